What follows belongs to an exercise in optimizing a design on an open flow for small area, a short achievable clock period and few clock cycles per item; a production flow would make more cautious choices.
At most, simulation tests tie the RTL to the original design; equivalence was not proved.
Order is by start time. A run may have started before the one above it ended, and the first run may already hold edits.
Some runs may be left out. An edit can pass the tests and still lose a function that they never use.
The RTL of runs 3, 8 to 10, 14 and 16 was laid out without a check of its function.

--- design/flow/config.mk ---
export PLATFORM = sky130hd
export DESIGN_NAME = fpu_top
export DESIGN_NICKNAME = fpu_top
export VERILOG_FILES = /design/flow/design.v
export SDC_FILE = /design/flow/constraint.sdc
export NUM_CORES = 4
export LEC_CHECK = 0
export CAP_MARGIN = 20
export CORE_MARGIN = 2
export CORE_UTILIZATION = 40
export SLEW_MARGIN = 20
--- design/flow/constraint.sdc ---
create_clock -name core_clock -period 45.0 [get_ports {clk}]
set_input_delay 9.0000 -clock core_clock [delete_from_list [all_inputs] [get_ports {clk}]]
set_output_delay 9.0000 -clock core_clock [all_outputs]
set_load 0.01 [all_outputs]
--- design/flow/design.v ---
module Float_Mult(
    input logic clk,
    input logic rst,
    input logic start,
    input logic [15:0] A,
    input logic [15:0] B,
    output logic [15:0] product,
    output logic valid,
    output logic underflag,overflag
);
    logic [10:0] A_mant, B_mant;
    logic product_sign;
    logic [21:0] product_mant;  
    logic signed [6:0] exp_sum;
    logic [9:0] norm_mant;
    logic signed [6:0] norm_exp;
    logic [1:0] state;
    assign A_mant = {1'b1, A[9:0]};
    assign B_mant = {1'b1, B[9:0]};
    always_ff @(posedge clk or negedge rst) begin
        if (!rst) begin
            valid <= 0;
            product <= 16'b0;
            underflag <= 0;
            overflag <= 0;
            state <= 2'b00;
            product_sign <= 0;
            product_mant <= 22'b0;
            exp_sum <= 7'sd0;
            norm_mant <= 10'b0;
            norm_exp <= 7'sd0;
        end else begin
            case (state)
            2'b00: begin
                if (start) begin
                    product_sign <= A[15] ^ B[15];
                    exp_sum <= $signed({2'b00, A[14:10]}) + $signed({2'b00, B[14:10]}) - 7'sd15;  
                    product_mant <= A_mant * B_mant;
                    valid <= 0;
                    state <= 2'b01;
                end
            end
            2'b01: begin
                norm_exp <= product_mant[21] ? exp_sum + 7'sd1 : exp_sum;
                norm_mant <= product_mant[21] ? product_mant[20:11] : product_mant[19:10];
                state <= 2'b10;
            end
            2'b10: begin
                if (norm_exp >= 7'sd31) begin
                    product <= {product_sign, 5'b11111, 10'b0};
                    overflag <= 1;
                    underflag <= 0;
                end else if (norm_exp <= 7'sd0) begin
                    product <= {product_sign, 5'b00000, 10'b0};
                    overflag <= 0;
                    underflag <= 1;
                end else begin
                    product <= {product_sign, norm_exp[4:0], norm_mant};
                    overflag <= 0;
                    underflag <= 0;
                end
                state <= 2'b11;
            end
            2'b11: begin
                valid <= 1;
                state <= 2'b00;
            end
            endcase
        end
    end
endmodule
module Float_Div(
    input logic clk,
    input logic rst,
    input logic start,
    input logic [15:0] A,
    input logic [15:0] B,
    output logic [15:0] quotient,
    output logic valid,
    output logic underflag,overflag
);
    logic quotient_sign;
    logic [10:0] A_mant, B_mant;
    logic [11:0] quotient_mant;
    logic signed [6:0] exp_diff;
    logic [9:0] norm_mant;
    logic signed [6:0] norm_exp;
    logic [1:0] state;
    always_ff @(posedge clk or negedge rst) begin
        if (!rst) begin
            valid <= 0;
            quotient <= 16'b0;
            underflag <= 0;
            overflag <= 0;
            state <= 2'b00;
            quotient_sign <= 0;
            A_mant <= 11'b0;
            B_mant <= 11'b0;
            quotient_mant <= 12'b0;
            exp_diff <= 7'sd0;
            norm_mant <= 10'b0;
            norm_exp <= 7'sd0;
        end else begin
            case (state)
            2'b00: begin
                if (start) begin
                    quotient_sign <= A[15] ^ B[15];
                    exp_diff <= $signed({2'b00, A[14:10]}) - $signed({2'b00, B[14:10]}) + 7'sd15;  
                    A_mant <= {1'b1, A[9:0]};
                    B_mant <= {1'b1, B[9:0]};
                    valid <= 0;
                    state <= 2'b01;
                end
            end
            2'b01: begin
                quotient_mant <= 12'({A_mant, 11'b0} / {11'b0, B_mant});
                state <= 2'b10;
            end
            2'b10: begin
                norm_mant <= quotient_mant[11] ? quotient_mant[10:1] : quotient_mant[9:0];
                norm_exp <= quotient_mant[11] ? exp_diff : exp_diff - 7'sd1;
                state <= 2'b11;
            end
            2'b11: begin
                if (norm_exp >= 7'sd31) begin
                    quotient <= {quotient_sign, 5'b11111, 10'b0};
                    overflag <= 1;
                    underflag <= 0;
                end else if (norm_exp <= 7'sd0) begin
                    quotient <= {quotient_sign, 5'b00000, 10'b0};
                    overflag <= 0;
                    underflag <= 1;
                end else begin
                    quotient <= {quotient_sign, norm_exp[4:0], norm_mant};
                    overflag <= 0;
                    underflag <= 0;
                end
                valid <= 1;
                state <= 2'b00;
            end
            endcase
        end
    end
endmodule
module Float_Add_16bit(clk, rst, start, X, Y, valid, sum, excflag);
input clk;
input rst;
input start;
input [15:0] X, Y;    
output [15:0] sum;    
output valid;
output excflag;       
reg X_sign, Y_sign;
reg [4:0] X_exp, Y_exp;
reg [10:0] X_mant, Y_mant;    
reg [15:0] X_r, Y_r;          
reg [10:0] X_mantissa, Y_mantissa;
reg [11:0] sum_mantissa, next_sum_mantissa;  
reg signed [6:0] sum_exp, next_sum_exp;
reg sum_sign, next_sum_sign;
reg [5:0] expsub;
reg [4:0] abs_diff;
reg [11:0] sum_mantissa_temp;
reg [1:0] next_state, pres_state;
reg valid, next_valid;
reg [15:0] sum, next_sum;
reg excflag, next_excflag;
reg [15:0] next_X_r, next_Y_r;
parameter IDLE = 2'b00;
parameter START = 2'b01;
parameter SHIFT_MANT = 2'b10;
always @ (posedge clk or negedge rst)
begin
    if(!rst)
    begin
        valid       <= 1'b0;
        pres_state  <= IDLE;
        sum_exp     <= 7'sd0;
        sum_mantissa <= 12'd0;
        sum_sign    <= 1'b0;
        sum         <= 16'd0;
        excflag     <= 1'b0;
        X_r         <= 16'd0;
        Y_r         <= 16'd0;
    end
    else
    begin
        valid       <= next_valid;
        pres_state  <= next_state;
        sum_exp     <= next_sum_exp;
        sum_mantissa <= next_sum_mantissa;
        sum_sign    <= next_sum_sign;
        sum         <= next_sum;
        excflag     <= next_excflag;
        X_r         <= next_X_r;
        Y_r         <= next_Y_r;
    end
end
always @ (*)
begin
    X_sign = X_r[15];
    X_exp = X_r[14:10];
    X_mant = {1'b1, X_r[9:0]};    
    Y_sign = Y_r[15];
    Y_exp = Y_r[14:10];
    Y_mant = {1'b1, Y_r[9:0]};
    next_valid = valid;
    next_sum_sign = sum_sign;
    next_sum_exp = sum_exp;
    next_sum_mantissa = sum_mantissa;
    next_state = pres_state;
    next_sum = sum;
    next_excflag = excflag;
    next_X_r = X_r;
    next_Y_r = Y_r;
    expsub = 6'd0;
    abs_diff = 5'd0;
    X_mantissa = 11'd0;
    Y_mantissa = 11'd0;
    sum_mantissa_temp = 12'd0;
    case(pres_state)
    IDLE:
    begin
        if (start)
        begin
            next_X_r = X;
            next_Y_r = Y;
            next_valid = 1'b0;
            next_state = START;
        end
    end
    START:
    begin
        expsub = {1'b0, X_exp} - {1'b0, Y_exp};
        abs_diff = expsub[5] ? ~(expsub[4:0]) + 1'b1 : expsub[4:0];   
        X_mantissa = expsub[5] ? X_mant >> abs_diff : X_mant;    
        Y_mantissa = expsub[5] ? Y_mant : Y_mant >> abs_diff;    
        next_sum_exp = expsub[5] ? {2'b00, Y_exp} : {2'b00, X_exp};   
        sum_mantissa_temp = !(X_sign ^ Y_sign) ? {1'b0, X_mantissa} + {1'b0, Y_mantissa} :  
                            (X_sign) ? {1'b0, Y_mantissa} - {1'b0, X_mantissa} :
                                       {1'b0, X_mantissa} - {1'b0, Y_mantissa};
        if ((X_sign ^ Y_sign) && sum_mantissa_temp[11])     
        begin
            next_sum_mantissa = ~(sum_mantissa_temp) + 1'b1;
            next_sum_sign = 1'b1;
        end
        else
        begin
            next_sum_mantissa = sum_mantissa_temp;
            next_sum_sign = (X_sign & Y_sign);
        end
        next_state = SHIFT_MANT;
    end
    SHIFT_MANT:                    
    begin
        if (sum_mantissa == 12'd0)
        begin
            next_sum = 16'd0;               
            next_excflag = 1'b0;
            next_valid = 1'b1;
            next_state = IDLE;
        end
        else if (sum_mantissa[11])
        begin
            next_sum_exp = sum_exp + 7'sd1;
            next_sum_mantissa = sum_mantissa >> 1;
        end
        else if (sum_mantissa[10])
        begin
            if (sum_exp >= 7'sd31)
            begin
                next_sum = {sum_sign, 5'b11111, 10'd0};
                next_excflag = 1'b1;
            end
            else if (sum_exp <= 7'sd0)
            begin
                next_sum = {sum_sign, 5'b00000, 10'd0};
                next_excflag = 1'b1;
            end
            else
            begin
                next_sum = {sum_sign, sum_exp[4:0], sum_mantissa[9:0]};
                next_excflag = 1'b0;
            end
            next_valid = 1'b1;
            next_state = IDLE;
        end
        else
        begin
            next_sum_exp = sum_exp - 7'sd1;
            next_sum_mantissa = sum_mantissa << 1;
        end
    end
    default:
        next_state = IDLE;
    endcase
end
endmodule
module fpu_top (
  input logic   clk,
  input logic   reset,
  input logic [15:0] a,
  input logic [15:0] b,
  output logic [15:0] quotient,product,sum,
  input logic start,
  output logic [4:0]  flags,
  output logic valid
);
logic div_valid, add_valid, mult_valid;
Float_Div div(
    .clk(clk),
    .rst(reset),
    .start(start),
    .A(a),
    .B(b),
    .quotient(quotient),
    .valid(div_valid),
    .underflag(flags[2]),
    .overflag(flags[3])
);
Float_Add_16bit add_sub(
.clk(clk),
.rst(reset),
.start(start),
.X(a),
.Y(b),
.valid(add_valid),
.sum(sum),
.excflag(flags[4])
);
Float_Mult mult(
    .clk(clk),
    .rst(reset),
    .start(start),
    .A(a),
    .B(b),
    .product(product),
    .valid(mult_valid),
    .underflag(flags[1]),
    .overflag(flags[0])
);
assign valid = div_valid & add_valid & mult_valid;
endmodule
--- design/flow/run.sh ---
#!/bin/bash
# synth_recipe.tcl (not shown) runs the flow's synth.tcl, then flattens the netlist and writes it again
# the make line also repeats each setting of config.mk as NAME=value (left out here)
make -C /OpenROAD-flow-scripts/flow DESIGN_CONFIG=/design/flow/config.mk WORK_HOME=/design/flow/orfs CLKGATE_MAP_FILE= SYNTH_SCRIPT=/design/flow/synth_recipe.tcl finish
==> results of run 1 <==
==> layout make-up <==
class | count | area share, %
Clock inverter | 15 | 0.5371
Sequential cell | 209 | 16.51
Timing Repair Buffer | 289 | 7.677
Inverter | 209 | 2.476
Tap cell | 873 | 3.447
Multi-Input combinational cell | 2738 | 66.94
Clock buffer | 35 | 2.417
==> critical path, delay by kind of cell (launching register included) <==
family / cells / cell delay, ns
AOI/OAI and AO/OA: 123 / 22.34
DFF: 1 / 0.34
muxes: 10 / 2.60
buffers and inverters: 14 / 1.86
adders and majority gates: 22 / 6.51
and+or+nand+nor: 52 / 8.97
==> what timing repair did <==
action,CTS,global route
pin swaps,1,42
setup endpoints to repair,1,2
endpoints found under the hold margin,0,0
setup buffers,3,64
cloned,0,3
gates resized for setup,12,97
==> cells by family after synthesis <==
group           after synthesis
xor+xnor                    170
compound gates              934
flops                       209
simple gates               1048
fa+ha+maj                   390
mux                         193
buf+inv                     349
==> state kept, by name, summed over array words and instances (netlist names), 11 cells and up <==
| name | count |
|---|---|
| mult.product_mant | 12 |
| div.B_mant | 11 |
| div.quotient_mant | 12 |
| add_sub.Y_r | 16 |
| add_sub.sum_mantissa | 12 |
| mult.product | 16 |
| add_sub.sum | 16 |
| div.quotient | 16 |
| add_sub.X_r | 16 |
==> metal layers <==
layer | track usage [%] | share of wire (%) | vias up
met5 | 0 | 0 | -
met4 | 4.886 | 2.3 | 0
met3 | 2.415 | 4.0 | 114
met2 | 36.89 | 48 | 513
met1 | 27.73 | 46 | 11780
li1 | - | - | 12160
==> worst max path at each step <==
stage,endpoint,cells after the start
3_5_place_dp,div.quotient_mant[0],214
6_report,div.quotient_mant[0],221
4_1_cts,div.quotient_mant[0],217
2_1_floorplan,div.quotient_mant[0],232
3_3_place_gp,div.quotient_mant[0],219
5_1_grt,div.quotient_mant[0],228
==> layout by cell type, fill, tap and decap left out, drive strengths merged, types with 22 or more instances in the layout <==
| cell type | synthesis | layout |
|---|---|---|
| a21o | 98 | 98 |
| a21oi | 231 | 231 |
| a22o | 22 | 22 |
| a31oi | 24 | 24 |
| and2 | 86 | 86 |
| and3 | 30 | 30 |
| buf | 28 | 201 |
| clkbuf | 112 | 36 |
| clkdlybuf4s50 | 0 | 87 |
| dfrtp | 209 | 209 |
| fa | 87 | 87 |
| ha | 303 | 303 |
| inv | 209 | 214 |
| mux2 | 109 | 109 |
| mux2i | 79 | 79 |
| nand2 | 314 | 314 |
| nand2b | 50 | 50 |
| nand3 | 71 | 71 |
| nand4 | 28 | 30 |
| nor2 | 273 | 273 |
| nor2b | 36 | 36 |
| nor3 | 74 | 74 |
| o211ai | 31 | 31 |
| o21a | 77 | 77 |
| o21ai | 212 | 212 |
| o31ai | 40 | 40 |
| xnor2 | 96 | 96 |
| xor2 | 74 | 74 |
==> through the flow <==
stage / setup TNS [ns] / setup WS, ns
6_report: 0 / 2.228
5_1_grt: -0.2968 / -0.2968
4_1_cts: 0 / 0.04906
3_5_place_dp: -1.314 / -1.314
3_3_place_gp: -0.3876 / -0.3876
2_1_floorplan: 0 / 0.04884
==> summary.txt, run 1 <==
crit-path max cell delay 0.62 ns; worst path required time 45.46 ns; simple-gate share of the synthesized area 18.80%; Mapped Area 27210 µm²; port bufs 88; Min-Delay Path Class flop to flop; WL per Instance 17.56 µm; Area Growth Syn to Fin 16.45%; register area share after synthesis 19.22%; layout cells sized above 1 15.39%; fillers 6620; 1st-pass router iterations 5; Data arrival, critical path 43.23 ns; Fmax 0.02338 GHz; Post-DP Area 29700 µm²; worst-path fanout max 15; first-pass GRT wire length 122.0 mm; Sink Count 209; r2r setup slk 2.23 ns; fin nets 3899; Period minus WS final 42.77 ns; Starting Density 40.44%; Synth Area in Compound Gates 23.15%; Max-cap violations 0; most used cell, CP o21a_1; hold path startpoint add_sub.sum[13]; worst setup path start div.B_mant[0]; cell accounting for the most synthesized area dfrtp_1; status finished clean; fin area 31680 µm²; antenna violations before repair 0; mux cell area share after synthesis 7.979%; Via density 5.623; GP Congestion 0.8904; post-route ant nets 0; Rel. slew slack 29.94%; multi-input logic area 21210 µm²; clk slew on worst S/H paths 0.07 ns; CTS tree yes; CP Launch Type flop; worst setup path class flop to flop; Synth top cells by count 314 x nand2_1, 303 x ha_1, 272 x nor2_1, 229 x a21oi_1, 209 x dfrtp_1; Starting DRT DRC Count 1415; GRT overflow 0; syn_nets 3718; hold slack 0.4755 ns; number of flops mapped to enable cells by yosys 0; DR vias 24560; Post-Place Cells 4247; final cell count without fillers 4368; clk_skew 0.02183 ns; R2R depth 221; worst reg2reg endpoint div.quotient_mant[0]; Post-synth ARST share 100.0%; num rows 95; Antenna Cells 0; Longest Clk Path Bufs 3; Worst Tran Pin Value 1.043 ns; xor and xnor area share after synthesis 5.500%; die width 264.8 µm; post-detail-place hpwl 58.01 mm; Top Ports 89; slowest CP cell or4b_2; core area 67280 µm²; CTS Buf Count 27; Synth Area per Inst 8.262 µm²; full die area 70120 µm²; final core area utilization 47.10%; Register Area 5230 µm²; Die H 264.8 µm; gr usage total 21.08%; hold path cells 2; yosys warns 3; largest family of logic cells by synthesized area compound AO/OA/AOI/OAI gates; CTS HTree Levels 1; # hold bufs at CTS 0; fin crit share 95.05%; number of synthesized register bits 209; Cells after Synth 3293; most frequent cell after synthesis nand2_1; vias in the first global route 23430; ys flop type dfrtp_1; root buf cell clkbuf_16; post-synth top area share 19.22%; Yosys cell types 125; fraction of the mapped netlist area in adder cells 20.34%; Max Slew Vio Count 0; Post-Route WL 76.72 mm; worst r2r src div.B_mant[0]; endpoints failing setup 0; nature of the critical path endpoint flop; Hold EP add_sub.sum[13]; Final Hold Fails 0; clock latency (worst-skew pair) 0.58 ns; Residual DRC 0; pin count of the biggest net entering global routing 87; top cells by area, synth dfrtp_1 19%, ha_1 14%, fa_1 6.4%, mux2_2 4.4%, nand2_1 4.3%
Testbench counts, summed over its fixed seeds: cycles 39,968, ops 8,000.
Power of run 1 is left out: the tool's default activity adds up to more than one toggle a clock period on the data nets, which glitch-free logic cannot reach.
==> inputs of run 2 (changes only) <==
==> design/flow/design.v (replaced) <==
module fpu_mul_comb (
    input  logic [15:0] x,
    input  logic [15:0] y,
    output logic [15:0] product,
    output logic        underflag,
    output logic        overflag
);
    logic [21:0] p;
    logic signed [6:0] e;
    logic        s;
    always_comb begin
        s = x[15] ^ y[15];
        p = {1'b1, x[9:0]} * {1'b1, y[9:0]};
        e = $signed({2'b00, x[14:10]}) + $signed({2'b00, y[14:10]}) - 7'sd15 + (p[21] ? 7'sd1 : 7'sd0);
        overflag  = (e >= 7'sd31);
        underflag = (e <= 7'sd0);
        if (overflag)
            product = {s, 5'b11111, 10'd0};
        else if (underflag)
            product = {s, 5'b00000, 10'd0};
        else
            product = {s, e[4:0], p[21] ? p[20:11] : p[19:10]};
    end
endmodule
module fpu_div_row (
    input  logic [10:0] r,
    input  logic [10:0] d,
    output logic        q,
    output logic [10:0] rn
);
    logic [11:0] s;
    always_comb begin
        s  = {r, 1'b0};
        q  = (s >= {1'b0, d});
        rn = q ? 11'(s - {1'b0, d}) : s[10:0];
    end
endmodule
module fpu_div_pre #(parameter int K = 6) (
    input  logic [15:0]  x,
    input  logic [15:0]  y,
    output logic [K-1:0] qhi,      
    output logic [10:0]  rem,
    output logic         sign,
    output logic [4:0]   exp,
    output logic         overflag,
    output logic         underflag
);
    logic [10:0] ma, mb;
    logic [10:0] r [0:K-1];
    logic signed [6:0] e;
    assign ma = {1'b1, x[9:0]};
    assign mb = {1'b1, y[9:0]};
    assign qhi[K-1] = (ma >= mb);
    assign r[0] = qhi[K-1] ? ma - mb : ma;
    for (genvar i = 1; i < K; i++) begin : g_row
        fpu_div_row row (.r(r[i-1]), .d(mb), .q(qhi[K-1-i]), .rn(r[i]));
    end
    assign rem = r[K-1];
    always_comb begin
        sign = x[15] ^ y[15];
        e = $signed({2'b00, x[14:10]}) - $signed({2'b00, y[14:10]}) + 7'sd14 + (qhi[K-1] ? 7'sd1 : 7'sd0);
        overflag  = (e >= 7'sd31);
        underflag = (e <= 7'sd0);
        exp = e[4:0];
    end
endmodule
module fpu_div_post #(parameter int K = 6) (
    input  logic [K-1:0] qhi,
    input  logic [10:0]  rem,
    input  logic [9:0]   fb,
    input  logic         sign,
    input  logic [4:0]   exp,
    input  logic         overflag,
    input  logic         underflag,
    output logic [15:0]  quotient
);
    logic [10:0] mb;
    logic [11:0] q;
    logic [10:0] r [0:12-K];
    assign mb = {1'b1, fb};
    assign q[11:12-K] = qhi;
    assign r[0] = rem;
    for (genvar i = 1; i <= 12 - K; i++) begin : g_row
        fpu_div_row row (.r(r[i-1]), .d(mb), .q(q[12-K-i]), .rn(r[i]));
    end
    always_comb begin
        if (overflag)
            quotient = {sign, 5'b11111, 10'd0};
        else if (underflag)
            quotient = {sign, 5'b00000, 10'd0};
        else
            quotient = {sign, exp, q[11] ? q[10:1] : q[9:0]};
    end
endmodule
module fpu_add_comb (
    input  logic [15:0] x,
    input  logic [15:0] y,
    output logic [15:0] sum,
    output logic        exc
);
    logic        xbig;
    logic        sb;
    logic [4:0]  eb, es;
    logic [10:0] mb, ms, msh;
    logic [4:0]  d;
    logic        sub;
    logic [11:0] m;
    logic [3:0]  lzc;
    logic [10:0] mn;
    logic signed [6:0] e;
    always_comb begin
        xbig = (x[14:0] >= y[14:0]);
        sb   = xbig ? x[15] : y[15];
        eb   = xbig ? x[14:10] : y[14:10];
        es   = xbig ? y[14:10] : x[14:10];
        mb   = {1'b1, xbig ? x[9:0] : y[9:0]};
        ms   = {1'b1, xbig ? y[9:0] : x[9:0]};
        d    = eb - es;
        msh  = ms >> d;
        sub  = x[15] ^ y[15];
        m    = sub ? ({1'b0, mb} - {1'b0, msh}) : ({1'b0, mb} + {1'b0, msh});
        lzc = 4'd0;
        for (int i = 0; i <= 10; i++)
            if (m[i]) lzc = 4'(10 - i);
        mn = m[10:0] << lzc;
        if (m[11])
            e = $signed({2'b00, eb}) + 7'sd1;
        else
            e = $signed({2'b00, eb}) - $signed({3'b000, lzc});
        if (m == 12'd0) begin
            sum = 16'd0;
            exc = 1'b0;
        end else if (e >= 7'sd31) begin
            sum = {sb, 5'b11111, 10'd0};
            exc = 1'b1;
        end else if (e <= 7'sd0) begin
            sum = {sb, 5'b00000, 10'd0};
            exc = 1'b1;
        end else begin
            sum = {sb, e[4:0], m[11] ? m[10:1] : mn[9:0]};
            exc = 1'b0;
        end
    end
endmodule
module fpu_top (
  input logic   clk,
  input logic   reset,
  input logic [15:0] a,
  input logic [15:0] b,
  output logic [15:0] quotient,product,sum,
  input logic start,
  output logic [4:0]  flags,
  output logic valid
);
localparam int K = 6;    
logic [15:0]  sum_d, prod_d;
logic         add_exc_d, mul_un_d, mul_ov_d;
logic [K-1:0] qhi_d;
logic [10:0]  rem_d;
logic         qsign_d, qov_d, qun_d;
logic [4:0]   qexp_d;
fpu_add_comb add_sub (.x(a), .y(b), .sum(sum_d), .exc(add_exc_d));
fpu_mul_comb mult (.x(a), .y(b), .product(prod_d), .underflag(mul_un_d), .overflag(mul_ov_d));
fpu_div_pre #(.K(K)) div_pre (
    .x(a), .y(b), .qhi(qhi_d), .rem(rem_d), .sign(qsign_d), .exp(qexp_d),
    .overflag(qov_d), .underflag(qun_d)
);
logic [15:0]  sum_q, prod_q;
logic         add_exc_q, mul_un_q, mul_ov_q;
logic [K-1:0] qhi_q;
logic [10:0]  rem_q;
logic [9:0]   fb_q;
logic         qsign_q, qov_q, qun_q;
logic [4:0]   qexp_q;
always_ff @(posedge clk) begin
    if (start) begin
        sum_q     <= sum_d;
        add_exc_q <= add_exc_d;
        prod_q    <= prod_d;
        mul_un_q  <= mul_un_d;
        mul_ov_q  <= mul_ov_d;
        qhi_q     <= qhi_d;
        rem_q     <= rem_d;
        fb_q      <= b[9:0];
        qsign_q   <= qsign_d;
        qexp_q    <= qexp_d;
        qov_q     <= qov_d;
        qun_q     <= qun_d;
    end
end
always_ff @(posedge clk or negedge reset) begin
    if (!reset)
        valid <= 1'b0;
    else if (start)
        valid <= 1'b1;
end
fpu_div_post #(.K(K)) div_post (
    .qhi(qhi_q), .rem(rem_q), .fb(fb_q), .sign(qsign_q), .exp(qexp_q),
    .overflag(qov_q), .underflag(qun_q), .quotient(quotient)
);
assign sum     = sum_q;
assign product = prod_q;
assign flags   = {add_exc_q, qov_q, qun_q, mul_un_q, mul_ov_q};
endmodule
--- a/design/flow/config.mk
+++ b/design/flow/config.mk
@@ -5,6 +5,7 @@
 export SDC_FILE = /design/flow/constraint.sdc
 export NUM_CORES = 4
 export LEC_CHECK = 0
+export ABC_AREA = 1
 export CAP_MARGIN = 20
 export CORE_MARGIN = 2
 export CORE_UTILIZATION = 40
==> summary.txt, run 2 <==
status finished clean; most common cell after layout, fill and taps aside nand2_1; 1st-pass router iterations 5 (unchanged); Starting DRT DRC Count 615 (-57%); # hold bufs at CTS 0 (unchanged); cts repair resizes 0 (-12); Longest Clk Path Bufs 2 (-1); Yosys cell types 50 (-60%); CTS Buf Count 9 (-67%); Post-CTS Setup Inserts 0 (-3); fin nets 2590 (-34%); register area share after synthesis 13.63% (-5.6 points); Max-cap violations 0 (unchanged); worst setup path class input pin to flop; fraction of the mapped netlist area in adder cells 27.93% (+7.6 points); worst path required time 45.10 ns (-0.36 ns); clk slew on worst S/H paths 0.06 ns (about the same); worst r2r src valid; max reg flops 16; fillers 3837 (-42%); WL per Instance 14.42 µm (-18%); top cells by area, synth ha_1 17%, edfxtp_1 13%, nand2_1 13%, fa_1 11%, inv_1 8.8%; simple-gate share of the synthesized area 25.73% (+6.9 points); Synth Area per Inst 6.935 µm² (-16%); port bufs 88 (unchanged); Post-Place Cells 2763 (-35%); layout cells sized above 1 4.718% (-11 points); ys flop type edfxtp_1; num rows 71 (-25%); Residual DRC 0 (unchanged); Post-synth ARST share 1.429% (-99 points); most frequent cells in the layout 533 x nand2_1, 361 x inv_1, 206 x ha_1, 147 x a21oi_1, 134 x nand3_1; Period minus WS final 23.90 ns (-18.88 ns); number of synthesized register bits 70 (-67%); DR vias 14140 (-42%); core area 37760 µm² (-44%); mux cell area share after synthesis 0% (-8.0 points); Cells after Synth 2219 (-33%); Antenna Cells 0 (unchanged); Via density 5.089 (-9.5%); vias in the first global route 13990 (-40%); cell accounting for the most synthesized area ha_1; GRT overflow 0 (unchanged); clk_skew 0 ns (-0.02183 ns); gr usage total 20.31% (-0.77 points); Rel. slew slack 33.29% (+3.3 points); full die area 40060 µm² (-43%); post-synth top area share 16.75% (-2.5 points); syn_nets 2546 (-32%); Mapped Area 15390 µm² (-43%); die width 200.2 µm (-24%); endpoints failing setup 0 (unchanged); antenna violations before repair 0 (unchanged); pin count of the biggest net entering global routing 71 (-18%); RSZ-0062 raised after global routing false; worst-path fanout max 23 (+8); Final Hold Fails 0 (unchanged); Area Growth Syn to Fin 10.16%; number of flops mapped to enable cells by yosys 69 (+69); Top Ports 89 (unchanged); post-route ant nets 0 (unchanged); CTS tree yes; Die H 200.2 µm (-24%); worst setup path start b[4]; crit-path max cell delay 0.98 ns (+0.36 ns); top flop regs sum_q (16), prod_q (15), rem_q (11); first-pass GRT wire length 67.68 mm (-45%); fin crit share 53.10% (-42 points); setup_tns 0 ns (unchanged); Max Slew Vio Count 0 (unchanged); hold path startpoint valid; Synth Area in Compound Gates 13.38% (-9.8 points); xor and xnor area share after synthesis 7.797% (+2.3 points); Largest Register sum_q; Fmax 0.04185 GHz (+79%); Sink Count 70 (-67%); Min-Delay Path Class flop to flop; nature of the critical path endpoint flop; fin area 16950 µm² (-46%); Worst Tran Pin Value 1.001 ns (-0.04274 ns); largest family of logic cells by synthesized area adder cells; Synth top cells by count 533 x nand2_1, 361 x inv_1, 206 x ha_1, 147 x a21oi_1, 134 x nand3_1; slowest CP cell clkdlybuf4s50_1; clock latency (worst-skew pair) 0.35 ns (-0.23 ns); GP Congestion 0.8892 (-0.13%); root buf cell clkbuf_16; Data arrival, critical path 23.99 ns (-19.24 ns); Starting Density 40.76% (+0.32 points); most frequent cell after synthesis nand2_1; yosys warns 10 (+7); post-detail-place hpwl 32.58 mm (-44%); CTS HTree Levels 3 (+2); Post-Route WL 40.08 mm (-48%); CP Launch Type input pin; final cell count without fillers 2779 (-36%); Post-DP Area 16620 µm² (-44%)
[run 2: cell count changes in the layout (fill, tap and decap cells not counted), moves of 73 or more]
cell | previous run | this run
a21o_1 | 97 | 10
dfrtp_1 | 209 | 1
and2_1 | 82 | 3
mux2i_1 | 73 | 0
mux2_2 | 106 | 0
nand2_1 | 310 | 533
ha_1 | 296 | 206
inv_1 | 207 | 361
buf_4 | 194 | 10
nor2_1 | 265 | 129
[run 2: through the flow]
stage	worst slack [ns]	utilization [%]	hold WS (ns)
after floorplan	23.81	-	0.5121
after global placement	21.29	44.03	0.4522
after detailed placement	20.84	44.03	0.4658
after CTS	21.18	44.90	0.4802
after global routing	19.34	44.90	0.4933
final	21.10	44.90	0.4797
[run 2: worst max-delay path, delay by kind of cell]
family | cells | cell delay (ns)
and+or+nand+nor | 28 | 3.95
AOI/OAI and AO/OA | 39 | 6.46
adders and majority gates | 6 | 2.11
buffers and inverters | 12 | 2.50
[run 2: kinds of logic (layout without fill, tap and decap cells)]
group / Yosys count / after routing
xor gates and xnor gates: 137 / 137
buffers and inverters: 443 / 492
adders and majority gates: 292 / 292
AOI/OAI and AO/OA: 368 / 368
and+or+nand+nor: 909 / 909
DFF: 70 / 70
[run 2: layout make-up]
cell class | instances | area [µm²] | share of cell area (%)
Timing Repair Buffer | 97 | 945.9 | 5.579
Inverter | 379 | 1423 | 8.391
Clock inverter | 7 | 105.1 | 0.6199
Tap cell | 511 | 639.4 | 3.771
Multi-Input combinational cell | 1706 | 11520 | 67.94
Clock buffer | 9 | 225.2 | 1.328
Sequential cell | 70 | 2097 | 12.37
[run 2: final timing paths]
kind / end / slack (ns) / depth (start not counted)
max in group asynchronous: valid / 36.12 / 1
setup / recovery: rem_q[8] / 21.10 / 85
setup reg to reg: valid / 44.22 / 1
hold reg to reg: valid / 0.48 / 1
hold / removal: valid / 0.48 / 1
min in group asynchronous: valid / 8.79 / 1
[run 2: routing by layer]
layer | up-vias | global-route usage (%) | part of all wire, % | wire, µm
met1 | 6603 | 26.58 | 47 | 18750
met2 | 246 | 35.97 | 48 | 19170
li1 | 7261 | - | - | -
met3 | 33 | 2.197 | 3.8 | 1536
met4 | 0 | 4.398 | 1.6 | 628
met5 | - | 0 | 0 | 0
Testbench counts for the RTL of run 2, summed over its fixed seeds: cycles 8,000, ops 8,000.
Power of run 2 is left out for the same reason.
==> inputs of run 3 (changes only) <==
--- a/design/flow/design.v
+++ b/design/flow/design.v
@@ -5,12 +5,12 @@
     output logic        underflag,
     output logic        overflag
 );
-    logic [21:0] p;
+    logic [21:10] p;
     logic signed [6:0] e;
     logic        s;
+    fpu_mant_mul mm (.fa(x[9:0]), .fb(y[9:0]), .p(p));
     always_comb begin
         s = x[15] ^ y[15];
-        p = {1'b1, x[9:0]} * {1'b1, y[9:0]};
         e = $signed({2'b00, x[14:10]}) + $signed({2'b00, y[14:10]}) - 7'sd15 + (p[21] ? 7'sd1 : 7'sd0);
         overflag  = (e >= 7'sd31);
         underflag = (e <= 7'sd0);
@@ -22,17 +22,263 @@
             product = {s, e[4:0], p[21] ? p[20:11] : p[19:10]};
     end
 endmodule
+module fpu_mant_mul (
+    input  logic [9:0]  fa,
+    input  logic [9:0]  fb,
+    output logic [21:10] p
+);
+    logic t1, t2, t3, t4, t5, t6, t7, t8, t9, t10, t11, t12, t13, t14, t15, t16, t17, t18, t19, t20, t21, t22, t23, t24, t25, t26, t27, t28, t29, t30, t31, t32, t33, t34, t35, t36, t37, t38, t39, t40, t41, t42, t43, t44, t45, t46, t47, t48, t49, t50, t51, t52, t53, t54, t55, t56, t57, t58, t59, t60, t61, t62, t63, t64, t65, t66, t67, t68, t69, t70, t71, t72, t73, t74, t75, t76, t77, t78, t79, t80, t81, t82, t83, t84, t85, t86, t87, t88, t89, t90, t91, t92, t93, t94, t95, t96, t97, t98, t99, t100, t101, t102, t103, t104, t105, t106, t107, t108, t109, t110, t111, t112, t113, t114, t115, t116, t117, t118, t119, t120, t121, t122, t123, t124, t125, t126, t127, t128, t129, t130, t131, t132, t133, t134, t135, t136, t137, t138, t139, t140, t141, t142, t143, t144, t145, t146, t147, t148, t149, t150, t151, t152, t153, t154, t155, t156, t157, t158, t159, t160, t161, t162, t163, t164, t165, t166, t167, t168, t169, t170, t171, t172, t173, t174, t175, t176, t177, t178, t179, t180, t181, t182, t183, t184, t185, t186, t187, t188, t189, t190, t191, t192, t193, t194, t195, t196, t197, t198, t199, t200, t201, t202, t203, t204, t205, t206, t207, t208, t209, t210, t211;
+    assign t1 = (fa[0] & fb[9]) ^ (fa[1] & fb[8]);
+    assign t2 = (fa[0] & fb[9]) & (fa[1] & fb[8]);
+    assign t3 = (fa[1] & fb[9]) ^ (fa[2] & fb[8]) ^ (fa[3] & fb[7]);
+    assign t4 = ((fa[1] & fb[9]) & (fa[2] & fb[8])) | ((fa[3] & fb[7]) & ((fa[1] & fb[9]) ^ (fa[2] & fb[8])));
+    assign t5 = (fa[4] & fb[6]) ^ (fa[5] & fb[5]);
+    assign t6 = (fa[4] & fb[6]) & (fa[5] & fb[5]);
+    assign t7 = (fa[2] & fb[9]) ^ (fa[3] & fb[8]) ^ (fa[4] & fb[7]);
+    assign t8 = ((fa[2] & fb[9]) & (fa[3] & fb[8])) | ((fa[4] & fb[7]) & ((fa[2] & fb[9]) ^ (fa[3] & fb[8])));
+    assign t9 = (fa[5] & fb[6]) ^ (fa[6] & fb[5]);
+    assign t10 = (fa[5] & fb[6]) & (fa[6] & fb[5]);
+    assign t11 = (fa[3] & fb[9]) ^ (fa[4] & fb[8]) ^ (fa[5] & fb[7]);
+    assign t12 = ((fa[3] & fb[9]) & (fa[4] & fb[8])) | ((fa[5] & fb[7]) & ((fa[3] & fb[9]) ^ (fa[4] & fb[8])));
+    assign t13 = (fa[0] & fb[6]) ^ (fa[1] & fb[5]);
+    assign t14 = (fa[0] & fb[6]) & (fa[1] & fb[5]);
+    assign t15 = (fa[0] & fb[7]) ^ (fa[1] & fb[6]) ^ (fa[2] & fb[5]);
+    assign t16 = ((fa[0] & fb[7]) & (fa[1] & fb[6])) | ((fa[2] & fb[5]) & ((fa[0] & fb[7]) ^ (fa[1] & fb[6])));
+    assign t17 = (fa[3] & fb[4]) ^ (fa[4] & fb[3]);
+    assign t18 = (fa[3] & fb[4]) & (fa[4] & fb[3]);
+    assign t19 = (fa[0] & fb[8]) ^ (fa[1] & fb[7]) ^ (fa[2] & fb[6]);
+    assign t20 = ((fa[0] & fb[8]) & (fa[1] & fb[7])) | ((fa[2] & fb[6]) & ((fa[0] & fb[8]) ^ (fa[1] & fb[7])));
+    assign t21 = (fa[3] & fb[5]) ^ (fa[4] & fb[4]) ^ (fa[5] & fb[3]);
+    assign t22 = ((fa[3] & fb[5]) & (fa[4] & fb[4])) | ((fa[5] & fb[3]) & ((fa[3] & fb[5]) ^ (fa[4] & fb[4])));
+    assign t23 = (fa[6] & fb[2]) ^ (fa[7] & fb[1]);
+    assign t24 = (fa[6] & fb[2]) & (fa[7] & fb[1]);
+    assign t25 = t1 ^ (fa[2] & fb[7]) ^ (fa[3] & fb[6]);
+    assign t26 = (t1 & (fa[2] & fb[7])) | ((fa[3] & fb[6]) & (t1 ^ (fa[2] & fb[7])));
+    assign t27 = (fa[4] & fb[5]) ^ (fa[5] & fb[4]) ^ (fa[6] & fb[3]);
+    assign t28 = ((fa[4] & fb[5]) & (fa[5] & fb[4])) | ((fa[6] & fb[3]) & ((fa[4] & fb[5]) ^ (fa[5] & fb[4])));
+    assign t29 = (fa[7] & fb[2]) ^ (fa[8] & fb[1]) ^ (fa[9] & fb[0]);
+    assign t30 = ((fa[7] & fb[2]) & (fa[8] & fb[1])) | ((fa[9] & fb[0]) & ((fa[7] & fb[2]) ^ (fa[8] & fb[1])));
+    assign t31 = t2 ^ t3 ^ t5;
+    assign t32 = (t2 & t3) | (t5 & (t2 ^ t3));
+    assign t33 = (fa[6] & fb[4]) ^ (fa[7] & fb[3]) ^ (fa[8] & fb[2]);
+    assign t34 = ((fa[6] & fb[4]) & (fa[7] & fb[3])) | ((fa[8] & fb[2]) & ((fa[6] & fb[4]) ^ (fa[7] & fb[3])));
+    assign t35 = (fa[9] & fb[1]) ^ fa[0] ^ fb[0];
+    assign t36 = ((fa[9] & fb[1]) & fa[0]) | (fb[0] & ((fa[9] & fb[1]) ^ fa[0]));
+    assign t37 = t4 ^ t6 ^ t7;
+    assign t38 = (t4 & t6) | (t7 & (t4 ^ t6));
+    assign t39 = t9 ^ (fa[7] & fb[4]) ^ (fa[8] & fb[3]);
+    assign t40 = (t9 & (fa[7] & fb[4])) | ((fa[8] & fb[3]) & (t9 ^ (fa[7] & fb[4])));
+    assign t41 = (fa[9] & fb[2]) ^ fa[1] ^ fb[1];
+    assign t42 = ((fa[9] & fb[2]) & fa[1]) | (fb[1] & ((fa[9] & fb[2]) ^ fa[1]));
+    assign t43 = t8 ^ t10 ^ t11;
+    assign t44 = (t8 & t10) | (t11 & (t8 ^ t10));
+    assign t45 = (fa[6] & fb[6]) ^ (fa[7] & fb[5]) ^ (fa[8] & fb[4]);
+    assign t46 = ((fa[6] & fb[6]) & (fa[7] & fb[5])) | ((fa[8] & fb[4]) & ((fa[6] & fb[6]) ^ (fa[7] & fb[5])));
+    assign t47 = (fa[9] & fb[3]) ^ fa[2] ^ fb[2];
+    assign t48 = ((fa[9] & fb[3]) & fa[2]) | (fb[2] & ((fa[9] & fb[3]) ^ fa[2]));
+    assign t49 = t12 ^ (fa[4] & fb[9]) ^ (fa[5] & fb[8]);
+    assign t50 = (t12 & (fa[4] & fb[9])) | ((fa[5] & fb[8]) & (t12 ^ (fa[4] & fb[9])));
+    assign t51 = (fa[6] & fb[7]) ^ (fa[7] & fb[6]) ^ (fa[8] & fb[5]);
+    assign t52 = ((fa[6] & fb[7]) & (fa[7] & fb[6])) | ((fa[8] & fb[5]) & ((fa[6] & fb[7]) ^ (fa[7] & fb[6])));
+    assign t53 = (fa[9] & fb[4]) ^ fa[3] ^ fb[3];
+    assign t54 = ((fa[9] & fb[4]) & fa[3]) | (fb[3] & ((fa[9] & fb[4]) ^ fa[3]));
+    assign t55 = (fa[5] & fb[9]) ^ (fa[6] & fb[8]) ^ (fa[7] & fb[7]);
+    assign t56 = ((fa[5] & fb[9]) & (fa[6] & fb[8])) | ((fa[7] & fb[7]) & ((fa[5] & fb[9]) ^ (fa[6] & fb[8])));
+    assign t57 = (fa[8] & fb[6]) ^ (fa[9] & fb[5]) ^ fa[4];
+    assign t58 = ((fa[8] & fb[6]) & (fa[9] & fb[5])) | (fa[4] & ((fa[8] & fb[6]) ^ (fa[9] & fb[5])));
+    assign t59 = (fa[6] & fb[9]) ^ (fa[7] & fb[8]) ^ (fa[8] & fb[7]);
+    assign t60 = ((fa[6] & fb[9]) & (fa[7] & fb[8])) | ((fa[8] & fb[7]) & ((fa[6] & fb[9]) ^ (fa[7] & fb[8])));
+    assign t61 = (fa[0] & fb[4]) ^ (fa[1] & fb[3]);
+    assign t62 = (fa[0] & fb[4]) & (fa[1] & fb[3]);
+    assign t63 = (fa[0] & fb[5]) ^ (fa[1] & fb[4]) ^ (fa[2] & fb[3]);
+    assign t64 = ((fa[0] & fb[5]) & (fa[1] & fb[4])) | ((fa[2] & fb[3]) & ((fa[0] & fb[5]) ^ (fa[1] & fb[4])));
+    assign t65 = (fa[3] & fb[2]) ^ (fa[4] & fb[1]);
+    assign t66 = (fa[3] & fb[2]) & (fa[4] & fb[1]);
+    assign t67 = t13 ^ (fa[2] & fb[4]) ^ (fa[3] & fb[3]);
+    assign t68 = (t13 & (fa[2] & fb[4])) | ((fa[3] & fb[3]) & (t13 ^ (fa[2] & fb[4])));
+    assign t69 = (fa[4] & fb[2]) ^ (fa[5] & fb[1]) ^ (fa[6] & fb[0]);
+    assign t70 = ((fa[4] & fb[2]) & (fa[5] & fb[1])) | ((fa[6] & fb[0]) & ((fa[4] & fb[2]) ^ (fa[5] & fb[1])));
+    assign t71 = t14 ^ t15 ^ t17;
+    assign t72 = (t14 & t15) | (t17 & (t14 ^ t15));
+    assign t73 = (fa[5] & fb[2]) ^ (fa[6] & fb[1]) ^ (fa[7] & fb[0]);
+    assign t74 = ((fa[5] & fb[2]) & (fa[6] & fb[1])) | ((fa[7] & fb[0]) & ((fa[5] & fb[2]) ^ (fa[6] & fb[1])));
+    assign t75 = t16 ^ t18 ^ t19;
+    assign t76 = (t16 & t18) | (t19 & (t16 ^ t18));
+    assign t77 = t21 ^ t23 ^ (fa[8] & fb[0]);
+    assign t78 = (t21 & t23) | ((fa[8] & fb[0]) & (t21 ^ t23));
+    assign t79 = t20 ^ t22 ^ t24;
+    assign t80 = (t20 & t22) | (t24 & (t20 ^ t22));
+    assign t81 = t25 ^ t27 ^ t29;
+    assign t82 = (t25 & t27) | (t29 & (t25 ^ t27));
+    assign t83 = t26 ^ t28 ^ t30;
+    assign t84 = (t26 & t28) | (t30 & (t26 ^ t28));
+    assign t85 = t31 ^ t33 ^ t35;
+    assign t86 = (t31 & t33) | (t35 & (t31 ^ t33));
+    assign t87 = t32 ^ t34 ^ t36;
+    assign t88 = (t32 & t34) | (t36 & (t32 ^ t34));
+    assign t89 = t37 ^ t39 ^ t41;
+    assign t90 = (t37 & t39) | (t41 & (t37 ^ t39));
+    assign t91 = t38 ^ t40 ^ t42;
+    assign t92 = (t38 & t40) | (t42 & (t38 ^ t40));
+    assign t93 = t43 ^ t45 ^ t47;
+    assign t94 = (t43 & t45) | (t47 & (t43 ^ t45));
+    assign t95 = t44 ^ t46 ^ t48;
+    assign t96 = (t44 & t46) | (t48 & (t44 ^ t46));
+    assign t97 = t49 ^ t51 ^ t53;
+    assign t98 = (t49 & t51) | (t53 & (t49 ^ t51));
+    assign t99 = t50 ^ t52 ^ t54;
+    assign t100 = (t50 & t52) | (t54 & (t50 ^ t52));
+    assign t101 = t55 ^ t57 ^ fb[4];
+    assign t102 = (t55 & t57) | (fb[4] & (t55 ^ t57));
+    assign t103 = t56 ^ t58 ^ t59;
+    assign t104 = (t56 & t58) | (t59 & (t56 ^ t58));
+    assign t105 = (fa[9] & fb[6]) ^ fa[5] ^ fb[5];
+    assign t106 = ((fa[9] & fb[6]) & fa[5]) | (fb[5] & ((fa[9] & fb[6]) ^ fa[5]));
+    assign t107 = t60 ^ (fa[7] & fb[9]) ^ (fa[8] & fb[8]);
+    assign t108 = (t60 & (fa[7] & fb[9])) | ((fa[8] & fb[8]) & (t60 ^ (fa[7] & fb[9])));
+    assign t109 = (fa[9] & fb[7]) ^ fa[6] ^ fb[6];
+    assign t110 = ((fa[9] & fb[7]) & fa[6]) | (fb[6] & ((fa[9] & fb[7]) ^ fa[6]));
+    assign t111 = (fa[8] & fb[9]) ^ (fa[9] & fb[8]) ^ fa[7];
+    assign t112 = ((fa[8] & fb[9]) & (fa[9] & fb[8])) | (fa[7] & ((fa[8] & fb[9]) ^ (fa[9] & fb[8])));
+    assign t113 = (fa[0] & fb[3]) ^ (fa[1] & fb[2]);
+    assign t114 = (fa[0] & fb[3]) & (fa[1] & fb[2]);
+    assign t115 = t61 ^ (fa[2] & fb[2]) ^ (fa[3] & fb[1]);
+    assign t116 = (t61 & (fa[2] & fb[2])) | ((fa[3] & fb[1]) & (t61 ^ (fa[2] & fb[2])));
+    assign t117 = t62 ^ t63 ^ t65;
+    assign t118 = (t62 & t63) | (t65 & (t62 ^ t63));
+    assign t119 = t64 ^ t66 ^ t67;
+    assign t120 = (t64 & t66) | (t67 & (t64 ^ t66));
+    assign t121 = t68 ^ t70 ^ t71;
+    assign t122 = (t68 & t70) | (t71 & (t68 ^ t70));
+    assign t123 = t72 ^ t74 ^ t75;
+    assign t124 = (t72 & t74) | (t75 & (t72 ^ t74));
+    assign t125 = t76 ^ t78 ^ t79;
+    assign t126 = (t76 & t78) | (t79 & (t76 ^ t78));
+    assign t127 = t80 ^ t82 ^ t83;
+    assign t128 = (t80 & t82) | (t83 & (t80 ^ t82));
+    assign t129 = t84 ^ t86 ^ t87;
+    assign t130 = (t84 & t86) | (t87 & (t84 ^ t86));
+    assign t131 = t88 ^ t90 ^ t91;
+    assign t132 = (t88 & t90) | (t91 & (t88 ^ t90));
+    assign t133 = t92 ^ t94 ^ t95;
+    assign t134 = (t92 & t94) | (t95 & (t92 ^ t94));
+    assign t135 = t96 ^ t98 ^ t99;
+    assign t136 = (t96 & t98) | (t99 & (t96 ^ t98));
+    assign t137 = t100 ^ t102 ^ t103;
+    assign t138 = (t100 & t102) | (t103 & (t100 ^ t102));
+    assign t139 = t104 ^ t106 ^ t107;
+    assign t140 = (t104 & t106) | (t107 & (t104 ^ t106));
+    assign t141 = t108 ^ t110 ^ t111;
+    assign t142 = (t108 & t110) | (t111 & (t108 ^ t110));
+    assign t143 = t112 ^ (fa[9] & fb[9]) ^ fa[8];
+    assign t144 = (t112 & (fa[9] & fb[9])) | (fa[8] & (t112 ^ (fa[9] & fb[9])));
+    assign t145 = (fa[0] & fb[2]) ^ (fa[1] & fb[1]);
+    assign t146 = (fa[0] & fb[2]) & (fa[1] & fb[1]);
+    assign t147 = t113 ^ (fa[2] & fb[1]) ^ (fa[3] & fb[0]);
+    assign t148 = (t113 & (fa[2] & fb[1])) | ((fa[3] & fb[0]) & (t113 ^ (fa[2] & fb[1])));
+    assign t149 = t114 ^ t115 ^ (fa[4] & fb[0]);
+    assign t150 = (t114 & t115) | ((fa[4] & fb[0]) & (t114 ^ t115));
+    assign t151 = t116 ^ t117 ^ (fa[5] & fb[0]);
+    assign t152 = (t116 & t117) | ((fa[5] & fb[0]) & (t116 ^ t117));
+    assign t153 = t118 ^ t119 ^ t69;
+    assign t154 = (t118 & t119) | (t69 & (t118 ^ t119));
+    assign t155 = t120 ^ t121 ^ t73;
+    assign t156 = (t120 & t121) | (t73 & (t120 ^ t121));
+    assign t157 = t122 ^ t123 ^ t77;
+    assign t158 = (t122 & t123) | (t77 & (t122 ^ t123));
+    assign t159 = t124 ^ t125 ^ t81;
+    assign t160 = (t124 & t125) | (t81 & (t124 ^ t125));
+    assign t161 = t126 ^ t127 ^ t85;
+    assign t162 = (t126 & t127) | (t85 & (t126 ^ t127));
+    assign t163 = t128 ^ t129 ^ t89;
+    assign t164 = (t128 & t129) | (t89 & (t128 ^ t129));
+    assign t165 = t130 ^ t131 ^ t93;
+    assign t166 = (t130 & t131) | (t93 & (t130 ^ t131));
+    assign t167 = t132 ^ t133 ^ t97;
+    assign t168 = (t132 & t133) | (t97 & (t132 ^ t133));
+    assign t169 = t134 ^ t135 ^ t101;
+    assign t170 = (t134 & t135) | (t101 & (t134 ^ t135));
+    assign t171 = t136 ^ t137 ^ t105;
+    assign t172 = (t136 & t137) | (t105 & (t136 ^ t137));
+    assign t173 = t138 ^ t139 ^ t109;
+    assign t174 = (t138 & t139) | (t109 & (t138 ^ t139));
+    assign t175 = t140 ^ t141 ^ fb[7];
+    assign t176 = (t140 & t141) | (fb[7] & (t140 ^ t141));
+    assign t177 = t142 ^ t143 ^ fb[8];
+    assign t178 = (t142 & t143) | (fb[8] & (t142 ^ t143));
+    assign t179 = t144 ^ fa[9] ^ fb[9];
+    assign t180 = (t144 & fa[9]) | (fb[9] & (t144 ^ fa[9]));
+    assign t181 = (fa[0] & fb[1]) & (fa[1] & fb[0]);
+    assign t182 = (t145 & (fa[2] & fb[0])) | (t181 & (t145 | (fa[2] & fb[0])));
+    assign t183 = (t146 & t147) | (t182 & (t146 | t147));
+    assign t184 = (t148 & t149) | (t183 & (t148 | t149));
+    assign t185 = (t150 & t151) | (t184 & (t150 | t151));
+    assign t186 = (t152 & t153) | (t185 & (t152 | t153));
+    assign t187 = (t154 & t155) | (t186 & (t154 | t155));
+    assign t188 = (t156 & t157) | (t187 & (t156 | t157));
+    assign t189 = (t158 & t159) | (t188 & (t158 | t159));
+    assign t190 = t160 ^ t161 ^ t189;
+    assign t191 = (t160 & t161) | (t189 & (t160 ^ t161));
+    assign t192 = t162 ^ t163 ^ t191;
+    assign t193 = (t162 & t163) | (t191 & (t162 ^ t163));
+    assign t194 = t164 ^ t165 ^ t193;
+    assign t195 = (t164 & t165) | (t193 & (t164 ^ t165));
+    assign t196 = t166 ^ t167 ^ t195;
+    assign t197 = (t166 & t167) | (t195 & (t166 ^ t167));
+    assign t198 = t168 ^ t169 ^ t197;
+    assign t199 = (t168 & t169) | (t197 & (t168 ^ t169));
+    assign t200 = t170 ^ t171 ^ t199;
+    assign t201 = (t170 & t171) | (t199 & (t170 ^ t171));
+    assign t202 = t172 ^ t173 ^ t201;
+    assign t203 = (t172 & t173) | (t201 & (t172 ^ t173));
+    assign t204 = t174 ^ t175 ^ t203;
+    assign t205 = (t174 & t175) | (t203 & (t174 ^ t175));
+    assign t206 = t176 ^ t177 ^ t205;
+    assign t207 = (t176 & t177) | (t205 & (t176 ^ t177));
+    assign t208 = t178 ^ t179 ^ t207;
+    assign t209 = (t178 & t179) | (t207 & (t178 ^ t179));
+    assign t210 = t180 ^ 1'b1 ^ t209;
+    assign t211 = (t180 & 1'b1) | (t209 & (t180 ^ 1'b1));
+    assign p[10] = t190;
+    assign p[11] = t192;
+    assign p[12] = t194;
+    assign p[13] = t196;
+    assign p[14] = t198;
+    assign p[15] = t200;
+    assign p[16] = t202;
+    assign p[17] = t204;
+    assign p[18] = t206;
+    assign p[19] = t208;
+    assign p[20] = t210;
+    assign p[21] = t211;
+endmodule
 module fpu_div_row (
     input  logic [10:0] r,
     input  logic [10:0] d,
     output logic        q,
     output logic [10:0] rn
 );
-    logic [11:0] s;
+    logic [11:0] a, b, g, t, G, T, Gn, Tn, bin;
     always_comb begin
-        s  = {r, 1'b0};
-        q  = (s >= {1'b0, d});
-        rn = q ? 11'(s - {1'b0, d}) : s[10:0];
+        a = {r, 1'b0};
+        b = {1'b0, d};
+        g = ~a & b;
+        t = ~a | b;
+        G = g;
+        T = t;
+        for (int s = 1; s < 12; s = s * 2) begin
+            Gn = G;
+            Tn = T;
+            for (int i = s; i < 12; i++) begin
+                Gn[i] = G[i] | (T[i] & G[i-s]);
+                Tn[i] = T[i] & T[i-s];
+            end
+            G = Gn;
+            T = Tn;
+        end
+        bin = {G[10:0], 1'b0};
+        q   = ~G[11];
+        rn  = a[10:0] ^ ({11{q}} & (b[10:0] ^ bin[10:0]));
     end
 endmodule
 module fpu_div_pre #(parameter int K = 6) (
@@ -101,32 +347,25 @@
     logic        xbig;
     logic        sb;
     logic [4:0]  eb, es;
-    logic [10:0] mb, ms, msh;
+    logic [9:0]  fb, fs;
+    logic [10:0] msh;
     logic [4:0]  d;
-    logic        sub;
     logic [11:0] m;
     logic [3:0]  lzc;
-    logic [10:0] mn;
+    logic [11:0] mn;
     logic signed [6:0] e;
     always_comb begin
         xbig = (x[14:0] >= y[14:0]);
-        sb   = xbig ? x[15] : y[15];
-        eb   = xbig ? x[14:10] : y[14:10];
-        es   = xbig ? y[14:10] : x[14:10];
-        mb   = {1'b1, xbig ? x[9:0] : y[9:0]};
-        ms   = {1'b1, xbig ? y[9:0] : x[9:0]};
+        {sb, eb, fb} = xbig ? x : y;
+        {es, fs}     = xbig ? y[14:0] : x[14:0];
         d    = eb - es;
-        msh  = ms >> d;
-        sub  = x[15] ^ y[15];
-        m    = sub ? ({1'b0, mb} - {1'b0, msh}) : ({1'b0, mb} + {1'b0, msh});
+        msh  = {1'b1, fs} >> d;
+        m    = (x[15] ^ y[15]) ? ({1'b0, 1'b1, fb} - {1'b0, msh}) : ({1'b0, 1'b1, fb} + {1'b0, msh});
         lzc = 4'd0;
-        for (int i = 0; i <= 10; i++)
-            if (m[i]) lzc = 4'(10 - i);
-        mn = m[10:0] << lzc;
-        if (m[11])
-            e = $signed({2'b00, eb}) + 7'sd1;
-        else
-            e = $signed({2'b00, eb}) - $signed({3'b000, lzc});
+        for (int i = 0; i <= 11; i++)
+            if (m[i]) lzc = 4'(11 - i);
+        mn = m << lzc;
+        e  = $signed({2'b00, eb}) + 7'sd1 - $signed({3'b000, lzc});
         if (m == 12'd0) begin
             sum = 16'd0;
             exc = 1'b0;
@@ -137,7 +376,7 @@
             sum = {sb, 5'b00000, 10'd0};
             exc = 1'b1;
         end else begin
-            sum = {sb, e[4:0], m[11] ? m[10:1] : mn[9:0]};
+            sum = {sb, e[4:0], mn[10:1]};
             exc = 1'b0;
         end
     end
==> design/flow/flow/run.sh (new file) <==
#!/bin/bash
# Own flow: the standard layout (standard.sh), with two changes:
#  - synthesis maps the logic with ABC's area-oriented mapper (flow/abc_area.script:
#    strash; dch; map -a) instead of ORFS's ABC script; everything else in synthesis,
#    including flip-flop mapping, flattening and renaming, is the standard flow's own script;
#  - port buffers are sky130_fd_sc_hd__buf_2 cells.
set -euo pipefail
W=$PWD
# ORFS synth.tcl with the ABC script replaced, right after its preamble.
sed "s|^source \$::env(SCRIPTS_DIR)/synth_preamble.tcl\$|&\nset abc_args [lreplace \$abc_args 1 1 $W/flow/abc_area.script]|" \
    "$FLOW_HOME/scripts/synth.tcl" > "$W/own_synth.tcl"
grep -q "own\|abc_area.script" "$W/own_synth.tcl"
sed "s|source \$::env(SCRIPTS_DIR)/synth.tcl|source $W/own_synth.tcl|" synth_recipe.tcl > "$W/own_synth_recipe.tcl"
grep -q own_synth.tcl "$W/own_synth_recipe.tcl"
sed -e "s|SYNTH_SCRIPT=[^ ]*|SYNTH_SCRIPT=$W/own_synth_recipe.tcl 'BUFFER_PORTS_ARGS=-buffer_cell sky130_fd_sc_hd__buf_2'|" standard.sh > "$W/own_standard.sh"
grep -q own_synth_recipe.tcl "$W/own_standard.sh"
bash "$W/own_standard.sh" > "$W/own_flow.log" 2>&1
==> design/flow/flow/abc_area.script (new file) <==
strash
dch
map -a
topo
stime -c
==> design/flow/standard.sh (new file) <==
#!/bin/bash
# synth_recipe.tcl (not shown) runs the flow's synth.tcl, then flattens the netlist and writes it again
# the make line also repeats each setting of config.mk as NAME=value (left out here)
make -C /OpenROAD-flow-scripts/flow DESIGN_CONFIG=/design/flow/config.mk WORK_HOME=/design/flow/orfs CLKGATE_MAP_FILE= SYNTH_SCRIPT=/design/flow/synth_recipe.tcl "${@:-finish}"
removed: design/flow/run.sh
==> summary.txt, run 3 <==
status finished clean; Sink Count 70 (unchanged); GP Congestion 0.9174 (+3.2%); fin crit share 46.20% (-6.9 points); Die H 185.6 µm (-7.2%); WL per Instance 14.58 µm (+1.1%); worst-path fanout max 23 (unchanged); yosys warns 10 (unchanged); clk slew on worst S/H paths 0.06 ns (about the same); top flop regs sum_q (16), prod_q (15), rem_q (11); full die area 34460 µm² (-14%); fin nets 2281 (-12%); worst setup path start b[2]; r2r setup slk 44.23 ns (about the same); post-detail-place hpwl 29.42 mm (-9.7%); clock latency (worst-skew pair) 0.35 ns (about the same); most common cell after layout, fill and taps aside nor2_1; Synth Area per Inst 6.619 µm² (-4.6%); Hold EP valid; worst r2r src valid; ys flop type edfxtp_1; first-pass GRT wire length 61.75 mm (-8.8%); Period minus WS final 20.79 ns (-3.107 ns); root buf cell clkbuf_16; post-synth top area share 15.70% (-1.0 points); Longest Clk Path Bufs 2 (unchanged); endpoints failing setup 0 (unchanged); Rel. slew slack 40.07% (+6.8 points); Data arrival, critical path 20.87 ns (-3.12 ns); number of flops mapped to enable cells by yosys 69 (unchanged); port bufs 88 (unchanged); most frequent cells in the layout 411 x nor2_1, 334 x clkinv_1, 330 x nand2_1, 157 x o21ai_0, 154 x a21oi_1; Starting DRT DRC Count 755 (+23%); DR vias 12920 (-8.7%); Min-Delay Path Class flop to flop; Synth top cells by count 411 x nor2_1, 334 x clkinv_1, 330 x nand2_1, 157 x o21ai_0, 154 x a21oi_1; CTS Buf Count 9 (unchanged); syn_nets 2186 (-14%); cell accounting for the most synthesized area edfxtp_1; max reg flops 16 (unchanged); post-route ant nets 0 (unchanged); CTS tree yes; setup_tns 0 ns (unchanged); hold path cells 1 (unchanged); CTS HTree Levels 3 (unchanged); GRT overflow 0 (unchanged); worst path required time 45.08 ns (-0.02 ns); Post-Route WL 36.99 mm (-7.7%); Mapped Area 13200 µm² (-14%); num rows 66 (-7.0%); Starting Density 40.56% (-0.20 points); Max-cap violations 0 (unchanged); vias in the first global route 12600 (-9.9%); number of synthesized register bits 70 (unchanged); antenna violations before repair 0 (unchanged); Post-CTS Setup Inserts 0 (unchanged); layout cells sized above 1 6.113% (+1.4 points); Post-synth ARST share 1.429% (unchanged); # hold bufs at CTS 0 (unchanged); crit-path max cell delay 0.63 ns (-0.35 ns); Area Growth Syn to Fin 9.395%; worst reg2reg endpoint valid; RSZ-0062 raised after global routing false; R2R depth 1 (unchanged); nature of the critical path endpoint flop; 1st-pass router iterations 5 (unchanged); Worst Tran Pin Value 0.8990 ns (-0.1016 ns); Top Ports 89 (unchanged); pin count of the biggest net entering global routing 71 (unchanged); Final Hold Fails 0 (unchanged); Largest Register sum_q; clk_skew 0 ns (unchanged); die width 185.6 µm (-7.2%); Antenna Cells 0 (unchanged); slowest CP cell clkinv_1; Residual DRC 0 (unchanged); Cells after Synth 1994 (-10%); register area share after synthesis 15.89% (+2.3 points); Max Slew Vio Count 0 (unchanged); worst setup path class input pin to flop; cts repair resizes 0 (unchanged); gr usage total 22.27% (+2.0 points); most frequent cell after synthesis nor2_1; top cells by area, synth edfxtp_1 16%, fa_1 14%, nor2_1 12%, clkinv_1 9.5%, nand2_1 9.4%; hold path startpoint valid; Yosys cell types 39 (-22%); hold slack 0.4616 ns (-0.01804 ns); Fmax 0.04810 GHz (+15%); CP Launch Type input pin; Via density 5.093 (about the same); core area 32540 µm² (-14%)
[run 3: changes by cell type in the layout (fill, tap and decap cells not counted), moves of 19 or more]
cell,before,now
buf_2,0,88
clkdlybuf4s50_1,87,0
clkinv_1,5,334
ha_1,206,62
inv_1,361,0
nand2_1,533,330
nand3_1,134,48
nand4_1,28,9
nor2_1,129,411
nor3_1,11,35
o21ai_0,132,157
xnor2_1,61,33
xor2_1,76,136
[run 3: cell families (layout without fill, tap and decap cells)]
group | Yosys count | count (layout) | share of synthesized area [%]
mux | 1 | 1 | 0.07585
buf+inv | 341 | 441 | 9.898
fa+ha+maj | 159 | 159 | 20.44
xor+xnor | 169 | 169 | 11.22
compound gates | 393 | 393 | 16.44
simple gates | 861 | 861 | 26.04
flops | 70 | 70 | 15.89
[run 3: cell type report]
class | count | area, µm²
timing repair buffer | 91 | 462.9
clock buffer | 9 | 225.2
multi-input combinational | 1583 | 9794
inverter | 334 | 1254
fill | 3452 | 18100
clock inverter | 7 | 51.30
sequential | 70 | 2097
tap | 442 | 553.0
[run 3: metal layers]
metal | track usage [%] | wire length [µm] | share of wire, % | vias to the layer above
met5 | 0 | 0 | 0 | -
met2 | 39.82 | 17990 | 49 | 288
li1 | - | - | - | 6642
met4 | 6.236 | 860 | 2.3 | 0
met3 | 2.544 | 1502 | 4.1 | 56
met1 | 28.32 | 16630 | 45 | 5930
[run 3: worst max path at each step]
stage,end,slack [ns],cells past startpoint
4_1_cts,rem_q[3],24.25,62
2_1_floorplan,sum_q[6],26.54,56
5_1_grt,rem_q[3],22.70,66
6_report,rem_q[3],24.21,62
3_3_place_gp,rem_q[8],24.10,62
3_5_place_dp,rem_q[3],23.91,62
[run 3: through the flow]
| step | util [%] | instances | area, µm² | setup WS, ns |
|---|---|---|---|---|
| floorplan | - | 1994 | 13200 | 26.54 |
| global placement | 43.52 | 2520 | 14160 | 24.10 |
| detailed placement | 43.52 | 2520 | 14160 | 23.91 |
| CTS | 44.37 | 2536 | 14440 | 24.25 |
| global route | 44.37 | 2536 | 14440 | 22.70 |
| finish | 44.37 | 2536 | 14440 | 24.21 |
[run 3: critical path: cells and delay by family]
kind / cells / cell delay (ns)
AOI/OAI and AO/OA: 16 / 2.94
xor gates and xnor gates: 5 / 1.26
adders and majority gates: 1 / 0.57
buffers and inverters: 15 / 3.13
and+or+nand+nor: 25 / 3.97
Power of run 3 is left out for the same reason.
==> inputs of run 4 (changes only) <==
--- a/design/flow/design.v
+++ b/design/flow/design.v
@@ -269,9 +269,11 @@
         for (int s = 1; s < 12; s = s * 2) begin
             Gn = G;
             Tn = T;
-            for (int i = s; i < 12; i++) begin
-                Gn[i] = G[i] | (T[i] & G[i-s]);
-                Tn[i] = T[i] & T[i-s];
+            for (int i = 0; i < 12; i++) begin
+                if ((i / s) % 2 == 1) begin
+                    Gn[i] = G[i] | (T[i] & G[(i / s) * s - 1]);
+                    Tn[i] = T[i] & T[(i / s) * s - 1];
+                end
             end
             G = Gn;
             T = Tn;
==> summary.txt, run 4 <==
Cells after Synth 1872 (-6.1%); Residual DRC 0 (unchanged); ys flop type edfxtp_1; Min-Delay Path Class flop to flop; routing usage on met2 38.05% (-1.8 points); dpl ws 23.54 ns (-0.3710 ns); fin crit share 47.15% (+0.95 points); port bufs 88 (unchanged); max reg flops 16 (unchanged); Die H 182.8 µm (-1.5%); Max Slew Vio Count 0 (unchanged); nature of the critical path endpoint flop; pin count of the biggest net entering global routing 67 (-5.6%); GRT met3 Usage 2.204% (-0.34 points); Rel. slew slack 38.86% (-1.2 points); CP Launch Type input pin; Yosys cell types 39 (unchanged); post-detail-place hpwl 28.17 mm (-4.3%); GRT overflow 0 (unchanged); first-pass GRT wire length 59.43 mm (-3.8%); fillers 3315 (-4.0%); status finished clean; Area Growth Syn to Fin 9.942%; Starting Density 40.52% (-0.044 points); post-synth top area share 16.21% (+0.51 points); fin nets 2163 (-5.2%); most frequent cells in the layout 358 x nand2_1, 323 x nor2_1, 295 x clkinv_1, 169 x o21ai_0, 138 x xor2_1; slowest CP cell clkinv_1; vias in the first global route 11880 (-5.7%); Mapped Area 12790 µm² (-3.1%); die width 182.8 µm (-1.5%); Post-synth ARST share 1.429% (unchanged); CTS Buf Count 9 (unchanged); Sink Count 70 (unchanged); full die area 33410 µm² (-3.1%); core area 31560 µm² (-3.0%); DR vias 12410 (-3.9%); Top Ports 89 (unchanged); worst setup path class input pin to flop; yosys warns 10 (unchanged); register area share after synthesis 16.40% (+0.51 points); endpoints failing setup 0 (unchanged); num rows 65 (-1.5%); cell accounting for the most synthesized area edfxtp_1; Final Hold Fails 0 (unchanged); Setup WS post-layout 23.78 ns (-0.4276 ns); top flop regs sum_q (16), prod_q (15), rem_q (11); WL per Instance 14.94 µm (+2.4%); Synth top cells by count 358 x nand2_1, 323 x nor2_1, 295 x clkinv_1, 169 x o21ai_0, 138 x xor2_1; grt met1 use 29.51% (+1.2 points); root buf cell clkbuf_16; antenna violations before repair 0 (unchanged); number of synthesized register bits 70 (unchanged); CTS HTree Levels 3 (unchanged); syn_nets 2064 (-5.6%); worst path required time 45.19 ns (+0.11 ns); clock latency (worst-skew pair) 0.35 ns (about the same); Via density 5.220 (+2.5%); gr usage total 21.92% (-0.36 points); # hold bufs at CTS 0 (unchanged); post-route ant nets 0 (unchanged); Longest Clk Path Bufs 2 (unchanged); CTS tree yes; GP Congestion 0.8682 (-5.4%); number of flops mapped to enable cells by yosys 69 (unchanged); Synth Area per Inst 6.830 µm² (+3.2%); Antenna Cells 0 (unchanged); clk slew on worst S/H paths 0.06 ns (about the same); 1st-pass router iterations 5 (unchanged); Post-CTS Setup Inserts 0 (unchanged); Fmax 0.04713 GHz (-2.0%); cts repair resizes 0 (unchanged); Largest Register sum_q; Worst Tran Pin Value 0.9171 ns (+0.01813 ns); Max-cap violations 0 (unchanged); Period minus WS final 21.22 ns (+0.4276 ns); clk_skew 0 ns (unchanged); most common cell after layout, fill and taps aside nand2_1; worst-path fanout max 48 (+110%); most used cell, CP nor2_1; RSZ-0062 raised after global routing false; Post-Route WL 35.52 mm (-4.0%); Data arrival, critical path 21.40 ns (+0.53 ns); layout cells sized above 1 6.680% (+0.57 points); most frequent cell after synthesis nand2_1; Starting DRT DRC Count 739 (-2.1%); crit-path max cell delay 0.64 ns (about the same); setup_tns 0 ns (unchanged); top cells by area, synth edfxtp_1 16%, fa_1 15%, nand2_1 11%, nor2_1 9.5%, xor2_1 9.5%; grt peak-use layer met2
## run 4: cell types whose count changed after synthesis, moves of 7 or more
cell,before,now
nor2_1,411,323
a21oi_1,154,111
clkinv_1,334,295
nand2_1,330,358
o21ai_0,157,169
mux2i_1,1,12
nand3_1,48,59
nor3_1,35,26
o211ai_1,6,14
xnor2_1,33,40
## run 4: critical path: cells and delay by family
family | cells | cell delay, ns
AND/OR/NAND/NOR | 28 | 4.07
XOR/XNOR | 2 | 0.43
buffers and inverters | 13 | 3.06
adder cells (fa/ha/maj) | 5 | 2.01
AO/OA/AOI/OAI | 14 | 2.82
## run 4: kinds of logic (layout without fill, tap and decap cells)
family                     after synthesis  in the layout  synth area share (%)
and+or+nand+nor                        791            791                 24.58
AOI/OAI and AO/OA                      361            361                 15.79
buffers and inverters                  302            406                 9.071
xor gates and xnor gates               178            178                 12.19
adders and majority gates              158            158                 21.02
DFF                                     70             70                 16.40
muxes                                   12             12                0.9395
## run 4: final timing paths
check,start,endpoint,slack (ns),cells after the start
worst max-delay path,b[5],sum_q[5],23.78,62
worst min-delay path,valid,valid,0.47,1
worst max register to register,valid,valid,44.23,1
worst min register to register,valid,valid,0.47,1
max in group asynchronous,reset,valid,36.51,1
min in group asynchronous,reset,valid,8.41,1
## run 4: final cells by class
type	instances	area (µm²)	share of cell area (%)
Clock buffer	11	242.7	1.727
Sequential cell	70	2097	14.92
Tap cell	402	503.0	3.578
Clock inverter	5	82.58	0.5875
Inverter	295	1107	7.877
Timing Repair Buffer	95	495.5	3.525
Multi-Input combinational cell	1500	9529	67.79
## run 4: per-layer routing
layer	vias to the layer above	share of wire (%)
met5	-	0
met4	0	1.8
met3	39	3.7
met2	276	48
met1	5795	46
li1	6303	-
## run 4: stage by stage
| step | hold WS, ns | instances | utilization, % | cell area [µm²] |
|---|---|---|---|---|
| final | 0.4651 | 2378 | 44.55 | 14060 |
| after global routing | 0.4875 | 2378 | 44.55 | 14060 |
| after CTS | 0.4679 | 2378 | 44.55 | 14060 |
| after detailed placement | 0.4535 | 2362 | 43.52 | 13730 |
| after global placement | 0.4465 | 2362 | 43.52 | 13730 |
| after floorplan | 0.5121 | 1872 | - | 12790 |
Testbench counts for the RTL of run 4, summed over its fixed seeds: cycles 8,000, ops 8,000.
Power of run 4 is left out for the same reason.
==> inputs of run 5 (changes only) <==
--- a/design/flow/flow/run.sh
+++ b/design/flow/flow/run.sh
@@ -12,6 +12,6 @@
 grep -q "own\|abc_area.script" "$W/own_synth.tcl"
 sed "s|source \$::env(SCRIPTS_DIR)/synth.tcl|source $W/own_synth.tcl|" synth_recipe.tcl > "$W/own_synth_recipe.tcl"
 grep -q own_synth.tcl "$W/own_synth_recipe.tcl"
-sed -e "s|SYNTH_SCRIPT=[^ ]*|SYNTH_SCRIPT=$W/own_synth_recipe.tcl 'BUFFER_PORTS_ARGS=-buffer_cell sky130_fd_sc_hd__buf_2'|" standard.sh > "$W/own_standard.sh"
+sed -e "s|SYNTH_SCRIPT=[^ ]*|SYNTH_SCRIPT=$W/own_synth_recipe.tcl 'BUFFER_PORTS_ARGS=-buffer_cell sky130_fd_sc_hd__buf_2' SETUP_SLACK_MARGIN=26|" standard.sh > "$W/own_standard.sh"
 grep -q own_synth_recipe.tcl "$W/own_standard.sh"
 bash "$W/own_standard.sh" > "$W/own_flow.log" 2>&1
==> summary.txt, run 5 <==
status finished clean; syn_nets 2064 (unchanged); clk_skew 0 ns (unchanged); GRT overflow 0 (unchanged); endpoints failing setup 0 (unchanged); Sink Count 70 (unchanged); gr usage total 22.70% (+0.79 points); Register Area 2097 µm² (unchanged); Rel. slew slack 34.71% (-4.1 points); multi-input logic area 10150 µm² (+6.5%); Mapped Area 12790 µm² (unchanged); clk slew on worst S/H paths 0.06 ns (about the same); Max Slew Vio Count 0 (unchanged); register area share after synthesis 16.40% (unchanged); core area 31560 µm² (unchanged); worst-path fanout max 13 (-73%); Largest Register sum_q; Residual DRC 0 (unchanged); CP Launch Type flop; post-detail-place hpwl 28.43 mm (+0.95%); fillers 3203 (-3.4%); Yosys cell types 39 (unchanged); top cells by area, synth edfxtp_1 16%, fa_1 15%, nand2_1 11%, nor2_1 9.5%, xor2_1 9.5%; CTS HTree Levels 3 (unchanged); max reg flops 16 (unchanged); Max-cap violations 0 (unchanged); antenna violations before repair 0 (unchanged); most common cell after layout, fill and taps aside nand2_1; Worst Tran Pin Value 0.9793 ns (+0.06220 ns); 1st-pass router iterations 5 (unchanged); fin crit share 40.78% (-6.4 points); Cells after Synth 1872 (unchanged); vias in the first global route 12300 (+3.5%); die width 182.8 µm (unchanged); top flop regs sum_q (16), prod_q (15), rem_q (11); RSZ-0062 raised after global routing true; Area Growth Syn to Fin 18.79%; port bufs 88 (unchanged); Min-Delay Path Class flop to flop; WL per Instance 15.77 µm (+5.6%); Data arrival, critical path 9.35 ns (-12.05 ns); most frequent cells in the layout 342 x nand2_1, 309 x nor2_1, 262 x clkinv_1, 146 x o21ai_0, 123 x xor2_1; fin nets 2213 (+2.3%); Via density 5.291 (+1.4%); post-route ant nets 0 (unchanged); nature of the critical path endpoint primary output; Period minus WS final 18.35 ns (-2.866 ns); worst setup path class flop to primary output; Synth Area per Inst 6.830 µm² (unchanged); # hold bufs at CTS 0 (unchanged); number of flops mapped to enable cells by yosys 69 (unchanged); Die H 182.8 µm (unchanged); setup_tns 0 ns (unchanged); Antenna Cells 0 (unchanged); number of synthesized register bits 70 (unchanged); root buf cell clkbuf_16; slowest CP cell edfxtp_1; ys flop type edfxtp_1; cell accounting for the most synthesized area edfxtp_1; first-pass GRT wire length 61.63 mm (+3.7%); CTS tree yes; layout cells sized above 1 15.30% (+8.6 points); Longest Clk Path Bufs 2 (unchanged); Synth top cells by count 358 x nand2_1, 323 x nor2_1, 295 x clkinv_1, 169 x o21ai_0, 138 x xor2_1; Post-synth ARST share 1.429% (unchanged); num rows 65 (unchanged); yosys warns 10 (unchanged); clock latency (worst-skew pair) 0.35 ns (about the same); Final Hold Fails 0 (unchanged); Post-Route WL 38.29 mm (+7.8%); post-synth top area share 16.21% (unchanged); Starting DRT DRC Count 771 (+4.3%); GP Congestion 0.9200 (+6.0%); CTS Buf Count 9 (unchanged); pin count of the biggest net entering global routing 71 (+6.0%); Top Ports 89 (unchanged); worst path required time 36.00 ns (-9.19 ns); Fmax 0.05450 GHz (+16%); most frequent cell after synthesis nand2_1; DR vias 12850 (+3.5%); Starting Density 40.52% (unchanged); crit-path max cell delay 0.40 ns (-0.24 ns); full die area 33410 µm² (unchanged)
==> run 5: cell types whose count changed in the layout (fill, tap and decap cells not counted), moves of 12 or more <==
cell | previous run | this run
buf_4 | 8 | 53
clkinv_1 | 295 | 262
o21ai_0 | 169 | 146
nand2_1 | 358 | 342
clkinvlp_4 | 0 | 15
xor2_1 | 138 | 123
xor2_2 | 0 | 15
nor2_1 | 323 | 309
o21ai_1 | 0 | 14
nand2_2 | 0 | 13
nor2_2 | 0 | 12
==> run 5: routing by layer <==
metal,GRT usage [%],share of wire (%),vias to the layer above
met5,0,0,-
met4,5.664,2.0,0
met3,2.323,4.8,57
met2,40.61,50,352
met1,29.43,43,6053
li1,-,-,6385
==> run 5: cell families (layout without fill, tap and decap cells) <==
kind of cell / after synthesis / in the layout / share of synthesized area [%]
compound gates: 361 / 361 / 15.79
xor+xnor: 178 / 178 / 12.19
fa+ha+maj: 158 / 158 / 21.02
buf+inv: 302 / 453 / 9.071
flops: 70 / 70 / 16.40
mux: 12 / 12 / 0.9395
simple gates: 791 / 794 / 24.58
==> run 5: layout make-up <==
| class | count | share of cell area, % |
|---|---|---|
| sequential | 70 | 13.81 |
| clock buffer | 11 | 1.598 |
| timing repair buffer | 138 | 5.808 |
| inverter | 295 | 8.081 |
| multi-input combinational | 1503 | 66.83 |
| clock inverter | 5 | 0.3872 |
| timing repair inverter | 4 | 0.1812 |
| tap | 402 | 3.312 |
==> run 5: through the flow <==
stage	utilization (%)	hold slack, ns	instance area (µm²)	std cells	setup WS [ns]
2_1_floorplan	-	0.5121	12790	1872	26.08
3_3_place_gp	43.44	0.4467	13710	2358	23.48
3_5_place_dp	43.44	0.4485	13710	2358	23.19
4_1_cts	45.44	0.4654	14340	2390	26.03
5_1_grt	48.13	0.4873	15190	2428	25.84
6_report	48.13	0.4618	15190	2428	26.65
==> run 5: path summary, 6_finish.rpt <==
path                           from          end  slack (ns)  depth (start not counted)
max in group asynchronous     reset        valid       36.51                          1
min in group asynchronous     reset        valid        8.41                          1
setup / recovery           rem_q[4]  quotient[0]       26.65                         63
setup reg to reg              valid        valid       44.23                          1
hold / removal                valid        valid        0.46                          1
hold reg to reg               valid        valid        0.46                          1
==> run 5: critical path, delay by kind of cell, from the launching register on <==
kind	cells	cell delay (ns)
compound gates	17	2.95
simple gates	28	3.29
flops	1	0.40
buf+inv	14	1.62
xor+xnor	4	0.70
==> run 5: repair_timing <==
action,in CTS,in global routing
buffers inserted,14,33
pin swaps,7,23
cloned,2,5
endpoints found under the setup margin,44,41
gates resized for setup,74,141
Power of run 5 is left out for the same reason.
==> inputs of run 6 (changes only) <==
--- a/design/flow/flow/run.sh
+++ b/design/flow/flow/run.sh
@@ -12,6 +12,6 @@
 grep -q "own\|abc_area.script" "$W/own_synth.tcl"
 sed "s|source \$::env(SCRIPTS_DIR)/synth.tcl|source $W/own_synth.tcl|" synth_recipe.tcl > "$W/own_synth_recipe.tcl"
 grep -q own_synth.tcl "$W/own_synth_recipe.tcl"
-sed -e "s|SYNTH_SCRIPT=[^ ]*|SYNTH_SCRIPT=$W/own_synth_recipe.tcl 'BUFFER_PORTS_ARGS=-buffer_cell sky130_fd_sc_hd__buf_2' SETUP_SLACK_MARGIN=26|" standard.sh > "$W/own_standard.sh"
+sed -e "s|SYNTH_SCRIPT=[^ ]*|SYNTH_SCRIPT=$W/own_synth_recipe.tcl 'BUFFER_PORTS_ARGS=-buffer_cell sky130_fd_sc_hd__buf_2' SETUP_SLACK_MARGIN=24|" standard.sh > "$W/own_standard.sh"
 grep -q own_synth_recipe.tcl "$W/own_standard.sh"
 bash "$W/own_standard.sh" > "$W/own_flow.log" 2>&1
==> summary.txt, run 6 <==
endpoints failing setup 0 (unchanged); worst setup path class flop to primary output; DR vias 12500 (-2.7%); setup_tns 0 ns (unchanged); fin nets 2193 (-0.90%); post-synth top area share 16.21% (unchanged); Largest Register sum_q; WL per Instance 14.82 µm (-6.0%); syn_nets 2064 (unchanged); Min-Delay Path Class flop to flop; Rel. slew slack 38.30% (+3.6 points); Post-DP Area 13730 µm² (+0.18%); num rows 65 (unchanged); Starting DRT DRC Count 665 (-14%); GRT overflow 0 (unchanged); xor and xnor area share after synthesis 12.19% (unchanged); Area Growth Syn to Fin 12.66%; slowest CP cell edfxtp_1; first-pass GRT wire length 59.43 mm (-3.6%); most used cell, CP nand2_1; Mapped Area 12790 µm² (unchanged); pin count of the biggest net entering global routing 67 (-5.6%); Post-Route WL 35.68 mm (-6.8%); post-route ant nets 0 (unchanged); hold path cells 1 (unchanged); Synth Area in Compound Gates 15.79% (unchanged); register area share after synthesis 16.40% (unchanged); r2r setup slk 44.23 ns (about the same); R2R depth 1 (unchanged); Synth Area per Inst 6.830 µm² (unchanged); root buf cell clkbuf_16; post-detail-place hpwl 28.17 mm (-0.94%); max reg flops 16 (unchanged); Data arrival, critical path 10.70 ns (+1.35 ns); Yosys cell types 39 (unchanged); worst-path fanout max 12 (-1); CTS HTree Levels 3 (unchanged); core area 31560 µm² (unchanged); fraction of the mapped netlist area in adder cells 21.02% (unchanged); hold path startpoint valid; port bufs 88 (unchanged); layout cells sized above 1 9.422% (-5.9 points); CP Launch Type flop; Period minus WS final 19.70 ns (+1.354 ns); 1st-pass router iterations 6 (+1); worst reg2reg endpoint valid; Post-synth ARST share 1.429% (unchanged); most frequent cells in the layout 355 x nand2_1, 321 x nor2_1, 281 x clkinv_1, 163 x o21ai_0, 138 x xor2_1; status finished clean; worst path required time 36.00 ns (about the same); Fmax 0.05075 GHz (-6.9%); top flop regs sum_q (16), prod_q (15), rem_q (11); crit-path max cell delay 0.41 ns (about the same); fin crit share 43.79% (+3.0 points); Die H 182.8 µm (unchanged); Top Ports 89 (unchanged); Max Slew Vio Count 0 (unchanged); worst r2r src valid; # hold bufs at CTS 0 (unchanged); Residual DRC 0 (unchanged); Final Hold Fails 0 (unchanged); Antenna Cells 0 (unchanged); mux cell area share after synthesis 0.9394% (unchanged); fin area 14410 µm² (-5.2%); CTS tree yes; gr usage total 21.92% (-0.79 points); cell accounting for the most synthesized area edfxtp_1; Via density 5.192 (-1.9%); Synth top cells by count 358 x nand2_1, 323 x nor2_1, 295 x clkinv_1, 169 x o21ai_0, 138 x xor2_1; CTS Buf Count 9 (unchanged); top cells by area, synth edfxtp_1 16%, fa_1 15%, nand2_1 11%, nor2_1 9.5%, xor2_1 9.5%; full die area 33410 µm² (unchanged); number of flops mapped to enable cells by yosys 69 (unchanged); antenna violations before repair 0 (unchanged); number of synthesized register bits 70 (unchanged); yosys warns 10 (unchanged); Cells after Synth 1872 (unchanged); ys flop type edfxtp_1; Max-cap violations 0 (unchanged); hold slack 0.4629 ns (+0.001073 ns); Starting Density 40.52% (unchanged); Hold EP valid; simple-gate share of the synthesized area 24.58% (unchanged); Worst Tran Pin Value 0.9256 ns (-0.05377 ns); clk slew on worst S/H paths 0.06 ns (about the same); most common cell after layout, fill and taps aside nand2_1; clock latency (worst-skew pair) 0.35 ns (about the same); most frequent cell after synthesis nand2_1; nature of the critical path endpoint primary output; vias in the first global route 11880 (-3.4%); clk_skew 0 ns (unchanged); die width 182.8 µm (unchanged); GP Congestion 0.8682 (-5.6%); largest family of logic cells by synthesized area simple AND/OR/NAND/NOR gates; Longest Clk Path Bufs 2 (unchanged); RSZ-0062 raised after global routing false; Sink Count 70 (unchanged)
run 6: critical path, delay by kind of cell (launching register included):
kind	cells	cell delay [ns]
flops	1	0.41
compound gates	14	2.60
simple gates	34	4.15
xor+xnor	4	0.98
buf+inv	14	2.19
run 6: cell type report:
type                            count  area, µm²
Timing Repair inverter              1      5.005
Inverter                          295       1156
Timing Repair Buffer              124      721.9
Sequential cell                    70       2097
Clock inverter                      5      82.58
Tap cell                          402      503.0
Fill cell                        3299      17150
Multi-Input combinational cell   1500       9597
Clock buffer                       11      242.7
run 6: cell families (layout without fill, tap and decap cells):
family / after synthesis / count (layout)
AO/OA/AOI/OAI: 361 / 361
XOR/XNOR: 178 / 178
adder cells (fa/ha/maj): 158 / 158
buffers and inverters: 302 / 436
flip-flops: 70 / 70
multiplexers: 12 / 12
AND/OR/NAND/NOR: 791 / 791
run 6: what timing repair did:
item	in CTS	in global routing
setup endpoints to repair	6	29
gates cloned	0	1
hold endpoints to repair	0	0
resized for setup	3	40
buffers inserted	0	29
run 6: routing by layer:
layer | GRT usage (%) | up-vias | part of all wire (%)
met5 | 0 | - | 0
met2 | 38.05 | 273 | 48
met3 | 2.204 | 27 | 4.3
li1 | - | 6357 | -
met4 | 5.120 | 0 | 1.3
met1 | 29.51 | 5845 | 46
run 6: worst max path at each step:
stage / startpoint / to / slack [ns]
floorplan: b[4] / sum_q[4] / 25.66
global placement: b[5] / sum_q[4] / 23.68
detailed placement: b[5] / sum_q[5] / 23.54
CTS: fb_q[3] / quotient[0] / 24.05
global route: b[4] / sum_q[4] / 23.98
finish: fb_q[0] / quotient[0] / 25.30
run 6: metrics by stage:
| step | cells | util, % | worst slack, ns |
|---|---|---|---|
| after detailed placement | 2362 | 43.52 | 23.54 |
| after CTS | 2378 | 44.56 | 24.05 |
| after floorplan | 1872 | - | 25.66 |
| final | 2408 | 45.65 | 25.30 |
| after global routing | 2408 | 45.65 | 23.98 |
| after global placement | 2362 | 43.52 | 23.68 |
Power of run 6 is left out for the same reason.
==> inputs of run 7 (changes only) <==
--- a/design/flow/flow/run.sh
+++ b/design/flow/flow/run.sh
@@ -12,6 +12,6 @@
 grep -q "own\|abc_area.script" "$W/own_synth.tcl"
 sed "s|source \$::env(SCRIPTS_DIR)/synth.tcl|source $W/own_synth.tcl|" synth_recipe.tcl > "$W/own_synth_recipe.tcl"
 grep -q own_synth.tcl "$W/own_synth_recipe.tcl"
-sed -e "s|SYNTH_SCRIPT=[^ ]*|SYNTH_SCRIPT=$W/own_synth_recipe.tcl 'BUFFER_PORTS_ARGS=-buffer_cell sky130_fd_sc_hd__buf_2' SETUP_SLACK_MARGIN=24|" standard.sh > "$W/own_standard.sh"
+sed -e "s|SYNTH_SCRIPT=[^ ]*|SYNTH_SCRIPT=$W/own_synth_recipe.tcl 'BUFFER_PORTS_ARGS=-buffer_cell sky130_fd_sc_hd__buf_2' SETUP_SLACK_MARGIN=29|" standard.sh > "$W/own_standard.sh"
 grep -q own_synth_recipe.tcl "$W/own_standard.sh"
 bash "$W/own_standard.sh" > "$W/own_flow.log" 2>&1
==> summary.txt, run 7 <==
status finished clean; CP Launch Type flop; nature of the critical path endpoint primary output; fin crit share 40.24% (-3.5 points); root buf cell clkbuf_16; layout cells sized above 1 46.56% (+37 points); clk slew on worst S/H paths 0.07 ns (about the same); Die H 182.8 µm (unchanged); clock latency (worst-skew pair) 0.35 ns (about the same); Data arrival, critical path 9.11 ns (-1.59 ns); worst-path fanout max 15 (+3); Longest Clk Path Bufs 2 (unchanged); Synth Area per Inst 6.830 µm² (unchanged); cell accounting for the most synthesized area edfxtp_1; core area 31560 µm² (unchanged); Post-synth ARST share 1.429% (unchanged); CTS Buf Count 9 (unchanged); antenna violations before repair 0 (unchanged); fillers 2382 (-28%); top flop regs sum_q (16), prod_q (15), rem_q (11); DR vias 15480 (+24%); Starting DRT DRC Count 1169 (+76%); WL per Instance 18.90 µm (+28%); Mapped Area 12790 µm² (unchanged); post-detail-place hpwl 30.20 mm (+7.2%); multi-input logic area 12590 µm² (+31%); Fmax 0.05523 GHz (+8.8%); Worst Tran Pin Value 1.220 ns (+0.2946 ns); Antenna Cells 0 (unchanged); Area Growth Syn to Fin 67.93%; Max Slew Vio Count 0 (unchanged); Top Ports 89 (unchanged); ys flop type edfxtp_1; GRT overflow 0 (unchanged); r2r setup slk 44.23 ns (about the same); Post-Place Cells 2356 (-0.25%); vias in the first global route 15340 (+29%); num rows 65 (unchanged); fin nets 2599 (+19%); Top delay family on crit path compound AO/OA/AOI/OAI gates; port bufs 88 (unchanged); Max-cap violations 0 (unchanged); die width 182.8 µm (unchanged); worst r2r src valid; Residual DRC 0 (unchanged); most common cell after layout, fill and taps aside buf_4; full die area 33410 µm² (unchanged); gr usage total 29.89% (+8.0 points); number of synthesized register bits 70 (unchanged); Starting Density 40.52% (unchanged); yosys warns 10 (unchanged); CTS HTree Levels 3 (unchanged); worst setup path class flop to primary output; endpoints failing setup 0 (unchanged); syn_nets 2064 (unchanged); most frequent cell after synthesis nand2_1; register area share after synthesis 16.40% (unchanged); worst path required time 36.00 ns (about the same); Rel. slew slack 18.35% (-20 points); Post-Route WL 53.18 mm (+49%); post-route ant nets 0 (unchanged); Cells after Synth 1872 (unchanged); slowest CP cell edfxtp_1; post-synth top area share 16.21% (unchanged); Final Hold Fails 0 (unchanged); 1st-pass router iterations 5 (-1); Period minus WS final 18.11 ns (-1.597 ns); GP Congestion 0.9130 (+5.2%); Min-Delay Path Class flop to flop; Sink Count 70 (unchanged); Synth top cells by count 358 x nand2_1, 323 x nor2_1, 295 x clkinv_1, 169 x o21ai_0, 138 x xor2_1; most frequent cells in the layout 373 x buf_4, 263 x nand2_1, 242 x nor2_1, 184 x clkinv_1; max reg flops 16 (unchanged); CTS tree yes; hold path startpoint valid; setup_tns 0 ns (unchanged); worst setup path start fb_q[9]; pin count of the biggest net entering global routing 71 (+6.0%); worst path bufs/invs 12 (-2); Largest Register sum_q; number of flops mapped to enable cells by yosys 69 (unchanged); top cells by area, synth edfxtp_1 16%, fa_1 15%, nand2_1 11%, nor2_1 9.5%, xor2_1 9.5%; final cell count without fillers 2814 (+17%); RSZ-0062 raised after global routing true; Yosys cell types 39 (unchanged); clk_skew 0 ns (unchanged); # hold bufs at CTS 0 (unchanged); Via density 5.502 (+6.0%); first-pass GRT wire length 78.71 mm (+32%); crit-path max cell delay 0.75 ns (+0.34 ns); Register Area 2097 µm² (unchanged)
-- run 7: cell counts after synthesis --
No cell type changed its count.
-- run 7: kinds of logic after synthesis --
group / Yosys count / share of synthesized area [%]
flip-flops: 70 / 16.40
XOR/XNOR: 178 / 12.19
AO/OA/AOI/OAI: 361 / 15.79
multiplexers: 12 / 0.9395
adder cells (fa/ha/maj): 158 / 21.02
buffers and inverters: 302 / 9.071
AND/OR/NAND/NOR: 791 / 24.58
-- run 7: cell type report --
type                    instances  area share (%)
flip-flops and latches         70           9.766
clock buffers                   9           1.049
inverters                     295           7.552
multi-input cells            1506           58.62
repair inverters                4          0.1573
clock inverters                 7          0.4895
repair buffers                521           20.03
well taps                     402           2.343
-- run 7: worst paths after layout --
| path | end | depth (start not counted) |
|---|---|---|
| setup / recovery | quotient[0] | 57 |
| hold / removal | valid | 1 |
| setup reg to reg | valid | 1 |
| hold reg to reg | valid | 1 |
| max in group asynchronous | valid | 1 |
| min in group asynchronous | valid | 1 |
-- run 7: per-layer routing --
metal  share of wire [%]  global-route usage, %
met5                   0                      0
met4                 4.5                  12.64
met3                 6.3                  3.574
met2                  50                  53.61
met1                  39                  36.28
-- run 7: repair_timing --
action | 4_1_cts | 5_1_grt
cloned | 12 | 0
resized for setup | 476 | 248
endpoints found under the setup margin | 50 | 49
pin swaps | 209 | 123
buffers inserted | 360 | 70
-- run 7: per-stage QoR --
step           hold slack (ns)  setup slack, ns  util, %  instance area, µm²
2_1_floorplan           0.5121            27.99        -               13830
3_3_place_gp            0.4454            25.70    46.69               14730
3_5_place_dp            0.4525            25.60    46.69               14730
4_1_cts                 0.4681            27.66    63.36               19990
5_1_grt                 0.4837            26.12    68.05               21470
6_report                0.4649            26.89    68.05               21470
Power of run 7 is left out for the same reason.
==> inputs of run 8 (changes only) <==
--- a/design/flow/design.v
+++ b/design/flow/design.v
@@ -406,7 +406,8 @@
     .x(a), .y(b), .qhi(qhi_d), .rem(rem_d), .sign(qsign_d), .exp(qexp_d),
     .overflag(qov_d), .underflag(qun_d)
 );
-logic [15:0]  sum_q, prod_q;
+logic [15:0]  sum_q;
+logic [14:0]  prod_q;
 logic         add_exc_q, mul_un_q, mul_ov_q;
 logic [K-1:0] qhi_q;
 logic [10:0]  rem_q;
@@ -417,7 +418,7 @@
     if (start) begin
         sum_q     <= sum_d;
         add_exc_q <= add_exc_d;
-        prod_q    <= prod_d;
+        prod_q    <= prod_d[14:0];
         mul_un_q  <= mul_un_d;
         mul_ov_q  <= mul_ov_d;
         qhi_q     <= qhi_d;
@@ -440,6 +441,6 @@
     .overflag(qov_q), .underflag(qun_q), .quotient(quotient)
 );
 assign sum     = sum_q;
-assign product = prod_q;
+assign product = {qsign_q, prod_q};    
 assign flags   = {add_exc_q, qov_q, qun_q, mul_un_q, mul_ov_q};
 endmodule
--- a/design/flow/flow/run.sh
+++ b/design/flow/flow/run.sh
@@ -12,6 +12,6 @@
 grep -q "own\|abc_area.script" "$W/own_synth.tcl"
 sed "s|source \$::env(SCRIPTS_DIR)/synth.tcl|source $W/own_synth.tcl|" synth_recipe.tcl > "$W/own_synth_recipe.tcl"
 grep -q own_synth.tcl "$W/own_synth_recipe.tcl"
-sed -e "s|SYNTH_SCRIPT=[^ ]*|SYNTH_SCRIPT=$W/own_synth_recipe.tcl 'BUFFER_PORTS_ARGS=-buffer_cell sky130_fd_sc_hd__buf_2' SETUP_SLACK_MARGIN=29|" standard.sh > "$W/own_standard.sh"
+sed -e "s|SYNTH_SCRIPT=[^ ]*|SYNTH_SCRIPT=$W/own_synth_recipe.tcl 'BUFFER_PORTS_ARGS=-buffer_cell sky130_fd_sc_hd__buf_2' SETUP_SLACK_MARGIN=26|" standard.sh > "$W/own_standard.sh"
 grep -q own_synth_recipe.tcl "$W/own_standard.sh"
 bash "$W/own_standard.sh" > "$W/own_flow.log" 2>&1
--- a/design/flow/config.mk
+++ b/design/flow/config.mk
@@ -8,5 +8,6 @@
 export ABC_AREA = 1
 export CAP_MARGIN = 20
 export CORE_MARGIN = 2
-export CORE_UTILIZATION = 40
+export CORE_UTILIZATION = 60
+export PLACE_DENSITY = 0.75
 export SLEW_MARGIN = 20
==> summary.txt, run 8 <==
clk_skew 0 ns (unchanged); Post-Route WL 35.90 mm (-32%); port bufs 88 (unchanged); number of synthesized register bits 70 (unchanged); Max Slew Vio Count 0 (unchanged); Antenna Cells 0 (unchanged); most frequent cells in the layout 348 x nand2_1, 305 x nor2_1, 265 x clkinv_1, 146 x o21ai_0, 126 x xor2_1; most common cell after layout, fill and taps aside nand2_1; Die H 150.0 µm (-18%); number of flops mapped to enable cells by yosys 69 (unchanged); slowest CP cell fa_1; register area share after synthesis 16.40% (unchanged); post-route ant nets 0 (unchanged); most frequent cell after synthesis nand2_1; Starting DRT DRC Count 912 (-22%); yosys warns 10 (unchanged); gr usage total 31.90% (+2.0 points); CTS HTree Levels 3 (unchanged); vias in the first global route 11930 (-22%); cell accounting for the most synthesized area edfxtp_1; Final Hold Fails 0 (unchanged); Rel. slew slack 37.95% (+20 points); fin crit share 40.96% (+0.72 points); Top Ports 89 (unchanged); post-detail-place hpwl 26.89 mm (-11%); Period minus WS final 18.43 ns (+0.3262 ns); num rows 53 (-18%); Cells after Synth 1872 (unchanged); status finished clean; Sink Count 70 (unchanged); Largest Register sum_q; RSZ-0062 raised after global routing true; most used cell, CP fa_1; Starting Density 61.02% (+20 points); Min-Delay Path Class flop to flop; Residual DRC 0 (unchanged); max reg flops 16 (unchanged); CTS tree yes; 1st-pass router iterations 5 (unchanged); Mapped Area 12790 µm² (unchanged); WL per Instance 15.66 µm (-17%); Longest Clk Path Bufs 2 (unchanged); full die area 22490 µm² (-33%); crit-path max cell delay 0.55 ns (-0.20 ns); syn_nets 2064 (unchanged); Worst Tran Pin Value 0.9307 ns (-0.2895 ns); root buf cell clkbuf_16; Fmax 0.05425 GHz (-1.8%); fin nets 2205 (-15%); GRT overflow 0 (unchanged); GP Congestion 0.8911 (-2.4%); ys flop type edfxtp_1; antenna violations before repair 0 (unchanged); top flop regs sum_q (16), prod_q (15), rem_q (11); CTS Buf Count 9 (unchanged); top cells by area, synth edfxtp_1 16%, fa_1 15%, nand2_1 11%, nor2_1 9.5%, xor2_1 9.5%; worst setup path class input pin to flop; first-pass GRT wire length 57.08 mm (-27%); setup_tns 0 ns (unchanged); nature of the critical path endpoint flop; Synth top cells by count 358 x nand2_1, 323 x nor2_1, 295 x clkinv_1, 169 x o21ai_0, 138 x xor2_1; Via density 5.629 (+2.3%); Post-synth ARST share 1.429% (unchanged); Yosys cell types 39 (unchanged); endpoints failing setup 0 (unchanged); Area Growth Syn to Fin 16.01%; worst path required time 45.10 ns (+9.10 ns); layout cells sized above 1 13.88% (-33 points); DR vias 12910 (-17%); clock latency (worst-skew pair) 0.36 ns (about the same); core area 20960 µm² (-34%); # hold bufs at CTS 0 (unchanged); die width 150.0 µm (-18%); clk slew on worst S/H paths 0.07 ns (about the same); Max-cap violations 0 (unchanged); fillers 1805 (-24%); worst-path fanout max 13 (-2); post-synth top area share 16.21% (unchanged); Data arrival, critical path 18.54 ns (+9.43 ns); CP Launch Type input pin; pin count of the biggest net entering global routing 71 (unchanged); Synth Area per Inst 6.830 µm² (unchanged)
## run 8: cell counts after synthesis
Identical to the previous run, type by type.
## run 8: worst paths after layout
check / from / endpoint / slack [ns] / depth (start not counted)
setup / recovery: a[1] / prod_q[9] / 26.57 / 38
hold / removal: valid / valid / 0.47 / 1
setup reg to reg: valid / valid / 44.23 / 1
hold reg to reg: valid / valid / 0.47 / 1
max in group asynchronous: reset / valid / 36.52 / 1
min in group asynchronous: reset / valid / 8.40 / 1
## run 8: routing by layer
metal,share of wire (%),GRT usage [%],wire length (µm)
met3,7.1,3.354,2543
met5,0,0,0
met2,48,53.22,17130
met4,3.7,13.44,1330
met1,42,42.29,14900
## run 8: cell families (layout without fill, tap and decap cells)
kind of cell    Yosys count  after routing  share of synthesized area [%]
buf+inv                 302            445                          9.071
mux                      12             12                         0.9395
compound gates          361            361                          15.79
fa+ha+maj               158            158                          21.02
simple gates            791            794                          24.58
xor+xnor                178            178                          12.19
flops                    70             70                          16.40
## run 8: layout make-up
type / instances / area (µm²) / area share (%)
Clock buffer: 9 / 225.2 / 1.518
Clock inverter: 7 / 61.31 / 0.4133
Inverter: 295 / 1219 / 8.216
Multi-Input combinational cell: 1503 / 10060 / 67.80
Sequential cell: 70 / 2097 / 14.14
Tap cell: 275 / 344.1 / 2.320
Timing Repair Buffer: 133 / 822.0 / 5.542
Timing Repair inverter: 1 / 7.507 / 0.05061
## run 8: stage by stage
step                cell area (µm²)  std cells  hold WS, ns  worst slack [ns]  util, %
floorplan                     12790       1872       0.5121             26.08        -
global placement              13540       2230       0.4458             23.33    64.60
detailed placement            13540       2230       0.4537             23.22    64.60
CTS                           14100       2258       0.4698             26.02    67.30
global route                  14830       2293       0.5104             25.86    70.78
finish                        14830       2293       0.4668             26.57    70.78
## run 8: what timing repair did
| item | CTS | global route |
|---|---|---|
| endpoints found under the setup margin | 40 | 43 |
| cloned | 2 | 2 |
| resized for setup | 67 | 123 |
| pin swaps | 4 | 19 |
| setup buffers | 10 | 33 |
## run 8: worst max-delay path, delay by kind of cell
| kind | cells | cell delay, ns |
|---|---|---|
| xor gates and xnor gates | 1 | 0.19 |
| buffers and inverters | 8 | 1.21 |
| and+or+nand+nor | 8 | 1.03 |
| adders and majority gates | 17 | 6.37 |
| AOI/OAI and AO/OA | 4 | 0.73 |
Power of run 8 is left out for the same reason.
==> inputs of run 9 (changes only) <==
==> design/flow/flow/abc_area.script (replaced) <==
strash
ifraig
dch
map -a
topo
stime -c
==> summary.txt, run 9 <==
core area 20960 µm² (unchanged); GRT overflow 0 (unchanged); worst setup path start a[1]; most frequent cells in the layout 348 x nand2_1, 296 x nor2_1, 265 x clkinv_1, 156 x o21ai_0, 129 x xor2_1; GP Congestion 0.9339 (+4.8%); most common cell after layout, fill and taps aside nand2_1; # hold bufs at CTS 0 (unchanged); Antenna Cells 0 (unchanged); number of synthesized register bits 70 (unchanged); Starting Density 60.96% (about the same); WL per Instance 15.93 µm (+1.8%); worst r2r src valid; Top Ports 89 (unchanged); endpoints failing setup 0 (unchanged); Period minus WS final 18.38 ns (-0.05320 ns); die width 149.9 µm (about the same); num rows 53 (unchanged); full die area 22470 µm² (about the same); Yosys cell types 41 (+5.1%); nature of the critical path endpoint flop; most used cell, CP fa_1; cell accounting for the most synthesized area edfxtp_1; clk slew on worst S/H paths 0.08 ns (about the same); CTS HTree Levels 3 (unchanged); vias in the first global route 12080 (+1.2%); Post-synth ARST share 1.429% (unchanged); clock latency (worst-skew pair) 0.35 ns (about the same); Worst Tran Pin Value 1.148 ns (+0.2174 ns); RSZ-0062 raised after global routing false; Via density 5.700 (+1.3%); worst path required time 45.18 ns (+0.08 ns); root buf cell clkbuf_16; Min-Delay Path Class flop to flop; gr usage total 32.27% (+0.37 points); Synth top cells by count 362 x nand2_1, 308 x nor2_1, 300 x clkinv_1, 179 x o21ai_0, 144 x xor2_1; worst setup path class input pin to flop; worst-path fanout max 13 (unchanged); post-detail-place hpwl 26.98 mm (+0.34%); register area share after synthesis 16.42% (about the same); status finished clean; setup_tns 0 ns (unchanged); Rel. slew slack 22.87% (-15 points); port bufs 88 (unchanged); antenna violations before repair 1 (+1); Area Growth Syn to Fin 16.21%; fin crit share 40.84% (-0.12 points); fin nets 2206 (+0.045%); 1st-pass router iterations 6 (+1); Max-cap violations 0 (unchanged); Max Slew Vio Count 0 (unchanged); post-route ant nets 0 (unchanged); Post-Route WL 36.55 mm (+1.8%); Cells after Synth 1873 (+0.053%); Fmax 0.05441 GHz (+0.29%); Synth Area per Inst 6.820 µm² (-0.15%); Sink Count 70 (unchanged); final core area utilization 70.84% (about the same); CP Launch Type input pin; slowest CP cell fa_1; Largest Register sum_q; ys flop type edfxtp_1; Longest Clk Path Bufs 2 (unchanged); Die H 149.9 µm (about the same); top cells by area, synth edfxtp_1 16%, fa_1 15%, nand2_1 11%, xor2_1 9.9%, nor2_1 9.1%; Residual DRC 0 (unchanged); CTS tree yes; hold path startpoint valid; CTS Buf Count 9 (unchanged); most frequent cell after synthesis nand2_1; post-synth top area share 16.22% (about the same); layout cells sized above 1 14.61% (+0.74 points); pin count of the biggest net entering global routing 71 (unchanged); Starting DRT DRC Count 990 (+8.6%); crit-path max cell delay 0.55 ns (about the same); Final Hold Fails 0 (unchanged); max reg flops 16 (unchanged); yosys warns 10 (unchanged); DR vias 13080 (+1.3%); top flop regs sum_q (16), prod_q (15), rem_q (11); number of flops mapped to enable cells by yosys 69 (unchanged); Mapped Area 12770 µm² (about the same); clk_skew 0 ns (unchanged); first-pass GRT wire length 57.90 mm (+1.5%); Data arrival, critical path 18.56 ns (+0.02 ns); syn_nets 2065 (+0.048%)
==> run 9: routing by layer <==
metal | vias to the layer above | track usage [%] | routed length, µm
met5 | - | 0 | 0
met4 | 0 | 10.85 | 1495
met3 | 127 | 3.323 | 2308
met2 | 490 | 55.75 | 17580
met1 | 6081 | 42.33 | 15170
li1 | 6378 | - | -
==> run 9: path summary, 6_finish.rpt <==
check | slack [ns] | depth (start not counted) | endpoint
worst max-delay path | 26.62 | 39 | prod_q[9]
worst min-delay path | 0.47 | 1 | valid
worst max register to register | 44.23 | 1 | valid
worst min register to register | 0.47 | 1 | valid
max in group asynchronous | 36.51 | 1 | valid
min in group asynchronous | 8.41 | 1 | valid
==> run 9: cell families (layout without fill, tap and decap cells) <==
group | Yosys count | count (layout) | synth area share, %
AND/OR/NAND/NOR | 794 | 795 | 24.87
AO/OA/AOI/OAI | 360 | 360 | 15.74
buffers and inverters | 307 | 452 | 9.227
XOR/XNOR | 175 | 175 | 12.00
adder cells (fa/ha/maj) | 158 | 158 | 21.04
flip-flops | 70 | 70 | 16.42
multiplexers | 9 | 9 | 0.7053
==> run 9: final cells by class <==
| cell class | instances | area (µm²) |
|---|---|---|
| repair buffers | 133 | 854.6 |
| well taps | 275 | 344.1 |
| inverters | 300 | 1256 |
| repair inverters | 3 | 22.52 |
| multi-input cells | 1497 | 9983 |
| flip-flops and latches | 70 | 2097 |
| fillers | 1787 | 6111 |
| clock inverters | 7 | 61.31 |
| clock buffers | 9 | 225.2 |
==> run 9: per-stage QoR <==
| step | std cells | instance area (µm²) | hold slack [ns] | setup WS (ns) |
|---|---|---|---|---|
| after global routing | 2294 | 14840 | 0.4878 | 25.84 |
| final | 2294 | 14840 | 0.4707 | 26.62 |
| after CTS | 2260 | 14110 | 0.4737 | 25.99 |
| after global placement | 2232 | 13530 | 0.4467 | 23.32 |
| after floorplan | 1873 | 12770 | 0.5121 | 26.26 |
| after detailed placement | 2232 | 13530 | 0.4579 | 23.12 |
==> run 9: critical path: cells and delay by family <==
kind / cells / cell delay, ns
simple gates: 7 / 0.98
buf+inv: 8 / 1.03
compound gates: 7 / 1.05
fa+ha+maj: 17 / 6.48
==> run 9: what timing repair did <==
action,4_1_cts,5_1_grt
gates cloned,1,3
resized for setup,70,143
setup endpoints to repair,41,39
pin swaps,4,25
setup buffers,11,31
Power of run 9 is left out for the same reason.
==> inputs of run 10 (changes only) <==
--- a/design/flow/flow/run.sh
+++ b/design/flow/flow/run.sh
@@ -12,6 +12,6 @@
 grep -q "own\|abc_area.script" "$W/own_synth.tcl"
 sed "s|source \$::env(SCRIPTS_DIR)/synth.tcl|source $W/own_synth.tcl|" synth_recipe.tcl > "$W/own_synth_recipe.tcl"
 grep -q own_synth.tcl "$W/own_synth_recipe.tcl"
-sed -e "s|SYNTH_SCRIPT=[^ ]*|SYNTH_SCRIPT=$W/own_synth_recipe.tcl 'BUFFER_PORTS_ARGS=-buffer_cell sky130_fd_sc_hd__buf_2' SETUP_SLACK_MARGIN=26|" standard.sh > "$W/own_standard.sh"
+sed -e "s|SYNTH_SCRIPT=[^ ]*|SYNTH_SCRIPT=$W/own_synth_recipe.tcl 'BUFFER_PORTS_ARGS=-buffer_cell sky130_fd_sc_hd__buf_2' SETUP_SLACK_MARGIN=27|" standard.sh > "$W/own_standard.sh"
 grep -q own_synth_recipe.tcl "$W/own_standard.sh"
 bash "$W/own_standard.sh" > "$W/own_flow.log" 2>&1
==> design/flow/flow/abc_area.script (replaced) <==
strash
dch
map -a
topo
stime -c
==> summary.txt, run 10 <==
Yosys cell types 39 (-4.9%); CTS HTree Levels 3 (unchanged); max reg flops 16 (unchanged); syn_nets 2064 (-0.048%); root buf cell clkbuf_16; fin crit share 41.61% (+0.76 points); post-synth top area share 16.21% (about the same); full die area 22490 µm² (about the same); antenna violations before repair 0 (-1); layout cells sized above 1 25.24% (+11 points); Synth top cells by count 358 x nand2_1, 323 x nor2_1, 295 x clkinv_1, 169 x o21ai_0, 138 x xor2_1; top flop regs sum_q (16), prod_q (15), rem_q (11); cell accounting for the most synthesized area edfxtp_1; core area 20960 µm² (unchanged); simple-gate share of the synthesized area 24.58% (-0.29 points); Worst Tran Pin Value 0.8840 ns (-0.2642 ns); pin count of the biggest net entering global routing 52 (-27%); status finished clean; endpoints failing setup 0 (unchanged); final core area utilization 78.96% (+8.1 points); Data arrival, critical path 9.72 ns (-8.84 ns); number of synthesized register bits 70 (unchanged); num rows 53 (unchanged); clock latency (worst-skew pair) 0.35 ns (about the same); Final Hold Fails 0 (unchanged); most used cell, CP nand2_1; Post-Route WL 42.47 mm (+16%); most frequent cell after synthesis nand2_1; ys flop type edfxtp_1; GRT overflow 0 (unchanged); RSZ-0062 raised after global routing true; clk_skew 0 ns (unchanged); hold path startpoint valid; Cells after Synth 1872 (-0.053%); Post-DP Area 13590 µm² (+0.43%); fin nets 2299 (+4.2%); Residual DRC 0 (unchanged); Via density 5.985 (+5.0%); Starting Density 61.02% (about the same); Max Slew Vio Count 0 (unchanged); number of flops mapped to enable cells by yosys 69 (unchanged); crit-path max cell delay 0.52 ns (-0.03 ns); largest family of logic cells by synthesized area simple AND/OR/NAND/NOR gates; worst path bufs/invs 12 (+4); Longest Clk Path Bufs 2 (unchanged); nature of the critical path endpoint primary output; Antenna Cells 0 (unchanged); DR vias 14290 (+9.3%); worst r2r src valid; post-detail-place hpwl 26.69 mm (-1.1%); hold slack 0.4600 ns (-0.01068 ns); most frequent cells in the layout 324 x nand2_1, 289 x nor2_1, 232 x clkinv_1, 135 x o21ai_0, 131 x buf_4; port bufs 88 (unchanged); Max-cap violations 0 (unchanged); fin area 16550 µm² (+11%); worst setup path class flop to primary output; fraction of the mapped netlist area in adder cells 21.02% (about the same); CP Launch Type flop; Min-Delay Path Class flop to flop; clk slew on worst S/H paths 0.06 ns (-0.02 ns); top cells by area, synth edfxtp_1 16%, fa_1 15%, nand2_1 11%, nor2_1 9.5%, xor2_1 9.5%; Die H 150.0 µm (about the same); mux cell area share after synthesis 0.9394% (+0.23 points); most common cell after layout, fill and taps aside nand2_1; # hold bufs at CTS 0 (unchanged); Area Growth Syn to Fin 29.42%; Synth Area per Inst 6.830 µm² (+0.15%); Rel. slew slack 40.44% (+18 points); Mapped Area 12790 µm² (about the same); CTS Buf Count 9 (unchanged); first-pass GRT wire length 60.25 mm (+4.1%); CTS tree yes; Top Ports 89 (unchanged); setup_tns 0 ns (unchanged); WL per Instance 17.79 µm (+12%); GP Congestion 0.9341 (about the same); die width 150.0 µm (about the same); gr usage total 33.55% (+1.3 points); post-route ant nets 0 (unchanged); 1st-pass router iterations 6 (unchanged); worst path required time 36.00 ns (-9.18 ns); worst setup path start fb_q[0]; Largest Register sum_q; slowest CP cell xor2_1; register area share after synthesis 16.40% (about the same); xor and xnor area share after synthesis 12.19% (+0.19 points); Sink Count 70 (unchanged); Period minus WS final 18.72 ns (+0.3431 ns); Fmax 0.05341 GHz (-1.8%); Synth Area in Compound Gates 15.79% (+0.053 points); Post-synth ARST share 1.429% (unchanged); Top delay family on crit path simple AND/OR/NAND/NOR gates; vias in the first global route 12660 (+4.8%); yosys warns 10 (unchanged); Starting DRT DRC Count 1284 (+30%); worst-path fanout max 8 (-5)
==> run 10: logic make-up after synthesis <==
kind of cell    Yosys count
compound gates          361
xor+xnor                178
fa+ha+maj               158
buf+inv                 302
flops                    70
mux                      12
simple gates            791
==> run 10: worst paths after layout <==
kind / to / slack (ns) / cells after the start
worst min register to register: valid / 0.46 / 1
min in group asynchronous: valid / 8.41 / 1
worst max register to register: valid / 44.23 / 1
max in group asynchronous: valid / 36.51 / 1
worst max-delay path: quotient[0] / 26.28 / 61
worst min-delay path: valid / 0.46 / 1
==> run 10: cell type report <==
class	count	area (µm²)
Multi-Input combinational cell	1506	10910
Tap cell	275	344.1
Fill cell	1492	4408
Clock buffer	10	239.0
Timing Repair Buffer	220	1560
Clock inverter	6	68.82
Sequential cell	70	2097
Timing Repair inverter	5	30.03
Inverter	295	1296
==> run 10: routing by layer <==
layer / routed length [µm] / up-vias / part of all wire, % / GRT usage [%]
met2: 19780 / 861 / 47 / 56.30
met1: 15980 / 6591 / 38 / 43.16
met3: 4237 / 263 / 10 / 5.823
li1: - / 6571 / - / -
met5: 0 / - / 0 / 0
met4: 2471 / 0 / 5.8 / 13.16
==> run 10: stage by stage <==
stage / setup WS, ns / cells
6_report: 26.28 / 2387
3_5_place_dp: 23.74 / 2232
2_1_floorplan: 27.03 / 1872
5_1_grt: 25.90 / 2387
3_3_place_gp: 23.79 / 2232
4_1_cts: 27.01 / 2305
==> run 10: timing repair <==
| action | 4_1_cts | 5_1_grt |
|---|---|---|
| cloned | 4 | 7 |
| setup buffers | 53 | 75 |
| resized for setup | 160 | 263 |
| setup endpoints to repair | 48 | 45 |
| pin swaps | 34 | 89 |
Power of run 10 is left out for the same reason.
==> inputs of run 11 (changes only) <==
--- a/design/flow/design.v
+++ b/design/flow/design.v
@@ -340,22 +340,18 @@
             quotient = {sign, exp, q[11] ? q[10:1] : q[9:0]};
     end
 endmodule
-module fpu_add_comb (
+module fpu_add_pre (
     input  logic [15:0] x,
     input  logic [15:0] y,
-    output logic [15:0] sum,
-    output logic        exc
+    output logic [11:0] m,       
+    output logic [4:0]  eb,      
+    output logic        sb       
 );
     logic        xbig;
-    logic        sb;
-    logic [4:0]  eb, es;
+    logic [4:0]  es;
     logic [9:0]  fb, fs;
     logic [10:0] msh;
     logic [4:0]  d;
-    logic [11:0] m;
-    logic [3:0]  lzc;
-    logic [11:0] mn;
-    logic signed [6:0] e;
     always_comb begin
         xbig = (x[14:0] >= y[14:0]);
         {sb, eb, fb} = xbig ? x : y;
@@ -363,6 +359,19 @@
         d    = eb - es;
         msh  = {1'b1, fs} >> d;
         m    = (x[15] ^ y[15]) ? ({1'b0, 1'b1, fb} - {1'b0, msh}) : ({1'b0, 1'b1, fb} + {1'b0, msh});
+    end
+endmodule
+module fpu_add_post (
+    input  logic [11:0] m,
+    input  logic [4:0]  eb,
+    input  logic        sb,
+    output logic [15:0] sum,
+    output logic        exc
+);
+    logic [3:0]  lzc;
+    logic [11:0] mn;
+    logic signed [6:0] e;
+    always_comb begin
         lzc = 4'd0;
         for (int i = 0; i <= 11; i++)
             if (m[i]) lzc = 4'(11 - i);
@@ -394,21 +403,26 @@
   output logic valid
 );
 localparam int K = 6;    
-logic [15:0]  sum_d, prod_d;
-logic         add_exc_d, mul_un_d, mul_ov_d;
+logic [15:0]  prod_d;
+logic [11:0]  add_m_d;
+logic [4:0]   add_e_d;
+logic         add_s_d;
+logic         mul_un_d, mul_ov_d;
 logic [K-1:0] qhi_d;
 logic [10:0]  rem_d;
 logic         qsign_d, qov_d, qun_d;
 logic [4:0]   qexp_d;
-fpu_add_comb add_sub (.x(a), .y(b), .sum(sum_d), .exc(add_exc_d));
+fpu_add_pre add_pre (.x(a), .y(b), .m(add_m_d), .eb(add_e_d), .sb(add_s_d));
 fpu_mul_comb mult (.x(a), .y(b), .product(prod_d), .underflag(mul_un_d), .overflag(mul_ov_d));
 fpu_div_pre #(.K(K)) div_pre (
     .x(a), .y(b), .qhi(qhi_d), .rem(rem_d), .sign(qsign_d), .exp(qexp_d),
     .overflag(qov_d), .underflag(qun_d)
 );
-logic [15:0]  sum_q;
+logic [11:0]  add_m_q;
+logic [4:0]   add_e_q;
+logic         add_s_q, add_exc;
 logic [14:0]  prod_q;
-logic         add_exc_q, mul_un_q, mul_ov_q;
+logic         mul_un_q, mul_ov_q;
 logic [K-1:0] qhi_q;
 logic [10:0]  rem_q;
 logic [9:0]   fb_q;
@@ -416,8 +430,9 @@
 logic [4:0]   qexp_q;
 always_ff @(posedge clk) begin
     if (start) begin
-        sum_q     <= sum_d;
-        add_exc_q <= add_exc_d;
+        add_m_q   <= add_m_d;
+        add_e_q   <= add_e_d;
+        add_s_q   <= add_s_d;
         prod_q    <= prod_d[14:0];
         mul_un_q  <= mul_un_d;
         mul_ov_q  <= mul_ov_d;
@@ -440,7 +455,7 @@
     .qhi(qhi_q), .rem(rem_q), .fb(fb_q), .sign(qsign_q), .exp(qexp_q),
     .overflag(qov_q), .underflag(qun_q), .quotient(quotient)
 );
-assign sum     = sum_q;
+fpu_add_post add_post (.m(add_m_q), .eb(add_e_q), .sb(add_s_q), .sum(sum), .exc(add_exc));
 assign product = {qsign_q, prod_q};    
-assign flags   = {add_exc_q, qov_q, qun_q, mul_un_q, mul_ov_q};
+assign flags   = {add_exc, qov_q, qun_q, mul_un_q, mul_ov_q};
 endmodule
--- a/design/flow/flow/run.sh
+++ b/design/flow/flow/run.sh
@@ -12,6 +12,6 @@
 grep -q "own\|abc_area.script" "$W/own_synth.tcl"
 sed "s|source \$::env(SCRIPTS_DIR)/synth.tcl|source $W/own_synth.tcl|" synth_recipe.tcl > "$W/own_synth_recipe.tcl"
 grep -q own_synth.tcl "$W/own_synth_recipe.tcl"
-sed -e "s|SYNTH_SCRIPT=[^ ]*|SYNTH_SCRIPT=$W/own_synth_recipe.tcl 'BUFFER_PORTS_ARGS=-buffer_cell sky130_fd_sc_hd__buf_2' SETUP_SLACK_MARGIN=27|" standard.sh > "$W/own_standard.sh"
+sed -e "s|SYNTH_SCRIPT=[^ ]*|SYNTH_SCRIPT=$W/own_synth_recipe.tcl 'BUFFER_PORTS_ARGS=-buffer_cell sky130_fd_sc_hd__buf_2' SETUP_SLACK_MARGIN=26|" standard.sh > "$W/own_standard.sh"
 grep -q own_synth_recipe.tcl "$W/own_standard.sh"
 bash "$W/own_standard.sh" > "$W/own_flow.log" 2>&1
==> summary.txt, run 11 <==
status finished clean; largest family of logic cells by synthesized area simple AND/OR/NAND/NOR gates; r2r setup slk 44.22 ns (about the same); worst setup path class input pin to flop; fin area 14690 µm² (-11%); clk_skew 0 ns (unchanged); post-route ant nets 0 (unchanged); die width 150.0 µm (about the same); clk slew on worst S/H paths 0.07 ns (about the same); simple-gate share of the synthesized area 25.12% (+0.53 points); worst-path fanout max 19 (+11); GRT overflow 0 (unchanged); fin crit share 40.80% (-0.80 points); Fmax 0.05446 GHz (+2.0%); Min-Delay Path Class flop to flop; nature of the critical path endpoint flop; Via density 5.616 (-6.2%); most used cell, CP nand2_1; register area share after synthesis 16.64% (+0.24 points); 1st-pass router iterations 5 (-1); setup_tns 0 ns (unchanged); number of flops mapped to enable cells by yosys 70 (+1.4%); vias in the first global route 11710 (-7.5%); fraction of the mapped netlist area in adder cells 21.10% (+0.082 points); Worst Tran Pin Value 1.012 ns (+0.1277 ns); most common cell after layout, fill and taps aside nand2_1; WL per Instance 15.15 µm (-15%); clock latency (worst-skew pair) 0.34 ns (about the same); top cells by area, synth edfxtp_1 16%, fa_1 15%, nand2_1 11%, xor2_1 9.6%, nor2_1 8.8%; CTS tree yes; slowest CP cell xnor2_1; Longest Clk Path Bufs 2 (unchanged); Starting DRT DRC Count 946 (-26%); num rows 53 (unchanged); dpl ws 24.39 ns (+0.6437 ns); Max-cap violations 0 (unchanged); Post-Route WL 34.73 mm (-18%); gr usage total 30.44% (-3.1 points); max reg flops 15 (-1); crit-path max cell delay 0.49 ns (-0.03 ns); Cells after Synth 1865 (-0.37%); Rel. slew slack 32.30% (-8.1 points); Synth Area in Compound Gates 15.34% (-0.46 points); Largest Register prod_q; fin nets 2204 (-4.1%); Post-synth ARST share 1.408% (-0.020 points); Post-DP Area 13550 µm² (-0.24%); DR vias 12870 (-9.9%); GP Congestion 0.9658 (+3.4%); Mapped Area 12780 µm² (about the same); cell accounting for the most synthesized area edfxtp_1; Final Hold Fails 0 (unchanged); Antenna Cells 0 (unchanged); Setup WS post-layout 26.64 ns (+0.3616 ns); endpoints failing setup 0 (unchanged); yosys warns 11 (+1); Top Ports 89 (unchanged); post-synth top area share 16.44% (+0.24 points); full die area 22490 µm² (about the same); pin count of the biggest net entering global routing 72 (+38%); R2R depth 1 (unchanged); Residual DRC 0 (unchanged); xor and xnor area share after synthesis 12.26% (+0.071 points); worst path required time 45.10 ns (+9.10 ns); first-pass GRT wire length 55.10 mm (-8.5%); most frequent cells in the layout 380 x nand2_1, 296 x nor2_1, 257 x clkinv_1, 150 x o21ai_0, 132 x xor2_1; number of synthesized register bits 71 (+1.4%); mux cell area share after synthesis 0.7928% (-0.15 points); ys flop type edfxtp_1; Die H 150.0 µm (about the same); Sink Count 71 (+1.4%); core area 20960 µm² (unchanged); layout cells sized above 1 12.64% (-13 points); Synth top cells by count 390 x nand2_1, 301 x nor2_1, 284 x clkinv_1, 172 x o21ai_0, 140 x xor2_1; Max Slew Vio Count 0 (unchanged); Post-Place Cells 2226 (-0.27%); Area Growth Syn to Fin 14.90%; Data arrival, critical path 18.46 ns (+8.74 ns); final cell count without fillers 2292 (-4.0%); CP Launch Type input pin; top flop regs prod_q (15), add_m_q (12), rem_q (11); CTS HTree Levels 3 (unchanged); fillers 1807 (+21%); RSZ-0062 raised after global routing true; Starting Density 61.00% (about the same); port bufs 88 (unchanged); most frequent cell after synthesis nand2_1; hold path cells 1 (unchanged); syn_nets 2057 (-0.34%); Period minus WS final 18.36 ns (-0.3616 ns); Synth Area per Inst 6.854 µm² (+0.36%); post-detail-place hpwl 26.15 mm (-2.0%); antenna violations before repair 0 (unchanged); Yosys cell types 44 (+13%); CTS Buf Count 9 (unchanged); root buf cell clkbuf_16
## run 11: cell count changes in the layout (fill, tap and decap cells not counted), moves of 16 or more
| cell | change |
|---|---|
| nand2_1 | +56 |
| nand2_2 | -16 |
| nor2_2 | -18 |
| inv_2 | -19 |
| buf_4 | -78 |
| clkinv_1 | +25 |
## run 11: logic make-up after synthesis
group                    after synthesis
adder cells (fa/ha/maj)              159
flip-flops                            71
multiplexers                          10
XOR/XNOR                             179
AND/OR/NAND/NOR                      808
AO/OA/AOI/OAI                        347
buffers and inverters                291
## run 11: final cells by class
class / instances / area (µm²) / area share (%)
clock buffer: 9 / 225.2 / 1.533
clock inverter: 7 / 77.57 / 0.5282
inverter: 284 / 1167 / 7.948
multi-input combinational: 1505 / 9869 / 67.20
sequential: 71 / 2127 / 14.48
tap: 275 / 344.1 / 2.343
timing repair buffer: 137 / 849.6 / 5.784
timing repair inverter: 4 / 27.53 / 0.1874
## run 11: metal layers
metal	global-route usage [%]	wire length (µm)	up-vias
met5	0	0	-
met4	8.632	883	0
met3	4.451	2376	74
met2	51.48	16830	422
met1	40.70	14650	6009
li1	-	-	6368
## run 11: through the flow
step | hold WS, ns | util [%]
floorplan | 0.5121 | -
global placement | 0.4476 | 64.68
detailed placement | 0.4699 | 64.68
CTS | 0.4819 | 66.88
global route | 0.5000 | 70.09
finish | 0.4703 | 70.09
## run 11: worst max-delay path, delay by kind of cell
family / cells / cell delay, ns
adder cells (fa/ha/maj): 1 / 0.39
AND/OR/NAND/NOR: 27 / 3.29
buffers and inverters: 14 / 1.88
XOR/XNOR: 5 / 1.20
AO/OA/AOI/OAI: 15 / 2.65
## run 11: what timing repair did
action	in CTS	in global routing
cloned	1	5
resized for setup	50	103
pin swaps	1	18
buffers inserted	4	40
hold buffers	0	0
setup endpoints to repair	17	18
## run 11: worst paths after layout
| path | from | end |
|---|---|---|
| max | b[6] | rem_q[7] |
| min | valid | valid |
| max reg2reg | valid | valid |
| min reg2reg | valid | valid |
| max in group asynchronous | reset | valid |
| min in group asynchronous | reset | valid |
Testbench counts for the RTL of run 11, summed over its fixed seeds: cycles 8,000, ops 8,000.
Power of run 11 is left out for the same reason.
==> inputs of run 12 (changes only) <==
--- a/design/flow/flow/run.sh
+++ b/design/flow/flow/run.sh
@@ -12,6 +12,6 @@
 grep -q "own\|abc_area.script" "$W/own_synth.tcl"
 sed "s|source \$::env(SCRIPTS_DIR)/synth.tcl|source $W/own_synth.tcl|" synth_recipe.tcl > "$W/own_synth_recipe.tcl"
 grep -q own_synth.tcl "$W/own_synth_recipe.tcl"
-sed -e "s|SYNTH_SCRIPT=[^ ]*|SYNTH_SCRIPT=$W/own_synth_recipe.tcl 'BUFFER_PORTS_ARGS=-buffer_cell sky130_fd_sc_hd__buf_2' SETUP_SLACK_MARGIN=26|" standard.sh > "$W/own_standard.sh"
+sed -e "s|SYNTH_SCRIPT=[^ ]*|SYNTH_SCRIPT=$W/own_synth_recipe.tcl 'BUFFER_PORTS_ARGS=-buffer_cell sky130_fd_sc_hd__buf_2' SETUP_SLACK_MARGIN=27|" standard.sh > "$W/own_standard.sh"
 grep -q own_synth_recipe.tcl "$W/own_standard.sh"
 bash "$W/own_standard.sh" > "$W/own_flow.log" 2>&1
--- a/design/flow/config.mk
+++ b/design/flow/config.mk
@@ -9,5 +9,6 @@
 export CAP_MARGIN = 20
 export CORE_MARGIN = 2
 export CORE_UTILIZATION = 60
+export CTS_BUF_LIST = sky130_fd_sc_hd__clkbuf_8
 export PLACE_DENSITY = 0.75
 export SLEW_MARGIN = 20
==> summary.txt, run 12 <==
pin count of the biggest net entering global routing 72 (unchanged); hold path startpoint valid; Post-Route WL 37.93 mm (+9.2%); antenna violations before repair 0 (unchanged); routing usage on met2 52.24% (+0.75 points); post-route ant nets 0 (unchanged); Post-DP Area 13550 µm² (unchanged); Rel. slew slack 26.95% (-5.4 points); Longest Clk Path Bufs 2 (unchanged); top flop regs prod_q (15), add_m_q (12), rem_q (11); Mapped Area 12780 µm² (unchanged); yosys warns 11 (unchanged); Final Hold Fails 0 (unchanged); most frequent cell after synthesis nand2_1; most frequent cells in the layout 372 x nand2_1, 275 x nor2_1, 226 x clkinv_1, 137 x o21ai_0, 122 x xor2_1; Top Ports 89 (unchanged); Data arrival, critical path 18.13 ns (-0.33 ns); WL per Instance 16.13 µm (+6.5%); R2R depth 1 (unchanged); worst r2r src valid; num rows 53 (unchanged); max reg flops 15 (unchanged); Starting DRT DRC Count 1009 (+6.7%); RSZ-0062 raised after global routing false; clk_skew 0 ns (unchanged); most used cell, CP nand2_1; Starting Density 61.00% (unchanged); nature of the critical path endpoint flop; core area 20960 µm² (unchanged); CP Launch Type input pin; GRT met3 Usage 3.994% (-0.46 points); Synth top cells by count 390 x nand2_1, 301 x nor2_1, 284 x clkinv_1, 172 x o21ai_0, 140 x xor2_1; CTS HTree Levels 3 (unchanged); worst-path fanout max 19 (unchanged); root buf cell clkbuf_8; fin area 15640 µm² (+6.5%); grt peak-use layer met2; Max Slew Vio Count 0 (unchanged); number of flops mapped to enable cells by yosys 70 (unchanged); post-detail-place hpwl 26.15 mm (unchanged); Largest Register prod_q; die width 150.0 µm (unchanged); Post-synth ARST share 1.408% (unchanged); Worst Tran Pin Value 1.092 ns (+0.07997 ns); r2r setup slk 44.22 ns (about the same); fin nets 2263 (+2.7%); fin crit share 40.02% (-0.79 points); fillers 1620 (-10%); Yosys cell types 44 (unchanged); setup_tns 0 ns (unchanged); most common cell after layout, fill and taps aside nand2_1; slowest CP cell ha_2; GP Congestion 0.9658 (unchanged); Area Growth Syn to Fin 22.33%; layout cells sized above 1 20.76% (+8.1 points); Die H 150.0 µm (unchanged); Hold EP valid; worst reg2reg endpoint valid; Cells after Synth 1865 (unchanged); Via density 5.752 (+2.4%); port bufs 88 (unchanged); CTS tree yes; Max-cap violations 0 (unchanged); endpoints failing setup 0 (unchanged); worst path required time 45.12 ns (+0.02 ns); clk slew on worst S/H paths 0.09 ns (+0.02 ns); Period minus WS final 18.01 ns (-0.3538 ns); post-synth top area share 16.44% (unchanged); hold path cells 1 (unchanged); full die area 22490 µm² (unchanged); first-pass GRT wire length 55.86 mm (+1.4%); Antenna Cells 0 (unchanged); Sink Count 71 (unchanged); status finished clean; worst setup path class input pin to flop; grt met1 use 40.95% (+0.25 points); vias in the first global route 11950 (+2.0%); clock latency (worst-skew pair) 0.36 ns (+0.02 ns); Min-Delay Path Class flop to flop; ys flop type edfxtp_1; top cells by area, synth edfxtp_1 16%, fa_1 15%, nand2_1 11%, xor2_1 9.6%, nor2_1 8.8%; Fmax 0.05553 GHz (+2.0%); Residual DRC 0 (unchanged); register area share after synthesis 16.64% (unchanged); 1st-pass router iterations 5 (unchanged); syn_nets 2057 (unchanged); gr usage total 30.78% (+0.35 points); hold slack 0.4761 ns (+0.005752 ns); DR vias 13520 (+5.0%); crit-path max cell delay 0.34 ns (-0.15 ns); number of synthesized register bits 71 (unchanged); CTS Buf Count 9 (unchanged); Synth Area per Inst 6.854 µm² (unchanged); GRT overflow 0 (unchanged); cell accounting for the most synthesized area edfxtp_1
## run 12: area by class of cell
class	instances	area, µm²	area share [%]
Clock inverter	7	77.57	0.4960
Multi-Input combinational cell	1506	10380	66.34
Timing Repair Buffer	195	1348	8.617
Inverter	284	1224	7.825
Timing Repair inverter	4	20.02	0.1280
Clock buffer	9	123.9	0.7921
Sequential cell	71	2127	13.60
Tap cell	275	344.1	2.200
## run 12: worst max-delay path by stage
| stage | from | end | slack, ns |
|---|---|---|---|
| 5_1_grt | b[6] | rem_q[9] | 26.48 |
| 2_1_floorplan | b[4] | rem_q[8] | 27.11 |
| 3_5_place_dp | b[4] | rem_q[7] | 24.39 |
| 6_report | b[6] | rem_q[9] | 26.99 |
| 3_3_place_gp | b[3] | rem_q[8] | 24.94 |
| 4_1_cts | b[2] | rem_q[1] | 27.01 |
## run 12: critical path, delay by kind of cell
kind / cells / cell delay [ns]
AO/OA/AOI/OAI: 14 / 2.27
adder cells (fa/ha/maj): 1 / 0.34
AND/OR/NAND/NOR: 28 / 3.49
XOR/XNOR: 6 / 1.24
buffers and inverters: 15 / 1.76
## run 12: what timing repair did
| action | CTS | global route |
|---|---|---|
| pin swaps | 17 | 75 |
| hold buffers | 0 | 0 |
| gates resized for setup | 109 | 214 |
| endpoints found under the setup margin | 32 | 30 |
| buffers inserted | 29 | 73 |
| cloned | 1 | 6 |
## run 12: layer usage
metal | vias up | wire, µm
li1 | 6476 | -
met1 | 6336 | 15060
met2 | 573 | 18510
met3 | 137 | 2900
met4 | 0 | 1457
met5 | - | 0
## run 12: logic make-up after synthesis
kind of cell,Yosys count,share of synthesized area [%]
fa+ha+maj,159,21.10
simple gates,808,25.12
compound gates,347,15.34
flops,71,16.64
xor+xnor,179,12.26
buf+inv,291,8.750
mux,10,0.7928
## run 12: per-stage QoR
step	util, %	setup slack, ns	std cells
global route	74.63	26.48	2351
floorplan	-	27.11	1865
global placement	64.68	24.94	2226
detailed placement	64.68	24.39	2226
finish	74.63	26.99	2351
CTS	68.33	27.01	2272
Power of run 12 is left out for the same reason.
==> inputs of run 13 (changes only) <==
--- a/design/flow/flow/run.sh
+++ b/design/flow/flow/run.sh
@@ -12,6 +12,6 @@
 grep -q "own\|abc_area.script" "$W/own_synth.tcl"
 sed "s|source \$::env(SCRIPTS_DIR)/synth.tcl|source $W/own_synth.tcl|" synth_recipe.tcl > "$W/own_synth_recipe.tcl"
 grep -q own_synth.tcl "$W/own_synth_recipe.tcl"
-sed -e "s|SYNTH_SCRIPT=[^ ]*|SYNTH_SCRIPT=$W/own_synth_recipe.tcl 'BUFFER_PORTS_ARGS=-buffer_cell sky130_fd_sc_hd__buf_2' SETUP_SLACK_MARGIN=27|" standard.sh > "$W/own_standard.sh"
+sed -e "s|SYNTH_SCRIPT=[^ ]*|SYNTH_SCRIPT=$W/own_synth_recipe.tcl 'BUFFER_PORTS_ARGS=-buffer_cell sky130_fd_sc_hd__buf_2' SETUP_SLACK_MARGIN=26|" standard.sh > "$W/own_standard.sh"
 grep -q own_synth_recipe.tcl "$W/own_standard.sh"
 bash "$W/own_standard.sh" > "$W/own_flow.log" 2>&1
==> summary.txt, run 13 <==
Cells after Synth 1865 (unchanged); slowest CP cell xnor2_1; Longest Clk Path Bufs 2 (unchanged); Yosys cell types 44 (unchanged); Synth Area in Compound Gates 15.34% (unchanged); Setup WS post-layout 26.68 ns (-0.3113 ns); xor and xnor area share after synthesis 12.26% (unchanged); status finished clean; nature of the critical path endpoint flop; die width 150.0 µm (unchanged); Fmax 0.05459 GHz (-1.7%); number of synthesized register bits 71 (unchanged); crit-path max cell delay 0.49 ns (+0.15 ns); CTS HTree Levels 3 (unchanged); worst path required time 45.12 ns (about the same); most common cell after layout, fill and taps aside nand2_1; 1st-pass router iterations 5 (unchanged); CTS Buf Count 9 (unchanged); CTS tree yes; post-detail-place hpwl 26.15 mm (unchanged); fraction of the mapped netlist area in adder cells 21.10% (unchanged); post-route ant nets 0 (unchanged); DR vias 12900 (-4.6%); most frequent cell after synthesis nand2_1; dpl ws 24.39 ns (unchanged); core area 20960 µm² (unchanged); most frequent cells in the layout 380 x nand2_1, 296 x nor2_1, 257 x clkinv_1, 150 x o21ai_0, 132 x xor2_1; pin count of the biggest net entering global routing 72 (unchanged); # hold bufs at CTS 0 (unchanged); mux cell area share after synthesis 0.7928% (unchanged); Post-synth ARST share 1.408% (unchanged); ys flop type edfxtp_1; fin crit share 40.71% (+0.69 points); syn_nets 2057 (unchanged); Min-Delay Path Class flop to flop; setup_tns 0 ns (unchanged); clk slew on worst S/H paths 0.07 ns (-0.02 ns); cell accounting for the most synthesized area edfxtp_1; top flop regs prod_q (15), add_m_q (12), rem_q (11); largest family of logic cells by synthesized area simple AND/OR/NAND/NOR gates; Final Hold Fails 0 (unchanged); Period minus WS final 18.32 ns (+0.3113 ns); clock latency (worst-skew pair) 0.36 ns (about the same); Top Ports 89 (unchanged); endpoints failing setup 0 (unchanged); top cells by area, synth edfxtp_1 16%, fa_1 15%, nand2_1 11%, xor2_1 9.6%, nor2_1 8.8%; Sink Count 71 (unchanged); Starting Density 61.00% (unchanged); Antenna Cells 0 (unchanged); worst setup path class input pin to flop; RSZ-0062 raised after global routing false; register area share after synthesis 16.64% (unchanged); Via density 5.627 (-2.2%); simple-gate share of the synthesized area 25.12% (unchanged); number of flops mapped to enable cells by yosys 70 (unchanged); Synth Area per Inst 6.854 µm² (unchanged); Synth top cells by count 390 x nand2_1, 301 x nor2_1, 284 x clkinv_1, 172 x o21ai_0, 140 x xor2_1; Post-Route WL 34.59 mm (-8.8%); WL per Instance 15.09 µm (-6.4%); Rel. slew slack 31.01% (+4.1 points); Max-cap violations 0 (unchanged); GP Congestion 0.9658 (unchanged); first-pass GRT wire length 54.92 mm (-1.7%); Area Growth Syn to Fin 14.02%; max reg flops 15 (unchanged); layout cells sized above 1 12.59% (-8.2 points); gr usage total 30.30% (-0.48 points); fillers 1823 (+13%); clk_skew 0 ns (unchanged); worst-path fanout max 20 (+1); fin nets 2204 (-2.6%); Worst Tran Pin Value 1.031 ns (-0.06058 ns); Data arrival, critical path 18.44 ns (+0.31 ns); Largest Register prod_q; GRT overflow 0 (unchanged); Mapped Area 12780 µm² (unchanged); full die area 22490 µm² (unchanged); port bufs 88 (unchanged); num rows 53 (unchanged); Starting DRT DRC Count 880 (-13%); Die H 150.0 µm (unchanged); root buf cell clkbuf_8; Residual DRC 0 (unchanged); antenna violations before repair 0 (unchanged); vias in the first global route 11710 (-2.1%); most used cell, CP nand2_1; post-synth top area share 16.44% (unchanged); Max Slew Vio Count 0 (unchanged); CP Launch Type input pin; yosys warns 11 (unchanged)
run 13: cell counts after synthesis:
Identical to the previous run, type by type.
run 13: logic make-up (layout without fill, tap and decap cells):
| family | count (synthesis) | in the layout |
|---|---|---|
| adder cells (fa/ha/maj) | 159 | 159 |
| multiplexers | 10 | 10 |
| AO/OA/AOI/OAI | 347 | 347 |
| buffers and inverters | 291 | 441 |
| XOR/XNOR | 179 | 179 |
| AND/OR/NAND/NOR | 808 | 810 |
| flip-flops | 71 | 71 |
run 13: stage by stage:
step | hold WS [ns] | instances | instance area [µm²] | utilization [%]
4_1_cts | 0.4862 | 2247 | 13910 | 66.40
3_3_place_gp | 0.4476 | 2226 | 13550 | 64.68
3_5_place_dp | 0.4699 | 2226 | 13550 | 64.68
5_1_grt | 0.5049 | 2292 | 14580 | 69.55
6_report | 0.4752 | 2292 | 14580 | 69.55
2_1_floorplan | 0.5121 | 1865 | 12780 | -
run 13: cell type report:
cell class	instances	area (µm²)	area share (%)
timing repair buffer	138	849.6	5.829
clock inverter	7	77.57	0.5322
multi-input combinational	1505	9866	67.69
tap	275	344.1	2.361
inverter	284	1165	7.992
sequential	71	2127	14.59
clock buffer	9	123.9	0.8499
timing repair inverter	3	22.52	0.1545
run 13: timing repair:
action	in CTS	in global routing
gates cloned	1	4
gates resized for setup	50	98
pin swaps	1	18
setup endpoints to repair	15	18
buffers inserted	4	41
run 13: final timing paths:
path	start	to	slack, ns	cells past startpoint
worst max-delay path	b[9]	rem_q[1]	26.68	62
worst min-delay path	valid	valid	0.48	1
worst max register to register	valid	valid	44.22	1
worst min register to register	valid	valid	0.48	1
max in group asynchronous	reset	valid	36.52	1
min in group asynchronous	reset	valid	8.40	1
run 13: per-layer routing:
layer	part of all wire (%)	up-vias	global-route usage [%]
met5	0	-	0
met4	2.4	0	9.057
met3	7.3	72	3.902
met2	49	456	51.30
met1	42	6003	40.62
li1	-	6366	-
run 13: critical path, delay by kind of cell:
family / cells / cell delay, ns
xor+xnor: 5 / 1.21
simple gates: 29 / 3.16
compound gates: 13 / 2.50
fa+ha+maj: 1 / 0.37
buf+inv: 14 / 2.18
Power of run 13 is left out for the same reason.
==> inputs of run 14 (changes only) <==
--- a/design/flow/design.v
+++ b/design/flow/design.v
@@ -27,7 +27,7 @@
     input  logic [9:0]  fb,
     output logic [21:10] p
 );
-    logic t1, t2, t3, t4, t5, t6, t7, t8, t9, t10, t11, t12, t13, t14, t15, t16, t17, t18, t19, t20, t21, t22, t23, t24, t25, t26, t27, t28, t29, t30, t31, t32, t33, t34, t35, t36, t37, t38, t39, t40, t41, t42, t43, t44, t45, t46, t47, t48, t49, t50, t51, t52, t53, t54, t55, t56, t57, t58, t59, t60, t61, t62, t63, t64, t65, t66, t67, t68, t69, t70, t71, t72, t73, t74, t75, t76, t77, t78, t79, t80, t81, t82, t83, t84, t85, t86, t87, t88, t89, t90, t91, t92, t93, t94, t95, t96, t97, t98, t99, t100, t101, t102, t103, t104, t105, t106, t107, t108, t109, t110, t111, t112, t113, t114, t115, t116, t117, t118, t119, t120, t121, t122, t123, t124, t125, t126, t127, t128, t129, t130, t131, t132, t133, t134, t135, t136, t137, t138, t139, t140, t141, t142, t143, t144, t145, t146, t147, t148, t149, t150, t151, t152, t153, t154, t155, t156, t157, t158, t159, t160, t161, t162, t163, t164, t165, t166, t167, t168, t169, t170, t171, t172, t173, t174, t175, t176, t177, t178, t179, t180, t181, t182, t183, t184, t185, t186, t187, t188, t189, t190, t191, t192, t193, t194, t195, t196, t197, t198, t199, t200, t201, t202, t203, t204, t205, t206, t207, t208, t209, t210, t211;
+    logic t1, t2, t3, t4, t5, t6, t7, t8, t9, t10, t11, t12, t13, t14, t15, t16, t17, t18, t19, t20, t21, t22, t23, t24, t25, t26, t27, t28, t29, t30, t31, t32, t33, t34, t35, t36, t37, t38, t39, t40, t41, t42, t43, t44, t45, t46, t47, t48, t49, t50, t51, t52, t53, t54, t55, t56, t57, t58, t59, t60, t61, t62, t63, t64, t65, t66, t67, t68, t69, t70, t71, t72, t73, t74, t75, t76, t77, t78, t79, t80, t81, t82, t83, t84, t85, t86, t87, t88, t89, t90, t91, t92, t93, t94, t95, t96, t97, t98, t99, t100, t101, t102, t103, t104, t105, t106, t107, t108, t109, t110, t111, t112, t113, t114, t115, t116, t117, t118, t119, t120, t121, t122, t123, t124, t125, t126, t127, t128, t129, t130, t131, t132, t133, t134, t135, t136, t137, t138, t139, t140, t141, t142, t143, t144, t145, t146, t147, t148, t149, t150, t151, t152, t153, t154, t155, t156, t157, t158, t159, t160, t161, t162, t163, t164, t165, t166, t167, t168, t169, t170, t171, t172, t173, t174, t175, t176, t177, t178, t179, t180, t181, t182, t183, t184, t185, t186, t187, t188, t189, cin_;
     assign t1 = (fa[0] & fb[9]) ^ (fa[1] & fb[8]);
     assign t2 = (fa[0] & fb[9]) & (fa[1] & fb[8]);
     assign t3 = (fa[1] & fb[9]) ^ (fa[2] & fb[8]) ^ (fa[3] & fb[7]);
@@ -217,40 +217,31 @@
     assign t187 = (t154 & t155) | (t186 & (t154 | t155));
     assign t188 = (t156 & t157) | (t187 & (t156 | t157));
     assign t189 = (t158 & t159) | (t188 & (t158 | t159));
-    assign t190 = t160 ^ t161 ^ t189;
-    assign t191 = (t160 & t161) | (t189 & (t160 ^ t161));
-    assign t192 = t162 ^ t163 ^ t191;
-    assign t193 = (t162 & t163) | (t191 & (t162 ^ t163));
-    assign t194 = t164 ^ t165 ^ t193;
-    assign t195 = (t164 & t165) | (t193 & (t164 ^ t165));
-    assign t196 = t166 ^ t167 ^ t195;
-    assign t197 = (t166 & t167) | (t195 & (t166 ^ t167));
-    assign t198 = t168 ^ t169 ^ t197;
-    assign t199 = (t168 & t169) | (t197 & (t168 ^ t169));
-    assign t200 = t170 ^ t171 ^ t199;
-    assign t201 = (t170 & t171) | (t199 & (t170 ^ t171));
-    assign t202 = t172 ^ t173 ^ t201;
-    assign t203 = (t172 & t173) | (t201 & (t172 ^ t173));
-    assign t204 = t174 ^ t175 ^ t203;
-    assign t205 = (t174 & t175) | (t203 & (t174 ^ t175));
-    assign t206 = t176 ^ t177 ^ t205;
-    assign t207 = (t176 & t177) | (t205 & (t176 ^ t177));
-    assign t208 = t178 ^ t179 ^ t207;
-    assign t209 = (t178 & t179) | (t207 & (t178 ^ t179));
-    assign t210 = t180 ^ 1'b1 ^ t209;
-    assign t211 = (t180 & 1'b1) | (t209 & (t180 ^ 1'b1));
-    assign p[10] = t190;
-    assign p[11] = t192;
-    assign p[12] = t194;
-    assign p[13] = t196;
-    assign p[14] = t198;
-    assign p[15] = t200;
-    assign p[16] = t202;
-    assign p[17] = t204;
-    assign p[18] = t206;
-    assign p[19] = t208;
-    assign p[20] = t210;
-    assign p[21] = t211;
+    logic [11:0] ha_, hb_;
+    assign ha_ = {1'b0, t180, t178, t176, t174, t172, t170, t168, t166, t164, t162, t160};
+    assign hb_ = {1'b0, 1'b1, t179, t177, t175, t173, t171, t169, t167, t165, t163, t161};
+    assign cin_ = t189;
+    logic [11:0] g_, t_, G_, T_, Gn_, Tn_;
+    always_comb begin
+        g_ = ha_ & hb_;
+        t_ = ha_ | hb_;
+        g_[0] = g_[0] | (t_[0] & cin_);
+        G_ = g_;
+        T_ = t_;
+        for (int s = 1; s < 12; s = s * 2) begin
+            Gn_ = G_;
+            Tn_ = T_;
+            for (int i = 0; i < 12; i++) begin
+                if ((i / s) % 2 == 1) begin
+                    Gn_[i] = G_[i] | (T_[i] & G_[(i / s) * s - 1]);
+                    Tn_[i] = T_[i] & T_[(i / s) * s - 1];
+                end
+            end
+            G_ = Gn_;
+            T_ = Tn_;
+        end
+        p = ha_ ^ hb_ ^ {G_[10:0], cin_};
+    end
 endmodule
 module fpu_div_row (
     input  logic [10:0] r,
==> summary.txt, run 14 <==
antenna violations before repair 1 (+1); root buf cell clkbuf_8; CP Launch Type input pin; Starting Density 61.32% (+0.32 points); WL per Instance 14.81 µm (-1.8%); fin crit share 40.65% (-0.063 points); r2r setup slk 44.22 ns (about the same); worst path bufs/invs 14 (unchanged); clk_skew 0 ns (unchanged); register area share after synthesis 16.45% (-0.19 points); nature of the critical path endpoint flop; worst reg2reg endpoint valid; max reg flops 15 (unchanged); Starting DRT DRC Count 890 (+1.1%); Max Slew Vio Count 0 (unchanged); clock latency (worst-skew pair) 0.37 ns (about the same); Residual DRC 0 (unchanged); vias in the first global route 11210 (-4.2%); full die area 22740 µm² (+1.1%); setup_tns 0 ns (unchanged); fin nets 2209 (+0.23%); ys flop type edfxtp_1; Fmax 0.05467 GHz (+0.15%); CTS Buf Count 9 (unchanged); Setup WS post-layout 26.71 ns (+0.02820 ns); slowest CP cell ha_4; Worst Tran Pin Value 0.9390 ns (-0.09210 ns); first-pass GRT wire length 53.83 mm (-2.0%); Synth top cells by count 409 x nand2_1, 295 x clkinv_1, 272 x nor2_1, 178 x o21ai_0, 148 x xor2_1; Area Growth Syn to Fin 12.99%; layout cells sized above 1 11.63% (-0.96 points); num rows 53 (unchanged); CTS tree yes; post-route ant nets 0 (unchanged); most frequent cell after synthesis nand2_1; Post-Route WL 33.88 mm (-2.1%); top flop regs prod_q (15), add_m_q (12), rem_q (11); fillers 1850 (+1.5%); status finished clean; Post-DP Area 13690 µm² (+0.98%); pin count of the biggest net entering global routing 72 (unchanged); worst-path fanout max 22 (+10%); hold path cells 1 (unchanged); # hold bufs at CTS 0 (unchanged); Rel. slew slack 37.40% (+6.4 points); endpoints failing setup 0 (unchanged); worst r2r src valid; Min-Delay Path Class flop to flop; dpl ws 23.78 ns (-0.6122 ns); Mapped Area 12930 µm² (+1.2%); clk slew on worst S/H paths 0.09 ns (+0.02 ns); fin area 14610 µm² (+0.24%); Max-cap violations 0 (unchanged); Period minus WS final 18.29 ns (-0.02820 ns); top cells by area, synth edfxtp_1 16%, fa_1 14%, nand2_1 12%, xor2_1 10%, clkinv_1 8.6%; gr usage total 29.49% (-0.81 points); Longest Clk Path Bufs 2 (unchanged); most common cell after layout, fill and taps aside nand2_1; worst setup path class input pin to flop; number of synthesized register bits 71 (unchanged); Cells after Synth 1888 (+1.2%); port bufs 88 (unchanged); Antenna Cells 0 (unchanged); yosys warns 12 (+1); die width 150.8 µm (+0.56%); most frequent cells in the layout 405 x nand2_1, 267 x clkinv_1, 264 x nor2_1, 160 x o21ai_0, 128 x xor2_1; hold path startpoint valid; RSZ-0062 raised after global routing true; post-synth top area share 16.26% (-0.19 points); Sink Count 71 (unchanged); Die H 150.8 µm (+0.56%); Top Ports 89 (unchanged); cell accounting for the most synthesized area edfxtp_1; number of flops mapped to enable cells by yosys 70 (unchanged); Final Hold Fails 0 (unchanged); Top delay family on crit path simple AND/OR/NAND/NOR gates; worst path required time 45.12 ns (about the same); crit-path max cell delay 0.33 ns (-0.16 ns); R2R depth 1 (unchanged); Hold EP valid; Data arrival, critical path 18.41 ns (-0.03 ns); 1st-pass router iterations 7 (+2); most used cell, CP nand2_1; syn_nets 2090 (+1.6%); post-detail-place hpwl 25.89 mm (-1.0%); CTS HTree Levels 3 (unchanged); Yosys cell types 44 (unchanged); core area 21090 µm² (+0.63%); Via density 5.569 (-1.0%); Post-synth ARST share 1.408% (unchanged); GP Congestion 0.9339 (-3.3%); Largest Register prod_q; GRT overflow 0 (unchanged); DR vias 12740 (-1.2%); Synth Area per Inst 6.849 µm² (about the same)
## run 14: repair_timing
item,CTS,global route
setup endpoints to repair,13,13
cloned,0,2
pin swaps,0,14
resized for setup,50,102
buffers inserted,6,16
hold endpoints to repair,0,0
## run 14: how the worst max path moves through the flow
| stage | start | endpoint | slack (ns) | cells past startpoint |
|---|---|---|---|---|
| final | b[5] | rem_q[1] | 26.71 | 64 |
| after global routing | b[8] | rem_q[1] | 25.86 | 64 |
| after CTS | b[2] | rem_q[1] | 26.01 | 67 |
| after detailed placement | b[8] | rem_q[1] | 23.78 | 63 |
| after global placement | b[8] | rem_q[1] | 24.42 | 63 |
| after floorplan | b[2] | rem_q[1] | 26.60 | 65 |
## run 14: cell type report
class | instances | area, µm² | area share (%)
clock buffer | 9 | 123.9 | 0.8478
clock inverter | 7 | 72.57 | 0.4967
sequential | 71 | 2127 | 14.56
timing repair buffer | 113 | 673.1 | 4.607
tap | 275 | 344.1 | 2.355
multi-input combinational | 1517 | 10050 | 68.79
inverter | 295 | 1219 | 8.341
## run 14: layer usage
layer	track usage, %	share of wire, %	vias up
li1	-	-	6380
met1	40.40	44	5880
met2	50.32	47	415
met3	2.801	6.4	59
met4	7.710	2.2	2
met5	0	0.047	-
## run 14: metrics by stage
stage               cells  hold WS (ns)  util [%]
floorplan            1888        0.5121         -
global placement     2247        0.4454     64.90
detailed placement   2247        0.4638     64.90
CTS                  2269        0.4903     66.58
global route         2287        0.4918     69.28
finish               2287        0.4820     69.28
## run 14: cells by family (layout without fill, tap and decap cells)
| kind of cell | after synthesis | after routing | share of synthesized area, % |
|---|---|---|---|
| simple gates | 801 | 803 | 24.71 |
| compound gates | 355 | 355 | 15.41 |
| buf+inv | 302 | 424 | 8.970 |
| xor+xnor | 185 | 185 | 12.53 |
| fa+ha+maj | 173 | 173 | 21.85 |
| flops | 71 | 71 | 16.45 |
| mux | 1 | 1 | 0.07741 |
Power of run 14 is left out for the same reason.
==> inputs of run 15 (changes only) <==
==> design/flow/design.v: back to that of run 11 <==
--- a/design/flow/config.mk
+++ b/design/flow/config.mk
@@ -8,7 +8,7 @@
 export ABC_AREA = 1
 export CAP_MARGIN = 20
 export CORE_MARGIN = 2
-export CORE_UTILIZATION = 60
+export CORE_UTILIZATION = 70
 export CTS_BUF_LIST = sky130_fd_sc_hd__clkbuf_8
-export PLACE_DENSITY = 0.75
+export PLACE_DENSITY = 0.85
 export SLEW_MARGIN = 20
==> summary.txt, run 15 <==
status finished clean; Cells after Synth 1865 (-1.2%); Largest Register prod_q; Mapped Area 12780 µm² (-1.1%); Synth top cells by count 390 x nand2_1, 301 x nor2_1, 284 x clkinv_1, 172 x o21ai_0, 140 x xor2_1; core area 17960 µm² (-15%); DR vias 13400 (+5.2%); ys flop type edfxtp_1; Longest Clk Path Bufs 2 (unchanged); WL per Instance 16.06 µm (+8.4%); max reg flops 15 (unchanged); top cells by area, synth edfxtp_1 16%, fa_1 15%, nand2_1 11%, xor2_1 9.6%, nor2_1 8.8%; Antenna Cells 0 (unchanged); CTS HTree Levels 3 (unchanged); top flop regs prod_q (15), add_m_q (12), rem_q (11); worst path required time 45.12 ns (about the same); # hold bufs at CTS 0 (unchanged); antenna violations before repair 0 (-1); worst-path fanout max 13 (-41%); layout cells sized above 1 12.54% (+0.91 points); first-pass GRT wire length 57.11 mm (+6.1%); Top Ports 89 (unchanged); most common cell after layout, fill and taps aside nand2_1; grt met1 use 45.26% (+4.9 points); Min-Delay Path Class flop to flop; fin crit share 41.25% (+0.61 points); num rows 49 (-7.5%); Residual DRC 0 (unchanged); clk slew on worst S/H paths 0.08 ns (about the same); endpoints failing setup 0 (unchanged); 1st-pass router iterations 9 (+2); Post-synth ARST share 1.408% (unchanged); worst setup path class input pin to flop; clk_skew 0 ns (unchanged); syn_nets 2057 (-1.6%); Starting DRT DRC Count 971 (+9.1%); Period minus WS final 18.56 ns (+0.2724 ns); most used cell, CP nand2_1; Final Hold Fails 0 (unchanged); number of flops mapped to enable cells by yosys 70 (unchanged); Synth Area per Inst 6.854 µm² (about the same); most frequent cell after synthesis nand2_1; GRT overflow 0 (unchanged); post-route ant nets 0 (unchanged); Rel. slew slack 25.21% (-12 points); post-detail-place hpwl 26.69 mm (+3.1%); crit-path max cell delay 0.37 ns (+0.04 ns); die width 139.1 µm (-7.7%); gr usage total 35.84% (+6.3 points); slowest CP cell o31ai_2; Yosys cell types 44 (unchanged); yosys warns 11 (-1); Worst Tran Pin Value 1.118 ns (+0.1788 ns); RSZ-0062 raised after global routing true; pin count of the biggest net entering global routing 72 (unchanged); CTS Buf Count 9 (unchanged); register area share after synthesis 16.64% (+0.19 points); fillers 1289 (-30%); number of synthesized register bits 71 (unchanged); Via density 5.967 (+7.2%); root buf cell clkbuf_8; Max Slew Vio Count 0 (unchanged); full die area 19360 µm² (-15%); CP Launch Type input pin; clock latency (worst-skew pair) 0.37 ns (about the same); setup_tns 0 ns (unchanged); Data arrival, critical path 18.69 ns (+0.28 ns); Area Growth Syn to Fin 13.37%; post-synth top area share 16.44% (+0.19 points); Starting Density 71.16% (+9.8 points); fin nets 2204 (-0.23%); routing usage on met2 62.35% (+12 points); Die H 139.1 µm (-7.7%); Sink Count 71 (unchanged); port bufs 88 (unchanged); vias in the first global route 12410 (+11%); GP Congestion 0.9829 (+5.2%); most frequent cells in the layout 381 x nand2_1, 295 x nor2_1, 259 x clkinv_1, 157 x o21ai_0, 130 x xor2_1; Max-cap violations 0 (unchanged); Fmax 0.05387 GHz (-1.5%); cell accounting for the most synthesized area edfxtp_1; CTS tree yes; GRT met3 Usage 4.385% (+1.6 points); grt peak-use layer met2; Post-Route WL 36.06 mm (+6.4%); nature of the critical path endpoint flop
==> run 15: final cells by class <==
type	count	area, µm²	share of cell area (%)
Timing Repair Buffer	136	849.6	5.862
Multi-Input combinational cell	1505	9869	68.10
Sequential cell	71	2127	14.68
Clock buffer	9	123.9	0.8547
Clock inverter	7	47.55	0.3281
Inverter	284	1151	7.943
Timing Repair inverter	5	37.54	0.2590
Tap cell	229	286.5	1.977
==> run 15: per-layer routing <==
| layer | vias to the layer above | wire length, µm |
|---|---|---|
| li1 | 6369 | - |
| met5 | - | 0 |
| met3 | 151 | 2884 |
| met2 | 633 | 17410 |
| met1 | 6250 | 13970 |
| met4 | 0 | 1808 |
==> run 15: cells by family after synthesis <==
logic type,synth area share (%)
muxes,0.7928
adders and majority gates,21.10
buffers and inverters,8.750
AOI/OAI and AO/OA,15.34
DFF,16.64
and+or+nand+nor,25.12
xor gates and xnor gates,12.26
==> run 15: path summary, 6_finish.rpt <==
check                           startpoint        to  slack, ns  depth (start not counted)
max in group asynchronous            reset     valid      36.53                          1
worst min-delay path                 valid     valid       0.47                          1
worst min register to register       valid     valid       0.47                          1
min in group asynchronous            reset     valid       8.39                          1
worst max register to register       valid     valid      44.23                          1
worst max-delay path                  b[1]  rem_q[8]      26.44                         66
==> run 15: repair_timing <==
| action | in CTS | in global routing |
|---|---|---|
| resized for setup | 42 | 97 |
| setup endpoints to repair | 15 | 24 |
| gates cloned | 0 | 7 |
| pin swaps | 1 | 19 |
| setup buffers | 1 | 40 |
==> run 15: worst max-delay path: cells and delay by family <==
kind                     cells  cell delay [ns]
AO/OA/AOI/OAI               11             2.17
adder cells (fa/ha/maj)      1             0.36
XOR/XNOR                     5             0.87
AND/OR/NAND/NOR             31             3.77
buffers and inverters       18             2.50
==> run 15: stage by stage <==
step / instance area, µm² / hold WS, ns / util [%] / worst slack [ns] / cells
6_report: 14490 / 0.4693 / 80.68 / 26.44 / 2246
5_1_grt: 14490 / 0.4835 / 80.68 / 25.70 / 2246
4_1_cts: 13790 / 0.4706 / 76.78 / 26.02 / 2199
3_5_place_dp: 13510 / 0.4533 / 75.21 / 24.42 / 2182
3_3_place_gp: 13510 / 0.4471 / 75.21 / 25.08 / 2182
2_1_floorplan: 12780 / 0.5121 / - / 27.11 / 1865
Testbench counts for the RTL of run 15, summed over its fixed seeds: cycles 8,000, ops 8,000.
Power of run 15 is left out for the same reason.
==> inputs of run 16 (changes only) <==
--- a/design/flow/design.v
+++ b/design/flow/design.v
@@ -283,10 +283,10 @@
         rn  = a[10:0] ^ ({11{q}} & (b[10:0] ^ bin[10:0]));
     end
 endmodule
-module fpu_div_pre #(parameter int K = 6) (
+module fpu_div_pre #(parameter int K = 5) (
     input  logic [15:0]  x,
     input  logic [15:0]  y,
-    output logic [K-1:0] qhi,      
+    output logic [K-1:0] fhi,      
     output logic [10:0]  rem,
     output logic         sign,
     output logic [4:0]   exp,
@@ -294,26 +294,31 @@
     output logic         underflag
 );
     logic [10:0] ma, mb;
-    logic [10:0] r [0:K-1];
+    logic [11:0] d1;           
+    logic [11:0] d2;           
+    logic        q11;
+    logic [10:0] r [0:K];
     logic signed [6:0] e;
     assign ma = {1'b1, x[9:0]};
     assign mb = {1'b1, y[9:0]};
-    assign qhi[K-1] = (ma >= mb);
-    assign r[0] = qhi[K-1] ? ma - mb : ma;
-    for (genvar i = 1; i < K; i++) begin : g_row
-        fpu_div_row row (.r(r[i-1]), .d(mb), .q(qhi[K-1-i]), .rn(r[i]));
+    assign d1 = {1'b0, ma} - {1'b0, mb};
+    assign d2 = {ma, 1'b0} - {1'b0, mb};
+    assign q11 = ~d1[11];
+    assign r[0] = q11 ? d1[10:0] : d2[10:0];
+    for (genvar i = 1; i <= K; i++) begin : g_row
+        fpu_div_row row (.r(r[i-1]), .d(mb), .q(fhi[K-i]), .rn(r[i]));
     end
-    assign rem = r[K-1];
+    assign rem = r[K];
     always_comb begin
         sign = x[15] ^ y[15];
-        e = $signed({2'b00, x[14:10]}) - $signed({2'b00, y[14:10]}) + 7'sd14 + (qhi[K-1] ? 7'sd1 : 7'sd0);
+        e = $signed({2'b00, x[14:10]}) - $signed({2'b00, y[14:10]}) + 7'sd14 + (q11 ? 7'sd1 : 7'sd0);
         overflag  = (e >= 7'sd31);
         underflag = (e <= 7'sd0);
         exp = e[4:0];
     end
 endmodule
-module fpu_div_post #(parameter int K = 6) (
-    input  logic [K-1:0] qhi,
+module fpu_div_post #(parameter int K = 5) (
+    input  logic [K-1:0] fhi,
     input  logic [10:0]  rem,
     input  logic [9:0]   fb,
     input  logic         sign,
@@ -323,13 +328,13 @@
     output logic [15:0]  quotient
 );
     logic [10:0] mb;
-    logic [11:0] q;
-    logic [10:0] r [0:12-K];
+    logic [9:0]  f;
+    logic [10:0] r [0:10-K];
     assign mb = {1'b1, fb};
-    assign q[11:12-K] = qhi;
+    assign f[9:10-K] = fhi;
     assign r[0] = rem;
-    for (genvar i = 1; i <= 12 - K; i++) begin : g_row
-        fpu_div_row row (.r(r[i-1]), .d(mb), .q(q[12-K-i]), .rn(r[i]));
+    for (genvar i = 1; i <= 10 - K; i++) begin : g_row
+        fpu_div_row row (.r(r[i-1]), .d(mb), .q(f[10-K-i]), .rn(r[i]));
     end
     always_comb begin
         if (overflag)
@@ -337,7 +342,7 @@
         else if (underflag)
             quotient = {sign, 5'b00000, 10'd0};
         else
-            quotient = {sign, exp, q[11] ? q[10:1] : q[9:0]};
+            quotient = {sign, exp, f};
     end
 endmodule
 module fpu_add_pre (
@@ -402,20 +407,20 @@
   output logic [4:0]  flags,
   output logic valid
 );
-localparam int K = 6;    
+localparam int K = 4;    
 logic [15:0]  prod_d;
 logic [11:0]  add_m_d;
 logic [4:0]   add_e_d;
 logic         add_s_d;
 logic         mul_un_d, mul_ov_d;
-logic [K-1:0] qhi_d;
+logic [K-1:0] fhi_d;
 logic [10:0]  rem_d;
 logic         qsign_d, qov_d, qun_d;
 logic [4:0]   qexp_d;
 fpu_add_pre add_pre (.x(a), .y(b), .m(add_m_d), .eb(add_e_d), .sb(add_s_d));
 fpu_mul_comb mult (.x(a), .y(b), .product(prod_d), .underflag(mul_un_d), .overflag(mul_ov_d));
 fpu_div_pre #(.K(K)) div_pre (
-    .x(a), .y(b), .qhi(qhi_d), .rem(rem_d), .sign(qsign_d), .exp(qexp_d),
+    .x(a), .y(b), .fhi(fhi_d), .rem(rem_d), .sign(qsign_d), .exp(qexp_d),
     .overflag(qov_d), .underflag(qun_d)
 );
 logic [11:0]  add_m_q;
@@ -423,7 +428,7 @@
 logic         add_s_q, add_exc;
 logic [14:0]  prod_q;
 logic         mul_un_q, mul_ov_q;
-logic [K-1:0] qhi_q;
+logic [K-1:0] fhi_q;
 logic [10:0]  rem_q;
 logic [9:0]   fb_q;
 logic         qsign_q, qov_q, qun_q;
@@ -436,7 +441,7 @@
         prod_q    <= prod_d[14:0];
         mul_un_q  <= mul_un_d;
         mul_ov_q  <= mul_ov_d;
-        qhi_q     <= qhi_d;
+        fhi_q     <= fhi_d;
         rem_q     <= rem_d;
         fb_q      <= b[9:0];
         qsign_q   <= qsign_d;
@@ -452,7 +457,7 @@
         valid <= 1'b1;
 end
 fpu_div_post #(.K(K)) div_post (
-    .qhi(qhi_q), .rem(rem_q), .fb(fb_q), .sign(qsign_q), .exp(qexp_q),
+    .fhi(fhi_q), .rem(rem_q), .fb(fb_q), .sign(qsign_q), .exp(qexp_q),
     .overflag(qov_q), .underflag(qun_q), .quotient(quotient)
 );
 fpu_add_post add_post (.m(add_m_q), .eb(add_e_q), .sb(add_s_q), .sum(sum), .exc(add_exc));
--- a/design/flow/config.mk
+++ b/design/flow/config.mk
@@ -8,7 +8,7 @@
 export ABC_AREA = 1
 export CAP_MARGIN = 20
 export CORE_MARGIN = 2
-export CORE_UTILIZATION = 70
+export CORE_UTILIZATION = 60
 export CTS_BUF_LIST = sky130_fd_sc_hd__clkbuf_8
-export PLACE_DENSITY = 0.85
+export PLACE_DENSITY = 0.75
 export SLEW_MARGIN = 20
==> summary.txt, run 16 <==
status finished clean; Min-Delay Path Class flop to flop; Synth top cells by count 386 x nand2_1, 294 x clkinv_1, 287 x nor2_1, 154 x o21ai_0, 122 x xor2_1; Starting DRT DRC Count 1027 (+5.8%); Starting Density 60.59% (-11 points); Synth Area per Inst 6.872 µm² (+0.26%); simple-gate share of the synthesized area 25.24% (+0.12 points); most frequent cells in the layout 377 x nand2_1, 282 x nor2_1, 271 x clkinv_1, 142 x o21ai_0, 112 x xor2_1; Rel. slew slack 39.50% (+14 points); Top Ports 89 (unchanged); yosys warns 11 (unchanged); antenna violations before repair 0 (unchanged); Via density 5.517 (-7.6%); root buf cell clkbuf_8; Yosys cell types 41 (-6.8%); Worst Tran Pin Value 0.9042 ns (-0.2136 ns); DR vias 12390 (-7.6%); pin count of the biggest net entering global routing 70 (-2.8%); Largest Register prod_q; Area Growth Syn to Fin 12.37%; xor and xnor area share after synthesis 10.97% (-1.3 points); number of synthesized register bits 69 (-2.8%); clk_skew 0 ns (unchanged); Max Slew Vio Count 0 (unchanged); Setup WS post-layout 26.52 ns (+0.08380 ns); Mapped Area 12620 µm² (-1.3%); worst-path fanout max 11 (-2); Data arrival, critical path 18.67 ns (-0.02 ns); endpoints failing setup 0 (unchanged); Final Hold Fails 0 (unchanged); vias in the first global route 11260 (-9.3%); RSZ-0062 raised after global routing true; Max-cap violations 0 (unchanged); clock latency (worst-skew pair) 0.36 ns (about the same); first-pass GRT wire length 54.32 mm (-4.9%); Longest Clk Path Bufs 2 (unchanged); Die H 149.0 µm (+7.1%); Sink Count 69 (-2.8%); cell accounting for the most synthesized area edfxtp_1; Synth Area in Compound Gates 14.45% (-0.89 points); WL per Instance 14.85 µm (-7.5%); slowest CP cell fa_1; post-synth top area share 16.18% (-0.26 points); ys flop type edfxtp_1; hold path startpoint valid; max reg flops 15 (unchanged); 1st-pass router iterations 6 (-3); GP Congestion 0.9613 (-2.2%); setup_tns 0 ns (unchanged); top cells by area, synth edfxtp_1 16%, fa_1 15%, nand2_1 11%, clkinv_1 8.7%, nor2_1 8.5%; dpl ws 24.82 ns (+0.3995 ns); mux cell area share after synthesis 0.1587% (-0.63 points); nature of the critical path endpoint flop; CTS tree yes; Cells after Synth 1836 (-1.6%); fin crit share 41.06% (-0.19 points); most common cell after layout, fill and taps aside nand2_1; Top delay family on crit path adder cells; crit-path max cell delay 0.57 ns (+0.20 ns); die width 149.0 µm (+7.1%); worst path required time 45.19 ns (+0.07 ns); number of flops mapped to enable cells by yosys 68 (-2.9%); fin nets 2177 (-1.2%); Fmax 0.05411 GHz (+0.45%); CTS Buf Count 9 (unchanged); Period minus WS final 18.48 ns (-0.08380 ns); Post-synth ARST share 1.449% (+0.041 points); port bufs 88 (unchanged); worst setup path start a[0]; top flop regs prod_q (15), add_m_q (12), rem_q (11); post-detail-place hpwl 26.03 mm (-2.5%); worst path bufs/invs 5 (-13); Antenna Cells 0 (unchanged); layout cells sized above 1 11.52% (-1.0 points); clk slew on worst S/H paths 0.08 ns (about the same); final core area utilization 68.09% (-13 points); Post-Route WL 33.35 mm (-7.5%); Residual DRC 0 (unchanged); gr usage total 30.40% (-5.4 points); GRT overflow 0 (unchanged); most frequent cell after synthesis nand2_1; full die area 22200 µm² (+15%); syn_nets 2047 (-0.49%); CP Launch Type input pin; worst r2r src valid; worst setup path class input pin to flop; fraction of the mapped netlist area in adder cells 23.64% (+2.5 points); register area share after synthesis 16.38% (-0.26 points); largest family of logic cells by synthesized area simple AND/OR/NAND/NOR gates; core area 20820 µm² (+16%); # hold bufs at CTS 0 (unchanged); CTS HTree Levels 3 (unchanged); post-route ant nets 0 (unchanged); most used cell, CP fa_1; num rows 53 (+8.2%)
run 16: cell count changes in the layout (fill, tap and decap cells not counted), moves of 11 or more:
cell and change:
ha_1 +22, a21oi_1 +11, o21ai_0 -15, buf_4 -11, nor2_1 -13, xor2_1 -18, clkinv_1 +12
run 16: timing repair:
item,in CTS,in global routing
endpoints found under the hold margin,0,0
pin swaps,6,19
resized for setup,32,72
cloned,0,1
endpoints found under the setup margin,25,29
setup buffers,8,25
run 16: worst paths after layout:
path	depth (start not counted)	to	slack [ns]
worst max register to register	1	valid	44.23
worst min-delay path	1	valid	0.47
min in group asynchronous	1	valid	8.39
worst min register to register	1	valid	0.47
worst max-delay path	33	prod_q[2]	26.52
max in group asynchronous	1	valid	36.53
run 16: area by class of cell:
class,instances,area (µm²)
fillers,1855,6645
clock inverters,7,113.9
clock buffers,9,123.9
well taps,275,344.1
flip-flops and latches,69,2067
repair inverters,1,7.507
inverters,294,1152
multi-input cells,1466,9643
repair buffers,125,725.7
run 16: kinds of logic (layout without fill, tap and decap cells):
| family | after synthesis | in the layout |
|---|---|---|
| buf+inv | 301 | 436 |
| simple gates | 795 | 795 |
| xor+xnor | 158 | 158 |
| flops | 69 | 69 |
| mux | 2 | 2 |
| compound gates | 329 | 329 |
| fa+ha+maj | 182 | 182 |
run 16: metal layers:
layer / part of all wire, % / global-route usage, %
met5: 0 / 0
met4: 2.0 / 8.238
met3: 7.1 / 3.761
met2: 46 / 50.39
met1: 44 / 42.23
run 16: stage by stage:
| step | hold slack (ns) | std cells | instance area [µm²] |
|---|---|---|---|
| floorplan | 0.5121 | 1836 | 12620 |
| global placement | 0.4483 | 2196 | 13380 |
| detailed placement | 0.4478 | 2196 | 13380 |
| CTS | 0.4733 | 2220 | 13770 |
| global route | 0.4865 | 2246 | 14180 |
| finish | 0.4677 | 2246 | 14180 |
Power of run 16 is left out for the same reason.
==> inputs of run 17 (changes only) <==
--- a/design/flow/design.v
+++ b/design/flow/design.v
@@ -27,7 +27,7 @@
     input  logic [9:0]  fb,
     output logic [21:10] p
 );
-    logic t1, t2, t3, t4, t5, t6, t7, t8, t9, t10, t11, t12, t13, t14, t15, t16, t17, t18, t19, t20, t21, t22, t23, t24, t25, t26, t27, t28, t29, t30, t31, t32, t33, t34, t35, t36, t37, t38, t39, t40, t41, t42, t43, t44, t45, t46, t47, t48, t49, t50, t51, t52, t53, t54, t55, t56, t57, t58, t59, t60, t61, t62, t63, t64, t65, t66, t67, t68, t69, t70, t71, t72, t73, t74, t75, t76, t77, t78, t79, t80, t81, t82, t83, t84, t85, t86, t87, t88, t89, t90, t91, t92, t93, t94, t95, t96, t97, t98, t99, t100, t101, t102, t103, t104, t105, t106, t107, t108, t109, t110, t111, t112, t113, t114, t115, t116, t117, t118, t119, t120, t121, t122, t123, t124, t125, t126, t127, t128, t129, t130, t131, t132, t133, t134, t135, t136, t137, t138, t139, t140, t141, t142, t143, t144, t145, t146, t147, t148, t149, t150, t151, t152, t153, t154, t155, t156, t157, t158, t159, t160, t161, t162, t163, t164, t165, t166, t167, t168, t169, t170, t171, t172, t173, t174, t175, t176, t177, t178, t179, t180, t181, t182, t183, t184, t185, t186, t187, t188, t189, t190, t191, t192, t193, t194, t195, t196, t197, t198, t199, t200, t201, t202, t203, t204, t205, t206, t207, t208, t209, t210, t211;
+    logic t1, t2, t3, t4, t5, t6, t7, t8, t9, t10, t11, t12, t13, t14, t15, t16, t17, t18, t19, t20, t21, t22, t23, t24, t25, t26, t27, t28, t29, t30, t31, t32, t33, t34, t35, t36, t37, t38, t39, t40, t41, t42, t43, t44, t45, t46, t47, t48, t49, t50, t51, t52, t53, t54, t55, t56, t57, t58, t59, t60, t61, t62, t63, t64, t65, t66, t67, t68, t69, t70, t71, t72, t73, t74, t75, t76, t77, t78, t79, t80, t81, t82, t83, t84, t85, t86, t87, t88, t89, t90, t91, t92, t93, t94, t95, t96, t97, t98, t99, t100, t101, t102, t103, t104, t105, t106, t107, t108, t109, t110, t111, t112, t113, t114, t115, t116, t117, t118, t119, t120, t121, t122, t123, t124, t125, t126, t127, t128, t129, t130, t131, t132, t133, t134, t135, t136, t137, t138, t139, t140, t141, t142, t143, t144, t145, t146, t147, t148, t149, t150, t151, t152, t153, t154, t155, t156, t157, t158, t159, t160, t161, t162, t163, t164, t165, t166, t167, t168, t169, t170, t171, t172, t173, t174, t175, t176, t177, t178, t179, t180, t181, t182, t183, t184, t185, t186, t187, t188, t189, cin_;
     assign t1 = (fa[0] & fb[9]) ^ (fa[1] & fb[8]);
     assign t2 = (fa[0] & fb[9]) & (fa[1] & fb[8]);
     assign t3 = (fa[1] & fb[9]) ^ (fa[2] & fb[8]) ^ (fa[3] & fb[7]);
@@ -217,40 +217,31 @@
     assign t187 = (t154 & t155) | (t186 & (t154 | t155));
     assign t188 = (t156 & t157) | (t187 & (t156 | t157));
     assign t189 = (t158 & t159) | (t188 & (t158 | t159));
-    assign t190 = t160 ^ t161 ^ t189;
-    assign t191 = (t160 & t161) | (t189 & (t160 ^ t161));
-    assign t192 = t162 ^ t163 ^ t191;
-    assign t193 = (t162 & t163) | (t191 & (t162 ^ t163));
-    assign t194 = t164 ^ t165 ^ t193;
-    assign t195 = (t164 & t165) | (t193 & (t164 ^ t165));
-    assign t196 = t166 ^ t167 ^ t195;
-    assign t197 = (t166 & t167) | (t195 & (t166 ^ t167));
-    assign t198 = t168 ^ t169 ^ t197;
-    assign t199 = (t168 & t169) | (t197 & (t168 ^ t169));
-    assign t200 = t170 ^ t171 ^ t199;
-    assign t201 = (t170 & t171) | (t199 & (t170 ^ t171));
-    assign t202 = t172 ^ t173 ^ t201;
-    assign t203 = (t172 & t173) | (t201 & (t172 ^ t173));
-    assign t204 = t174 ^ t175 ^ t203;
-    assign t205 = (t174 & t175) | (t203 & (t174 ^ t175));
-    assign t206 = t176 ^ t177 ^ t205;
-    assign t207 = (t176 & t177) | (t205 & (t176 ^ t177));
-    assign t208 = t178 ^ t179 ^ t207;
-    assign t209 = (t178 & t179) | (t207 & (t178 ^ t179));
-    assign t210 = t180 ^ 1'b1 ^ t209;
-    assign t211 = (t180 & 1'b1) | (t209 & (t180 ^ 1'b1));
-    assign p[10] = t190;
-    assign p[11] = t192;
-    assign p[12] = t194;
-    assign p[13] = t196;
-    assign p[14] = t198;
-    assign p[15] = t200;
-    assign p[16] = t202;
-    assign p[17] = t204;
-    assign p[18] = t206;
-    assign p[19] = t208;
-    assign p[20] = t210;
-    assign p[21] = t211;
+    logic [11:0] ha_, hb_;
+    assign ha_ = {1'b0, t180, t178, t176, t174, t172, t170, t168, t166, t164, t162, t160};
+    assign hb_ = {1'b0, 1'b1, t179, t177, t175, t173, t171, t169, t167, t165, t163, t161};
+    assign cin_ = t189;
+    logic [11:0] g_, t_, G_, T_, Gn_, Tn_;
+    always_comb begin
+        g_ = ha_ & hb_;
+        t_ = ha_ | hb_;
+        g_[0] = g_[0] | (t_[0] & cin_);
+        G_ = g_;
+        T_ = t_;
+        for (int s = 1; s < 12; s = s * 2) begin
+            Gn_ = G_;
+            Tn_ = T_;
+            for (int i = 0; i < 12; i++) begin
+                if ((i / s) % 2 == 1) begin
+                    Gn_[i] = G_[i] | (T_[i] & G_[(i / s) * s - 1]);
+                    Tn_[i] = T_[i] & T_[(i / s) * s - 1];
+                end
+            end
+            G_ = Gn_;
+            T_ = Tn_;
+        end
+        p = ha_ ^ hb_ ^ {G_[10:0], cin_};
+    end
 endmodule
 module fpu_div_row (
     input  logic [10:0] r,
==> summary.txt, run 17 <==
GP Congestion 0.9228 (-4.0%); yosys warns 12 (+1); Max Slew Vio Count 0 (unchanged); Mapped Area 12840 µm² (+1.8%); Worst Tran Pin Value 0.9068 ns (+0.002636 ns); num rows 53 (unchanged); setup_tns 0 ns (unchanged); most common cell after layout, fill and taps aside nand2_1; xor and xnor area share after synthesis 11.32% (+0.36 points); Starting Density 61.08% (+0.49 points); Rel. slew slack 39.54% (+0.047 points); post-route ant nets 0 (unchanged); clk_skew 0 ns (unchanged); top flop regs prod_q (15), add_m_q (12), rem_q (11); worst setup path class input pin to flop; fraction of the mapped netlist area in adder cells 23.84% (+0.19 points); status finished clean; Top Ports 89 (unchanged); port bufs 88 (unchanged); endpoints failing setup 0 (unchanged); slowest CP cell clkinv_1; crit-path max cell delay 0.57 ns (about the same); Data arrival, critical path 18.29 ns (-0.38 ns); Cells after Synth 1875 (+2.1%); fin nets 2211 (+1.6%); Synth Area per Inst 6.848 µm² (-0.35%); CP Launch Type input pin; post-detail-place hpwl 26.44 mm (+1.6%); Synth Area in Compound Gates 14.99% (+0.54 points); worst-path fanout max 17 (+6); most frequent cells in the layout 376 x nand2_1, 294 x nor2_1, 288 x clkinv_1, 161 x o21ai_0, 116 x xor2_1; 1st-pass router iterations 5 (-1); vias in the first global route 11690 (+3.8%); fillers 1855 (unchanged); Fmax 0.05500 GHz (+1.6%); Die H 150.3 µm (+0.86%); CTS HTree Levels 3 (unchanged); Min-Delay Path Class flop to flop; largest family of logic cells by synthesized area simple AND/OR/NAND/NOR gates; RSZ-0062 raised after global routing false; max reg flops 15 (unchanged); full die area 22590 µm² (+1.7%); Starting DRT DRC Count 655 (-36%); layout cells sized above 1 10.23% (-1.3 points); register area share after synthesis 16.10% (-0.28 points); Residual DRC 0 (unchanged); worst path required time 45.10 ns (-0.09 ns); Post-Route WL 33.34 mm (about the same); Largest Register prod_q; Final Hold Fails 0 (unchanged); Yosys cell types 43 (+4.9%); top cells by area, synth edfxtp_1 16%, fa_1 14%, nand2_1 11%, ha_1 9.3%, clkinv_1 9.1%; ys flop type edfxtp_1; Max-cap violations 0 (unchanged); root buf cell clkbuf_8; fin crit share 40.41% (-0.66 points); Area Growth Syn to Fin 10.51%; nature of the critical path endpoint flop; mux cell area share after synthesis 0.07796% (-0.081 points); post-synth top area share 15.90% (-0.28 points); clock latency (worst-skew pair) 0.37 ns (about the same); number of synthesized register bits 69 (unchanged); GRT overflow 0 (unchanged); pin count of the biggest net entering global routing 70 (unchanged); cell accounting for the most synthesized area edfxtp_1; Longest Clk Path Bufs 2 (unchanged); WL per Instance 14.69 µm (-1.1%); die width 150.3 µm (+0.86%); gr usage total 30.25% (-0.15 points); Antenna Cells 0 (unchanged); Post-synth ARST share 1.449% (unchanged); number of flops mapped to enable cells by yosys 68 (unchanged); most used cell, CP nand2_1; clk slew on worst S/H paths 0.09 ns (about the same); Sink Count 69 (unchanged); core area 21020 µm² (+0.96%); Via density 5.496 (-0.37%); syn_nets 2096 (+2.4%); CTS tree yes; simple-gate share of the synthesized area 24.15% (-1.1 points); Period minus WS final 18.18 ns (-0.2963 ns); CTS Buf Count 9 (unchanged); DR vias 12480 (+0.69%); first-pass GRT wire length 54.70 mm (+0.69%); Synth top cells by count 385 x nand2_1, 312 x clkinv_1, 302 x nor2_1, 174 x o21ai_0, 123 x xor2_1; antenna violations before repair 0 (unchanged); most frequent cell after synthesis nand2_1
[run 17: timing repair]
| item | CTS | global route |
|---|---|---|
| pin swaps | 3 | 16 |
| gates cloned | 0 | 1 |
| gates resized for setup | 29 | 69 |
| buffers inserted | 0 | 17 |
| endpoints found under the setup margin | 13 | 14 |
| hold buffers | 0 | 0 |
[run 17: final cells by class]
cell class,instances,area (µm²),share of cell area [%]
clock inverters,7,73.82,0.5202
well taps,275,344.1,2.425
clock buffers,9,123.9,0.8729
multi-input cells,1487,9729,68.57
repair inverters,1,7.507,0.05291
repair buffers,110,620.6,4.373
flip-flops and latches,69,2067,14.57
inverters,312,1224,8.624
[run 17: worst paths after layout]
check                      start       end  slack [ns]  depth (start not counted)
setup / recovery            b[9]  rem_q[2]       26.82                         57
hold / removal             valid     valid        0.48                          1
setup reg to reg           valid     valid       44.22                          1
hold reg to reg            valid     valid        0.48                          1
max in group asynchronous  reset     valid       36.54                          1
min in group asynchronous  reset     valid        8.38                          1
[run 17: logic make-up after synthesis]
family,after synthesis
compound gates,345
buf+inv,319
mux,1
xor+xnor,166
fa+ha+maj,191
simple gates,784
flops,69
[run 17: worst max-delay path, delay by kind of cell]
| kind | cells | cell delay, ns |
|---|---|---|
| AOI/OAI and AO/OA | 11 | 1.74 |
| adders and majority gates | 3 | 1.31 |
| and+or+nand+nor | 30 | 3.73 |
| buffers and inverters | 10 | 2.02 |
| xor gates and xnor gates | 3 | 0.47 |
[run 17: routing by layer]
metal	part of all wire (%)	track usage, %	vias to the layer above
met1	43	38.09	5782
met3	4.5	3.030	59
met5	0	0	-
met2	50	54.43	349
li1	-	-	6287
met4	2.6	9.670	0
[run 17: stage by stage]
| stage | utilization, % | worst slack, ns | cell area (µm²) | hold WS (ns) | std cells |
|---|---|---|---|---|---|
| global route | 67.50 | 25.89 | 14190 | 0.4873 | 2270 |
| CTS | 65.98 | 26.00 | 13870 | 0.4817 | 2252 |
| finish | 67.50 | 26.82 | 14190 | 0.4809 | 2270 |
| detailed placement | 64.74 | 24.32 | 13610 | 0.4529 | 2236 |
| global placement | 64.74 | 24.45 | 13610 | 0.4474 | 2236 |
| floorplan | - | 27.55 | 12840 | 0.5121 | 1875 |
Testbench counts for the RTL of run 17, summed over its fixed seeds: cycles 8,000, ops 8,000.
Power of run 17 is left out for the same reason.
==> inputs of run 18 (changes only) <==
--- a/design/flow/flow/run.sh
+++ b/design/flow/flow/run.sh
@@ -12,6 +12,6 @@
 grep -q "own\|abc_area.script" "$W/own_synth.tcl"
 sed "s|source \$::env(SCRIPTS_DIR)/synth.tcl|source $W/own_synth.tcl|" synth_recipe.tcl > "$W/own_synth_recipe.tcl"
 grep -q own_synth.tcl "$W/own_synth_recipe.tcl"
-sed -e "s|SYNTH_SCRIPT=[^ ]*|SYNTH_SCRIPT=$W/own_synth_recipe.tcl 'BUFFER_PORTS_ARGS=-buffer_cell sky130_fd_sc_hd__buf_2' SETUP_SLACK_MARGIN=26|" standard.sh > "$W/own_standard.sh"
+sed -e "s|SYNTH_SCRIPT=[^ ]*|SYNTH_SCRIPT=$W/own_synth_recipe.tcl 'BUFFER_PORTS_ARGS=-buffer_cell sky130_fd_sc_hd__buf_2' SETUP_SLACK_MARGIN=27|" standard.sh > "$W/own_standard.sh"
 grep -q own_synth_recipe.tcl "$W/own_standard.sh"
 bash "$W/own_standard.sh" > "$W/own_flow.log" 2>&1
==> summary.txt, run 18 <==
status finished clean; register area share after synthesis 16.10% (unchanged); cell accounting for the most synthesized area edfxtp_1; antenna violations before repair 0 (unchanged); Area Growth Syn to Fin 16.89%; number of flops mapped to enable cells by yosys 68 (unchanged); fin crit share 39.32% (-1.1 points); Residual DRC 0 (unchanged); hold slack 0.4816 ns (+0.0007670 ns); top flop regs prod_q (15), add_m_q (12), rem_q (11); Period minus WS final 17.69 ns (-0.4906 ns); Post-synth ARST share 1.449% (unchanged); gr usage total 30.82% (+0.57 points); worst path required time 36.00 ns (-9.10 ns); Synth top cells by count 385 x nand2_1, 312 x clkinv_1, 302 x nor2_1, 174 x o21ai_0, 123 x xor2_1; Post-Route WL 35.58 mm (+6.7%); 1st-pass router iterations 5 (unchanged); num rows 53 (unchanged); die width 150.3 µm (unchanged); post-synth top area share 15.90% (unchanged); post-detail-place hpwl 26.44 mm (unchanged); GP Congestion 0.9228 (unchanged); most common cell after layout, fill and taps aside nand2_1; Yosys cell types 43 (unchanged); fillers 1736 (-6.4%); Largest Register prod_q; Starting DRT DRC Count 768 (+17%); Max Slew Vio Count 0 (unchanged); worst-path fanout max 17 (unchanged); Max-cap violations 0 (unchanged); endpoints failing setup 0 (unchanged); most frequent cell after synthesis nand2_1; CP Launch Type flop; Final Hold Fails 0 (unchanged); most frequent cells in the layout 366 x nand2_1, 285 x nor2_1, 267 x clkinv_1, 146 x o21ai_0, 110 x xor2_1; Rel. slew slack 39.63% (+0.087 points); layout cells sized above 1 16.34% (+6.1 points); post-route ant nets 0 (unchanged); pin count of the biggest net entering global routing 70 (unchanged); CTS HTree Levels 3 (unchanged); ys flop type edfxtp_1; clock latency (worst-skew pair) 0.38 ns (about the same); full die area 22590 µm² (unchanged); port bufs 88 (unchanged); Min-Delay Path Class flop to flop; Via density 5.582 (+1.6%); syn_nets 2096 (unchanged); Longest Clk Path Bufs 2 (unchanged); clk_skew 0 ns (unchanged); slowest CP cell edfxtp_1; most used cell, CP nand2_1; Fmax 0.05652 GHz (+2.8%); Synth Area per Inst 6.848 µm² (unchanged); vias in the first global route 11890 (+1.7%); DR vias 12940 (+3.7%); fin nets 2260 (+2.2%); WL per Instance 15.34 µm (+4.4%); core area 21020 µm² (unchanged); yosys warns 12 (unchanged); top cells by area, synth edfxtp_1 16%, fa_1 14%, nand2_1 11%, ha_1 9.3%, clkinv_1 9.1%; number of synthesized register bits 69 (unchanged); Top Ports 89 (unchanged); CTS Buf Count 9 (unchanged); Die H 150.3 µm (unchanged); Data arrival, critical path 8.69 ns (-9.60 ns); Antenna Cells 0 (unchanged); first-pass GRT wire length 55.68 mm (+1.8%); Cells after Synth 1875 (unchanged); Worst Tran Pin Value 0.9055 ns (-0.001304 ns); clk slew on worst S/H paths 0.09 ns (about the same); root buf cell clkbuf_8; Sink Count 69 (unchanged); GRT overflow 0 (unchanged); setup_tns 0 ns (unchanged); nature of the critical path endpoint primary output; crit-path max cell delay 0.77 ns (+0.20 ns); worst setup path class flop to primary output; Mapped Area 12840 µm² (unchanged); CTS tree yes; RSZ-0062 raised after global routing true; Starting Density 61.08% (unchanged); max reg flops 15 (unchanged)
run 18: final timing paths:
path                            startpoint           to  slack, ns  depth (start not counted)
worst min register to register       valid        valid       0.48                          1
worst max-delay path               fb_q[8]  quotient[0]      27.31                         54
worst max register to register       valid        valid      44.22                          1
min in group asynchronous            reset        valid       8.38                          1
max in group asynchronous            reset        valid      36.54                          1
worst min-delay path                 valid        valid       0.48                          1
run 18: cells by family (layout without fill, tap and decap cells):
logic type	count (synthesis)	after routing	synth area share [%]
AOI/OAI and AO/OA	345	345	14.99
xor gates and xnor gates	166	166	11.32
adders and majority gates	191	191	23.84
buffers and inverters	319	488	9.530
DFF	69	69	16.10
muxes	1	1	0.07796
and+or+nand+nor	784	784	24.15
run 18: per-layer routing:
layer | vias up | GRT usage, % | share of wire (%)
li1 | 6382 | - | -
met1 | 6049 | 38.59 | 42
met2 | 430 | 55.48 | 50
met3 | 83 | 3.091 | 5.1
met4 | 0 | 10.38 | 3.2
met5 | - | 0 | 0
run 18: what timing repair did:
action,CTS,global route
gates cloned,0,3
hold endpoints to repair,0,0
gates resized for setup,79,154
setup endpoints to repair,15,14
buffers inserted,19,45
hold buffers,0,0
pin swaps,15,56
run 18: area by class of cell:
type	instances	area, µm²	share of cell area, %
multi-input cells	1487	10090	67.25
flip-flops and latches	69	2067	13.77
inverters	312	1280	8.529
repair buffers	157	1006	6.703
well taps	275	344.1	2.293
clock buffers	9	123.9	0.8253
clock inverters	7	73.82	0.4919
repair inverters	3	20.02	0.1334
run 18: critical path, delay by kind of cell, from the launching register on:
kind / cells / cell delay, ns
buffers and inverters: 11 / 1.33
AOI/OAI and AO/OA: 16 / 2.31
and+or+nand+nor: 21 / 2.58
DFF: 1 / 0.77
xor gates and xnor gates: 5 / 1.11
adders and majority gates: 1 / 0.19
run 18: per-stage QoR:
step	cells	instance area (µm²)	worst slack [ns]	utilization, %
after floorplan	1875	12840	27.55	-
after global placement	2236	13610	24.45	64.74
after detailed placement	2236	13610	24.32	64.74
after CTS	2271	14170	27.01	67.42
after global routing	2319	15010	26.65	71.39
final	2319	15010	27.31	71.39
Power of run 18 is left out for the same reason.
==> inputs of run 19 (changes only) <==
--- a/design/flow/flow/run.sh
+++ b/design/flow/flow/run.sh
@@ -12,6 +12,6 @@
 grep -q "own\|abc_area.script" "$W/own_synth.tcl"
 sed "s|source \$::env(SCRIPTS_DIR)/synth.tcl|source $W/own_synth.tcl|" synth_recipe.tcl > "$W/own_synth_recipe.tcl"
 grep -q own_synth.tcl "$W/own_synth_recipe.tcl"
-sed -e "s|SYNTH_SCRIPT=[^ ]*|SYNTH_SCRIPT=$W/own_synth_recipe.tcl 'BUFFER_PORTS_ARGS=-buffer_cell sky130_fd_sc_hd__buf_2' SETUP_SLACK_MARGIN=27|" standard.sh > "$W/own_standard.sh"
+sed -e "s|SYNTH_SCRIPT=[^ ]*|SYNTH_SCRIPT=$W/own_synth_recipe.tcl 'BUFFER_PORTS_ARGS=-buffer_cell sky130_fd_sc_hd__buf_2' SETUP_SLACK_MARGIN=25|" standard.sh > "$W/own_standard.sh"
 grep -q own_synth_recipe.tcl "$W/own_standard.sh"
 bash "$W/own_standard.sh" > "$W/own_flow.log" 2>&1
==> summary.txt, run 19 <==
root buf cell clkbuf_8; Synth Area in Compound Gates 14.99% (unchanged); register area share after synthesis 16.10% (unchanged); r2r setup slk 44.22 ns (about the same); mux cell area share after synthesis 0.07796% (unchanged); worst path required time 45.12 ns (+9.12 ns); CTS HTree Levels 3 (unchanged); worst setup path class input pin to flop; Critical Path Stages 65 (+20%); Largest Register prod_q; Fmax 0.05295 GHz (-6.3%); Worst Tran Pin Value 0.9123 ns (+0.006796 ns); gr usage total 30.22% (-0.60 points); clk_skew 0 ns (unchanged); antenna violations before repair 0 (unchanged); first-pass GRT wire length 54.65 mm (-1.8%); CTS tree yes; syn_nets 2096 (unchanged); most used cell, CP nand2_1; Starting Density 61.08% (unchanged); most frequent cells in the layout 381 x nand2_1, 298 x nor2_1, 293 x clkinv_1, 169 x o21ai_0, 119 x xor2_1; Residual DRC 0 (unchanged); vias in the first global route 11670 (-1.8%); most common cell after layout, fill and taps aside nand2_1; Post-synth ARST share 1.449% (unchanged); fraction of the mapped netlist area in adder cells 23.84% (unchanged); endpoints failing setup 0 (unchanged); Top delay family on crit path simple AND/OR/NAND/NOR gates; post-detail-place hpwl 26.44 mm (unchanged); num rows 53 (unchanged); slowest CP cell maj3_1; Data arrival, critical path 19.00 ns (+10.31 ns); R2R depth 1 (unchanged); port bufs 88 (unchanged); Rel. slew slack 39.18% (-0.45 points); setup_tns 0 ns (unchanged); die width 150.3 µm (unchanged); nature of the critical path endpoint flop; most frequent cell after synthesis nand2_1; pin count of the biggest net entering global routing 70 (unchanged); cell accounting for the most synthesized area edfxtp_1; simple-gate share of the synthesized area 24.15% (unchanged); Antenna Cells 0 (unchanged); Min-Delay Path Class flop to flop; GP Congestion 0.9228 (unchanged); worst setup path start b[2]; Max-cap violations 0 (unchanged); Die H 150.3 µm (unchanged); top flop regs prod_q (15), add_m_q (12), rem_q (11); Mapped Area 12840 µm² (unchanged); CP Launch Type input pin; post-synth top area share 15.90% (unchanged); Cells after Synth 1875 (unchanged); Period minus WS final 18.89 ns (+1.194 ns); Longest Clk Path Bufs 2 (unchanged); fin crit share 41.97% (+2.7 points); Via density 5.508 (-1.3%); xor and xnor area share after synthesis 11.32% (unchanged); worst reg2reg endpoint valid; Final Hold Fails 0 (unchanged); worst-path fanout max 15 (-2); worst r2r src valid; Max Slew Vio Count 0 (unchanged); number of synthesized register bits 69 (unchanged); clock latency (worst-skew pair) 0.38 ns (about the same); Synth Area per Inst 6.848 µm² (unchanged); ys flop type edfxtp_1; Synth top cells by count 385 x nand2_1, 312 x clkinv_1, 302 x nor2_1, 174 x o21ai_0, 123 x xor2_1; post-route ant nets 0 (unchanged); core area 21020 µm² (unchanged); WL per Instance 14.65 µm (-4.5%); RSZ-0062 raised after global routing false; Area Growth Syn to Fin 9.121%; full die area 22590 µm² (unchanged); CTS Buf Count 9 (unchanged); DR vias 12470 (-3.7%); # hold bufs at CTS 0 (unchanged); number of flops mapped to enable cells by yosys 68 (unchanged); GRT overflow 0 (unchanged); largest family of logic cells by synthesized area simple AND/OR/NAND/NOR gates; 1st-pass router iterations 7 (+2); Starting DRT DRC Count 622 (-19%); Top Ports 89 (unchanged); yosys warns 12 (unchanged); fin nets 2205 (-2.4%); top cells by area, synth edfxtp_1 16%, fa_1 14%, nand2_1 11%, ha_1 9.3%, clkinv_1 9.1%; status finished clean; max reg flops 15 (unchanged); Post-Route WL 33.17 mm (-6.8%); worst path bufs/invs 14 (+3); end of the critical path rem_q[8]; clk slew on worst S/H paths 0.09 ns (about the same); Yosys cell types 43 (unchanged); layout cells sized above 1 8.597% (-7.7 points); crit-path max cell delay 0.39 ns (-0.38 ns); Sink Count 69 (unchanged)
==> run 19: cells by family (layout without fill, tap and decap cells) <==
| family | after synthesis | after routing |
|---|---|---|
| and+or+nand+nor | 784 | 784 |
| AOI/OAI and AO/OA | 345 | 345 |
| buffers and inverters | 319 | 433 |
| adders and majority gates | 191 | 191 |
| xor gates and xnor gates | 166 | 166 |
| DFF | 69 | 69 |
| muxes | 1 | 1 |
==> run 19: metrics by stage <==
step           setup slack, ns  hold WS (ns)  util [%]  cell area [µm²]  std cells
3_5_place_dp             24.32        0.4529     64.74            13610       2236
5_1_grt                  25.00        0.4880     66.65            14010       2264
4_1_cts                  25.15        0.4817     65.72            13820       2252
2_1_floorplan            27.55        0.5121         -            12840       1875
6_report                 26.11        0.4809     66.65            14010       2264
3_3_place_gp             24.45        0.4474     64.74            13610       2236
==> run 19: area by class of cell <==
class	count	area, µm²
Inverter	312	1216
Tap cell	275	344.1
Multi-Input combinational cell	1487	9615
Sequential cell	69	2067
Clock inverter	7	73.82
Timing Repair inverter	2	10.01
Fill cell	1879	7010
Timing Repair Buffer	103	560.5
Clock buffer	9	123.9
==> run 19: how the worst min path moves through the flow <==
| stage | startpoint | end | slack (ns) | cells after the start |
|---|---|---|---|---|
| 3_5_place_dp | valid | valid | 0.45 | 1 |
| 4_1_cts | valid | valid | 0.48 | 1 |
| 3_3_place_gp | valid | valid | 0.45 | 1 |
| 2_1_floorplan | valid | valid | 0.51 | 1 |
| 6_report | valid | valid | 0.48 | 1 |
| 5_1_grt | valid | valid | 0.49 | 1 |
==> run 19: metal layers <==
| metal | up-vias | wire (µm) | GRT usage (%) |
|---|---|---|---|
| met2 | 336 | 16450 | 54.41 |
| li1 | 6275 | - | - |
| met1 | 5798 | 14200 | 37.93 |
| met3 | 62 | 1583 | 3.091 |
| met4 | 0 | 937 | 9.764 |
| met5 | - | 0 | 0 |
==> run 19: what timing repair did <==
action                                  CTS  global route
cloned                                    0             2
pin swaps                                 0             3
endpoints found under the setup margin   11            13
gates resized for setup                   7            40
setup buffers                             0            10
Power of run 19 is left out for the same reason.
==> inputs of run 20 (changes only) <==
--- a/design/flow/flow/run.sh
+++ b/design/flow/flow/run.sh
@@ -12,6 +12,6 @@
 grep -q "own\|abc_area.script" "$W/own_synth.tcl"
 sed "s|source \$::env(SCRIPTS_DIR)/synth.tcl|source $W/own_synth.tcl|" synth_recipe.tcl > "$W/own_synth_recipe.tcl"
 grep -q own_synth.tcl "$W/own_synth_recipe.tcl"
-sed -e "s|SYNTH_SCRIPT=[^ ]*|SYNTH_SCRIPT=$W/own_synth_recipe.tcl 'BUFFER_PORTS_ARGS=-buffer_cell sky130_fd_sc_hd__buf_2' SETUP_SLACK_MARGIN=25|" standard.sh > "$W/own_standard.sh"
+sed -e "s|SYNTH_SCRIPT=[^ ]*|SYNTH_SCRIPT=$W/own_synth_recipe.tcl 'BUFFER_PORTS_ARGS=-buffer_cell sky130_fd_sc_hd__buf_2' SETUP_SLACK_MARGIN=26|" standard.sh > "$W/own_standard.sh"
 grep -q own_synth_recipe.tcl "$W/own_standard.sh"
 bash "$W/own_standard.sh" > "$W/own_flow.log" 2>&1
==> design/flow/flow/abc_area.script (replaced) <==
strash
&get -n
&dch
&put
map -a
topo
stime -c
==> summary.txt, run 20 <==
first-pass GRT wire length 54.52 mm (-0.25%); cell accounting for the most synthesized area edfxtp_1; num rows 53 (unchanged); layout cells sized above 1 10.36% (+1.8 points); Post-synth ARST share 1.449% (unchanged); worst path required time 36.00 ns (-9.12 ns); clk_skew 0 ns (unchanged); CTS Buf Count 9 (unchanged); full die area 22820 µm² (+1.0%); Longest Clk Path Bufs 2 (unchanged); Cells after Synth 1899 (+1.3%); CP Launch Type flop; Starting Density 61.34% (+0.26 points); post-synth top area share 15.74% (-0.17 points); Data arrival, critical path 9.32 ns (-9.68 ns); syn_nets 2120 (+1.1%); RSZ-0062 raised after global routing true; Top Ports 89 (unchanged); CTS tree yes; worst-path fanout max 11 (-4); 1st-pass router iterations 5 (-2); # hold bufs at CTS 0 (unchanged); DR vias 12610 (+1.1%); Final Hold Fails 0 (unchanged); crit-path max cell delay 0.46 ns (+0.07 ns); Largest Register prod_q; Max Slew Vio Count 0 (unchanged); Period minus WS final 18.32 ns (-0.5687 ns); clk slew on worst S/H paths 0.08 ns (about the same); setup_tns 0 ns (unchanged); post-detail-place hpwl 26.44 mm (about the same); Starting DRT DRC Count 812 (+31%); slowest CP cell edfxtp_1; GRT overflow 0 (unchanged); Post-DP Area 13740 µm² (+0.94%); port bufs 88 (unchanged); GP Congestion 0.9523 (+3.2%); max reg flops 15 (unchanged); top flop regs prod_q (15), add_m_q (12), rem_q (11); Residual DRC 0 (unchanged); number of flops mapped to enable cells by yosys 68 (unchanged); fin nets 2245 (+1.8%); post-route ant nets 0 (unchanged); pin count of the biggest net entering global routing 70 (unchanged); Synth top cells by count 375 x nand2_1, 326 x clkinv_1, 313 x nor2_1, 154 x o21ai_0, 132 x xor2_1; Rel. slew slack 37.16% (-2.0 points); final core area utilization 67.98% (+1.3 points); register area share after synthesis 15.93% (-0.17 points); clock latency (worst-skew pair) 0.37 ns (about the same); Min-Delay Path Class flop to flop; Synth Area per Inst 6.833 µm² (-0.22%); Post-Route WL 33.71 mm (+1.6%); worst setup path class flop to primary output; yosys warns 12 (unchanged); most frequent cell after synthesis nand2_1; nature of the critical path endpoint primary output; Mapped Area 12970 µm² (+1.1%); Sink Count 69 (unchanged); antenna violations before repair 0 (unchanged); Antenna Cells 0 (unchanged); die width 151.1 µm (+0.51%); root buf cell clkbuf_8; number of synthesized register bits 69 (unchanged); hold slack 0.4689 ns (-0.01198 ns); Worst Tran Pin Value 0.9425 ns (+0.03023 ns); Via density 5.477 (-0.57%); endpoints failing setup 0 (unchanged); core area 21150 µm² (+0.63%); Fmax 0.05459 GHz (+3.1%); vias in the first global route 11450 (-1.9%); most frequent cells in the layout 371 x nand2_1, 306 x nor2_1, 303 x clkinv_1, 143 x o21ai_0, 128 x xor2_1; CTS HTree Levels 3 (unchanged); Max-cap violations 0 (unchanged); most used cell, CP nand2_1; most common cell after layout, fill and taps aside nand2_1; fin crit share 40.71% (-1.3 points); Yosys cell types 43 (unchanged); Die H 151.1 µm (+0.51%); status finished clean; Area Growth Syn to Fin 10.84%; fin area 14380 µm² (+2.6%); gr usage total 30.01% (-0.21 points); WL per Instance 14.64 µm (-0.11%); ys flop type edfxtp_1; top cells by area, synth edfxtp_1 16%, fa_1 14%, nand2_1 11%, clkinv_1 9.4%, ha_1 9.2%
run 20: cell count changes after synthesis, moves of 3 or more:
cell | previous run | this run
a211oi_1 | 13 | 10
a22oi_1 | 3 | 10
a31oi_1 | 4 | 10
clkinv_1 | 312 | 326
nand2_1 | 385 | 375
nand3_1 | 43 | 49
nor2_1 | 302 | 313
nor3_1 | 29 | 33
nor4_1 | 7 | 3
o211ai_1 | 8 | 12
o21ai_0 | 174 | 154
or2_2 | 8 | 14
xnor2_1 | 43 | 36
xor2_1 | 123 | 132
run 20: final timing paths:
| kind | from | endpoint | slack [ns] | cells after the start |
|---|---|---|---|---|
| worst max-delay path | fb_q[0] | quotient[0] | 26.68 | 68 |
| worst max register to register | valid | valid | 44.23 | 1 |
| worst min register to register | valid | valid | 0.47 | 1 |
| min in group asynchronous | reset | valid | 8.38 | 1 |
| max in group asynchronous | reset | valid | 36.54 | 1 |
| worst min-delay path | valid | valid | 0.47 | 1 |
run 20: cell families (layout without fill, tap and decap cells):
group                      Yosys count  count (layout)  share of synthesized area, %
and+or+nand+nor                    798             798                         24.46
AOI/OAI and AO/OA                  341             341                         14.92
buffers and inverters              333             462                         9.836
adders and majority gates          190             190                         23.51
xor gates and xnor gates           168             168                         11.34
DFF                                 69              69                         15.93
run 20: worst max-delay path: cells and delay by family (launching register included):
family,cells,cell delay [ns]
and+or+nand+nor,32,3.97
AOI/OAI and AO/OA,17,2.17
buffers and inverters,15,1.57
xor gates and xnor gates,4,0.75
DFF,1,0.46
run 20: final cells by class:
class,instances,area (µm²)
fillers,1886,6773
multi-input cells,1497,9751
clock inverters,6,65.06
clock buffers,9,123.9
inverters,326,1304
repair buffers,121,726.9
flip-flops and latches,69,2067
well taps,275,344.1
run 20: per-stage QoR:
step           cells  setup WS [ns]
2_1_floorplan   1899          27.01
3_3_place_gp    2259          24.35
3_5_place_dp    2259          24.13
4_1_cts         2275          26.00
5_1_grt         2303          25.75
6_report        2303          26.68
run 20: layer usage:
metal / track usage, % / wire [µm]
met2: 50.34 / 15690
met1: 41.85 / 15280
met5: 0 / 0
met4: 7.430 / 617
met3: 3.042 / 2123
run 20: what timing repair did:
action	CTS	global route
buffers inserted	1	28
pin swaps	1	21
gates resized for setup	37	60
endpoints found under the setup margin	13	14
hold endpoints to repair	0	0
Power of run 20 is left out for the same reason.

port drivers added, routing unchanged:
Ports are ideal in the flow. The routed layouts listed here were re-timed in OpenROAD.
Step 1 assumes that a clkbuf_16 drives the clock port and a buf_2 every other input.
Step 2 also shifts input and output timing later by t, the mid clock arrival at the registers, as if the neighbouring blocks saw the same clock.
Slacks: no drivers / after step 1 / after step 2; pairs: no drivers / after step 1.
run	t (ns)	setup slack, ns	clock arrival spread, ns	worst data-port slew with drivers (ns)
run 1	0.629	2.228 / 2.228 / 2.228	0.022 / 0.022	0.07
run 2	0.398	21.105 / 21.122 / 20.724	0.016 / 0.017	0.05
run 3	0.391	24.212 / 24.235 / 23.844	0.012 / 0.012	0.04
run 4	0.394	23.784 / 23.789 / 23.395	0.016 / 0.016	0.04
run 5	0.406	26.650 / 26.600 / 26.290	0.014 / 0.015	0.06
run 6	0.395	25.296 / 25.250 / 24.951	0.016 / 0.017	0.04
run 7	0.400	26.893 / 26.845 / 27.245	0.016 / 0.016	0.19
run 8	0.406	26.567 / 26.531 / 26.180	0.017 / 0.017	0.05
run 9	0.402	26.620 / 26.641 / 26.238	0.017 / 0.017	0.06
run 10	0.392	26.277 / 26.230 / 26.622	0.012 / 0.012	0.08
run 11	0.395	26.639 / 26.663 / 26.269	0.015 / 0.015	0.05
run 12	0.410	26.993 / 26.984 / 26.574	0.017 / 0.017	0.06
run 13	0.412	26.681 / 26.703 / 26.291	0.017 / 0.018	0.04
run 14	0.405	26.709 / 26.710 / 26.305	0.018 / 0.018	0.05
run 15	0.418	26.437 / 26.455 / 26.037	0.019 / 0.019	0.04
run 16	0.406	26.521 / 26.536 / 26.130	0.013 / 0.013	0.04
run 17	0.406	26.817 / 26.807 / 26.420	0.015 / 0.014	0.04
run 18	0.409	27.308 / 27.267 / 27.125	0.017 / 0.018	0.05
run 19	0.409	26.114 / 26.118 / 25.709	0.019 / 0.019	0.04
run 20	0.414	26.683 / 26.640 / 26.286	0.018 / 0.018	0.05
After both steps every run listed still meets setup and hold. The setup slack of run 12, which loses most, moves by -0.009 ns with the drivers and by -0.419 ns with both steps.
